Context: an optimization exercise on an open-source flow, tuned for small area. The choices shown serve that exercise and are no tape-out recipe. At most, simulation tests tie the RTL to the original design; equivalence was not proved. Runs are listed by start time; runs that overlapped did not see each other's results, and the first one shown may already differ from the original design. Some runs may be left out. An edit can pass the tests and still lose a function that they never use. Only the layout flow was run in runs 16, 18 to 20 and 28; the RTL was not checked for function there. The clock port is modelled as an ideal driver; clocking choices that lean on that would not hold on a real chip. Power figures rest on the tool's default switching activity, not on a simulated workload.

$ cat run.sh
#!/bin/bash
# synth_recipe.tcl (not shown) runs the flow's synth.tcl, then flattens the netlist and writes it again
# the make line also repeats each setting of config.mk as NAME=value (left out here)
make -C /OpenROAD-flow-scripts/flow DESIGN_CONFIG=/design/flow/config.mk WORK_HOME=/design/flow/orfs CLKGATE_MAP_FILE= SYNTH_SCRIPT=/design/flow/synth_recipe.tcl finish
$ cat config.mk
export PLATFORM = sky130hd
export DESIGN_NAME = dvi_status
export DESIGN_NICKNAME = dvi_status
export VERILOG_FILES = /design/flow/design.v
export SDC_FILE = /design/flow/constraint.sdc
export NUM_CORES = 4
export LEC_CHECK = 0
export CAP_MARGIN = 20
export CORE_MARGIN = 2
export CORE_UTILIZATION = 40
export PLACE_DENSITY = 0.6
export SLEW_MARGIN = 20
$ cat constraint.sdc
create_clock -name core_clock -period 10.0 [get_ports {clk}]
set_input_delay 2.0000 -clock core_clock [delete_from_list [all_inputs] [get_ports {clk}]]
set_output_delay 2.0000 -clock core_clock [all_outputs]
set_load 0.01 [all_outputs]
$ cat design.v
module vgaout
(
	input clk,
	input rst,  
	input clk_en,
	input [31:0] rez1,
	input [31:0] rez2,
	input [15:0] freq,
	input [15:0] elapsed,
	input  [7:0] mark,
	output reg hs,
	output reg vs,
	output reg de,
	output reg [1:0] b,
	output reg [1:0] r,
	output reg [1:0] g
);
localparam HSYNC_BEG   = 12'd0;
localparam HSYNC_END   = 12'd62;
localparam HSCRN_BEG   = 12'd128;
localparam HREZ        = 12'd240;
localparam HSCRN_END   = 12'd848;
localparam HMAX        = 12'd858;
localparam VSYNC_BEG   = 12'd0;
localparam VSYNC_END   = 12'd6;
localparam VSCRN_BEG   = 12'd30;
localparam VREZ4       = 12'd96;
localparam VREZ3       = 12'd112;
localparam VREZ1       = 12'd240;
localparam VREZ2       = 12'd368;
localparam VSCRN_END   = 12'd510;
localparam VMAX        = 12'd525;
reg [11:0] hcount, vcount;
reg hscr, vscr, nextline;
reg [31:0] r1, r2, r3;
reg [7:0] r4;
reg [5:0] xr;
reg [3:0] yr;
wire [3:0] rn;
wire rezpix;
assign rn = (vcount>=VREZ2) ? r2[31:28] : (vcount>=VREZ1) ? r1[31:28] : r3[31:28];
wire pix = (vcount<VREZ3) ? mpix : rezpix;
wire [5:0] pixcolor = (vcount>=VREZ2) ? 6'b001100 : (vcount>=VREZ1) ? 6'b110000 : (vcount>=VREZ3) ? 6'b111100 : 6'b110011;
hexnum digs
(
	.value(rn),
	.x({xr[2],xr[1]|xr[0]}),
	.y({yr[3:2],yr[1]|yr[0]}),
	.hide(vcount<VREZ1 && xr[5:3]==4),
	.image(rezpix)
);
wire mpix = ({xr[2],xr[1]|xr[0]} <= 2) && ((vcount>>3) == (VREZ4>>3)) && r4[7];
always @(posedge clk) 
if(rst)
begin
	hcount <= 12'd0;
	vcount <= 12'd0;
	hscr <= 1'b0;
	vscr <= 1'b0;
	nextline <= 1'b0;
	de <= 1'b0;
	hs <= 1'b1;
	vs <= 1'b0;
	xr <= 6'd0;
	yr <= 4'd0;
	r1 <= 32'd0;
	r2 <= 32'd0;
	r3 <= 32'd0;
	r4 <= 8'd0;
	{g,r,b} <= 6'd0;
end
else if(clk_en)
begin
	if (hcount==HMAX) hcount <= 9'd0;
		else hcount <= hcount + 9'd1;
	if (hcount==HSCRN_END) begin
		hscr <= 1'b0;
		de <= 0;
	end else if (hcount==HSCRN_BEG) begin
		hscr <= 1'b1;
		de <= vscr;
	end
	if (hcount==HSYNC_BEG) begin
		nextline <= 1'b1;
		hs <= 1'b0;                   
	end
	else
	begin
		nextline <= 1'b0;
		if (hcount==HSYNC_END)
			hs <= 1'b1;
	end
	if (hcount==HREZ) begin
		xr <= 6'd0;
		r1 <= rez1;
		r2 <= rez2;
		r3 <= {elapsed, freq};
		r4 <= mark;
	end
	else if ( (!hcount[2:0]) && (xr!=6'h3f) ) begin
		xr <= xr + 6'd1;
		if (xr[2:0]==3'd7) begin
			r1[31:4] <= r1[27:0];
			r2[31:4] <= r2[27:0];
			r3[31:4] <= r3[27:0];
			r4[7:1]  <= r4[6:0];
		end
	end
	if (nextline) begin
		if (vcount==VMAX)
			vcount <= 9'd0;
		else
			vcount <= vcount + 9'd1;
		if (vcount==VSCRN_END)
			vscr <= 1'b0;
		else if (vcount==VSCRN_BEG)
			vscr <= 1'b1;
		if (vcount==VSYNC_BEG)
			vs <= 1'b1;                  
		else if (vcount==VSYNC_END)
			vs <= 1'b0;
		if ( (vcount==VREZ1) || (vcount==VREZ2) || (vcount==VREZ3))
			yr <= 4'd0;
		else if ( (vcount[2:0]==3'b000) && (yr!=4'hf) )
			yr <= yr + 4'd1;
	end
	{g,r,b} <= pix ? pixcolor : (hscr&vscr) ? 6'b000001 : 6'b000000;
end
endmodule
module hexnum
(
	input  [3:0] value,
	input  [1:0] x,
	input  [2:0] y,
	input        hide,
	output image
);
reg [6:0] ss;
reg i;
always @(*) begin
	if(hide) ss <= 7'b0000000;
	else
	case (value)   
	4'h0: ss <= 7'b0111111;
	4'h1: ss <= 7'b0000110;
	4'h2: ss <= 7'b1011011;
	4'h3: ss <= 7'b1001111;
	4'h4: ss <= 7'b1100110;
	4'h5: ss <= 7'b1101101;
	4'h6: ss <= 7'b1111101;
	4'h7: ss <= 7'b0000111;
	4'h8: ss <= 7'b1111111;
	4'h9: ss <= 7'b1101111;
	4'ha: ss <= 7'b1110111;
	4'hb: ss <= 7'b1111100;
	4'hc: ss <= 7'b0111001;
	4'hd: ss <= 7'b1011110;
	4'he: ss <= 7'b1111001;
	4'hf: ss <= 7'b1110001;
	endcase
end
always @(*) begin
	case (y)
	3'd0: case (x)
				3'd0: i <= ss[0]|ss[5];
				3'd1: i <= ss[0];
				3'd2: i <= ss[0]|ss[1];
				default: i <= 1'b0;
			endcase
	3'd1: case (x)
				3'd0: i <= ss[5];
				3'd2: i <= ss[1];
				default: i <= 1'b0;
			endcase
	3'd2: case (x)
				3'd0: i <= ss[5]|ss[4]; 
				3'd1: i <= ss[6];
				3'd2: i <= ss[1]|ss[2]; 
				default: i <= 1'b0;
			endcase
	3'd3: case (x)
				3'd0: i <= ss[4];
				3'd2: i <= ss[2];
				default: i <= 1'b0;
			endcase
	3'd4: case (x)
				3'd0: i <= ss[3]|ss[4];
				3'd1: i <= ss[3];
				3'd2: i <= ss[3]|ss[2];
				default: i <= 1'b0;
			endcase
	default: i <= 1'b0;
	endcase
end
assign image = i;
endmodule
module tmds_encoder
(
	input clk,
	input rst,  
	input [7:0] data,
	input [1:0] c,
	input blank,
	output reg [9:0] encoded
);
	wire [8:0] xored, xnored;
	assign xored[0] = data[0];
	assign xnored[0] = data[0];
	genvar i;
	generate
		for (i = 1; i < 8; i = i + 1) begin : g_x
			assign xored[i]  = data[i] ^ xored[i-1];
			assign xnored[i] = ~(data[i] ^ xnored[i-1]);
		end
	endgenerate
	assign xored[8] = 1'b1;
	assign xnored[8] = 1'b0;
	wire [3:0] ones = data[0] + data[1] + data[2] + data[3]
	                + data[4] + data[5] + data[6] + data[7];
	wire use_xnor = (ones > 4'd4) || (ones == 4'd4 && data[0] == 1'b0);
	wire [8:0] data_word     = use_xnor ? xnored : xored;
	wire [8:0] data_word_inv = ~data_word;
	wire [3:0] data_word_disparity = 4'b1100 + data_word[0] + data_word[1] + data_word[2] + data_word[3]
	                                         + data_word[4] + data_word[5] + data_word[6] + data_word[7];
	reg [3:0] dc_bias;
	always @(posedge clk) begin
		if (rst) begin
			encoded <= 10'b1101010100;
			dc_bias <= 4'd0;
		end else if (blank) begin
			case (c)
				2'b00:   encoded <= 10'b1101010100;
				2'b01:   encoded <= 10'b0010101011;
				2'b10:   encoded <= 10'b0101010100;
				default: encoded <= 10'b1010101011;
			endcase
			dc_bias <= 4'd0;
		end else begin
			if (data_word_disparity == 4'd0) begin
				if (data_word[8]) begin
					encoded <= {2'b01, data_word[7:0]};
					dc_bias <= dc_bias + data_word_disparity;
				end else begin
					encoded <= {2'b10, data_word_inv[7:0]};
					dc_bias <= dc_bias - data_word_disparity;
				end
			end else if (dc_bias[3] == data_word_disparity[3]) begin
				encoded <= {1'b1, data_word[8], data_word_inv[7:0]};
				dc_bias <= dc_bias + data_word[8] - data_word_disparity;
			end else begin
				encoded <= {1'b0, data_word};
				dc_bias <= dc_bias - data_word_inv[8] + data_word_disparity;
			end
		end
	end
endmodule
module dvi_status
(
	input clk,               
	input rst,               
	input clk_en,            
	input [31:0] rez1,       
	input [31:0] rez2,       
	input [15:0] freq,       
	input [15:0] elapsed,    
	input  [7:0] mark,
	output [9:0] tmds_red,
	output [9:0] tmds_green,
	output [9:0] tmds_blue
);
	wire vga_hsync, vga_vsync, vga_de;
	wire [1:0] vga_r, vga_g, vga_b;
	vgaout showrez
	(
		.clk(clk),
		.rst(rst),
		.clk_en(clk_en),
		.rez1(rez1),
		.rez2(rez2),
		.elapsed(elapsed),
		.freq(freq),
		.mark(mark),
		.hs(vga_hsync),
		.vs(vga_vsync),
		.de(vga_de),
		.r(vga_r),
		.g(vga_g),
		.b(vga_b)
	);
	wire in_hsync = ~vga_hsync;
	wire in_vsync = ~vga_vsync;
	wire in_blank = ~vga_de;
	wire [7:0] red_d   = {vga_r, {6{vga_r[0]}}};
	wire [7:0] green_d = {vga_g, {6{vga_g[0]}}};
	wire [7:0] blue_d  = {vga_b, {6{vga_b[0]}}};
	wire [9:0] encoded_red, encoded_green, encoded_blue;
	tmds_encoder u21 (.clk(clk), .rst(rst), .data(red_d),   .c(2'b00), .blank(in_blank), .encoded(encoded_red));
	tmds_encoder u22 (.clk(clk), .rst(rst), .data(green_d), .c(2'b00), .blank(in_blank), .encoded(encoded_green));
	tmds_encoder u23 (.clk(clk), .rst(rst), .data(blue_d),  .c({in_vsync, in_hsync}), .blank(in_blank), .encoded(encoded_blue));
	reg [9:0] latched_red, latched_green, latched_blue;
	always @(posedge clk) begin
		latched_red   <= encoded_red;
		latched_green <= encoded_green;
		latched_blue  <= encoded_blue;
	end
	assign tmds_red   = latched_red;
	assign tmds_green = latched_green;
	assign tmds_blue  = latched_blue;
endmodule
==> impl_metrics.toml, run 1 <==
[status]
status = "no timing/DRC/antenna violations"

[placed_design]
port_buffers = 136
place_congestion = 0.871
pre_cts_ws_ns = 4.34
dpl.hpwl_mm = 15.2

[cts]
cts_root_buffer = "clkbuf_16"
numCtsBuffers = 17
tritoncts = "yes"
cts-htree-levels = 4
clkTransAtPathRegs_ns = 0.08
cts_hold_buf = 0
cts_buffer_depth = 2
post_cts_buffers = 0
insertion_delay_ns = 0.44
clock-sinks = 188
cts_resized = 0

[drt]
drc = 0
first_pass_iters = 5
first_iter_violations = 481
drt-total-wl_mm = 21.8
viasPerCell = 5.14
drt.antenna.violating_nets = 0
vias = 7550
wl_per_cell_um = 14.9

[critical_path]
critPathSlowestCell = "buf_4"
cp_cell_sequence = "clkdlybuf4s50_1, nand2_1, nand2_4, buf_4, nor2_1, a211oi_1"
start_kind = "input port"
arrival_ns = 5.54
cp-end-kind = "flop"
path_max_fanout = 107
crit_required_ns = 10.34
timing.critical_path.slowest_cell_delay_ns = 0.91
critPathKind = "input port to flop"

[grt]
grt_use_met1 = 0.245
grt_pass1_vias = 7164
grt-ovfl-total = 0
grt_usage = 0.176
gr-usage-met2 = 0.271
busiest_layer = "met2"
grt_first_pass_wirelength_mm = 35.1
grt_max_degree = 108
grtUsageMet3 = 0.0403
antenna_found_initial = 2

[sta]
finClkSkew_ns = 0.0167
hold_violations = 0
period_needed_ns = 5.19
final_max_slew_viol_count = 0
slew_headroom = 0.336
hold_slack_ns = 0.330
clock.fmax_ghz = 0.193
fin_crit_sh = 0.519
setup_viol = 0
rsz0062_at_grt = "false"
setup_tns_ns = 0
fin_ws_ns = 4.81
worstMarginPinSlew_ns = 0.995

[logic_synthesis]
yosys_register_bits = 188
synth_cell_types = 64
synth_area_um2 = 9530
synth.most_common_cell = "dfxtp_1"
async_reset_ff_frac = 0
synth_flop_cell = "dfxtp_1"
ys_warn_count = 4
synth_top_area_share = 0.395
synth_seq_area_share = 0.395
syn_inst = 1061
synth_edf_count = 0
synth_common_cells = "dfxtp_1 (188), nor2_1 (153), mux2i_1 (102)"
avgSynthCellArea_um2 = 8.98
yosys.area.top_type = "dfxtp_1"
synth.area.top_cells = "dfxtp_1 (39%), mux2i_1 (11%), a211oi_1 (8.0%)"

[power]
irDropWorstVdd_uv = 93.1
finalPower_uw = 1600
power_leakage_uw = 0.00392
powerDensity_nw_per_um2 = 138

[final_layout]
drive_gt1_frac = 0.0487
nets = 1302
area_growth_pct = 21.5

[floorplan]
io_pins = 137
fp.dieW_um = 158
num_rows = 56
core_um2 = 23400
start_util = 0.407
die-area_um2 = 25100
die_h_um = 158

[hold_path]
min_path_type = "flop to flop"

[flow_run]
drv_cap = 0
[worst paths after layout]
kind	depth (start not counted)	slack [ns]	to	startpoint
setup / recovery	6	4.81	showrez.r1[10]$_SDFFE_PP0P_	clk_en
hold / removal	0	0.33	latched_blue[8]$_DFF_P_	u23.encoded[8]$_SDFF_PP1_
setup reg to reg	10	5.46	showrez.r1[10]$_SDFFE_PP0P_	showrez.hcount[0]$_SDFFE_PP0P_
hold reg to reg	0	0.33	latched_blue[8]$_DFF_P_	u23.encoded[8]$_SDFF_PP1_
[cells by family after synthesis]
group,synth area share
AOI/OAI and AO/OA,0.155
adders and majority gates,0.0793
xor gates and xnor gates,0.0413
buffers and inverters,0.0578
DFF,0.395
and+or+nand+nor,0.157
muxes,0.114
[worst max-delay path: cells and delay by family]
family,cells,cell delay (ns)
AO/OA/AOI/OAI,1,0.27
buffers and inverters,2,1.79
AND/OR/NAND/NOR,3,1.44
[cell usage in the layout (no fill, tap or decap), drive strengths merged, types with 7 or more instances in the layout]
master and count:
o21ai 17, a211oi 101, inv 47, and2 9, clkbuf 17, clkdlybuf4s50 135
dfxtp 188, xor2 28, a31oi 8, a21oi 46, nand2 75, nand3 13
ha 54, o211ai 8, or3 7, nand4 13, clkinv 9, mux2i 102
xnor2 17, nor3 18, nor2 153
[power by group]
part	switching, µW	internal (µW)
sequential	7.89	758
combinational	56.2	68.8
clock	345	363
total	409	1190
[sequential cells by signal, summed over array words and instances (netlist names), 2 cells and up]
signal and count:
latched_blue 6, latched_green 4, latched_red 4, showrez.b 2, showrez.hcount 12, showrez.r1 32
showrez.r2 32, showrez.r3 32, showrez.r4 8, showrez.vcount 12, showrez.xr 6, showrez.yr 4
u21.dc_bias 4, u21.encoded 4, u22.dc_bias 4, u22.encoded 4, u23.dc_bias 4, u23.encoded 6
[metal layers]
| layer | up-vias | part of all wire |
|---|---|---|
| li1 | 3872 | - |
| met1 | 3474 | 0.49 |
| met2 | 177 | 0.44 |
| met3 | 25 | 0.055 |
| met4 | 2 | 0.013 |
| met5 | - | 0.00055 |
[final cells by class]
type                    count  area (µm²)
clock inverters            15         196
flip-flops and latches    188        3760
well taps                 319         399
repair buffers            141        1400
diodes                      1        2.50
multi-input cells         747        5230
clock buffers              17         425
fillers                  2247       11800
inverters                  42         158
[through the flow]
stage	std cells	instance area [µm²]	utilization
final	1470	11600	0.495
after global routing	1469	11600	0.495
after CTS	1469	11600	0.494
after detailed placement	1437	10900	0.468
after global placement	1437	10900	0.468
after floorplan	1061	9530	-
==> run 2: changes to the inputs <==
==> design.v (replaced) <==
module vgaout
(
	input clk,
	input rst,       
	input en,        
	input en1,       
	input [31:0] rez1,
	input [31:0] rez2,
	input [15:0] freq,
	input [15:0] elapsed,
	input  [7:0] mark,
	output de,
	output hs,
	output vs,
	output first,    
	output pix,      
	output [1:0] row
);
reg [9:0] c, d;
wire c_wrap = c[9] & c[8] & c[6] & c[5] & c[3];
wire d_wrap = d[9] & d[4] & d[3] & d[2];
wire nextline = (c == 10'd15);
always @(posedge clk)
	if (rst) begin
		c <= 10'd14;
		d <= 10'd15;
	end else if (en) begin
		c <= c_wrap ? 10'd14 : c + 10'd1;
		if (nextline)
			d <= d_wrap ? 10'd15 : d + 10'd1;
	end
assign hs = !(c >= 10'd15 && c <= 10'd76);
assign vs = (d >= 10'd16 && d <= 10'd21);
assign de = (c >= 10'd143 && c <= 10'd862) && (d >= 10'd46 && d <= 10'd525);
assign first = (c == 10'd143);
assign row = d[8:7];
reg [31:0] rv;
wire [1:0] ahead = {1'b0, en1} + {1'b0, en};
wire ld = (c[9:7] == 3'b001) && (c[6:0] != 7'h7f) &&
          !(c[6:0] == 7'h7e && ahead != 2'd0) &&
          !(c[6:0] == 7'h7d && ahead == 2'd2);
wire [31:0] r3 = {elapsed, freq};
wire [31:0] src;
genvar i;
generate
	for (i = 0; i < 32; i = i + 1) begin : g_src
		if (i % 4 == 3) begin : g_m
			assign src[i] = d[8] ? (d[7] ? rez2[i] : rez1[i]) : (d[7] ? r3[i] : mark[i/4]);
		end else begin : g_n
			assign src[i] = d[8] ? (d[7] ? rez2[i] : rez1[i]) : r3[i];
		end
	end
endgenerate
always @(posedge clk)
	if (ld)
		rv <= src;
wire window = c[9] ^ c[8];
wire [2:0] digit = {c[9], c[7:6]};
wire [1:0] x = {c[5], c[4] | c[3]};
wire [2:0] y = {d[6:5], d[4] | d[3]};
reg [3:0] nib;
always @(*)
	case (digit)
	3'd0: nib = rv[31:28];
	3'd1: nib = rv[27:24];
	3'd2: nib = rv[23:20];
	3'd3: nib = rv[19:16];
	3'd4: nib = rv[15:12];
	3'd5: nib = rv[11:8];
	3'd6: nib = rv[7:4];
	default: nib = rv[3:0];
	endcase
wire rezpix;
hexnum digs
(
	.value(nib),
	.x(x),
	.y(y),
	.hide(d[8:7] == 2'b01 && digit == 3'd4),
	.image(rezpix)
);
wire mrow = (d >= 10'd111 && d <= 10'd118);
wire mpix = (x != 2'd3) && mrow && nib[3];
assign pix = window && (d[9:7] == 3'b000 ? mpix : (!d[9] && rezpix));
endmodule
module hexnum
(
	input  [3:0] value,
	input  [1:0] x,
	input  [2:0] y,
	input        hide,
	output image
);
reg [6:0] ss;
reg i;
always @(*) begin
	if(hide) ss = 7'b0000000;
	else
	case (value)   
	4'h0: ss = 7'b0111111;
	4'h1: ss = 7'b0000110;
	4'h2: ss = 7'b1011011;
	4'h3: ss = 7'b1001111;
	4'h4: ss = 7'b1100110;
	4'h5: ss = 7'b1101101;
	4'h6: ss = 7'b1111101;
	4'h7: ss = 7'b0000111;
	4'h8: ss = 7'b1111111;
	4'h9: ss = 7'b1101111;
	4'ha: ss = 7'b1110111;
	4'hb: ss = 7'b1111100;
	4'hc: ss = 7'b0111001;
	4'hd: ss = 7'b1011110;
	4'he: ss = 7'b1111001;
	4'hf: ss = 7'b1110001;
	endcase
end
always @(*) begin
	case (y)
	3'd0: case (x)
				2'd0: i = ss[0]|ss[5];
				2'd1: i = ss[0];
				2'd2: i = ss[0]|ss[1];
				default: i = 1'b0;
			endcase
	3'd1: case (x)
				2'd0: i = ss[5];
				2'd2: i = ss[1];
				default: i = 1'b0;
			endcase
	3'd2: case (x)
				2'd0: i = ss[5]|ss[4];
				2'd1: i = ss[6];
				2'd2: i = ss[1]|ss[2];
				default: i = 1'b0;
			endcase
	3'd3: case (x)
				2'd0: i = ss[4];
				2'd2: i = ss[2];
				default: i = 1'b0;
			endcase
	3'd4: case (x)
				2'd0: i = ss[3]|ss[4];
				2'd1: i = ss[3];
				2'd2: i = ss[3]|ss[2];
				default: i = 1'b0;
			endcase
	default: i = 1'b0;
	endcase
end
assign image = i;
endmodule
module tmds_encoder
(
	input clk,
	input rst,        
	input blank,
	input ff,         
	input f7,         
	output neg        
);
	reg [3:0] dc_bias;
	assign neg = dc_bias[3];
	always @(posedge clk)
		if (rst || blank)
			dc_bias <= 4'd0;
		else if (neg)
			dc_bias <= dc_bias + (ff ? 4'd3 : f7 ? 4'd2 : 4'd5);
		else
			dc_bias <= dc_bias - (f7 ? 4'd3 : 4'd4);
endmodule
module dvi_status
(
	input clk,               
	input rst,               
	input clk_en,            
	input [31:0] rez1,       
	input [31:0] rez2,       
	input [15:0] freq,       
	input [15:0] elapsed,    
	input  [7:0] mark,
	output [9:0] tmds_red,
	output [9:0] tmds_green,
	output [9:0] tmds_blue
);
	reg rst1, rst2, en1, en2;
	always @(posedge clk) begin
		rst1 <= rst;
		rst2 <= rst1;
		en1 <= clk_en;
		en2 <= en1;
	end
	wire de, hs, vs, first, pix;
	wire [1:0] row;
	vgaout showrez
	(
		.clk(clk),
		.rst(rst2),
		.en(en2),
		.en1(en1),
		.rez1(rez1),
		.rez2(rez2),
		.freq(freq),
		.elapsed(elapsed),
		.mark(mark),
		.de(de),
		.hs(hs),
		.vs(vs),
		.first(first),
		.pix(pix),
		.row(row)
	);
	wire r_ff = pix & row[0];
	wire g_ff = pix & ~(row[1] & row[0]);
	wire b_ff = pix & ~row[1] & ~row[0];
	wire b_7f = ~pix & ~first;
	wire blank = ~de;
	wire r_neg, g_neg, b_neg;
	tmds_encoder u21 (.clk(clk), .rst(rst2), .blank(blank), .ff(r_ff), .f7(1'b0), .neg(r_neg));
	tmds_encoder u22 (.clk(clk), .rst(rst2), .blank(blank), .ff(g_ff), .f7(1'b0), .neg(g_neg));
	tmds_encoder u23 (.clk(clk), .rst(rst2), .blank(blank), .ff(b_ff), .f7(b_7f), .neg(b_neg));
	wire k = rst2 | blank;
	assign tmds_red   = {k | (r_ff ^ r_neg), k | ~r_ff,
	                     ~k & r_neg, k | r_neg, ~k & r_neg, k | r_neg,
	                     ~k & r_neg, k | r_neg, ~k & r_neg, ~k & r_neg};
	assign tmds_green = {k | (g_ff ^ g_neg), k | ~g_ff,
	                     ~k & g_neg, k | g_neg, ~k & g_neg, k | g_neg,
	                     ~k & g_neg, k | g_neg, ~k & g_neg, ~k & g_neg};
	wire c0 = ~hs;                       
	wire c1 = ~vs;                       
	wire b_00 = ~b_ff & ~b_7f;
	wire b9 = blank ? ~(c1 ^ c0) : (b_neg ^ ~b_00);
	wire b8 = blank ? ~c0 : b_00;
	wire b7 = blank ? c0 : (b_neg ^ b_7f);
	wire bo = blank ? c0 : b_neg;        
	wire be = blank ? ~c0 : b_neg;       
	assign tmds_blue = {b9 | rst2, b8 | rst2, b7 & ~rst2, be | rst2, bo & ~rst2, be | rst2,
	                    bo & ~rst2, be | rst2, bo & ~rst2, bo & ~rst2};
endmodule
==> run 2 against run 1 <==
  * Combinational power shrank 23%
  * Total power shrank 58%
  * Clock-buffer cell count shrank 4
  * Area after synthesis shrank 50%
  * Via count shrank 46%
  * Global-route usage grew 1.6 points
  * Sequential power shrank about 60%
  * Clock power shrank 61%
  * Sequential share of layout area shrank 5.9 points
  * Worst hold slack lost 0.0023 ns
  * Non-clock buffer count shrank 2
  * Core utilization grew 5.3 points
==> impl_metrics.toml, run 2 <==
[hold_path]
min_path_cells = 0
hp-start = "rst1$_DFF_P_"
min_path_type = "flop to flop"
min_to = "rst2$_DFF_P_"

[final_layout]
largest_reg_flops = 32
nets = 749
area_growth_pct = 32.2
num_antenna_cells = 0
fillers = 1072
seq_area_um2 = 1680
mostFrequentLayoutCells = "clkdlybuf4s50_1 (136), nor2_1 (62), a21oi_1 (48)"
multi_input_area_um2 = 2750
reg_top3 = "showrez.rv (32), showrez.c (10), showrez.d (10)"
mostFrequentLayoutCell = "clkdlybuf4s50_1"
regMostFlops = "showrez.rv"
drive_gt1_frac = 0.0722

[grt]
grt_usage = 0.191
grt_first_pass_wirelength_mm = 19.6
grt_pass1_vias = 4096
grt-ovfl-total = 0
grt_max_degree = 62
antenna_found_initial = 0

[logic_synthesis]
synth.area.top_cells = "edfxtp_1 (20%), dfxtp_1 (15%), mux2i_1 (6.5%)"
yosys.area.top_type = "edfxtp_1"
yosys_register_bits = 68
avgSynthCellArea_um2 = 9.27
async_reset_ff_frac = 0
synth_cell_types = 68
synth.most_common_cell = "nor2_1"
synth_edf_count = 32
ys_warn_count = 4
syn_inst = 517
synth_seq_area_share = 0.351
synth_top_area_share = 0.201
synth_area_um2 = 4790
synth_common_cells = "nor2_1 (62), a21oi_1 (48), dfxtp_1 (36)"
synth_flop_cell = "dfxtp_1"

[cts]
tritoncts = "yes"
clkTransAtPathRegs_ns = 0.05
cts-htree-levels = 3
numCtsBuffers = 9
post_cts_buffers = 0
cts_hold_buf = 0
cts_root_buffer = "clkbuf_16"
cts_buffer_depth = 2
clock-sinks = 68
cts_resized = 0
insertion_delay_ns = 0.34

[floorplan]
die_h_um = 113
num_rows = 39
core_um2 = 11600
fp.dieW_um = 113
io_pins = 137
start_util = 0.414
die-area_um2 = 12900

[sta]
worstMarginPinSlew_ns = 0.862
final_max_slew_viol_count = 0
setup_viol = 0
rsz0062_at_grt = "false"
fin_crit_sh = 0.666
slew_headroom = 0.424
period_needed_ns = 6.66
finClkSkew_ns = 0.00739
clock.fmax_ghz = 0.150
setup_tns_ns = 0
hold_violations = 0

[critical_path]
crit_required_ns = 8.00
cp-end-kind = "primary output"
path_max_fanout = 23
regToRegSetupSlack_ns = 5.61
reg2reg_to = "u23.dc_bias[2]$_SDFF_PP0_"
start_kind = "flop"
critPathKind = "flop to primary output"
arrival_ns = 4.66
rr_worst_depth = 14
r2r_start = "showrez.c[7]$_SDFFE_PP0P_"

[placed_design]
port_buffers = 136
place_congestion = 0.910
dpl.hpwl_mm = 9.12

[drt]
first_iter_violations = 239
drc = 0
drt-total-wl_mm = 11.6
first_pass_iters = 4
drt.antenna.violating_nets = 0
vias = 4045
wl_per_cell_um = 15.2
viasPerCell = 5.28

[power]
powerDensity_nw_per_um2 = 107
power_leakage_uw = 0.00233
finalPower_uw = 676
irDropWorstVdd_uv = 68.0

[flow_run]
drv_cap = 0

[status]
status = "no timing/DRC/antenna violations"
run 2: cell count changes in the layout (fill, tap and decap cells not counted), sizes merged, moves of 13 or more:
cell	before	now
dfxtp	188	36
nand3	13	26
inv	47	19
xor2	28	11
mux2i	102	31
a211oi	101	4
nand2	75	30
ha	54	21
nor2	153	62
edfxtp	0	32
run 2: per-stage QoR:
step                hold WS [ns]  worst slack, ns  std cells  cell area (µm²)  utilization
finish                     0.327             3.34        766             6330        0.548
global route               0.342             2.88        766             6330        0.548
CTS                        0.330             3.32        766             6330        0.548
detailed placement         0.315             3.70        750             6080        0.525
global placement           0.318             3.79        750             6080        0.525
floorplan                  0.310             4.85        517             4790            -
run 2: kinds of logic after synthesis:
logic type               count (synthesis)  synth area share
AND/OR/NAND/NOR                        174             0.179
AO/OA/AOI/OAI                          118             0.170
buffers and inverters                   69            0.0750
flip-flops                              68             0.351
multiplexers                            43             0.120
adder cells (fa/ha/maj)                 24            0.0674
XOR/XNOR                                21            0.0384
run 2: worst max-delay path: stages (launching register included):
cell	delay [ns]
dfxtp_1	0.88
mux4_1	0.64
mux2_4	0.34
ha_1	0.29
o211ai_1	0.08
o2111ai_1	0.17
nor2_1	0.13
o41ai_4	0.38
nand3_1	0.18
a21oi_1	0.26
ha_1	0.29
mux2i_1	0.14
nand2b_1	0.07
clkdlybuf4s50_1	0.47
run 2: power by group:
group | leakage (µW) | total [µW] | internal (µW) | switching (µW)
Combinational | 0.00162 | 96.0 | 63.0 | 32.9
Sequential | 0.000581 | 303 | 296 | 7.70
Clock | 0.000127 | 277 | 166 | 111
Total | 0.00233 | 676 | 525 | 151
run 2: worst max-delay path by stage:
stage	from	endpoint	depth (start not counted)
2_1_floorplan	showrez.c[9]$_SDFFE_PP0P_	tmds_blue[9]	17
3_3_place_gp	showrez.c[9]$_SDFFE_PP0P_	tmds_blue[9]	16
3_5_place_dp	showrez.c[7]$_SDFFE_PP0P_	tmds_blue[9]	13
4_1_cts	showrez.c[7]$_SDFFE_PP0P_	tmds_blue[9]	13
5_1_grt	showrez.c[6]$_SDFFE_PP0P_	tmds_blue[9]	16
6_report	showrez.c[7]$_SDFFE_PP0P_	tmds_blue[9]	13
run 2: layer usage:
layer,GRT usage,part of all wire
met1,0.230,0.43
met5,0,0
met4,0.0585,0.017
met3,0.0579,0.051
met2,0.330,0.50
run 2: cell type report:
cell class / instances / area share
inverter: 20 / 0.0126
clock inverter: 3 / 0.00237
sequential: 68 / 0.266
multi-input combinational: 380 / 0.434
tap: 143 / 0.0283
clock buffer: 13 / 0.0379
timing repair buffer: 139 / 0.219
==> run 3: changes to the inputs <==
--- a/config.mk
+++ b/config.mk
@@ -8,5 +8,6 @@
 export CAP_MARGIN = 20
 export CORE_MARGIN = 2
 export CORE_UTILIZATION = 40
+export CTS_BUF_LIST = sky130_fd_sc_hd__clkbuf_4
 export PLACE_DENSITY = 0.6
 export SLEW_MARGIN = 20
==> run 3 against run 2 <==
  * Still clean on timing, DRC and antenna
  * Non-clock buffer count unchanged
  * Routed wire length increased by 0.23%
  * Sequential share of layout area increased by 0.61 points
  * First-iteration DRC count decreased by 2.9%
  * Cell count unchanged
  * Global-route usage about the same
  * Via count increased by 0.64%
  * Clock skew increased by 0.0034 ns
  * Flip-flop and latch count unchanged
  * Critical path type unchanged
  * Largest cell class unchanged
==> impl_metrics.toml, run 3 <==
[floorplan]
core_um2 = 11600
io_pins = 137
fp.dieW_um = 113
die_h_um = 113
num_rows = 39
start_util = 0.414
die-area_um2 = 12900

[cts]
numCtsBuffers = 9
tritoncts = "yes"
post_cts_buffers = 0
cts-htree-levels = 3
cts_resized = 0
cts_buffer_depth = 2
clkTransAtPathRegs_ns = 0.11
insertion_delay_ns = 0.43
cts_root_buffer = "clkbuf_4"
cts_hold_buf = 0
clock-sinks = 68

[drt]
first_iter_violations = 232
drc = 0
first_pass_iters = 4
viasPerCell = 5.31
route.met2.wl_mm = 5.76
vias = 4071
wl_met1_mm = 5.14
top_layer = "met4"
dr_wl_met3_um = 563
drt-total-wl_mm = 11.7
drt.antenna.violating_nets = 0
wl_per_cell_um = 15.2

[critical_path]
crit_required_ns = 8.00
cp_cell_sequence = "mux4_1, mux2_4, ha_1, o211ai_1, o2111ai_1, nor2_1, o41ai_4, nand3_1, a21oi_1, ha_1, mux2i_1, nand2b_1, clkdlybuf4s50_1"
timing.critical_path.slowest_cell_delay_ns = 0.91
critPathKind = "flop to primary output"
path_max_fanout = 23
cp-end-kind = "primary output"
arrival_ns = 4.79
crit_path_frequent_cell = "ha_1"
start_kind = "flop"
critPathSlowestCell = "dfxtp_1"

[placed_design]
pre_cts_ws_ns = 3.70
dp.cells = 750
dpl.hpwl_mm = 9.12
port_buffers = 136
place_congestion = 0.910

[final_layout]
fin_cells = 766
regMostFlops = "showrez.rv"
mostFrequentLayoutCells = "clkdlybuf4s50_1 (136), nor2_1 (62), a21oi_1 (48)"
final_util = 0.535
mostFrequentLayoutCell = "clkdlybuf4s50_1"
nets = 749
largest_reg_flops = 32
area_growth_pct = 29.2
num_antenna_cells = 0
reg_top3 = "showrez.rv (32), showrez.c (10), showrez.d (10)"
drive_gt1_frac = 0.0787

[power]
irDropWorstVdd_uv = 69.2
seqPwrFrac = 0.546
p_switching_uw = 135
clock_power_share = 0.281
p_int_uw = 419
powerDensity_nw_per_um2 = 89.5
combPwrFrac = 0.173
power_leakage_uw = 0.00227
switching_share = 0.243

[grt]
grt_max_degree = 62
grt-ovfl-total = 0
grt_pass1_vias = 4094
grt_first_pass_wirelength_mm = 19.6
grt_usage = 0.191
antenna_found_initial = 0

[logic_synthesis]
avgSynthCellArea_um2 = 9.27
synth_flop_cell = "dfxtp_1"
synth.most_common_cell = "nor2_1"
synth_edf_count = 32
yosys_register_bits = 68
synth_common_cells = "nor2_1 (62), a21oi_1 (48), dfxtp_1 (36)"
synth_area_um2 = 4790
synth_seq_area_share = 0.351
async_reset_ff_frac = 0
ys_warn_count = 4
synth.area.top_cells = "edfxtp_1 (20%), dfxtp_1 (15%), mux2i_1 (6.5%)"
yosys.area.top_type = "edfxtp_1"
synth_cell_types = 68
synth_top_area_share = 0.201
syn_inst = 517

[sta]
period_needed_ns = 6.79
fin_ws_ns = 3.21
slew_headroom = 0.413
rsz0062_at_grt = "false"
setup_viol = 0
setup_tns_ns = 0
hold_violations = 0
clock.fmax_ghz = 0.147
fin_crit_sh = 0.679
worstMarginPinSlew_ns = 0.879
finClkSkew_ns = 0.0108
final_max_slew_viol_count = 0

[hold_path]
min_path_type = "flop to flop"

[flow_run]
drv_cap = 0

[status]
status = "no timing/DRC/antenna violations"
==> run 3: cell count changes in the layout (fill, tap and decap cells not counted) <==
| cell | previous run | this run |
|---|---|---|
| clkbuf_16 | 9 | 0 |
| clkbuf_1 | 4 | 0 |
| clkbuf_4 | 0 | 13 |
==> run 3: per-layer routing <==
layer | vias to the layer above | GRT usage
met5 | - | 0
met4 | 0 | 0.0561
met2 | 107 | 0.331
li1 | 2059 | -
met3 | 18 | 0.0579
met1 | 1887 | 0.230
==> run 3: power groups by stage <==
stage	clock [µW]	sequential (µW)	combinational, µW
3_5_place_dp	0	309	96.6
5_1_grt	177	304	106
6_report	155	303	96.0
3_3_place_gp	0	309	95.5
4_1_cts	164	303	97.0
2_1_floorplan	0	305	44.3
==> run 3: area by class of cell <==
class / count / area, µm²
clock inverters: 3 / 15.0
well taps: 143 / 179
clock buffers: 13 / 97.6
multi-input cells: 380 / 2750
inverters: 20 / 80.1
repair buffers: 139 / 1380
fillers: 1086 / 5380
flip-flops and latches: 68 / 1680
==> run 3: worst paths after layout <==
check | from | to | slack, ns | cells past startpoint
worst max-delay path | showrez.c[7]$_SDFFE_PP0P_ | tmds_blue[9] | 3.21 | 13
worst max register to register | showrez.c[7]$_SDFFE_PP0P_ | u23.dc_bias[2]$_SDFF_PP0_ | 5.58 | 14
worst min register to register | rst1$_DFF_P_ | rst2$_DFF_P_ | 0.34 | 0
worst min-delay path | rst1$_DFF_P_ | rst2$_DFF_P_ | 0.34 | 0
==> run 3: cell families after synthesis <==
logic type                 after synthesis  share of synthesized area
AOI/OAI and AO/OA                      118                      0.170
xor gates and xnor gates                21                     0.0384
adders and majority gates               24                     0.0674
buffers and inverters                   69                     0.0750
DFF                                     68                      0.351
muxes                                   43                      0.120
and+or+nand+nor                        174                      0.179
==> run 3: critical path: cells and delay by family (launching register included) <==
family / cells / cell delay (ns)
AO/OA/AOI/OAI: 4 / 0.89
adder cells (fa/ha/maj): 2 / 0.58
multiplexers: 3 / 1.12
buffers and inverters: 1 / 0.47
flip-flops: 1 / 0.91
AND/OR/NAND/NOR: 3 / 0.38
==> run 3: metrics by stage <==
| stage | total power [µW] | area [µm²] | hold WS [ns] |
|---|---|---|---|
| CTS | 563 | 6190 | 0.342 |
| floorplan | 349 | 4790 | 0.310 |
| detailed placement | 405 | 6080 | 0.315 |
| global placement | 404 | 6080 | 0.318 |
| global route | 587 | 6190 | 0.354 |
| finish | 554 | 6190 | 0.341 |
==> run 4: changes to the inputs <==
--- a/config.mk
+++ b/config.mk
@@ -8,6 +8,6 @@
 export CAP_MARGIN = 20
 export CORE_MARGIN = 2
 export CORE_UTILIZATION = 40
-export CTS_BUF_LIST = sky130_fd_sc_hd__clkbuf_4
+export CTS_BUF_LIST = sky130_fd_sc_hd__clkbuf_2 sky130_fd_sc_hd__clkbuf_4 sky130_fd_sc_hd__clkbuf_8
 export PLACE_DENSITY = 0.6
 export SLEW_MARGIN = 20
==> run 4 against run 3 <==
  * Still clean on timing, DRC and antenna
  * Setup slack improved by 0.093 ns
  * Flip-flop and latch count unchanged
  * Via count barely moved
  * Register-to-register slack improved by 0.02 ns
  * Sequential power is essentially flat
  * Maximum frequency increased by 1.4%
  * Global-route usage grew 0.054 points
  * Clock power grew about 30%
  * Total power up 8.5%
  * Sequential share of layout area down 0.25 points
  * Critical path type unchanged
==> impl_metrics.toml, run 4 <==
[logic_synthesis]
synth_flop_cell = "dfxtp_1"
synth_top_area_share = 0.201
synth_edf_count = 32
synth_seq_area_share = 0.351
yosys.area.top_type = "edfxtp_1"
ys_warn_count = 4
yosys_register_bits = 68
synth_area_um2 = 4790
syn_inst = 517
async_reset_ff_frac = 0
synth_cell_types = 68
synth_common_cells = "nor2_1 (62), a21oi_1 (48), dfxtp_1 (36)"
synth.area.top_cells = "edfxtp_1 (20%), dfxtp_1 (15%), mux2i_1 (6.5%)"
avgSynthCellArea_um2 = 9.27
synth.most_common_cell = "nor2_1"

[critical_path]
start_kind = "flop"
cp-end-kind = "primary output"
arrival_ns = 4.69
path_max_fanout = 19
crit_required_ns = 8.00
critPathKind = "flop to primary output"
rr_worst_depth = 18

[grt]
grt_first_pass_wirelength_mm = 19.6
grt-ovfl-total = 0
antenna_found_initial = 0
grt_usage = 0.192
grt_pass1_vias = 4100
grt_max_degree = 62

[floorplan]
fp.dieW_um = 113
core_um2 = 11600
die_h_um = 113
num_rows = 39
io_pins = 137
die-area_um2 = 12900
start_util = 0.414

[power]
powerDensity_nw_per_um2 = 96.2
p_int_uw = 458
irDropWorstVdd_uv = 55.7
combPwrFrac = 0.160
clock_power_share = 0.337
switching_share = 0.238
p_switching_uw = 143
power_leakage_uw = 0.00229
seqPwrFrac = 0.504

[final_layout]
mostFrequentLayoutCells = "clkdlybuf4s50_1 (136), nor2_1 (62), a21oi_1 (48)"
num_antenna_cells = 0
reg_top3 = "showrez.rv (32), showrez.c (10), showrez.d (10)"
mostFrequentLayoutCell = "clkdlybuf4s50_1"
regMostFlops = "showrez.rv"
multi_input_area_um2 = 2750
fillers = 1084
largest_reg_flops = 32
nets = 749
fin_cells = 766
area_growth_pct = 30.4
final_util = 0.540
seq_area_um2 = 1680
drive_gt1_frac = 0.0787

[cts]
cts_buffer_depth = 2
cts_root_buffer = "clkbuf_8"
clock-sinks = 68
cts_resized = 0
numCtsBuffers = 9
clkTransAtPathRegs_ns = 0.07
insertion_delay_ns = 0.37
post_cts_buffers = 0
cts_hold_buf = 0
cts-htree-levels = 3
tritoncts = "yes"

[sta]
slew_headroom = 0.418
hold_violations = 0
finClkSkew_ns = 0.00924
setup_viol = 0
clock.fmax_ghz = 0.149
worstMarginPinSlew_ns = 0.872
fin_ws_ns = 3.31
period_needed_ns = 6.69
setup_tns_ns = 0
fin_crit_sh = 0.669
final_max_slew_viol_count = 0
rsz0062_at_grt = "false"

[drt]
drt-total-wl_mm = 11.7
viasPerCell = 5.32
vias = 4072
wl_per_cell_um = 15.2
drt.antenna.violating_nets = 0
drc = 0
first_iter_violations = 217
first_pass_iters = 4

[placed_design]
dpl.hpwl_mm = 9.12
port_buffers = 136
place_congestion = 0.910
dp.cells = 750
pre_cts_ws_ns = 3.70

[hold_path]
min_path_type = "flop to flop"
min_path_cells = 0

[status]
status = "no timing/DRC/antenna violations"

[flow_run]
drv_cap = 0
run 4: cells by family after synthesis:
family / after synthesis / synth area share
simple gates: 174 / 0.179
mux: 43 / 0.120
buf+inv: 69 / 0.0750
compound gates: 118 / 0.170
flops: 68 / 0.351
fa+ha+maj: 24 / 0.0674
xor+xnor: 21 / 0.0384
run 4: cell type report:
class                           instances  area share
Sequential cell                        68       0.270
Tap cell                              143      0.0286
Inverter                               20      0.0128
Multi-Input combinational cell        380       0.440
Timing Repair Buffer                  139       0.222
Clock buffer                           13      0.0246
Clock inverter                          3     0.00240
run 4: path summary, 6_finish.rpt:
kind / start / to / slack (ns)
worst max-delay path: showrez.c[9]$_SDFFE_PP0P_ / tmds_blue[9] / 3.31
worst min register to register: rst1$_DFF_P_ / rst2$_DFF_P_ / 0.33
worst max register to register: showrez.c[9]$_SDFFE_PP0P_ / u23.dc_bias[2]$_SDFF_PP0_ / 5.60
worst min-delay path: rst1$_DFF_P_ / rst2$_DFF_P_ / 0.33
run 4: layer usage:
layer / global-route usage / share of wire / vias to the layer above
met2: 0.328 / 0.50 / 112
met5: 0 / 0 / -
met4: 0.0683 / 0.022 / 0
li1: - / - / 2060
met1: 0.232 / 0.43 / 1880
met3: 0.0531 / 0.053 / 20
run 4: critical path: stages (launching register included):
cell             delay [ns]
dfxtp_1                0.77
mux2_4                 0.35
a22o_1                 0.23
o21bai_2               0.13
and2_1                 0.30
inv_2                  0.11
ha_1                   0.28
o211ai_1               0.08
o2111ai_1              0.17
nor2_1                 0.13
o41ai_4                0.38
nand3_1                0.17
a21oi_1                0.25
ha_1                   0.28
mux2i_1                0.14
nand2b_1               0.07
clkdlybuf4s50_1        0.47
run 4: per-stage QoR:
stage	total power (µW)	hold slack [ns]	instance area [µm²]
final	601	0.332	6250
after global routing	632	0.347	6250
after CTS	608	0.334	6250
after detailed placement	405	0.315	6080
after global placement	404	0.318	6080
after floorplan	349	0.310	4790
run 4: power by group through the flow:
stage	sequential [µW]	clock, µW	combinational (µW)
CTS	303	209	96.9
floorplan	305	0	44.3
detailed placement	309	0	96.6
global route	303	223	106
global placement	309	0	95.5
finish	303	202	95.9
==> run 5: changes to the inputs <==
--- a/config.mk
+++ b/config.mk
@@ -8,6 +8,8 @@
 export CAP_MARGIN = 20
 export CORE_MARGIN = 2
 export CORE_UTILIZATION = 40
-export CTS_BUF_LIST = sky130_fd_sc_hd__clkbuf_2 sky130_fd_sc_hd__clkbuf_4 sky130_fd_sc_hd__clkbuf_8
+export CTS_BUF_LIST = sky130_fd_sc_hd__clkbuf_4
+export CTS_CLUSTER_DIAMETER = 200
+export CTS_CLUSTER_SIZE = 40
 export PLACE_DENSITY = 0.6
 export SLEW_MARGIN = 20
==> run 5 against run 4 <==
  * Synthesized cell count unchanged
  * Clock skew increased by 0.0015 ns
  * Flip-flop and latch count unchanged
  * Worst hold slack improved by 0.0086 ns
  * Cell area decreased by 0.90%
  * Maximum frequency decreased by 1.4%
  * Setup slack got worse by 0.093 ns
  * Clock-buffer cell count unchanged
  * Combinational power about the same
  * Sequential share of layout area increased by 0.25 points
  * Critical path type unchanged
  * Largest cell class unchanged
  * Highest routed layer unchanged
==> impl_metrics.toml, run 5 <==
[cts]
clkTransAtPathRegs_ns = 0.11
clock-sinks = 68
tritoncts = "yes"
cts_resized = 0
cts-htree-levels = 3
post_cts_buffers = 0
insertion_delay_ns = 0.43
cts_buffer_depth = 2
numCtsBuffers = 9
cts_hold_buf = 0
cts_root_buffer = "clkbuf_4"

[drt]
vias = 4071
drc = 0
first_iter_violations = 232
drt-total-wl_mm = 11.7
drt.antenna.violating_nets = 0
viasPerCell = 5.31
first_pass_iters = 4
wl_per_cell_um = 15.2

[final_layout]
regMostFlops = "showrez.rv"
mostFrequentLayoutCell = "clkdlybuf4s50_1"
reg_top3 = "showrez.rv (32), showrez.c (10), showrez.d (10)"
largest_reg_flops = 32
fillers = 1086
mostFrequentLayoutCells = "clkdlybuf4s50_1 (136), nor2_1 (62), a21oi_1 (48)"
num_antenna_cells = 0
multi_input_area_um2 = 2750
drive_gt1_frac = 0.0787
nets = 749
seq_area_um2 = 1680
area_growth_pct = 29.2
final_util = 0.535

[power]
powerDensity_nw_per_um2 = 89.5
irDropWorstVdd_uv = 69.2
power_leakage_uw = 0.00227

[logic_synthesis]
ys_warn_count = 4
synth_flop_cell = "dfxtp_1"
synth.area.top_cells = "edfxtp_1 (20%), dfxtp_1 (15%), mux2i_1 (6.5%)"
synth_seq_area_share = 0.351
async_reset_ff_frac = 0
synth_area_um2 = 4790
synth.most_common_cell = "nor2_1"
synth_top_area_share = 0.201
synth_common_cells = "nor2_1 (62), a21oi_1 (48), dfxtp_1 (36)"
syn_inst = 517
yosys.area.top_type = "edfxtp_1"
yosys_register_bits = 68
avgSynthCellArea_um2 = 9.27
synth_cell_types = 68
synth_edf_count = 32

[placed_design]
place_congestion = 0.910
dpl.hpwl_mm = 9.12
port_buffers = 136

[flow_run]
drv_cap = 0

[sta]
clock.fmax_ghz = 0.147
period_needed_ns = 6.79
setup_viol = 0
slew_headroom = 0.413
finClkSkew_ns = 0.0108
setup_tns_ns = 0
worstMarginPinSlew_ns = 0.879
hold_violations = 0
rsz0062_at_grt = "false"
final_max_slew_viol_count = 0
fin_crit_sh = 0.679

[critical_path]
critPathKind = "flop to primary output"
cp_top_family = "multiplexers"
cp-end-kind = "primary output"
critical_path_buf_inv_count = 1
path_max_fanout = 23
cp_cell_sequence = "mux4_1, mux2_4, ha_1, o211ai_1, o2111ai_1, nor2_1, o41ai_4, nand3_1, a21oi_1, ha_1, mux2i_1, nand2b_1, clkdlybuf4s50_1"
arrival_ns = 4.79
crit_path_frequent_cell = "ha_1"
crit_required_ns = 8.00
timing.critical_path.slowest_cell_delay_ns = 0.91
critPathSlowestCell = "dfxtp_1"
start_kind = "flop"

[floorplan]
fp.dieW_um = 113
io_pins = 137
die_h_um = 113
start_util = 0.414
core_um2 = 11600
num_rows = 39
die-area_um2 = 12900

[grt]
antenna_found_initial = 0
grt_pass1_vias = 4094
grt_max_degree = 62
grt_first_pass_wirelength_mm = 19.6
grt-ovfl-total = 0
grt_usage = 0.191

[status]
status = "no timing/DRC/antenna violations"

[hold_path]
min_path_type = "flop to flop"
run 5: per-stage QoR:
step / std cells / worst slack [ns] / hold WS [ns] / instance area, µm² / total power [µW]
after floorplan: 517 / 4.85 / 0.310 / 4790 / 349
after global placement: 750 / 3.79 / 0.318 / 6080 / 404
after detailed placement: 750 / 3.70 / 0.315 / 6080 / 405
after CTS: 766 / 3.16 / 0.342 / 6190 / 563
after global routing: 766 / 2.72 / 0.354 / 6190 / 587
final: 766 / 3.21 / 0.341 / 6190 / 554
run 5: path summary, 6_finish.rpt:
| path | from | end | slack (ns) | depth (start not counted) |
|---|---|---|---|---|
| worst max-delay path | showrez.c[7]$_SDFFE_PP0P_ | tmds_blue[9] | 3.21 | 13 |
| worst min-delay path | rst1$_DFF_P_ | rst2$_DFF_P_ | 0.34 | 0 |
| worst max register to register | showrez.c[7]$_SDFFE_PP0P_ | u23.dc_bias[2]$_SDFF_PP0_ | 5.58 | 14 |
| worst min register to register | rst1$_DFF_P_ | rst2$_DFF_P_ | 0.34 | 0 |
run 5: routing by layer:
metal / wire length, µm / vias up / global-route usage
met2: 5760 / 107 / 0.331
met4: 199 / 0 / 0.0561
met1: 5140 / 1887 / 0.230
li1: - / 2059 / -
met5: 0 / - / 0
met3: 563 / 18 / 0.0579
run 5: kinds of logic after synthesis:
group | share of synthesized area
buf+inv | 0.0750
fa+ha+maj | 0.0674
simple gates | 0.179
flops | 0.351
xor+xnor | 0.0384
mux | 0.120
compound gates | 0.170
run 5: area by class of cell:
| class | count | share of cell area |
|---|---|---|
| Tap cell | 143 | 0.0289 |
| Multi-Input combinational cell | 380 | 0.444 |
| Clock buffer | 13 | 0.0158 |
| Timing Repair Buffer | 139 | 0.224 |
| Clock inverter | 3 | 0.00243 |
| Inverter | 20 | 0.0129 |
| Sequential cell | 68 | 0.272 |
run 5: report_power, final:
group	total [µW]	switching (µW)	internal (µW)
Combinational	96.0	33.0	63.0
Sequential	303	7.69	295
Clock	155	94.2	61.2
Total	554	135	419
==> run 6: changes to the inputs <==
--- a/config.mk
+++ b/config.mk
@@ -8,8 +8,8 @@
 export CAP_MARGIN = 20
 export CORE_MARGIN = 2
 export CORE_UTILIZATION = 40
-export CTS_BUF_LIST = sky130_fd_sc_hd__clkbuf_4
-export CTS_CLUSTER_DIAMETER = 200
-export CTS_CLUSTER_SIZE = 40
+export CTS_BUF_LIST = sky130_fd_sc_hd__clkbuf_8
+export CTS_CLUSTER_DIAMETER = 500
+export CTS_CLUSTER_SIZE = 100
 export PLACE_DENSITY = 0.6
 export SLEW_MARGIN = 20
==> run 6 against run 5 <==
  * Still clean on timing, DRC and antenna
  * Cell count unchanged
  * Core utilization is 0.36 points higher
  * Sequential share of layout area shrank 0.18 points
  * Clock-buffer cell count down 4
  * Via count grew 0.39%
  * Register-to-register slack about the same
  * Clock power rose by about 20%
  * Die area did not move
  * Setup slack improved by 0.073 ns
  * Synthesized cell count did not move
  * Cell area is 0.67% higher
  * Sequential power about the same
==> impl_metrics.toml, run 6 <==
[status]
status = "no timing/DRC/antenna violations"

[final_layout]
fin_cells = 766
regMostFlops = "showrez.rv"
area_growth_pct = 30.1
final_util = 0.539
nets = 749
largest_reg_flops = 32
reg_top3 = "showrez.rv (32), showrez.c (10), showrez.d (10)"
num_antenna_cells = 0
mostFrequentLayoutCells = "clkdlybuf4s50_1 (136), nor2_1 (62), a21oi_1 (48)"
mostFrequentLayoutCell = "clkdlybuf4s50_1"
drive_gt1_frac = 0.0722
fillers = 1088

[critical_path]
critical_path_buf_inv_count = 2
path_max_fanout = 19
cp_cell_sequence = "mux2_4, a22o_1, o21bai_2, and2_1, inv_2, ha_1, o211ai_1, o2111ai_1, nor2_1, o41ai_4, nand3_1, a21oi_1, ha_1, mux2i_1, nand2b_1, clkdlybuf4s50_1"
cp_top_family = "compound AO/OA/AOI/OAI gates"
cp-end-kind = "primary output"
arrival_ns = 4.71
timing.critical_path.slowest_cell_delay_ns = 0.77
start_kind = "flop"
crit_required_ns = 8.00
crit_path_frequent_cell = "ha_1"
critPathKind = "flop to primary output"
critPathSlowestCell = "dfxtp_1"

[logic_synthesis]
synth_top_family_by_area = "simple AND/OR/NAND/NOR gates"
synth.area.top_cells = "edfxtp_1 (20%), dfxtp_1 (15%), mux2i_1 (6.5%)"
synth_area_um2 = 4790
yosys.area_share.simple = 0.179
synth_flop_cell = "dfxtp_1"
synthXorXnorAreaFrac = 0.0384
synth_seq_area_share = 0.351
async_reset_ff_frac = 0
yosys.area.top_type = "edfxtp_1"
synth_top_area_share = 0.201
synth_cell_types = 68
ys_warn_count = 4
avgSynthCellArea_um2 = 9.27
synth_edf_count = 32
synth.most_common_cell = "nor2_1"
synth_compound_area_frac = 0.170
synth_fa_ha_area_frac = 0.0674
yosys-mux-area-fraction = 0.120
synth_common_cells = "nor2_1 (62), a21oi_1 (48), dfxtp_1 (36)"
yosys_register_bits = 68
syn_inst = 517

[power]
clock_power_share = 0.318
irDropWorstVdd_uv = 55.4
p_switching_uw = 141
seqPwrFrac = 0.518
power_leakage_uw = 0.00230
p_int_uw = 443
combPwrFrac = 0.164
switching_share = 0.242
powerDensity_nw_per_um2 = 93.8
finalPower_uw = 584

[grt]
grt_pass1_vias = 4099
grt-ovfl-total = 0
grt_usage = 0.191
grt_max_degree = 62
grt_first_pass_wirelength_mm = 19.6
antenna_found_initial = 0

[placed_design]
dp.cells = 750
port_buffers = 136
place_congestion = 0.910
dpl.hpwl_mm = 9.12

[sta]
clock.fmax_ghz = 0.149
setup_tns_ns = 0
final_max_slew_viol_count = 0
period_needed_ns = 6.71
slew_headroom = 0.417
rsz0062_at_grt = "false"
hold_violations = 0
fin_crit_sh = 0.671
finClkSkew_ns = 0.00857
setup_viol = 0
worstMarginPinSlew_ns = 0.873

[cts]
cts-htree-levels = 3
insertion_delay_ns = 0.36
cts_root_buffer = "clkbuf_8"
post_cts_buffers = 0
cts_hold_buf = 0
tritoncts = "yes"
clock-sinks = 68
cts_resized = 0
numCtsBuffers = 9
clkTransAtPathRegs_ns = 0.07
cts_buffer_depth = 2

[drt]
vias = 4087
viasPerCell = 5.34
drt-total-wl_mm = 11.7
wl_per_cell_um = 15.2
drc = 0
drt.antenna.violating_nets = 0
first_iter_violations = 237
first_pass_iters = 4

[hold_path]
min_path_type = "flop to flop"

[floorplan]
io_pins = 137
num_rows = 39
core_um2 = 11600
die_h_um = 113
die-area_um2 = 12900
start_util = 0.414
fp.dieW_um = 113

[flow_run]
drv_cap = 0
-- run 6: cell counts after synthesis --
Identical to the previous run, type by type.
-- run 6: per-stage QoR --
stage / setup WS [ns] / hold slack, ns / area [µm²]
2_1_floorplan: 4.85 / 0.310 / 4790
5_1_grt: 2.83 / 0.347 / 6230
3_3_place_gp: 3.79 / 0.318 / 6080
3_5_place_dp: 3.70 / 0.315 / 6080
6_report: 3.29 / 0.332 / 6230
4_1_cts: 3.27 / 0.334 / 6230
-- run 6: kinds of logic after synthesis --
kind of cell / after synthesis
xor gates and xnor gates: 21
AOI/OAI and AO/OA: 118
buffers and inverters: 69
muxes: 43
DFF: 68
adders and majority gates: 24
and+or+nand+nor: 174
-- run 6: routing by layer --
layer  wire [µm]  track usage
met3         630       0.0531
met4         202       0.0659
met2        5850        0.329
met5           0            0
met1        4990        0.232
-- run 6: worst reg2reg max path, stage by stage, from the launching register on --
cell and delay (ns):
dfxtp_1 0.77, mux2_4 0.35, a22o_1 0.23, o21bai_2 0.13, and2_1 0.30, inv_2 0.11
ha_1 0.28, o211ai_1 0.08, o2111ai_1 0.17, nor2_1 0.13, o41ai_4 0.38, nand3_1 0.18
a21oi_1 0.27, ha_1 0.24, inv_1 0.08, fa_1 0.40, xor2_1 0.14, nor2_1 0.05
-- run 6: power groups by stage --
stage	Combinational [µW]	Clock, µW	Sequential (µW)
2_1_floorplan	44.3	0	305
3_3_place_gp	95.5	0	309
3_5_place_dp	96.6	0	309
4_1_cts	96.9	194	303
5_1_grt	106	208	303
6_report	95.9	186	303
-- run 6: final timing paths --
kind | start | endpoint | slack [ns] | cells after the start
max | showrez.c[9]$_SDFFE_PP0P_ | tmds_blue[9] | 3.29 | 16
min reg2reg | rst1$_DFF_P_ | rst2$_DFF_P_ | 0.33 | 0
min | rst1$_DFF_P_ | rst2$_DFF_P_ | 0.33 | 0
max reg2reg | showrez.c[9]$_SDFFE_PP0P_ | u23.dc_bias[2]$_SDFF_PP0_ | 5.58 | 17
-- run 6: area by class of cell --
type	instances	area [µm²]	share of cell area
multi-input cells	380	2750	0.441
flip-flops and latches	68	1680	0.270
repair buffers	139	1380	0.222
well taps	143	179	0.0287
clock buffers	9	124	0.0199
inverters	20	80.1	0.0129
clock inverters	7	30.0	0.00482
==> run 7: changes to the inputs <==
--- a/design.v
+++ b/design.v
@@ -20,15 +20,14 @@
 wire c_wrap = c[9] & c[8] & c[6] & c[5] & c[3];
 wire d_wrap = d[9] & d[4] & d[3] & d[2];
 wire nextline = (c == 10'd15);
-always @(posedge clk)
-	if (rst) begin
-		c <= 10'd14;
-		d <= 10'd15;
-	end else if (en) begin
-		c <= c_wrap ? 10'd14 : c + 10'd1;
-		if (nextline)
-			d <= d_wrap ? 10'd15 : d + 10'd1;
-	end
+wire c_load = rst | (en & c_wrap);
+wire d_load = rst | (en & nextline & d_wrap);
+wire [9:0] c_inc = c + {9'd0, en};
+wire [9:0] d_inc = d + {9'd0, en & nextline};
+always @(posedge clk) begin
+	c <= c_load ? 10'd14 : c_inc;
+	d <= d_load ? 10'd15 : d_inc;
+end
 assign hs = !(c >= 10'd15 && c <= 10'd76);
 assign vs = (d >= 10'd16 && d <= 10'd21);
 assign de = (c >= 10'd143 && c <= 10'd862) && (d >= 10'd46 && d <= 10'd525);
@@ -215,10 +214,12 @@
 	wire b_ff = pix & ~row[1] & ~row[0];
 	wire b_7f = ~pix & ~first;
 	wire blank = ~de;
-	wire r_neg, g_neg, b_neg;
-	tmds_encoder u21 (.clk(clk), .rst(rst2), .blank(blank), .ff(r_ff), .f7(1'b0), .neg(r_neg));
-	tmds_encoder u22 (.clk(clk), .rst(rst2), .blank(blank), .ff(g_ff), .f7(1'b0), .neg(g_neg));
+	wire p_neg, z_neg, b_neg;
+	tmds_encoder u21 (.clk(clk), .rst(rst2), .blank(blank), .ff(pix),  .f7(1'b0), .neg(p_neg));
+	tmds_encoder u22 (.clk(clk), .rst(rst2), .blank(blank), .ff(1'b0), .f7(1'b0), .neg(z_neg));
 	tmds_encoder u23 (.clk(clk), .rst(rst2), .blank(blank), .ff(b_ff), .f7(b_7f), .neg(b_neg));
+	wire r_neg = row[0] ? p_neg : z_neg;
+	wire g_neg = (row[1] & row[0]) ? z_neg : p_neg;
 	wire k = rst2 | blank;
 	assign tmds_red   = {k | (r_ff ^ r_neg), k | ~r_ff,
 	                     ~k & r_neg, k | r_neg, ~k & r_neg, k | r_neg,
==> flow/run.sh (new file) <==
#!/bin/bash
# Layout flow: the standard layout (standard.sh), with three changes:
#  - ports are buffered with the smallest buffer (buf_1) instead of the
#    resizer's default pick;
#  - right after floorplan, each combinational cell is set to the smallest
#    cell of the same function (repair_design sizes up again where needed);
#  - clock tree built from clkbuf_4 without dummy loads.
# Each step's full tool output goes to orfs/logs (ORFS's own logs); make's
# output goes to standard.log in this folder.
set -euo pipefail
here=$(cd "$(dirname "$0")" && pwd)
export BUFFER_PORTS_ARGS="-buffer_cell sky130_fd_sc_hd__buf_1"
export POST_FLOORPLAN_TCL="$here/downsize.tcl"
bash standard.sh > standard.log 2>&1
==> flow/downsize.tcl (new file) <==
# Set every combinational cell to the smallest-area cell of the same
# function (same base name, other drive strength). Registers, clock cells,
# tie cells and physical cells are left as they are.
set n 0
foreach inst [get_cells *] {
  set master [get_property $inst ref_name]
  if {![regexp {^(sky130_fd_sc_hd__([a-z0-9]+))_([0-9]+)$} $master -> base short size]} { continue }
  if {[regexp {^(df|edf|sdf|sedf|dl|clk|conb|tap|fill|decap|diode|lpflow|probe)} $short]} { continue }
  set best ""
  set best_area 1e9
  foreach lc [get_lib_cells -quiet "*/${base}_*"] {
    set name [get_name $lc]
    if {![regexp "^${base}_\[0-9\]+\$" $name]} { continue }
    if {[get_property $lc is_dont_use]} { continue }
    set a [get_property $lc area]
    if {$a < $best_area} { set best_area $a; set best $lc }
  }
  if {$best ne "" && [get_name $best] ne $master} {
    replace_cell $inst $best
    incr n
  }
}
puts "downsize: replaced $n cells"
==> standard.sh (new file) <==
#!/bin/bash
# synth_recipe.tcl (not shown) runs the flow's synth.tcl, then flattens the netlist and writes it again
# the make line also repeats each setting of config.mk as NAME=value (left out here)
make -C /OpenROAD-flow-scripts/flow DESIGN_CONFIG=/design/flow/config.mk WORK_HOME=/design/flow/orfs CLKGATE_MAP_FILE= SYNTH_SCRIPT=/design/flow/synth_recipe.tcl "${@:-finish}"
--- a/config.mk
+++ b/config.mk
@@ -8,8 +8,6 @@
 export CAP_MARGIN = 20
 export CORE_MARGIN = 2
 export CORE_UTILIZATION = 40
-export CTS_BUF_LIST = sky130_fd_sc_hd__clkbuf_8
-export CTS_CLUSTER_DIAMETER = 500
-export CTS_CLUSTER_SIZE = 100
+export CTS_BUF_LIST = sky130_fd_sc_hd__clkbuf_4
 export PLACE_DENSITY = 0.6
 export SLEW_MARGIN = 20
removed: run.sh
==> run 7 against run 6 <==
  * The flow now stops in 2_1_floorplan
  * Area after synthesis decreased by 6.6%
  * Synthesized cell count decreased by 7.2%
==> impl_metrics.toml, run 7 <==
[logic_synthesis]
async_reset_ff_frac = 0
synth_flop_cell = "dfxtp_1"
synth_top_area_share = 0.215
synth.most_common_cell = "nor2_1"
synth_common_cells = "nor2_1 (66), dfxtp_1 (36), a21oi_1 (35)"
avgSynthCellArea_um2 = 9.33
yosys.area.top_type = "edfxtp_1"
yosys_register_bits = 68
synth_edf_count = 32
synth_area_um2 = 4480
ys_warn_count = 4
synth_seq_area_share = 0.376
synth.area.top_cells = "edfxtp_1 (21%), dfxtp_1 (16%), mux2i_1 (7.2%)"
syn_inst = 480
synth_cell_types = 69

[floorplan]
fp.dieW_um = 110
start_util = 0.411
die_h_um = 110
num_rows = 38

[status]
status = "aborted with a tool error"
error = "Error: floorplan.tcl, 161 liberty_cell objects do not have a is_dont_use property."
haltStage = "2_1_floorplan"
## run 7: cell types whose count changed after synthesis, sizes merged, moves of 5 or more
cell	delta
xnor2	+6
nand2	-7
ha	-5
a31oi	+5
a21o	-9
nand3	-8
a21oi	-13
## run 7: kinds of logic after synthesis
family,count (synthesis),synth area share
simple gates,157,0.167
compound gates,106,0.165
flops,68,0.376
buf+inv,65,0.0741
mux,43,0.122
xor+xnor,23,0.0450
fa+ha+maj,18,0.0517
==> run 8: changes to the inputs <==
==> run.sh (new file) <==
#!/bin/bash
# synth_recipe.tcl (not shown) runs the flow's synth.tcl, then flattens the netlist and writes it again
# the make line also repeats each setting of config.mk as NAME=value (left out here)
make -C /OpenROAD-flow-scripts/flow DESIGN_CONFIG=/design/flow/config.mk WORK_HOME=/design/flow/orfs CLKGATE_MAP_FILE= SYNTH_SCRIPT=/design/flow/synth_recipe.tcl finish
removed: flow/run.sh
removed: flow/downsize.tcl
removed: standard.sh
==> run 8 against run 7 <==
  * Now clean on timing, DRC and antenna
  * Area after synthesis did not move
  * Synthesized cell count stayed put
==> impl_metrics.toml, run 8 <==
[final_layout]
mostFrequentLayoutCell = "clkdlybuf4s50_1"
regMostFlops = "showrez.rv"
mostFrequentLayoutCells = "clkdlybuf4s50_1 (136), nor2_1 (66), a21oi_1 (35)"
nets = 706
largest_reg_flops = 32
stdcell_area_um2 = 5920
drive_gt1_frac = 0.0852
area_growth_pct = 32.3
reg_top3 = "showrez.rv (32), showrez.c (10), showrez.d (10)"

[grt]
grt-ovfl-total = 0
grt_max_degree = 63
antenna_found_initial = 1
grt_pass1_vias = 3741
grt_first_pass_wirelength_mm = 17.8
grt_usage = 0.188

[floorplan]
num_rows = 38
die_h_um = 110
start_util = 0.411
io_pins = 137
fp.dieW_um = 110
core_um2 = 10900
die-area_um2 = 12100

[sta]
hold_slack_ns = 0.338
finClkSkew_ns = 0.0179
slew_headroom = 0.452
rsz0062_at_grt = "false"
worstMarginPinSlew_ns = 0.821
hold_violations = 0
setup_tns_ns = 0
final_max_slew_viol_count = 0
clock.fmax_ghz = 0.148
setup_viol = 0
fin_crit_sh = 0.677
period_needed_ns = 6.77

[placed_design]
dpl.hpwl_mm = 8.20
port_buffers = 136
post_dp_cell_area_um2 = 5780
place_congestion = 0.958

[cts]
post_cts_buffers = 0
cts-htree-levels = 3
cts_root_buffer = "clkbuf_4"
cts_hold_buf = 0
tritoncts = "yes"
insertion_delay_ns = 0.41
cts_resized = 0
clock-sinks = 68
clkTransAtPathRegs_ns = 0.11
cts_buffer_depth = 2
numCtsBuffers = 9

[critical_path]
path_max_fanout = 20
cp-end-kind = "primary output"
start_kind = "flop"
critPathSlowestCell = "dfxtp_1"
timing.critical_path.slowest_cell_delay_ns = 0.87
critPathKind = "flop to primary output"
crit_required_ns = 8.00
cp_cell_sequence = "mux2i_1, o311ai_1, o22ai_1, inv_1, ha_1, o21bai_1, a31oi_1, a31oi_1, o32ai_1, o31ai_2, a21boi_0, ha_1, o21ai_0, nand2b_1, clkdlybuf4s50_1"
arrival_ns = 4.77

[power]
power_leakage_uw = 0.00204
irDropWorstVdd_uv = 55.6
powerDensity_nw_per_um2 = 91.8

[drt]
viasPerCell = 5.35
drc = 0
vias = 3898
first_pass_iters = 4
drt.antenna.violating_nets = 0
drt-total-wl_mm = 10.8
wl_per_cell_um = 14.8
first_iter_violations = 236

[logic_synthesis]
synth.area.top_cells = "edfxtp_1 (21%), dfxtp_1 (16%), mux2i_1 (7.2%)"
synth_top_area_share = 0.215
synth_flop_cell = "dfxtp_1"
synth_cell_types = 69
syn_inst = 480
synth_area_um2 = 4480
avgSynthCellArea_um2 = 9.33
synth_edf_count = 32
synth_seq_area_share = 0.376
ys_warn_count = 4
yosys_register_bits = 68
async_reset_ff_frac = 0
synth_common_cells = "nor2_1 (66), dfxtp_1 (36), a21oi_1 (35)"
yosys.area.top_type = "edfxtp_1"
synth.most_common_cell = "nor2_1"

[flow_run]
drv_cap = 0

[status]
status = "no timing/DRC/antenna violations"

[hold_path]
min_path_type = "flop to flop"
run 8: logic make-up (layout without fill, tap and decap cells):
family,Yosys count,in the layout,share of synthesized area
simple gates,157,157,0.167
compound gates,106,106,0.165
flops,68,68,0.376
buf+inv,65,172,0.0741
mux,43,43,0.122
xor+xnor,23,23,0.0450
fa+ha+maj,18,18,0.0517
other cells,0,1,0
run 8: stage by stage:
step / cells / total power (µW) / utilization / setup slack (ns)
after floorplan: 480 / 346 / - / 5.00
after global placement: 710 / 400 / 0.531 / 3.86
after detailed placement: 710 / 402 / 0.531 / 3.73
after CTS: 726 / 552 / 0.541 / 3.26
after global routing: 728 / 574 / 0.544 / 2.80
final: 728 / 543 / 0.544 / 3.23
run 8: worst paths after layout:
kind,start,endpoint,slack (ns),depth (start not counted)
setup / recovery,showrez.c[6]$_SDFF_PP0_,tmds_blue[9],3.23,15
setup reg to reg,showrez.c[6]$_SDFF_PP0_,u23.dc_bias[1]$_SDFF_PN0_,5.42,17
hold reg to reg,rst1$_DFF_P_,rst2$_DFF_P_,0.34,0
hold / removal,rst1$_DFF_P_,rst2$_DFF_P_,0.34,0
run 8: power breakdown:
part,switching [µW],leakage (µW),internal [µW]
clock network,98.0,0.0000701,50.1
registers,8.68,0.000581,295
logic,29.3,0.00139,62.1
run 8: layer usage:
layer,GRT usage,vias to the layer above,wire length [µm]
li1,-,1939,-
met1,0.231,1829,4620
met2,0.326,114,5390
met3,0.0397,16,637
met4,0.0651,0,161
met5,0,-,0
run 8: final cells by class:
| cell class | count | area (µm²) |
|---|---|---|
| tap | 140 | 175 |
| inverter | 17 | 63.8 |
| fill | 999 | 4970 |
| timing repair buffer | 139 | 1400 |
| clock inverter | 7 | 42.5 |
| multi-input combinational | 347 | 2480 |
| sequential | 68 | 1680 |
| antenna | 1 | 2.50 |
| clock buffer | 9 | 67.6 |
run 8: critical path: cells and delay by family, from the launching register on:
family,cells,cell delay (ns)
multiplexers,1,0.35
buffers and inverters,2,0.69
flip-flops,1,0.87
adder cells (fa/ha/maj),2,0.60
AND/OR/NAND/NOR,1,0.07
AO/OA/AOI/OAI,9,1.77
==> run 9: changes to the inputs <==
==> flow/run.sh (new file) <==
#!/bin/bash
# Layout flow: the standard layout (standard.sh), with three changes:
#  - ports are buffered with the smallest buffer (buf_1) instead of the
#    resizer's default pick;
#  - right after floorplan, each combinational cell is set to the smallest
#    cell of the same function (repair_design sizes up again where needed);
#  - clock tree built from clkbuf_4 without dummy loads.
# Each step's full tool output goes to orfs/logs (ORFS's own logs); make's
# output goes to standard.log in this folder.
set -euo pipefail
here=$(cd "$(dirname "$0")" && pwd)
export BUFFER_PORTS_ARGS="-buffer_cell sky130_fd_sc_hd__buf_1"
export POST_FLOORPLAN_TCL="$here/downsize.tcl"
bash standard.sh > standard.log 2>&1
==> flow/downsize.tcl (new file) <==
# Set every combinational cell to the smallest-area cell of the same
# function (same base name, other drive strength). Registers, clock cells,
# tie cells and physical cells are left as they are.
set n 0
foreach inst [get_cells *] {
  set master [get_property $inst ref_name]
  if {![regexp {^(sky130_fd_sc_hd__([a-z0-9]+))_([0-9]+)$} $master -> base short size]} { continue }
  if {[regexp {^(df|edf|sdf|sedf|dl|clk|conb|tap|fill|decap|diode|lpflow|probe)} $short]} { continue }
  set best ""
  set best_area 1e9
  foreach lc [get_lib_cells -quiet "*/${base}_*"] {
    set name [get_name $lc]
    if {![regexp "^${base}_\[0-9\]+\$" $name]} { continue }
    if {[get_property $lc dont_use]} { continue }
    set skip 0
    foreach pat $::env(DONT_USE_CELLS) { if {[string match $pat $name]} { set skip 1 } }
    if {$skip} { continue }
    set a [get_property $lc area]
    if {$a < $best_area} { set best_area $a; set best $lc }
  }
  if {$best ne "" && [get_name $best] ne $master} {
    replace_cell $inst $best
    incr n
  }
}
puts "downsize: replaced $n cells"
==> standard.sh (new file) <==
#!/bin/bash
# synth_recipe.tcl (not shown) runs the flow's synth.tcl, then flattens the netlist and writes it again
# the make line also repeats each setting of config.mk as NAME=value (left out here)
make -C /OpenROAD-flow-scripts/flow DESIGN_CONFIG=/design/flow/config.mk WORK_HOME=/design/flow/orfs CLKGATE_MAP_FILE= SYNTH_SCRIPT=/design/flow/synth_recipe.tcl "${@:-finish}"
--- a/config.mk
+++ b/config.mk
@@ -8,6 +8,6 @@
 export CAP_MARGIN = 20
 export CORE_MARGIN = 2
 export CORE_UTILIZATION = 40
-export CTS_BUF_LIST = sky130_fd_sc_hd__clkbuf_4
+export CTS_BUF_LIST = sky130_fd_sc_hd__clkbuf_4 sky130_fd_sc_hd__clkbuf_8
 export PLACE_DENSITY = 0.6
 export SLEW_MARGIN = 20
removed: run.sh
==> run 9 against run 8 <==
  * Total power grew 9.8%
  * Worst hold slack got worse by 0.0051 ns
  * Global-route usage shrank 1.7 points
  * Clock power rose by 58%
  * Combinational power decreased by 35%
  * Sequential share of layout area up 4.5 points
  * Register-to-register slack worse by 0.39 ns
  * Still clean on timing, DRC and antenna
  * Cell area is 14% lower
==> impl_metrics.toml, run 9 <==
[status]
status = "no timing/DRC/antenna violations"

[logic_synthesis]
ys_warn_count = 4
syn_inst = 480
async_reset_ff_frac = 0
synth_area_um2 = 4480
synth_seq_area_share = 0.376
synth.most_common_cell = "nor2_1"
synth_cell_types = 69
synth.area.top_cells = "edfxtp_1 (21%), dfxtp_1 (16%), mux2i_1 (7.2%)"
synth_common_cells = "nor2_1 (66), dfxtp_1 (36), a21oi_1 (35)"
synth_edf_count = 32
yosys.area.top_type = "edfxtp_1"
avgSynthCellArea_um2 = 9.33
synth_top_area_share = 0.215
yosys_register_bits = 68
synth_flop_cell = "dfxtp_1"

[floorplan]
die_h_um = 110
io_pins = 137
die-area_um2 = 12100
core_um2 = 10900
start_util = 0.411
num_rows = 38
fp.dieW_um = 110

[drt]
first_pass_iters = 4
drt-total-wl_mm = 9.91
first_iter_violations = 187
wl_per_cell_um = 13.6
vias = 3799
drt.antenna.violating_nets = 0
drc = 0
viasPerCell = 5.23

[placed_design]
post_dp_cell_area_um2 = 4880
port_buffers = 136
place_congestion = 0.832
dp.cells = 710
dpl.hpwl_mm = 7.53

[critical_path]
critPathSlowestCell = "dfxtp_1"
r2r_start = "showrez.c[7]$_SDFF_PP0_"
crit_start = "showrez.c[7]$_SDFF_PP0_"
path_max_fanout = 23
regToRegSetupSlack_ns = 5.03
start_kind = "flop"
arrival_ns = 4.59
critPathKind = "flop to primary output"
cp-endpoint = "tmds_blue[7]"
cp-end-kind = "primary output"
cp_cell_sequence = "mux4_2, nor2_1, a211oi_1, inv_1, ha_1, o21ai_0, o211ai_1, a22oi_1, a311oi_1, o31ai_1, nand2_1, o21a_1, o31a_1, buf_1"
rr_worst_depth = 18
timing.critical_path.slowest_cell_delay_ns = 0.86
reg2reg_to = "u23.dc_bias[2]$_SDFF_PN0_"
crit_required_ns = 8.00

[grt]
grt-ovfl-total = 0
grt_usage = 0.172
grt_pass1_vias = 3531
grt_max_degree = 62
grt_first_pass_wirelength_mm = 16.4
antenna_found_initial = 0

[cts]
numCtsBuffers = 9
post_cts_buffers = 0
clkTransAtPathRegs_ns = 0.09
insertion_delay_ns = 0.35
cts-htree-levels = 3
cts_root_buffer = "clkbuf_8"
tritoncts = "yes"
cts_buffer_depth = 2
clock-sinks = 68
cts_resized = 0
cts_hold_buf = 0

[final_layout]
reg_top3 = "showrez.rv (32), showrez.c (10), showrez.d (10)"
nets = 706
area_growth_pct = 14.3
largest_reg_flops = 32
fin_cells = 727
stdcell_area_um2 = 5120
drive_gt1_frac = 0.0528
final_util = 0.470
mostFrequentLayoutCells = "buf_1 (136), nor2_1 (66), a21oi_1 (36)"
regMostFlops = "showrez.rv"
num_antenna_cells = 0
mostFrequentLayoutCell = "buf_1"

[sta]
finClkSkew_ns = 0.00950
fin_crit_sh = 0.659
final_max_slew_viol_count = 0
hold_violations = 0
period_needed_ns = 6.59
setup_viol = 0
clock.fmax_ghz = 0.152
rsz0062_at_grt = "false"
slew_headroom = 0.398
setup_tns_ns = 0
worstMarginPinSlew_ns = 0.903

[hold_path]
min_path_type = "flop to flop"

[power]
power_leakage_uw = 0.00168
irDropWorstVdd_uv = 61.9
powerDensity_nw_per_um2 = 117

[flow_run]
drv_cap = 0
==> run 9: kinds of logic (layout without fill, tap and decap cells) <==
family / count (synthesis) / after routing / share of synthesized area
adder cells (fa/ha/maj): 18 / 18 / 0.0517
AO/OA/AOI/OAI: 106 / 106 / 0.165
buffers and inverters: 65 / 172 / 0.0741
flip-flops: 68 / 68 / 0.376
AND/OR/NAND/NOR: 157 / 157 / 0.167
multiplexers: 43 / 43 / 0.122
XOR/XNOR: 23 / 23 / 0.0450
==> run 9: layer usage <==
| layer | GRT usage | routed length, µm | vias up |
|---|---|---|---|
| li1 | - | - | 1938 |
| met1 | 0.225 | 4470 | 1768 |
| met2 | 0.289 | 4970 | 86 |
| met3 | 0.0362 | 389 | 7 |
| met4 | 0.0425 | 88 | 0 |
| met5 | 0 | 0 | - |
==> run 9: through the flow <==
stage / total power, µW / setup WS, ns / hold WS (ns)
floorplan: 346 / 5.00 / 0.310
global placement: 368 / 3.98 / 0.316
detailed placement: 369 / 3.82 / 0.314
CTS: 604 / 3.42 / 0.338
global route: 626 / 2.87 / 0.346
finish: 597 / 3.41 / 0.333
==> run 9: how the worst min path moves through the flow <==
stage,from,slack (ns),end,cells after the start
global route,rst1$_DFF_P_,0.35,rst2$_DFF_P_,0
global placement,rst1$_DFF_P_,0.32,rst2$_DFF_P_,0
floorplan,rst1$_DFF_P_,0.31,rst2$_DFF_P_,0
CTS,rst1$_DFF_P_,0.34,rst2$_DFF_P_,0
finish,rst1$_DFF_P_,0.33,rst2$_DFF_P_,0
detailed placement,rst1$_DFF_P_,0.31,rst2$_DFF_P_,0
==> run 9: power by group <==
group / leakage, µW / switching, µW / internal (µW)
combinational: 0.00100 / 29.4 / 29.6
sequential: 0.000581 / 8.35 / 295
clock: 0.0000984 / 115 / 119
==> run 9: layout make-up <==
type	count	area, µm²
Tap cell	140	175
Sequential cell	68	1680
Fill cell	1030	5770
Timing Repair Buffer	139	553
Clock inverter	7	82.6
Multi-Input combinational cell	347	2430
Inverter	17	63.8
Clock buffer	9	124
==> run 9: worst max-delay path: cells and delay by family (launching register included) <==
family / cells / cell delay (ns)
AOI/OAI and AO/OA: 8 / 2.03
buffers and inverters: 2 / 0.36
muxes: 1 / 0.36
and+or+nand+nor: 2 / 0.36
DFF: 1 / 0.86
adders and majority gates: 1 / 0.27
==> run 10: changes to the inputs <==
--- a/config.mk
+++ b/config.mk
@@ -8,6 +8,6 @@
 export CAP_MARGIN = 20
 export CORE_MARGIN = 2
 export CORE_UTILIZATION = 40
-export CTS_BUF_LIST = sky130_fd_sc_hd__clkbuf_4 sky130_fd_sc_hd__clkbuf_8
+export CTS_BUF_LIST = sky130_fd_sc_hd__clkbuf_8
 export PLACE_DENSITY = 0.6
 export SLEW_MARGIN = 20
==> run 10 against run 9 <==
  * Register-to-register slack barely moved
  * Largest power group unchanged
  * Total power unchanged
  * Core utilization unchanged
  * Largest cell class unchanged
  * Die area stayed put
  * Cell count unchanged
  * Setup slack unchanged
  * First-iteration DRC count stayed put
  * Clock power about the same
  * Combinational power about the same
  * Sequential share of layout area stayed put
==> impl_metrics.toml, run 10 <==
[critical_path]
rr_worst_depth = 18
arrival_ns = 4.59
path_max_fanout = 23
start_kind = "flop"
critPathKind = "flop to primary output"
crit_required_ns = 8.00
cp-end-kind = "primary output"

[drt]
drt-total-wl_mm = 9.91
vias = 3799
wl_per_cell_um = 13.6
drc = 0
first_pass_iters = 4
drt.antenna.violating_nets = 0
first_iter_violations = 187
viasPerCell = 5.23

[sta]
worstMarginPinSlew_ns = 0.903
slew_headroom = 0.398
final_max_slew_viol_count = 0
hold_violations = 0
clock.fmax_ghz = 0.152
period_needed_ns = 6.59
setup_tns_ns = 0
setup_viol = 0
finClkSkew_ns = 0.00950
rsz0062_at_grt = "false"
fin_crit_sh = 0.659

[logic_synthesis]
async_reset_ff_frac = 0
synth.area.top_cells = "edfxtp_1 (21%), dfxtp_1 (16%), mux2i_1 (7.2%)"
synth_common_cells = "nor2_1 (66), dfxtp_1 (36), a21oi_1 (35)"
ys_warn_count = 4
syn_inst = 480
synth_edf_count = 32
yosys_register_bits = 68
synth_seq_area_share = 0.376
synth_top_area_share = 0.215
avgSynthCellArea_um2 = 9.33
synth_flop_cell = "dfxtp_1"
yosys.area.top_type = "edfxtp_1"
synth.most_common_cell = "nor2_1"
synth_area_um2 = 4480
synth_cell_types = 69

[cts]
cts_resized = 0
clkTransAtPathRegs_ns = 0.09
cts_buffer_depth = 2
cts-htree-levels = 3
tritoncts = "yes"
post_cts_buffers = 0
insertion_delay_ns = 0.35
cts_hold_buf = 0
clock-sinks = 68
cts_root_buffer = "clkbuf_8"
numCtsBuffers = 9

[final_layout]
regMostFlops = "showrez.rv"
nets = 706
reg_top3 = "showrez.rv (32), showrez.c (10), showrez.d (10)"
area_growth_pct = 14.3
num_antenna_cells = 0
largest_reg_flops = 32
mostFrequentLayoutCells = "buf_1 (136), nor2_1 (66), a21oi_1 (36)"
drive_gt1_frac = 0.0528
fillers = 1030
mostFrequentLayoutCell = "buf_1"

[hold_path]
min_path_cells = 0
min_path_type = "flop to flop"

[flow_run]
drv_cap = 0

[grt]
grt_pass1_vias = 3531
grt_first_pass_wirelength_mm = 16.4
grt_usage = 0.172
grt-ovfl-total = 0
grt_max_degree = 62
antenna_found_initial = 0

[status]
status = "no timing/DRC/antenna violations"

[floorplan]
num_rows = 38
die-area_um2 = 12100
die_h_um = 110
core_um2 = 10900
fp.dieW_um = 110
io_pins = 137
start_util = 0.411

[power]
powerDensity_nw_per_um2 = 117
power_leakage_uw = 0.00168
irDropWorstVdd_uv = 61.9
finalPower_uw = 597

[placed_design]
port_buffers = 136
dpl.hpwl_mm = 7.53
place_congestion = 0.832
run 10: final timing paths:
check	slack, ns	start	end
worst min register to register	0.33	rst1$_DFF_P_	rst2$_DFF_P_
worst max-delay path	3.41	showrez.c[7]$_SDFF_PP0_	tmds_blue[7]
worst max register to register	5.03	showrez.c[7]$_SDFF_PP0_	u23.dc_bias[2]$_SDFF_PN0_
worst min-delay path	0.33	rst1$_DFF_P_	rst2$_DFF_P_
run 10: power by group:
| part | internal, µW | leakage (µW) | total (µW) | switching (µW) |
|---|---|---|---|---|
| Sequential | 295 | 0.000581 | 304 | 8.35 |
| Clock | 119 | 0.0000984 | 234 | 115 |
| Combinational | 29.6 | 0.00100 | 59.0 | 29.4 |
| Total | 444 | 0.00168 | 597 | 153 |
run 10: worst max-delay path: stages (launching register included):
cell and delay [ns]:
dfxtp_1 0.86, mux4_2 0.36, nor2_1 0.04, a211oi_1 0.46
inv_1 0.24, ha_1 0.27, o21ai_0 0.07, o211ai_1 0.11
a22oi_1 0.31, a311oi_1 0.14, o31ai_1 0.38, nand2_1 0.32
o21a_1 0.28, o31a_1 0.28, buf_1 0.12
run 10: area by class of cell:
class	count	area [µm²]	area share
sequential	68	1680	0.329
clock buffer	9	124	0.0242
timing repair buffer	139	553	0.108
inverter	17	63.8	0.0125
multi-input combinational	347	2430	0.476
tap	140	175	0.0342
clock inverter	7	82.6	0.0161
run 10: cell families after synthesis:
group / count (synthesis) / synth area share
flops: 68 / 0.376
fa+ha+maj: 18 / 0.0517
buf+inv: 65 / 0.0741
compound gates: 106 / 0.165
simple gates: 157 / 0.167
mux: 43 / 0.122
xor+xnor: 23 / 0.0450
run 10: metrics by stage:
| stage | hold WS [ns] | utilization | setup slack (ns) | area [µm²] | instances |
|---|---|---|---|---|---|
| finish | 0.333 | 0.470 | 3.41 | 5120 | 727 |
| global placement | 0.316 | 0.448 | 3.98 | 4880 | 710 |
| global route | 0.346 | 0.470 | 2.87 | 5120 | 727 |
| floorplan | 0.310 | - | 5.00 | 4480 | 480 |
| detailed placement | 0.314 | 0.448 | 3.82 | 4880 | 710 |
| CTS | 0.338 | 0.467 | 3.42 | 5090 | 726 |
run 10: metal layers:
metal | global-route usage | wire [µm] | share of wire | vias up
met4 | 0.0425 | 88 | 0.0089 | 0
met3 | 0.0362 | 389 | 0.039 | 7
met5 | 0 | 0 | 0 | -
li1 | - | - | - | 1938
met2 | 0.289 | 4970 | 0.50 | 86
met1 | 0.225 | 4470 | 0.45 | 1768
==> run 11: changes to the inputs <==
--- a/flow/run.sh
+++ b/flow/run.sh
@@ -11,4 +11,5 @@
 here=$(cd "$(dirname "$0")" && pwd)
 export BUFFER_PORTS_ARGS="-buffer_cell sky130_fd_sc_hd__buf_1"
 export POST_FLOORPLAN_TCL="$here/downsize.tcl"
+export CTS_ARGS="-buf_list sky130_fd_sc_hd__clkbuf_16 -root_buf sky130_fd_sc_hd__clkbuf_16 -dont_use_dummy_load -repair_clock_nets"
 bash standard.sh > standard.log 2>&1
==> run 11 against run 10 <==
  * Via count barely moved
  * Combinational power barely moved
  * Register-to-register slack about the same
  * Routed wire length increased by 0.52%
  * Sequential share of layout area is 0.12 points lower
  * Sequential power barely moved
  * Clock-buffer cell count unchanged
  * Critical path type unchanged
  * Largest power group unchanged
  * Highest routed layer unchanged
==> impl_metrics.toml, run 11 <==
[hold_path]
min_path_type = "flop to flop"

[final_layout]
area_growth_pct = 14.7
reg_top3 = "showrez.rv (32), showrez.c (10), showrez.d (10)"
drive_gt1_frac = 0.0414
stdcell_area_um2 = 5130
regMostFlops = "showrez.rv"
fin_cells = 720
seq_area_um2 = 1680
num_antenna_cells = 0
multi_input_area_um2 = 2430
final_util = 0.472
mostFrequentLayoutCells = "buf_1 (136), nor2_1 (66), a21oi_1 (36)"
fillers = 1026
mostFrequentLayoutCell = "buf_1"
largest_reg_flops = 32
nets = 706

[grt]
grt_max_degree = 62
grt_pass1_vias = 3540
antenna_found_initial = 0
grt-ovfl-total = 0
grt_first_pass_wirelength_mm = 16.4
grt_usage = 0.173

[critical_path]
crit_required_ns = 8.00
critPathKind = "flop to primary output"
arrival_ns = 4.57
start_kind = "flop"
path_max_fanout = 23
cp-end-kind = "primary output"

[logic_synthesis]
async_reset_ff_frac = 0
synth.most_common_cell = "nor2_1"
synth_common_cells = "nor2_1 (66), dfxtp_1 (36), a21oi_1 (35)"
synth_flop_cell = "dfxtp_1"
ys_warn_count = 4
avgSynthCellArea_um2 = 9.33
yosys.area.top_type = "edfxtp_1"
yosys_register_bits = 68
synth_top_area_share = 0.215
synth_cell_types = 69
synth_seq_area_share = 0.376
syn_inst = 480
synth.area.top_cells = "edfxtp_1 (21%), dfxtp_1 (16%), mux2i_1 (7.2%)"
synth_area_um2 = 4480
synth_edf_count = 32

[drt]
drt.antenna.violating_nets = 0
vias = 3797
wl_per_cell_um = 13.8
viasPerCell = 5.27
drc = 0
drt-total-wl_mm = 9.96
first_iter_violations = 178
first_pass_iters = 4

[cts]
cts_resized = 0
cts_hold_buf = 0
numCtsBuffers = 9
cts-htree-levels = 3
insertion_delay_ns = 0.33
post_cts_buffers = 0
clkTransAtPathRegs_ns = 0.06
clock-sinks = 68
cts_root_buffer = "clkbuf_16"
cts_buffer_depth = 2
tritoncts = "yes"

[placed_design]
post_dp_cell_area_um2 = 4880
pre_cts_ws_ns = 3.82
dpl.hpwl_mm = 7.53
dp.cells = 710
place_congestion = 0.832
port_buffers = 136

[flow_run]
drv_cap = 0

[sta]
period_needed_ns = 6.57
finClkSkew_ns = 0.0218
hold_violations = 0
final_max_slew_viol_count = 0
setup_viol = 0
fin_ws_ns = 3.43
fin_crit_sh = 0.657
rsz0062_at_grt = "false"
clock.fmax_ghz = 0.152
setup_tns_ns = 0
slew_headroom = 0.405
worstMarginPinSlew_ns = 0.892

[floorplan]
core_um2 = 10900
die_h_um = 110
fp.dieW_um = 110
io_pins = 137
num_rows = 38
die-area_um2 = 12100
start_util = 0.411

[status]
status = "no timing/DRC/antenna violations"

[power]
powerDensity_nw_per_um2 = 121
irDropWorstVdd_uv = 62.8
power_leakage_uw = 0.00170
[run 11: cell counts after synthesis]
Identical to the previous run, type by type.
[run 11: metal layers]
metal | GRT usage | vias to the layer above | wire [µm] | share of wire
met5 | 0 | - | 0 | 0
met4 | 0.0542 | 0 | 129 | 0.013
met3 | 0.0379 | 14 | 377 | 0.038
met2 | 0.290 | 82 | 4940 | 0.50
met1 | 0.223 | 1772 | 4510 | 0.45
li1 | - | 1929 | - | -
[run 11: per-stage QoR]
stage | total power (µW) | hold WS [ns]
CTS | 627 | 0.329
detailed placement | 369 | 0.314
floorplan | 346 | 0.310
global placement | 368 | 0.316
finish | 621 | 0.325
global route | 648 | 0.337
[run 11: cell families (layout without fill, tap and decap cells)]
family / after synthesis / count (layout) / share of synthesized area
fa+ha+maj: 18 / 18 / 0.0517
buf+inv: 65 / 165 / 0.0741
mux: 43 / 43 / 0.122
simple gates: 157 / 157 / 0.167
compound gates: 106 / 106 / 0.165
flops: 68 / 68 / 0.376
xor+xnor: 23 / 23 / 0.0450
[run 11: area by class of cell]
| type | count | share of cell area |
|---|---|---|
| tap | 140 | 0.0341 |
| timing repair buffer | 139 | 0.108 |
| clock buffer | 9 | 0.0439 |
| multi-input combinational | 347 | 0.474 |
| inverter | 17 | 0.0124 |
| sequential | 68 | 0.328 |
[run 11: worst paths after layout]
path              slack (ns)               startpoint  depth (start not counted)                        end
setup / recovery        3.43  showrez.c[7]$_SDFF_PP0_                         14               tmds_blue[7]
hold / removal          0.32             rst1$_DFF_P_                          0               rst2$_DFF_P_
setup reg to reg        5.02  showrez.c[7]$_SDFF_PP0_                         18  u23.dc_bias[2]$_SDFF_PN0_
hold reg to reg         0.32             rst1$_DFF_P_                          0               rst2$_DFF_P_
[run 11: worst max-delay path: stages, from the launching register on]
cell      delay (ns)
dfxtp_1         0.83
mux4_2          0.36
nor2_1          0.04
a211oi_1        0.46
inv_1           0.24
ha_1            0.27
o21ai_0         0.07
o211ai_1        0.11
a22oi_1         0.31
a311oi_1        0.14
o31ai_1         0.39
nand2_1         0.32
o21a_1          0.28
o31a_1          0.28
buf_1           0.12
[run 11: report_power, final]
group          switching, µW  total (µW)  internal (µW)
Sequential              8.36         305            296
Clock                    100         257            157
Combinational           29.4        59.0           29.6
==> run 12: changes to the inputs <==
--- a/flow/run.sh
+++ b/flow/run.sh
@@ -11,5 +11,5 @@
 here=$(cd "$(dirname "$0")" && pwd)
 export BUFFER_PORTS_ARGS="-buffer_cell sky130_fd_sc_hd__buf_1"
 export POST_FLOORPLAN_TCL="$here/downsize.tcl"
-export CTS_ARGS="-buf_list sky130_fd_sc_hd__clkbuf_16 -root_buf sky130_fd_sc_hd__clkbuf_16 -dont_use_dummy_load -repair_clock_nets"
+export CTS_ARGS="-sink_clustering_enable -sink_clustering_size 34 -sink_clustering_max_diameter 200 -buf_list sky130_fd_sc_hd__clkbuf_8 -dont_use_dummy_load -repair_clock_nets"
 bash standard.sh > standard.log 2>&1
==> run 12 against run 11 <==
  * Global-route usage is 0.10 points lower
  * Total power decreased by 14%
  * Synthesized cell count did not move
  * Critical path depth unchanged
  * Core utilization decreased by 0.93 points
  * Clock-buffer cell count stayed put
  * Combinational power about the same
  * Sequential share of layout area is 0.66 points higher
  * Non-clock buffer count stayed put
  * Register-to-register slack worse by 0.02 ns
  * Area after synthesis stayed put
  * Critical endpoint unchanged
  * Highest routed layer unchanged
==> impl_metrics.toml, run 12 <==
[drt]
wl_per_cell_um = 13.8
first_iter_violations = 176
drt.antenna.violating_nets = 0
drt-total-wl_mm = 9.92
drc = 0
viasPerCell = 5.22
vias = 3758
first_pass_iters = 4

[sta]
worstMarginPinSlew_ns = 0.896
rsz0062_at_grt = "false"
fin_crit_sh = 0.660
finClkSkew_ns = 0.0285
slew_headroom = 0.403
hold_violations = 0
period_needed_ns = 6.60
final_max_slew_viol_count = 0
setup_viol = 0
clock.fmax_ghz = 0.151
setup_tns_ns = 0
hold_slack_ns = 0.326

[placed_design]
dpl.hpwl_mm = 7.53
place_congestion = 0.832
port_buffers = 136
dp.cells = 710

[cts]
clkTransAtPathRegs_ns = 0.07
tritoncts = "yes"
cts_resized = 0
cts-htree-levels = 3
post_cts_buffers = 0
cts_root_buffer = "clkbuf_8"
numCtsBuffers = 9
cts_buffer_depth = 2
clock-sinks = 68
cts_hold_buf = 0
insertion_delay_ns = 0.35

[final_layout]
area_growth_pct = 12.4
final_util = 0.462
nets = 706
drive_gt1_frac = 0.0414
num_antenna_cells = 0
mostFrequentLayoutCells = "buf_1 (136), nor2_1 (66), a21oi_1 (36)"
regMostFlops = "showrez.rv"
mostFrequentLayoutCell = "buf_1"
reg_top3 = "showrez.rv (32), showrez.c (10), showrez.d (10)"
largest_reg_flops = 32
fin_cells = 720

[power]
p_int_uw = 405
switching_share = 0.238
powerDensity_nw_per_um2 = 106
combPwrFrac = 0.111
irDropWorstVdd_uv = 45.5
power_leakage_uw = 0.00165
seqPwrFrac = 0.572
clock_power_share = 0.317
p_switching_uw = 126

[critical_path]
cp_top_family = "compound AO/OA/AOI/OAI gates"
arrival_ns = 4.60
critPathKind = "flop to primary output"
critPathSlowestCell = "dfxtp_1"
crit_required_ns = 8.00
path_max_fanout = 23
r2r_start = "showrez.c[7]$_SDFF_PP0_"
start_kind = "flop"
timing.critical_path.slowest_cell_delay_ns = 0.85
critical_path_buf_inv_count = 2
cp_cell_sequence = "mux4_2, nor2_1, a211oi_1, inv_1, ha_1, o21ai_0, o211ai_1, a22oi_1, a311oi_1, o31ai_1, nand2_1, o21a_1, o31a_1, buf_1"
cp-end-kind = "primary output"
crit_start = "showrez.c[7]$_SDFF_PP0_"

[logic_synthesis]
synth_compound_area_frac = 0.165
synth_edf_count = 32
yosys.area.top_type = "edfxtp_1"
yosys.area_share.simple = 0.167
synth_fa_ha_area_frac = 0.0517
synth_flop_cell = "dfxtp_1"
synth_cell_types = 69
async_reset_ff_frac = 0
synth_common_cells = "nor2_1 (66), dfxtp_1 (36), a21oi_1 (35)"
yosys-mux-area-fraction = 0.122
syn_inst = 480
synth.most_common_cell = "nor2_1"
ys_warn_count = 4
synth_area_um2 = 4480
yosys_register_bits = 68
avgSynthCellArea_um2 = 9.33
synthXorXnorAreaFrac = 0.0450
synth_top_area_share = 0.215
synth.area.top_cells = "edfxtp_1 (21%), dfxtp_1 (16%), mux2i_1 (7.2%)"
synth_seq_area_share = 0.376
synth_top_family_by_area = "simple AND/OR/NAND/NOR gates"

[grt]
antenna_found_initial = 0
grt_max_degree = 62
grt_pass1_vias = 3539
grt_usage = 0.172
grt-ovfl-total = 0
grt_first_pass_wirelength_mm = 16.3

[hold_path]
hp-start = "rst1$_DFF_P_"
min_path_type = "flop to flop"

[status]
status = "no timing/DRC/antenna violations"

[floorplan]
die-area_um2 = 12100
core_um2 = 10900
die_h_um = 110
io_pins = 137
fp.dieW_um = 110
start_util = 0.411
num_rows = 38

[flow_run]
drv_cap = 0
## run 12: cell counts after synthesis
Identical to the previous run, type by type.
## run 12: logic make-up after synthesis
kind of cell / after synthesis
adders and majority gates: 18
muxes: 43
xor gates and xnor gates: 23
AOI/OAI and AO/OA: 106
and+or+nand+nor: 157
buffers and inverters: 65
DFF: 68
## run 12: worst paths after layout
path	endpoint	slack, ns	cells after the start
worst max-delay path	tmds_blue[7]	3.40	14
worst min-delay path	rst2$_DFF_P_	0.33	0
worst max register to register	u23.dc_bias[2]$_SDFF_PN0_	5.00	18
worst min register to register	rst2$_DFF_P_	0.33	0
## run 12: layout make-up
cell class | instances | area, µm²
well taps | 140 | 175
multi-input cells | 347 | 2430
repair buffers | 139 | 553
fillers | 1038 | 5850
flip-flops and latches | 68 | 1680
clock buffers | 9 | 124
inverters | 17 | 63.8
## run 12: per-stage QoR
stage	worst slack, ns	area (µm²)	power, µW
2_1_floorplan	5.00	4480	346
5_1_grt	2.91	5030	559
3_5_place_dp	3.82	4880	369
4_1_cts	3.43	5010	538
3_3_place_gp	3.98	4880	368
6_report	3.40	5030	531
## run 12: per-layer routing
metal,track usage,vias to the layer above,share of wire
met3,0.0290,12,0.038
li1,-,1924,-
met1,0.223,1743,0.45
met5,0,-,0
met2,0.289,79,0.50
met4,0.0624,0,0.015
## run 12: power groups by stage
stage	Sequential, µW	Combinational (µW)	Clock (µW)
2_1_floorplan	304	42.2	0
3_3_place_gp	310	58.1	0
3_5_place_dp	310	59.4	0
4_1_cts	304	59.7	175
5_1_grt	305	67.9	186
6_report	304	59.0	168
==> run 13: changes to the inputs <==
--- a/flow/run.sh
+++ b/flow/run.sh
@@ -11,5 +11,6 @@
 here=$(cd "$(dirname "$0")" && pwd)
 export BUFFER_PORTS_ARGS="-buffer_cell sky130_fd_sc_hd__buf_1"
 export POST_FLOORPLAN_TCL="$here/downsize.tcl"
-export CTS_ARGS="-sink_clustering_enable -sink_clustering_size 34 -sink_clustering_max_diameter 200 -buf_list sky130_fd_sc_hd__clkbuf_8 -dont_use_dummy_load -repair_clock_nets"
+export PRE_CTS_TCL="$here/cts_pre.tcl"
+export CTS_ARGS="-buf_list sky130_fd_sc_hd__clkbuf_8 -dont_use_dummy_load -repair_clock_nets"
 bash standard.sh > standard.log 2>&1
==> flow/cts_pre.tcl (new file) <==
# One clock buffer between the clock port and all the registers.
insert_buffer -buffer_cell sky130_fd_sc_hd__clkbuf_16 -net clk -buffer_name clkroot -net_name clk_root
==> run 13 against run 12 <==
  * Maximum frequency down 1.8%
  * Global-route usage unchanged
  * Critical path depth unchanged
  * Sequential power about the same
  * Cell count up 0.14%
  * Cell area up 0.50%
  * Clock power up 14%
  * Routed wire length about the same
  * Die area unchanged
  * Sequential share of layout area down 0.17 points
  * Flip-flop and latch count unchanged
==> impl_metrics.toml, run 13 <==
[sta]
finClkSkew_ns = 0.0287
fin_ws_ns = 3.28
setup_viol = 0
period_needed_ns = 6.72
worstMarginPinSlew_ns = 0.896
slew_headroom = 0.403
setup_tns_ns = 0
clock.fmax_ghz = 0.149
hold_violations = 0
rsz0062_at_grt = "false"
fin_crit_sh = 0.672
final_max_slew_viol_count = 0

[floorplan]
start_util = 0.411
core_um2 = 10900
die_h_um = 110
io_pins = 137
fp.dieW_um = 110
num_rows = 38
die-area_um2 = 12100

[final_layout]
num_antenna_cells = 0
mostFrequentLayoutCell = "buf_1"
fillers = 1036
area_growth_pct = 13.0
largest_reg_flops = 32
seq_area_um2 = 1680
regMostFlops = "showrez.rv"
mostFrequentLayoutCells = "buf_1 (136), nor2_1 (66), a21oi_1 (36)"
multi_input_area_um2 = 2430
nets = 707
reg_top3 = "showrez.rv (32), showrez.c (10), showrez.d (10)"
drive_gt1_frac = 0.0430

[grt]
grt_pass1_vias = 3543
grt_max_degree = 62
antenna_found_initial = 0
grt-ovfl-total = 0
grt_first_pass_wirelength_mm = 16.3
grt_usage = 0.172

[drt]
route.met2.wl_mm = 4.93
wl_met1_mm = 4.46
dr_wl_met3_um = 376
wl_per_cell_um = 13.8
first_iter_violations = 173
first_pass_iters = 4
viasPerCell = 5.24
vias = 3780
drc = 0
drt-total-wl_mm = 9.92
drt.antenna.violating_nets = 0
top_layer = "met4"

[logic_synthesis]
yosys.area_share.simple = 0.167
avgSynthCellArea_um2 = 9.33
yosys_register_bits = 68
synth.most_common_cell = "nor2_1"
synth_area_um2 = 4480
synth_common_cells = "nor2_1 (66), dfxtp_1 (36), a21oi_1 (35)"
yosys-mux-area-fraction = 0.122
synth.area.top_cells = "edfxtp_1 (21%), dfxtp_1 (16%), mux2i_1 (7.2%)"
async_reset_ff_frac = 0
synth_compound_area_frac = 0.165
synth_edf_count = 32
ys_warn_count = 4
synth_top_area_share = 0.215
synth_flop_cell = "dfxtp_1"
synth_top_family_by_area = "simple AND/OR/NAND/NOR gates"
yosys.area.top_type = "edfxtp_1"
syn_inst = 480
synthXorXnorAreaFrac = 0.0450
synth_seq_area_share = 0.376
synth_fa_ha_area_frac = 0.0517
synth_cell_types = 69

[cts]
post_cts_buffers = 0
clock-sinks = 68
clkTransAtPathRegs_ns = 0.07
insertion_delay_ns = 0.47
tritoncts = "yes"
cts_hold_buf = 0
numCtsBuffers = 9
cts_resized = 0

[critical_path]
start_kind = "flop"
reg2reg_to = "u23.dc_bias[2]$_SDFF_PN0_"
critPathKind = "flop to primary output"
cp-end-kind = "primary output"
arrival_ns = 4.72
rr_worst_depth = 18
path_max_fanout = 23
crit_required_ns = 8.00
regToRegSetupSlack_ns = 5.00
r2r_start = "showrez.c[7]$_SDFF_PP0_"

[status]
status = "no timing/DRC/antenna violations"

[power]
powerDensity_nw_per_um2 = 110
power_leakage_uw = 0.00166
irDropWorstVdd_uv = 101

[hold_path]
min_to = "rst2$_DFF_P_"
min_path_type = "flop to flop"
min_path_cells = 0
hp-start = "rst1$_DFF_P_"

[placed_design]
port_buffers = 136
place_congestion = 0.832
pre_cts_ws_ns = 3.82
dpl.hpwl_mm = 7.53

[flow_run]
drv_cap = 0
run 13: critical path, stage by stage (launching register included):
cell and delay [ns]:
dfxtp_1 0.84, mux4_2 0.36, nor2_1 0.04, a211oi_1 0.46
inv_1 0.24, ha_1 0.27, o21ai_0 0.07, o211ai_1 0.11
a22oi_1 0.30, a311oi_1 0.14, o31ai_1 0.40, nand2_1 0.33
o21a_1 0.28, o31a_1 0.28, buf_1 0.12
run 13: how the worst max path moves through the flow:
stage | depth (start not counted) | end | slack, ns | start
after global routing | 14 | tmds_blue[7] | 2.78 | showrez.c[7]$_SDFF_PP0_
after CTS | 14 | tmds_blue[7] | 3.30 | showrez.c[7]$_SDFF_PP0_
after detailed placement | 14 | tmds_blue[7] | 3.82 | showrez.c[7]$_SDFF_PP0_
after global placement | 14 | tmds_blue[7] | 3.98 | showrez.c[7]$_SDFF_PP0_
after floorplan | 16 | tmds_blue[9] | 5.00 | showrez.c[9]$_SDFF_PP0_
final | 14 | tmds_blue[7] | 3.28 | showrez.c[7]$_SDFF_PP0_
run 13: kinds of logic (layout without fill, tap and decap cells):
logic type	count (synthesis)	count (layout)
simple gates	157	157
flops	68	68
fa+ha+maj	18	18
mux	43	43
xor+xnor	23	23
buf+inv	65	166
compound gates	106	106
run 13: metal layers:
layer,vias to the layer above,track usage
li1,1928,-
met1,1762,0.223
met2,78,0.289
met3,12,0.0290
met4,0,0.0624
met5,-,0
run 13: power by group:
group	switching (µW)	internal, µW
Sequential	8.34	296
Clock	93.8	97.2
Combinational	29.3	29.6
Total	131	422
run 13: layout make-up, clock buffers not listed:
class / instances / share of cell area
well taps: 140 / 0.0346
flip-flops and latches: 68 / 0.333
multi-input cells: 347 / 0.481
repair buffers: 139 / 0.109
inverters: 17 / 0.0126
run 13: per-stage QoR:
| step | instance area, µm² | std cells | power (µW) | utilization | hold slack, ns |
|---|---|---|---|---|---|
| floorplan | 4480 | 480 | 346 | - | 0.310 |
| global placement | 4880 | 710 | 368 | 0.448 | 0.316 |
| detailed placement | 4880 | 710 | 369 | 0.448 | 0.314 |
| CTS | 5030 | 720 | 563 | 0.462 | 0.331 |
| global route | 5060 | 721 | 583 | 0.465 | 0.339 |
| finish | 5060 | 721 | 554 | 0.465 | 0.326 |
==> run 14: changes to the inputs <==
--- a/flow/run.sh
+++ b/flow/run.sh
@@ -11,6 +11,5 @@
 here=$(cd "$(dirname "$0")" && pwd)
 export BUFFER_PORTS_ARGS="-buffer_cell sky130_fd_sc_hd__buf_1"
 export POST_FLOORPLAN_TCL="$here/downsize.tcl"
-export PRE_CTS_TCL="$here/cts_pre.tcl"
-export CTS_ARGS="-buf_list sky130_fd_sc_hd__clkbuf_8 -dont_use_dummy_load -repair_clock_nets"
+export CTS_ARGS="-sink_clustering_enable -sink_clustering_size 34 -sink_clustering_max_diameter 200 -buf_list sky130_fd_sc_hd__clkbuf_8 -dont_use_dummy_load -repair_clock_nets"
 bash standard.sh > standard.log 2>&1
--- a/config.mk
+++ b/config.mk
@@ -5,9 +5,9 @@
 export SDC_FILE = /design/flow/constraint.sdc
 export NUM_CORES = 4
 export LEC_CHECK = 0
-export CAP_MARGIN = 20
+export CAP_MARGIN = 0
 export CORE_MARGIN = 2
 export CORE_UTILIZATION = 40
 export CTS_BUF_LIST = sky130_fd_sc_hd__clkbuf_8
 export PLACE_DENSITY = 0.6
-export SLEW_MARGIN = 20
+export SLEW_MARGIN = 0
removed: flow/cts_pre.tcl
==> run 14 against run 13 <==
  * Sequential share of layout area rose by 0.35 points
  * Cell count decreased by 0.28%
  * Combinational power barely moved
  * Largest cell class unchanged
  * Clock power fell by 12%
  * Register-to-register slack is essentially flat
  * Via count hardly changed
  * Global-route usage is the same
  * Area after synthesis unchanged
  * Flip-flop and latch count is the same
  * Critical path type unchanged
  * Synthesized cell count unchanged
==> impl_metrics.toml, run 14 <==
[status]
status = "no timing/DRC/antenna violations"

[cts]
clock-sinks = 68
insertion_delay_ns = 0.35
tritoncts = "yes"
cts-htree-levels = 3
cts_hold_buf = 0
cts_buffer_depth = 2
post_cts_buffers = 0
cts_resized = 0
cts_root_buffer = "clkbuf_8"
clkTransAtPathRegs_ns = 0.07
numCtsBuffers = 9

[sta]
slew_headroom = 0.260
fin_crit_sh = 0.660
setup_tns_ns = 0
rsz0062_at_grt = "false"
final_max_slew_viol_count = 0
clock.fmax_ghz = 0.152
worstMarginPinSlew_ns = 1.11
hold_violations = 0
hold_slack_ns = 0.326
period_needed_ns = 6.60
finClkSkew_ns = 0.0289
fin_ws_ns = 3.40
setup_viol = 0

[logic_synthesis]
async_reset_ff_frac = 0
yosys.area.top_type = "edfxtp_1"
synth_common_cells = "nor2_1 (66), dfxtp_1 (36), a21oi_1 (35)"
avgSynthCellArea_um2 = 9.33
syn_inst = 480
synth_edf_count = 32
synth_top_area_share = 0.215
synth.most_common_cell = "nor2_1"
synth_cell_types = 69
synth.area.top_cells = "edfxtp_1 (21%), dfxtp_1 (16%), mux2i_1 (7.2%)"
synth_area_um2 = 4480
ys_warn_count = 4
synth_flop_cell = "dfxtp_1"
yosys_register_bits = 68
synth_seq_area_share = 0.376

[flow_run]
drv_cap = 0

[hold_path]
min_path_type = "flop to flop"

[drt]
first_iter_violations = 203
drt.antenna.violating_nets = 0
viasPerCell = 5.25
drc = 0
first_pass_iters = 4
vias = 3778
drt-total-wl_mm = 9.95
wl_per_cell_um = 13.8

[final_layout]
largest_reg_flops = 32
nets = 705
drive_gt1_frac = 0.0397
reg_top3 = "showrez.rv (32), showrez.c (10), showrez.d (10)"
mostFrequentLayoutCell = "buf_1"
area_growth_pct = 11.8
num_antenna_cells = 0
fin_cells = 719
regMostFlops = "showrez.rv"
stdcell_area_um2 = 5010
mostFrequentLayoutCells = "buf_1 (136), nor2_1 (66), a21oi_1 (36)"
fillers = 1040

[critical_path]
start_kind = "flop"
critPathSlowestCell = "dfxtp_1"
timing.critical_path.slowest_cell_delay_ns = 0.84
crit_required_ns = 8.00
cp-end-kind = "primary output"
path_max_fanout = 23
critPathKind = "flop to primary output"
cp_cell_sequence = "mux4_2, nor2_1, a211oi_1, inv_1, ha_1, o21ai_0, o211ai_1, a22oi_1, a311oi_1, o31ai_1, nand2_1, o21a_1, o31a_1, buf_1"
arrival_ns = 4.60

[power]
powerDensity_nw_per_um2 = 106
power_leakage_uw = 0.00164
irDropWorstVdd_uv = 45.6

[floorplan]
io_pins = 137
die_h_um = 110
start_util = 0.411
num_rows = 38
fp.dieW_um = 110
core_um2 = 10900
die-area_um2 = 12100

[placed_design]
post_dp_cell_area_um2 = 4880
pre_cts_ws_ns = 3.82
port_buffers = 136
dpl.hpwl_mm = 7.53
dp.cells = 710
place_congestion = 0.832

[grt]
grt-ovfl-total = 0
antenna_found_initial = 0
grt_max_degree = 62
grt_pass1_vias = 3539
grt_usage = 0.172
grt_first_pass_wirelength_mm = 16.3
## run 14: cell types whose count changed in the layout (fill, tap and decap cells not counted)
cell and change:
clkbuf_16 -1, buf_16 -1
## run 14: final timing paths
check,slack (ns),startpoint,to,depth (start not counted)
worst max register to register,5.00,showrez.c[7]$_SDFF_PP0_,u23.dc_bias[2]$_SDFF_PN0_,18
worst min register to register,0.33,rst1$_DFF_P_,rst2$_DFF_P_,0
worst min-delay path,0.33,rst1$_DFF_P_,rst2$_DFF_P_,0
worst max-delay path,3.40,showrez.c[7]$_SDFF_PP0_,tmds_blue[7],14
## run 14: cells by family after synthesis
family	share of synthesized area
simple gates	0.167
compound gates	0.165
flops	0.376
buf+inv	0.0741
mux	0.122
xor+xnor	0.0450
fa+ha+maj	0.0517
## run 14: power breakdown
| group | internal (µW) | switching, µW |
|---|---|---|
| combinational | 29.6 | 29.5 |
| clock | 80.0 | 88.4 |
| sequential | 296 | 8.40 |
| total | 405 | 126 |
## run 14: layer usage
layer  share of wire  GRT usage
met1            0.46      0.223
met2            0.49      0.289
met3           0.032     0.0290
met4           0.015     0.0624
met5               0          0
## run 14: worst max-delay path, delay by kind of cell, from the launching register on
kind / cells / cell delay [ns]
adder cells (fa/ha/maj): 1 / 0.27
flip-flops: 1 / 0.84
AND/OR/NAND/NOR: 2 / 0.37
buffers and inverters: 2 / 0.36
multiplexers: 1 / 0.36
AO/OA/AOI/OAI: 8 / 2.04
## run 14: metrics by stage
stage | util | power, µW
after global placement | 0.448 | 368
final | 0.460 | 532
after CTS | 0.460 | 538
after detailed placement | 0.448 | 369
after global routing | 0.460 | 559
after floorplan | - | 346
## run 14: area by class of cell
class / count / area, µm² / share of cell area
clock buffer: 9 / 124 / 0.0247
inverter: 17 / 63.8 / 0.0127
multi-input combinational: 347 / 2430 / 0.486
sequential: 68 / 1680 / 0.336
tap: 140 / 175 / 0.0350
timing repair buffer: 138 / 526 / 0.105
==> run 15: changes to the inputs <==
--- a/design.v
+++ b/design.v
@@ -43,7 +43,11 @@
 genvar i;
 generate
 	for (i = 0; i < 32; i = i + 1) begin : g_src
-		if (i % 4 == 3) begin : g_m
+		if (i == 15) begin : g_h
+			assign src[i] = d[8] ? (d[7] ? rez2[i] : rez1[i]) : mark[i/4];
+		end else if (i >= 12 && i < 15) begin : g_hn
+			assign src[i] = d[7] ? rez2[i] : rez1[i];
+		end else if (i % 4 == 3) begin : g_m
 			assign src[i] = d[8] ? (d[7] ? rez2[i] : rez1[i]) : (d[7] ? r3[i] : mark[i/4]);
 		end else begin : g_n
 			assign src[i] = d[8] ? (d[7] ? rez2[i] : rez1[i]) : r3[i];
==> run 15 against run 14 <==
  * Die area is 0.87% higher
  * Clock skew is 0.00057 ns lower
  * Core utilization is 0.13 points lower
  * Via count hardly changed
  * Critical path type unchanged
  * Still clean on timing, DRC and antenna
  * Cell count is 1.1% lower
  * Maximum frequency is 6.9% lower
  * Combinational power is 4.7% lower
  * Register-to-register slack worse by 0.16 ns
  * Cell area is 0.15% higher
  * Largest power group unchanged
==> impl_metrics.toml, run 15 <==
[final_layout]
regMostFlops = "showrez.rv"
reg_top3 = "showrez.rv (32), showrez.c (10), showrez.d (10)"
mostFrequentLayoutCells = "buf_1 (132), nor2_1 (57), a21oi_1 (41)"
drive_gt1_frac = 0.0438
largest_reg_flops = 32
num_antenna_cells = 0
nets = 697
stdcell_area_um2 = 5010
area_growth_pct = 11.0
mostFrequentLayoutCell = "buf_1"

[cts]
cts-htree-levels = 3
tritoncts = "yes"
cts_buffer_depth = 2
insertion_delay_ns = 0.35
cts_resized = 0
cts_hold_buf = 0
clock-sinks = 68
post_cts_buffers = 0
cts_root_buffer = "clkbuf_8"
clkTransAtPathRegs_ns = 0.05
numCtsBuffers = 9

[status]
status = "no timing/DRC/antenna violations"

[sta]
hold_violations = 0
slew_headroom = 0.384
worstMarginPinSlew_ns = 0.924
final_max_slew_viol_count = 0
period_needed_ns = 7.09
setup_tns_ns = 0
fin_crit_sh = 0.709
rsz0062_at_grt = "false"
clock.fmax_ghz = 0.141
finClkSkew_ns = 0.0284
setup_viol = 0

[logic_synthesis]
synthXorXnorAreaFrac = 0.0446
synth.most_common_cell = "nor2_1"
synth_cell_types = 73
synth_fa_ha_area_frac = 0.0512
yosys-mux-area-fraction = 0.120
synth_seq_area_share = 0.372
async_reset_ff_frac = 0
synth_common_cells = "nor2_1 (57), a21oi_1 (39), dfxtp_1 (36)"
synth_edf_count = 32
yosys.area.top_type = "edfxtp_1"
syn_inst = 476
synth_top_area_share = 0.213
synth_compound_area_frac = 0.152
avgSynthCellArea_um2 = 9.49
synth_area_um2 = 4520
synth.area.top_cells = "edfxtp_1 (21%), dfxtp_1 (16%), mux2i_1 (6.4%)"
synth_flop_cell = "dfxtp_1"
ys_warn_count = 4
yosys.area_share.simple = 0.188
yosys_register_bits = 68
synth_top_family_by_area = "simple AND/OR/NAND/NOR gates"

[grt]
grt-ovfl-total = 0
grt_max_degree = 60
grt_first_pass_wirelength_mm = 16.2
antenna_found_initial = 0
grt_pass1_vias = 3523
grt_usage = 0.172

[hold_path]
min_path_type = "flop to flop"

[power]
irDropWorstVdd_uv = 61.8
power_leakage_uw = 0.00162
powerDensity_nw_per_um2 = 105

[critical_path]
critPathSlowestCell = "o32ai_1"
start_kind = "flop"
cp_cell_sequence = "inv_1, o32ai_1, inv_1, o311ai_0, a22oi_1, o2111ai_1, o31a_1, clkinv_4, nand2_1, nand2_1, ha_1, mux2i_1, nand2b_1, buf_1"
crit_required_ns = 8.00
critPathKind = "flop to primary output"
timing.critical_path.slowest_cell_delay_ns = 0.84
arrival_ns = 5.09
path_max_fanout = 21
cp-end-kind = "primary output"

[placed_design]
post_dp_cell_area_um2 = 4890
dpl.hpwl_mm = 7.42
port_buffers = 132
place_congestion = 0.890

[floorplan]
io_pins = 137
fp.dieW_um = 110
die_h_um = 110
die-area_um2 = 12200
core_um2 = 10900
num_rows = 38
start_util = 0.413

[flow_run]
drv_cap = 0

[drt]
first_pass_iters = 4
viasPerCell = 5.31
drt-total-wl_mm = 10.0
drc = 0
wl_per_cell_um = 14.1
drt.antenna.violating_nets = 0
first_iter_violations = 161
vias = 3776
run 15: stage by stage:
| stage | power (µW) | utilization | cells | setup WS [ns] | hold slack (ns) |
|---|---|---|---|---|---|
| CTS | 535 | 0.458 | 711 | 2.92 | 0.333 |
| finish | 528 | 0.458 | 711 | 2.91 | 0.331 |
| global placement | 365 | 0.447 | 702 | 3.53 | 0.310 |
| global route | 556 | 0.458 | 711 | 2.68 | 0.338 |
| floorplan | 346 | - | 476 | 4.93 | 0.310 |
| detailed placement | 366 | 0.447 | 702 | 3.29 | 0.319 |
run 15: path summary, 6_finish.rpt:
check | from | end | slack [ns] | cells past startpoint
worst max-delay path | showrez.c[9]$_SDFF_PP0_ | tmds_blue[9] | 2.91 | 14
worst min-delay path | rst1$_DFF_P_ | rst2$_DFF_P_ | 0.33 | 0
worst max register to register | showrez.c[9]$_SDFF_PP0_ | u23.dc_bias[2]$_SDFF_PN0_ | 4.84 | 15
worst min register to register | rst1$_DFF_P_ | rst2$_DFF_P_ | 0.33 | 0
run 15: report_power, final:
group	total (µW)	leakage, µW	switching, µW	internal, µW
Clock	169	0.0000647	88.6	80.0
Sequential	303	0.000581	7.57	296
Combinational	56.3	0.000978	27.8	28.5
run 15: cell type report:
class | instances | area (µm²)
Timing Repair Buffer | 135 | 518
Sequential cell | 68 | 1680
Multi-Input combinational cell | 346 | 2460
Fill cell | 1092 | 5920
Tap cell | 140 | 175
Clock buffer | 9 | 124
Inverter | 13 | 53.8
run 15: layer usage:
metal | part of all wire | global-route usage
met1 | 0.45 | 0.212
met2 | 0.49 | 0.291
met3 | 0.044 | 0.0482
met4 | 0.016 | 0.0554
met5 | 0 | 0
run 15: kinds of logic (layout without fill, tap and decap cells):
logic type                 count (synthesis)  in the layout
muxes                                     42             42
adders and majority gates                 18             18
and+or+nand+nor                          165            165
xor gates and xnor gates                  23             23
buffers and inverters                     62            157
AOI/OAI and AO/OA                         98             98
DFF                                       68             68
run 15: worst max-delay path, delay by kind of cell (launching register included):
family | cells | cell delay (ns)
multiplexers | 1 | 0.14
buffers and inverters | 4 | 0.92
adder cells (fa/ha/maj) | 1 | 0.27
flip-flops | 1 | 0.83
AND/OR/NAND/NOR | 3 | 0.30
AO/OA/AOI/OAI | 5 | 2.28
==> run 16: changes to the inputs <==
--- a/design.v
+++ b/design.v
@@ -73,33 +73,9 @@
 	3'd6: nib = rv[7:4];
 	default: nib = rv[3:0];
 	endcase
-wire rezpix;
-hexnum digs
-(
-	.value(nib),
-	.x(x),
-	.y(y),
-	.hide(d[8:7] == 2'b01 && digit == 3'd4),
-	.image(rezpix)
-);
-wire mrow = (d >= 10'd111 && d <= 10'd118);
-wire mpix = (x != 2'd3) && mrow && nib[3];
-assign pix = window && (d[9:7] == 3'b000 ? mpix : (!d[9] && rezpix));
-endmodule
-module hexnum
-(
-	input  [3:0] value,
-	input  [1:0] x,
-	input  [2:0] y,
-	input        hide,
-	output image
-);
-reg [6:0] ss;
-reg i;
-always @(*) begin
-	if(hide) ss = 7'b0000000;
-	else
-	case (value)   
+reg [6:0] ss;    
+always @(*)
+	case (nib)
 	4'h0: ss = 7'b0111111;
 	4'h1: ss = 7'b0000110;
 	4'h2: ss = 7'b1011011;
@@ -115,43 +91,24 @@
 	4'hc: ss = 7'b0111001;
 	4'hd: ss = 7'b1011110;
 	4'he: ss = 7'b1111001;
-	4'hf: ss = 7'b1110001;
+	default: ss = 7'b1110001;
 	endcase
-end
-always @(*) begin
-	case (y)
-	3'd0: case (x)
-				2'd0: i = ss[0]|ss[5];
-				2'd1: i = ss[0];
-				2'd2: i = ss[0]|ss[1];
-				default: i = 1'b0;
-			endcase
-	3'd1: case (x)
-				2'd0: i = ss[5];
-				2'd2: i = ss[1];
-				default: i = 1'b0;
-			endcase
-	3'd2: case (x)
-				2'd0: i = ss[5]|ss[4];
-				2'd1: i = ss[6];
-				2'd2: i = ss[1]|ss[2];
-				default: i = 1'b0;
-			endcase
-	3'd3: case (x)
-				2'd0: i = ss[4];
-				2'd2: i = ss[2];
-				default: i = 1'b0;
-			endcase
-	3'd4: case (x)
-				2'd0: i = ss[3]|ss[4];
-				2'd1: i = ss[3];
-				2'd2: i = ss[3]|ss[2];
-				default: i = 1'b0;
-			endcase
-	default: i = 1'b0;
-	endcase
-end
-assign image = i;
+wire [3:0] yr = d[6:3];
+wire l_top = (yr == 4'd0);
+wire l_mid = (yr == 4'd4);
+wire l_bot = (yr == 4'd8);
+wire l_upper = (yr <= 4'd4);
+wire l_lower = (yr >= 4'd4) && (yr <= 4'd8);
+wire x0 = (x == 2'd0), x1 = (x == 2'd1), x2 = (x == 2'd2);
+wire hide = (d[8:7] == 2'b01) && (digit == 3'd4);
+wire rezpix = !hide && (
+	((ss[0] & l_top | ss[3] & l_bot) & !(x[1] & x[0])) |
+	(ss[6] & l_mid & x1) |
+	((ss[5] & x0 | ss[1] & x2) & l_upper) |
+	((ss[4] & x0 | ss[2] & x2) & l_lower));
+wire mrow = (d >= 10'd111 && d <= 10'd118);
+wire mpix = (x != 2'd3) && mrow && nib[3];
+assign pix = window && (d[9:7] == 3'b000 ? mpix : (!d[9] && rezpix));
 endmodule
 module tmds_encoder
 (
==> run 16 against run 15 <==
  * Area after synthesis rose by 2.2%
  * Clock power is essentially flat
  * Non-clock buffer count stayed put
  * Synthesized cell count up 1.3%
  * Critical path type unchanged
  * Highest routed layer unchanged
  * Still clean on timing, DRC and antenna
  * Sequential share of layout area down 0.32 points
==> impl_metrics.toml, run 16 <==
[grt]
antenna_found_initial = 0
grt_pass1_vias = 3695
grt_usage = 0.165
grt_max_degree = 59
grt_first_pass_wirelength_mm = 17.0
grt-ovfl-total = 0

[sta]
setup_viol = 0
rsz0062_at_grt = "false"
setup_tns_ns = 0
clock.fmax_ghz = 0.141
hold_violations = 0
final_max_slew_viol_count = 0
finClkSkew_ns = 0.0312
slew_headroom = 0.253
fin_crit_sh = 0.707
period_needed_ns = 7.07
worstMarginPinSlew_ns = 1.12

[critical_path]
cp_cell_sequence = "mux2_1, o2bb2ai_1, o32ai_1, inv_1, ha_1, mux4_2, or2_0, nand3_1, a221oi_1, buf_4, o21bai_1, o21ai_0, ha_1, a211o_1, buf_1"
critPathKind = "flop to primary output"
timing.critical_path.slowest_cell_delay_ns = 0.98
crit_required_ns = 8.00
crit_path_frequent_cell = "ha_1"
critPathSlowestCell = "dfxtp_1"
path_max_fanout = 23
cp-end-kind = "primary output"
start_kind = "flop"
arrival_ns = 5.07

[logic_synthesis]
synth_edf_count = 32
yosys.area.top_type = "edfxtp_1"
synth_cell_types = 72
yosys_register_bits = 68
synth_flop_cell = "dfxtp_1"
synth_top_area_share = 0.208
syn_inst = 482
async_reset_ff_frac = 0
ys_warn_count = 3
synth_seq_area_share = 0.364
avgSynthCellArea_um2 = 9.57
synth.most_common_cell = "nor2_1"
synth.area.top_cells = "edfxtp_1 (21%), dfxtp_1 (16%), mux2i_1 (8.2%)"
synth_common_cells = "nor2_1 (61), mux2i_1 (38), dfxtp_1 (36)"
synth_area_um2 = 4610

[status]
status = "no timing/DRC/antenna violations"

[final_layout]
mostFrequentLayoutCell = "buf_1"
regMostFlops = "showrez.rv"
area_growth_pct = 9.68
largest_reg_flops = 32
reg_top3 = "showrez.rv (32), showrez.c (10), showrez.d (10)"
nets = 705
fin_cells = 720
drive_gt1_frac = 0.0399
final_util = 0.447
num_antenna_cells = 0
mostFrequentLayoutCells = "buf_1 (132), nor2_1 (61), mux2i_1 (38)"

[cts]
cts_hold_buf = 0
clkTransAtPathRegs_ns = 0.07
tritoncts = "yes"
post_cts_buffers = 0
numCtsBuffers = 9
insertion_delay_ns = 0.35
cts_buffer_depth = 2
cts-htree-levels = 3
cts_root_buffer = "clkbuf_8"
clock-sinks = 68
cts_resized = 0

[floorplan]
start_util = 0.408
core_um2 = 11300
die_h_um = 111
fp.dieW_um = 111
io_pins = 137
die-area_um2 = 12400
num_rows = 39

[drt]
wl_met1_mm = 4.45
drt-total-wl_mm = 9.89
drt.antenna.violating_nets = 0
wl_per_cell_um = 13.7
vias = 3768
dr_wl_met3_um = 462
first_pass_iters = 5
first_iter_violations = 183
route.met2.wl_mm = 4.82
drc = 0
viasPerCell = 5.23
top_layer = "met4"

[placed_design]
dpl.hpwl_mm = 7.46
place_congestion = 0.825
port_buffers = 132
dp.cells = 711

[power]
finalPower_uw = 530
irDropWorstVdd_uv = 48.0
power_leakage_uw = 0.00166
powerDensity_nw_per_um2 = 105

[flow_run]
drv_cap = 0

[hold_path]
min_path_type = "flop to flop"
## run 16: power by group
part           internal (µW)  leakage (µW)  switching [µW]
combinational           29.5       0.00101            30.7
sequential               296      0.000581            7.82
clock                   80.0     0.0000647            86.8
## run 16: cells by family (layout without fill, tap and decap cells)
kind of cell,after synthesis,after routing,synth area share
AO/OA/AOI/OAI,94,94,0.152
XOR/XNOR,19,19,0.0361
adder cells (fa/ha/maj),19,19,0.0531
buffers and inverters,64,159,0.0748
flip-flops,68,68,0.364
multiplexers,54,54,0.142
AND/OR/NAND/NOR,164,164,0.178
## run 16: stage by stage
| step | setup WS [ns] | hold slack [ns] | instance area (µm²) |
|---|---|---|---|
| 3_5_place_dp | 3.27 | 0.320 | 4940 |
| 6_report | 2.93 | 0.330 | 5060 |
| 2_1_floorplan | 4.50 | 0.310 | 4610 |
| 4_1_cts | 2.91 | 0.330 | 5060 |
| 3_3_place_gp | 3.36 | 0.313 | 4940 |
| 5_1_grt | 2.59 | 0.335 | 5060 |
## run 16: final timing paths
path | start | endpoint | slack, ns | cells past startpoint
hold reg to reg | rst1$_DFF_P_ | rst2$_DFF_P_ | 0.33 | 0
hold / removal | rst1$_DFF_P_ | rst2$_DFF_P_ | 0.33 | 0
setup reg to reg | showrez.c[9]$_SDFF_PP0_ | u23.dc_bias[2]$_SDFF_PN0_ | 4.87 | 17
setup / recovery | showrez.c[9]$_SDFF_PP0_ | tmds_blue[9] | 2.93 | 15
## run 16: metal layers
| layer | GRT usage | vias to the layer above |
|---|---|---|
| met3 | 0.0348 | 9 |
| met2 | 0.279 | 102 |
| li1 | - | 1927 |
| met4 | 0.0535 | 0 |
| met1 | 0.210 | 1730 |
| met5 | 0 | - |
## run 16: cell type report
class / instances / area [µm²]
clock buffers: 9 / 124
fillers: 1121 / 6260
inverters: 15 / 56.3
multi-input cells: 350 / 2500
flip-flops and latches: 68 / 1680
well taps: 143 / 179
repair buffers: 135 / 518
## run 16: worst max-delay path, delay by kind of cell, from the launching register on
family / cells / cell delay [ns]
compound gates: 6 / 1.49
fa+ha+maj: 2 / 0.66
buf+inv: 3 / 0.49
flops: 1 / 0.98
mux: 2 / 0.85
simple gates: 2 / 0.29
==> run 17: changes to the inputs <==
--- a/design.v
+++ b/design.v
@@ -73,9 +73,33 @@
 	3'd6: nib = rv[7:4];
 	default: nib = rv[3:0];
 	endcase
-reg [6:0] ss;    
-always @(*)
-	case (nib)
+wire rezpix;
+hexnum digs
+(
+	.value(nib),
+	.x(x),
+	.y(y),
+	.hide(d[8:7] == 2'b01 && digit == 3'd4),
+	.image(rezpix)
+);
+wire mrow = (d >= 10'd111 && d <= 10'd118);
+wire mpix = (x != 2'd3) && mrow && nib[3];
+assign pix = window && (d[9:7] == 3'b000 ? mpix : (!d[9] && rezpix));
+endmodule
+module hexnum
+(
+	input  [3:0] value,
+	input  [1:0] x,
+	input  [2:0] y,
+	input        hide,
+	output image
+);
+reg [6:0] ss;
+reg i;
+always @(*) begin
+	if(hide) ss = 7'b0000000;
+	else
+	case (value)   
 	4'h0: ss = 7'b0111111;
 	4'h1: ss = 7'b0000110;
 	4'h2: ss = 7'b1011011;
@@ -91,24 +115,43 @@
 	4'hc: ss = 7'b0111001;
 	4'hd: ss = 7'b1011110;
 	4'he: ss = 7'b1111001;
-	default: ss = 7'b1110001;
+	4'hf: ss = 7'b1110001;
 	endcase
-wire [3:0] yr = d[6:3];
-wire l_top = (yr == 4'd0);
-wire l_mid = (yr == 4'd4);
-wire l_bot = (yr == 4'd8);
-wire l_upper = (yr <= 4'd4);
-wire l_lower = (yr >= 4'd4) && (yr <= 4'd8);
-wire x0 = (x == 2'd0), x1 = (x == 2'd1), x2 = (x == 2'd2);
-wire hide = (d[8:7] == 2'b01) && (digit == 3'd4);
-wire rezpix = !hide && (
-	((ss[0] & l_top | ss[3] & l_bot) & !(x[1] & x[0])) |
-	(ss[6] & l_mid & x1) |
-	((ss[5] & x0 | ss[1] & x2) & l_upper) |
-	((ss[4] & x0 | ss[2] & x2) & l_lower));
-wire mrow = (d >= 10'd111 && d <= 10'd118);
-wire mpix = (x != 2'd3) && mrow && nib[3];
-assign pix = window && (d[9:7] == 3'b000 ? mpix : (!d[9] && rezpix));
+end
+always @(*) begin
+	case (y)
+	3'd0: case (x)
+				2'd0: i = ss[0]|ss[5];
+				2'd1: i = ss[0];
+				2'd2: i = ss[0]|ss[1];
+				default: i = 1'b0;
+			endcase
+	3'd1: case (x)
+				2'd0: i = ss[5];
+				2'd2: i = ss[1];
+				default: i = 1'b0;
+			endcase
+	3'd2: case (x)
+				2'd0: i = ss[5]|ss[4];
+				2'd1: i = ss[6];
+				2'd2: i = ss[1]|ss[2];
+				default: i = 1'b0;
+			endcase
+	3'd3: case (x)
+				2'd0: i = ss[4];
+				2'd2: i = ss[2];
+				default: i = 1'b0;
+			endcase
+	3'd4: case (x)
+				2'd0: i = ss[3]|ss[4];
+				2'd1: i = ss[3];
+				2'd2: i = ss[3]|ss[2];
+				default: i = 1'b0;
+			endcase
+	default: i = 1'b0;
+	endcase
+end
+assign image = i;
 endmodule
 module tmds_encoder
 (
--- a/config.mk
+++ b/config.mk
@@ -5,9 +5,9 @@
 export SDC_FILE = /design/flow/constraint.sdc
 export NUM_CORES = 4
 export LEC_CHECK = 0
-export CAP_MARGIN = 0
+export CAP_MARGIN = 10
 export CORE_MARGIN = 2
 export CORE_UTILIZATION = 40
 export CTS_BUF_LIST = sky130_fd_sc_hd__clkbuf_8
 export PLACE_DENSITY = 0.6
-export SLEW_MARGIN = 0
+export SLEW_MARGIN = 10
==> run 17 against run 16 <==
  * First-iteration DRC count down 12%
  * Sequential share of layout area up 0.32 points
  * Total power down 0.43%
  * Highest routed layer unchanged
  * Still clean on timing, DRC and antenna
  * Clock skew down 0.0028 ns
==> impl_metrics.toml, run 17 <==
[critical_path]
reg2reg_to = "u23.dc_bias[2]$_SDFF_PN0_"
cp-endpoint = "tmds_blue[9]"
r2r_start = "showrez.c[9]$_SDFF_PP0_"
arrival_ns = 5.09
crit_required_ns = 8.00
critPathKind = "flop to primary output"
cp-end-kind = "primary output"
start_kind = "flop"
path_max_fanout = 21
rr_worst_depth = 15
regToRegSetupSlack_ns = 4.84
crit_start = "showrez.c[9]$_SDFF_PP0_"

[sta]
clock.fmax_ghz = 0.141
final_max_slew_viol_count = 0
hold_violations = 0
slew_headroom = 0.384
setup_tns_ns = 0
fin_crit_sh = 0.709
rsz0062_at_grt = "false"
setup_viol = 0
worstMarginPinSlew_ns = 0.924
hold_slack_ns = 0.331
finClkSkew_ns = 0.0284
period_needed_ns = 7.09

[final_layout]
multi_input_area_um2 = 2460
reg_top3 = "showrez.rv (32), showrez.c (10), showrez.d (10)"
num_antenna_cells = 0
mostFrequentLayoutCells = "buf_1 (132), nor2_1 (57), a21oi_1 (41)"
seq_area_um2 = 1680
regMostFlops = "showrez.rv"
area_growth_pct = 11.0
largest_reg_flops = 32
nets = 697
fillers = 1092
drive_gt1_frac = 0.0438
mostFrequentLayoutCell = "buf_1"
final_util = 0.458

[logic_synthesis]
synth_edf_count = 32
yosys.area.top_type = "edfxtp_1"
synth_common_cells = "nor2_1 (57), a21oi_1 (39), dfxtp_1 (36)"
ys_warn_count = 4
syn_inst = 476
synth_seq_area_share = 0.372
synth_cell_types = 73
synth.most_common_cell = "nor2_1"
synth_flop_cell = "dfxtp_1"
synth_area_um2 = 4520
synth_top_area_share = 0.213
synth.area.top_cells = "edfxtp_1 (21%), dfxtp_1 (16%), mux2i_1 (6.4%)"
yosys_register_bits = 68
avgSynthCellArea_um2 = 9.49
async_reset_ff_frac = 0

[floorplan]
fp.dieW_um = 110
core_um2 = 10900
die_h_um = 110
start_util = 0.413
io_pins = 137
num_rows = 38
die-area_um2 = 12200

[cts]
cts_hold_buf = 0
clock-sinks = 68
clkTransAtPathRegs_ns = 0.05
cts_resized = 0
cts_root_buffer = "clkbuf_8"
numCtsBuffers = 9
tritoncts = "yes"
insertion_delay_ns = 0.35
post_cts_buffers = 0
cts-htree-levels = 3
cts_buffer_depth = 2

[placed_design]
dpl.hpwl_mm = 7.42
place_congestion = 0.890
port_buffers = 132

[drt]
wl_per_cell_um = 14.1
vias = 3776
drc = 0
drt.antenna.violating_nets = 0
first_pass_iters = 4
drt-total-wl_mm = 10.0
first_iter_violations = 161
viasPerCell = 5.31

[grt]
grt_pass1_vias = 3523
grt_usage = 0.172
grt_first_pass_wirelength_mm = 16.2
grt_max_degree = 60
grt-ovfl-total = 0
antenna_found_initial = 0

[power]
powerDensity_nw_per_um2 = 105
power_leakage_uw = 0.00162
irDropWorstVdd_uv = 61.8

[flow_run]
drv_cap = 0

[hold_path]
min_path_type = "flop to flop"

[status]
status = "no timing/DRC/antenna violations"
-- run 17: cell count changes after synthesis, moves of 4 or more --
cell | previous run | this run
o21ai_0 | 14 | 10
and3_1 | 8 | 4
nor2_1 | 61 | 57
inv_1 | 15 | 9
a21oi_1 | 32 | 39
mux2i_1 | 38 | 29
xnor2_1 | 9 | 14
nor4_1 | 3 | 7
-- run 17: worst max-delay path: stages, from the launching register on --
cell and delay [ns]:
dfxtp_1 0.83, inv_1 0.31, o32ai_1 0.84, inv_1 0.34
o311ai_0 0.65, a22oi_1 0.19, o2111ai_1 0.22, o31a_1 0.38
clkinv_4 0.15, nand2_1 0.15, nand2_1 0.08, ha_1 0.27
mux2i_1 0.14, nand2b_1 0.07, buf_1 0.12
-- run 17: how the worst min path moves through the flow --
stage | slack [ns] | cells after the start | to | start
2_1_floorplan | 0.31 | 0 | rst2$_DFF_P_ | rst1$_DFF_P_
3_3_place_gp | 0.31 | 0 | rst2$_DFF_P_ | rst1$_DFF_P_
3_5_place_dp | 0.32 | 0 | rst2$_DFF_P_ | rst1$_DFF_P_
4_1_cts | 0.33 | 0 | rst2$_DFF_P_ | rst1$_DFF_P_
5_1_grt | 0.34 | 0 | rst2$_DFF_P_ | rst1$_DFF_P_
6_report | 0.33 | 0 | rst2$_DFF_P_ | rst1$_DFF_P_
-- run 17: where the power goes --
group          internal [µW]  switching, µW
logic                   28.5           27.8
registers                296           7.57
clock network           80.0           88.6
-- run 17: cell type report --
type                    count  area share
clock buffers               9      0.0247
repair buffers            135       0.103
inverters                  13      0.0107
multi-input cells         346       0.490
well taps                 140      0.0349
flip-flops and latches     68       0.336
-- run 17: per-layer routing --
metal	wire, µm	global-route usage	up-vias	share of wire
met1	4480	0.212	1742	0.45
met5	0	0	-	0
met4	156	0.0554	0	0.016
li1	-	-	1921	-
met2	4970	0.291	100	0.49
met3	439	0.0482	13	0.044
-- run 17: logic make-up (layout without fill, tap and decap cells) --
family                   after synthesis  after routing  share of synthesized area
buffers and inverters                 62            157                     0.0723
multiplexers                          42             42                      0.120
adder cells (fa/ha/maj)               18             18                     0.0512
AND/OR/NAND/NOR                      165            165                      0.188
flip-flops                            68             68                      0.372
AO/OA/AOI/OAI                         98             98                      0.152
XOR/XNOR                              23             23                     0.0446
-- run 17: stage by stage --
stage	std cells	power [µW]	area [µm²]	setup slack, ns
after floorplan	476	346	4520	4.93
after global placement	702	365	4890	3.53
after detailed placement	702	366	4890	3.29
after CTS	711	535	5010	2.92
after global routing	711	556	5010	2.68
final	711	528	5010	2.91
==> run 18: changes to the inputs <==
--- a/design.v
+++ b/design.v
@@ -17,6 +17,26 @@
 	output [1:0] row
 );
 reg [9:0] c, d;
+function ge;    
+	input [9:0] x;
+	input [9:0] k;
+	integer i;
+	begin
+		ge = 1'b1;
+		for (i = 0; i < 10; i = i + 1)
+			ge = k[i] ? (x[i] & ge) : (x[i] | ge);
+	end
+endfunction
+function le;    
+	input [9:0] x;
+	input [9:0] k;
+	integer i;
+	begin
+		le = 1'b1;
+		for (i = 0; i < 10; i = i + 1)
+			le = k[i] ? (~x[i] | le) : (~x[i] & le);
+	end
+endfunction
 wire c_wrap = c[9] & c[8] & c[6] & c[5] & c[3];
 wire d_wrap = d[9] & d[4] & d[3] & d[2];
 wire nextline = (c == 10'd15);
@@ -28,16 +48,15 @@
 	c <= c_load ? 10'd14 : c_inc;
 	d <= d_load ? 10'd15 : d_inc;
 end
-assign hs = !(c >= 10'd15 && c <= 10'd76);
-assign vs = (d >= 10'd16 && d <= 10'd21);
-assign de = (c >= 10'd143 && c <= 10'd862) && (d >= 10'd46 && d <= 10'd525);
+assign hs = !(ge(c, 10'd15) && le(c, 10'd76));
+assign vs = ge(d, 10'd16) && le(d, 10'd21);
+assign de = ge(c, 10'd143) && le(c, 10'd862) && ge(d, 10'd46) && le(d, 10'd525);
 assign first = (c == 10'd143);
 assign row = d[8:7];
 reg [31:0] rv;
-wire [1:0] ahead = {1'b0, en1} + {1'b0, en};
 wire ld = (c[9:7] == 3'b001) && (c[6:0] != 7'h7f) &&
-          !(c[6:0] == 7'h7e && ahead != 2'd0) &&
-          !(c[6:0] == 7'h7d && ahead == 2'd2);
+          !(c[6:0] == 7'h7e && (en1 || en)) &&
+          !(c[6:0] == 7'h7d && en1 && en);
 wire [31:0] r3 = {elapsed, freq};
 wire [31:0] src;
 genvar i;
@@ -82,7 +101,7 @@
 	.hide(d[8:7] == 2'b01 && digit == 3'd4),
 	.image(rezpix)
 );
-wire mrow = (d >= 10'd111 && d <= 10'd118);
+wire mrow = ge(d, 10'd111) && le(d, 10'd118);
 wire mpix = (x != 2'd3) && mrow && nib[3];
 assign pix = window && (d[9:7] == 3'b000 ? mpix : (!d[9] && rezpix));
 endmodule
--- a/flow/run.sh
+++ b/flow/run.sh
@@ -4,7 +4,7 @@
 #    resizer's default pick;
 #  - right after floorplan, each combinational cell is set to the smallest
 #    cell of the same function (repair_design sizes up again where needed);
-#  - clock tree built from clkbuf_4 without dummy loads.
+#  - clock tree built from clkbuf_8 without dummy loads.
 # Each step's full tool output goes to orfs/logs (ORFS's own logs); make's
 # output goes to standard.log in this folder.
 set -euo pipefail
==> run 18 against run 17 <==
  * First-iteration DRC count rose by 59%
  * Setup slack got worse by 0.11 ns
  * Via count fell by 0.13%
  * Synthesized cell count rose by 0.84%
==> impl_metrics.toml, run 18 <==
[critical_path]
critical_path_buf_inv_count = 2
crit_required_ns = 8.00
critPathKind = "flop to primary output"
start_kind = "flop"
cp_cell_sequence = "inv_1, or4_1, a32oi_1, nor2_1, ha_1, a31oi_1, o311ai_0, o32ai_1, a211oi_1, o21ai_0, xor2_1, a211o_1, buf_1"
path_max_fanout = 25
arrival_ns = 5.20
critPathSlowestCell = "dfxtp_1"
timing.critical_path.slowest_cell_delay_ns = 0.95
cp_top_family = "compound AO/OA/AOI/OAI gates"
cp-end-kind = "primary output"

[cts]
clkTransAtPathRegs_ns = 0.07
cts_buffer_depth = 2
cts_hold_buf = 0
insertion_delay_ns = 0.34
cts_resized = 0
cts-htree-levels = 3
post_cts_buffers = 0
numCtsBuffers = 9
clock-sinks = 68
tritoncts = "yes"
cts_root_buffer = "clkbuf_8"

[sta]
fin_ws_ns = 2.80
fin_crit_sh = 0.720
period_needed_ns = 7.20
hold_slack_ns = 0.347
finClkSkew_ns = 0.0160
rsz0062_at_grt = "false"
worstMarginPinSlew_ns = 1.03
hold_violations = 0
slew_headroom = 0.313
final_max_slew_viol_count = 0
setup_viol = 0
setup_tns_ns = 0
clock.fmax_ghz = 0.139

[drt]
drt-total-wl_mm = 9.95
wl_per_cell_um = 13.9
dr_wl_met3_um = 500
drc = 0
top_layer = "met4"
vias = 3771
first_iter_violations = 256
first_pass_iters = 5
viasPerCell = 5.29
wl_met1_mm = 4.58
drt.antenna.violating_nets = 0
route.met2.wl_mm = 4.78

[final_layout]
drive_gt1_frac = 0.0366
mostFrequentLayoutCell = "buf_1"
largest_reg_flops = 32
reg_top3 = "showrez.rv (32), showrez.c (10), showrez.d (10)"
num_antenna_cells = 0
mostFrequentLayoutCells = "buf_1 (132), nor2_1 (64), a21oi_1 (34), dfxtp_1 (34)"
regMostFlops = "showrez.rv"
nets = 698
area_growth_pct = 9.56

[logic_synthesis]
yosys.area.top_type = "edfxtp_1"
synth.area.top_cells = "edfxtp_1 (21%), dfxtp_1 (16%), mux2i_1 (7.1%)"
synth_area_um2 = 4520
synth_top_area_share = 0.213
synth.most_common_cell = "nor2_1"
yosys_register_bits = 68
async_reset_ff_frac = 0
synth_common_cells = "nor2_1 (63), dfxtp_1 (36), a21oi_1 (33)"
syn_inst = 480
avgSynthCellArea_um2 = 9.41
synth_cell_types = 73
synth_seq_area_share = 0.372
ys_warn_count = 4
synth_flop_cell = "dfxtp_1"
synth_edf_count = 32

[power]
irDropWorstVdd_uv = 39.6
p_int_uw = 404
power_leakage_uw = 0.00162
switching_share = 0.241
combPwrFrac = 0.112
powerDensity_nw_per_um2 = 108
clock_power_share = 0.320
seqPwrFrac = 0.568
p_switching_uw = 129
finalPower_uw = 533

[placed_design]
port_buffers = 132
place_congestion = 0.833
dpl.hpwl_mm = 7.36
pre_cts_ws_ns = 3.31

[hold_path]
min_path_type = "flop to flop"

[status]
status = "no timing/DRC/antenna violations"

[floorplan]
start_util = 0.413
fp.dieW_um = 110
die_h_um = 110
core_um2 = 10900
die-area_um2 = 12200
io_pins = 137
num_rows = 38

[flow_run]
drv_cap = 0

[grt]
grt_usage = 0.173
grt_first_pass_wirelength_mm = 16.3
grt-ovfl-total = 0
antenna_found_initial = 0
grt_max_degree = 59
grt_pass1_vias = 3485
[run 18: per-layer routing]
layer | GRT usage | vias up
li1 | - | 1917
met1 | 0.228 | 1732
met2 | 0.283 | 116
met3 | 0.0429 | 6
met4 | 0.0518 | 0
met5 | 0 | -
[run 18: per-stage QoR]
| step | instance area [µm²] | std cells | utilization |
|---|---|---|---|
| after detailed placement | 4820 | 704 | 0.441 |
| after floorplan | 4520 | 480 | - |
| final | 4950 | 713 | 0.453 |
| after global routing | 4950 | 713 | 0.453 |
| after global placement | 4820 | 704 | 0.441 |
| after CTS | 4950 | 713 | 0.453 |
[run 18: worst paths after layout]
| kind | from | end | slack, ns | depth (start not counted) |
|---|---|---|---|---|
| max | showrez.c[7]$_SDFF_PP0_ | tmds_green[9] | 2.80 | 13 |
| min | rst1$_DFF_P_ | rst2$_DFF_P_ | 0.35 | 0 |
| max reg2reg | showrez.c[7]$_SDFF_PP0_ | u21.dc_bias[2]$_SDFF_PN0_ | 4.81 | 15 |
| min reg2reg | rst1$_DFF_P_ | rst2$_DFF_P_ | 0.35 | 0 |
[run 18: power groups by stage]
| stage | clock [µW] | sequential, µW | combinational, µW |
|---|---|---|---|
| 6_report | 171 | 303 | 59.6 |
| 5_1_grt | 189 | 304 | 68.5 |
| 4_1_cts | 177 | 303 | 60.4 |
| 3_5_place_dp | 0 | 308 | 60.1 |
| 3_3_place_gp | 0 | 308 | 58.8 |
| 2_1_floorplan | 0 | 304 | 43.2 |
[run 18: cells by family (layout without fill, tap and decap cells)]
logic type                 Yosys count  after routing  share of synthesized area
AOI/OAI and AO/OA                  107            107                      0.175
xor gates and xnor gates            23             23                     0.0446
adders and majority gates           17             17                     0.0485
buffers and inverters               66            159                     0.0748
DFF                                 68             68                      0.372
muxes                               42             42                      0.113
and+or+nand+nor                    157            157                      0.171
[run 18: cell type report]
class                      instances  area, µm²
clock buffer                       9        124
sequential                        68       1680
tap                              140        175
fill                            1118       5990
timing repair buffer             134        510
inverter                          16       60.1
multi-input combinational        346       2390
==> run 19: changes to the inputs <==
--- a/design.v
+++ b/design.v
@@ -181,15 +181,24 @@
 	input f7,         
 	output neg        
 );
-	reg [3:0] dc_bias;
-	assign neg = dc_bias[3];
+	reg [3:0] k;
+	assign neg = k[0];
+	reg [3:0] nxt;
+	always @(*)
+		case (k)
+		4'd0: nxt = f7 ? 4'd3 : 4'd1;
+		4'd1: nxt = ff ? 4'd7 : f7 ? 4'd5 : 4'd2;
+		4'd2: nxt = f7 ? 4'd5 : 4'd3;
+		4'd3: nxt = ff ? 4'd0 : f7 ? 4'd7 : 4'd4;
+		4'd4: nxt = f7 ? 4'd7 : 4'd5;
+		4'd5: nxt = ff ? 4'd2 : f7 ? 4'd0 : 4'd6;
+		4'd6: nxt = f7 ? 4'd0 : 4'd7;
+		4'd7: nxt = ff ? 4'd4 : f7 ? 4'd2 : 4'd8;
+		default: nxt = f7 ? 4'd2 : 4'd0;
+		endcase
 	always @(posedge clk)
-		if (rst || blank)
-			dc_bias <= 4'd0;
-		else if (neg)
-			dc_bias <= dc_bias + (ff ? 4'd3 : f7 ? 4'd2 : 4'd5);
-		else
-			dc_bias <= dc_bias - (f7 ? 4'd3 : 4'd4);
+		if (rst || blank) k <= 4'd0;
+		else k <= nxt;
 endmodule
 module dvi_status
 (
==> run 19 against run 18 <==
  * Sequential power barely moved
  * Cell count rose by 2.1%
  * Cell area rose by 0.25%
  * Clock skew rose by 0.0093 ns
  * Non-clock buffer count did not move
  * Global-route usage rose by 0.29 points
  * Die area fell by 0.16%
  * Core utilization rose by 0.11 points
  * Clock-buffer cell count did not move
  * Total power fell by 0.43%
  * Setup slack got worse by 0.32 ns
  * Clock power barely moved
  * Largest cell class unchanged
  * Highest routed layer unchanged
==> impl_metrics.toml, run 19 <==
[status]
status = "no timing/DRC/antenna violations"

[logic_synthesis]
synth.most_common_cell = "nor2_1"
async_reset_ff_frac = 0
synth_seq_area_share = 0.373
yosys.area_share.simple = 0.192
avgSynthCellArea_um2 = 9.04
synth_cell_types = 68
synth_flop_cell = "dfxtp_1"
synth_area_um2 = 4510
synth_fa_ha_area_frac = 0.0222
synth_top_family_by_area = "simple AND/OR/NAND/NOR gates"
ys_warn_count = 4
syn_inst = 499
synth_edf_count = 32
synth_compound_area_frac = 0.163
synth_common_cells = "nor2_1 (58), a21oi_1 (40), dfxtp_1 (36)"
synth.area.top_cells = "edfxtp_1 (21%), dfxtp_1 (16%), mux2i_1 (6.7%)"
yosys-mux-area-fraction = 0.127
synthXorXnorAreaFrac = 0.0408
synth_top_area_share = 0.213
yosys_register_bits = 68
yosys.area.top_type = "edfxtp_1"

[sta]
fin_ws_ns = 2.48
finClkSkew_ns = 0.0253
setup_viol = 0
worstMarginPinSlew_ns = 1.22
clock.fmax_ghz = 0.133
fin_crit_sh = 0.752
final_max_slew_viol_count = 0
hold_violations = 0
setup_tns_ns = 0
rsz0062_at_grt = "false"
period_needed_ns = 7.52
slew_headroom = 0.181

[grt]
grt-ovfl-total = 0
grt_usage = 0.176
grt_pass1_vias = 3684
grt_first_pass_wirelength_mm = 16.9
gr-usage-met2 = 0.301
busiest_layer = "met2"
grt_max_degree = 61
grt_use_met1 = 0.226
antenna_found_initial = 0
grtUsageMet3 = 0.0394

[critical_path]
cp_cell_sequence = "mux2_1, o221a_1, o32ai_1, inv_1, ha_1, and2_0, o31ai_1, nand2_1, o31a_1, o21ai_0, o21ai_0, o2111ai_1, buf_1"
critPathSlowestCell = "dfxtp_1"
critPathKind = "flop to primary output"
crit_path_frequent_cell = "o21ai_0"
arrival_ns = 5.52
start_kind = "flop"
crit_required_ns = 8.00
path_max_fanout = 19
regToRegSetupSlack_ns = 4.97
timing.critical_path.slowest_cell_delay_ns = 0.84
cp-end-kind = "primary output"

[floorplan]
num_rows = 38
fp.dieW_um = 110
die_h_um = 110
start_util = 0.412
io_pins = 137
die-area_um2 = 12100
core_um2 = 10900

[drt]
drt.antenna.violating_nets = 0
drt-total-wl_mm = 10.3
first_iter_violations = 251
drc = 0
viasPerCell = 5.42
first_pass_iters = 4
vias = 3945
wl_per_cell_um = 14.2

[cts]
cts_root_buffer = "clkbuf_8"
post_cts_buffers = 0
cts-htree-levels = 3
cts_buffer_depth = 2
numCtsBuffers = 9
cts_hold_buf = 0
clkTransAtPathRegs_ns = 0.07
insertion_delay_ns = 0.34
cts_resized = 0
tritoncts = "yes"
clock-sinks = 68

[hold_path]
min_path_type = "flop to flop"

[final_layout]
stdcell_area_um2 = 4960
drive_gt1_frac = 0.0374
regMostFlops = "showrez.rv"
mostFrequentLayoutCell = "buf_1"
fin_cells = 728
nets = 705
area_growth_pct = 10.0
mostFrequentLayoutCells = "buf_1 (132), nor2_1 (58), a21oi_1 (39)"
largest_reg_flops = 32
num_antenna_cells = 0
reg_top3 = "showrez.rv (32), showrez.c (10), showrez.d (10)"
fillers = 1089

[power]
irDropWorstVdd_uv = 49.0
power_leakage_uw = 0.00158
powerDensity_nw_per_um2 = 107
finalPower_uw = 531

[placed_design]
place_congestion = 0.842
post_dp_cell_area_um2 = 4840
dpl.hpwl_mm = 7.74
dp.cells = 719
pre_cts_ws_ns = 2.90
port_buffers = 132

[flow_run]
drv_cap = 0
[run 19: cell count changes after synthesis, moves of 6 or more]
cell      previous run  this run
a21oi_1             33        40
ha_1                15         8
nor3_1               4        19
nand2_1             24        31
nand2b_1             4        10
nand3_1             17        27
[run 19: cell type report]
cell class | count | area (µm²) | share of cell area
sequential | 68 | 1680 | 0.339
multi-input combinational | 362 | 2400 | 0.483
timing repair buffer | 134 | 510 | 0.103
clock buffer | 9 | 124 | 0.0250
inverter | 15 | 68.8 | 0.0139
tap | 140 | 175 | 0.0353
[run 19: worst paths after layout]
kind / from / endpoint / depth (start not counted)
setup / recovery: showrez.c[9]$_SDFF_PP0_ / tmds_green[9] / 13
hold reg to reg: rst1$_DFF_P_ / rst2$_DFF_P_ / 0
hold / removal: rst1$_DFF_P_ / rst2$_DFF_P_ / 0
setup reg to reg: showrez.c[9]$_SDFF_PP0_ / u21.k[3]$_SDFF_PN0_ / 12
[run 19: cells by family after synthesis]
family	Yosys count
simple gates	181
compound gates	106
buf+inv	69
flops	68
mux	46
xor+xnor	21
fa+ha+maj	8
[run 19: where the power goes]
group          switching, µW  leakage [µW]  internal, µW
Sequential              7.87      0.000581           296
Clock                   88.1     0.0000647          80.1
Combinational           30.4      0.000933          28.5
[run 19: per-layer routing]
| metal | vias up | share of wire |
|---|---|---|
| met2 | 141 | 0.49 |
| li1 | 1977 | - |
| met4 | 0 | 0.010 |
| met3 | 7 | 0.058 |
| met1 | 1820 | 0.44 |
| met5 | - | 0 |
[run 19: metrics by stage]
stage | utilization | hold WS (ns)
final | 0.454 | 0.332
after global routing | 0.454 | 0.339
after floorplan | - | 0.310
after detailed placement | 0.442 | 0.320
after global placement | 0.442 | 0.311
after CTS | 0.454 | 0.336
[run 19: worst max-delay path: cells and delay by family (launching register included)]
kind / cells / cell delay, ns
buf+inv: 2 / 0.52
fa+ha+maj: 1 / 0.29
simple gates: 2 / 0.23
compound gates: 7 / 2.91
flops: 1 / 0.84
mux: 1 / 0.39
==> run 20: changes to the inputs <==
--- a/design.v
+++ b/design.v
@@ -172,7 +172,60 @@
 end
 assign image = i;
 endmodule
-module tmds_encoder
+module tmds_bias_p
+(
+	input clk,
+	input rst,        
+	input blank,
+	input ff,         
+	output neg        
+);
+	reg [3:0] k;
+	assign neg = k[0];
+	reg [3:0] nxt;
+	always @(*)
+		case (k)
+		4'd0: nxt = 4'd1;
+		4'd1: nxt = ff ? 4'd7 : 4'd2;
+		4'd2: nxt = 4'd3;
+		4'd3: nxt = ff ? 4'd0 : 4'd4;
+		4'd4: nxt = 4'd5;
+		4'd5: nxt = ff ? 4'd2 : 4'd6;
+		4'd6: nxt = 4'd7;
+		4'd7: nxt = ff ? 4'd4 : 4'd8;
+		default: nxt = 4'd0;
+		endcase
+	always @(posedge clk)
+		if (rst || blank) k <= 4'd0;
+		else k <= nxt;
+endmodule
+module tmds_bias_z
+(
+	input clk,
+	input rst,        
+	input blank,
+	output neg        
+);
+	reg [3:0] k;
+	assign neg = k[0];
+	reg [3:0] nxt;
+	always @(*)
+		case (k)
+		4'd0: nxt = 4'd1;
+		4'd1: nxt = 4'd2;
+		4'd2: nxt = 4'd3;
+		4'd3: nxt = 4'd4;
+		4'd4: nxt = 4'd5;
+		4'd5: nxt = 4'd6;
+		4'd6: nxt = 4'd7;
+		4'd7: nxt = 4'd8;
+		default: nxt = 4'd0;
+		endcase
+	always @(posedge clk)
+		if (rst || blank) k <= 4'd0;
+		else k <= nxt;
+endmodule
+module tmds_bias_b
 (
 	input clk,
 	input rst,        
@@ -247,9 +300,9 @@
 	wire b_7f = ~pix & ~first;
 	wire blank = ~de;
 	wire p_neg, z_neg, b_neg;
-	tmds_encoder u21 (.clk(clk), .rst(rst2), .blank(blank), .ff(pix),  .f7(1'b0), .neg(p_neg));
-	tmds_encoder u22 (.clk(clk), .rst(rst2), .blank(blank), .ff(1'b0), .f7(1'b0), .neg(z_neg));
-	tmds_encoder u23 (.clk(clk), .rst(rst2), .blank(blank), .ff(b_ff), .f7(b_7f), .neg(b_neg));
+	tmds_bias_p u21 (.clk(clk), .rst(rst2), .blank(blank), .ff(pix), .neg(p_neg));
+	tmds_bias_z u22 (.clk(clk), .rst(rst2), .blank(blank), .neg(z_neg));
+	tmds_bias_b u23 (.clk(clk), .rst(rst2), .blank(blank), .ff(b_ff), .f7(b_7f), .neg(b_neg));
 	wire r_neg = row[0] ? p_neg : z_neg;
 	wire g_neg = (row[1] & row[0]) ? z_neg : p_neg;
 	wire k = rst2 | blank;
==> run 20 against run 19 <==
  * First-iteration DRC count fell by 2.0%
  * Highest routed layer unchanged
  * Total power fell by 0.44%
  * Largest power group unchanged
  * Clock skew rose by 0.0040 ns
  * Largest cell class unchanged
  * Combinational power fell by 2%
  * Core utilization fell by 0.13 points
  * Register-to-register slack improved by 0.99 ns
  * Sequential power barely moved
==> impl_metrics.toml, run 20 <==
[critical_path]
crit_required_ns = 8.00
timing.critical_path.slowest_cell_delay_ns = 0.87
cp_top_family = "compound AO/OA/AOI/OAI gates"
arrival_ns = 4.52
cp-end-kind = "primary output"
critPathSlowestCell = "dfxtp_1"
critPathKind = "flop to primary output"
start_kind = "flop"
cp_cell_sequence = "mux2_1, a22oi_1, o22a_1, inv_1, ha_1, nand3_1, o311a_1, o41ai_1, a31oi_1, o22ai_1, nand2_1, xor2_1, a211o_1, buf_1"
critical_path_buf_inv_count = 2
path_max_fanout = 24

[final_layout]
area_growth_pct = 10.6
mostFrequentLayoutCell = "buf_1"
largest_reg_flops = 32
num_antenna_cells = 0
fillers = 1069
mostFrequentLayoutCells = "buf_1 (132), nor2_1 (55), a21oi_1 (35)"
reg_top3 = "showrez.rv (32), showrez.c (10), showrez.d (10)"
multi_input_area_um2 = 2340
regMostFlops = "showrez.rv"
drive_gt1_frac = 0.0390
nets = 683
seq_area_um2 = 1680

[power]
powerDensity_nw_per_um2 = 108
irDropWorstVdd_uv = 54.6
power_leakage_uw = 0.00164
finalPower_uw = 528

[grt]
grt_pass1_vias = 3526
grt_usage = 0.171
antenna_found_initial = 0
grt_first_pass_wirelength_mm = 16.2
grt_max_degree = 59
grt-ovfl-total = 0

[logic_synthesis]
avgSynthCellArea_um2 = 9.37
synth_area_um2 = 4420
async_reset_ff_frac = 0
synth_common_cells = "nor2_1 (55), dfxtp_1 (36), a21oi_1 (35)"
yosys.area_share.simple = 0.192
synth_flop_cell = "dfxtp_1"
synth_top_area_share = 0.218
synth.most_common_cell = "nor2_1"
ys_warn_count = 6
syn_inst = 471
synth_fa_ha_area_frac = 0.0283
synth_edf_count = 32
yosys_register_bits = 68
yosys-mux-area-fraction = 0.120
synth_compound_area_frac = 0.158
synth_cell_types = 71
synth_seq_area_share = 0.381
synthXorXnorAreaFrac = 0.0436
synth_top_family_by_area = "simple AND/OR/NAND/NOR gates"
yosys.area.top_type = "edfxtp_1"
synth.area.top_cells = "edfxtp_1 (22%), dfxtp_1 (16%), mux2i_1 (5.9%)"

[hold_path]
min_path_type = "flop to flop"

[cts]
numCtsBuffers = 9
cts_root_buffer = "clkbuf_8"
cts-htree-levels = 3
tritoncts = "yes"
clock-sinks = 68
cts_buffer_depth = 2
cts_hold_buf = 0
post_cts_buffers = 0
insertion_delay_ns = 0.34
clkTransAtPathRegs_ns = 0.07
cts_resized = 0

[drt]
wl_per_cell_um = 13.7
viasPerCell = 5.27
drc = 0
first_iter_violations = 246
vias = 3707
drt.antenna.violating_nets = 0
drt-total-wl_mm = 9.61
first_pass_iters = 5

[floorplan]
num_rows = 38
fp.dieW_um = 109
die-area_um2 = 11900
start_util = 0.409
die_h_um = 109
io_pins = 137
core_um2 = 10800

[flow_run]
drv_cap = 0

[placed_design]
place_congestion = 0.842
dpl.hpwl_mm = 7.16
port_buffers = 132

[sta]
setup_tns_ns = 0
hold_violations = 0
rsz0062_at_grt = "false"
final_max_slew_viol_count = 0
period_needed_ns = 6.52
setup_viol = 0
slew_headroom = 0.324
fin_crit_sh = 0.652
worstMarginPinSlew_ns = 1.01
clock.fmax_ghz = 0.153
finClkSkew_ns = 0.0293

[status]
status = "no timing/DRC/antenna violations"
[run 20: power by group]
| part | internal, µW | switching [µW] |
|---|---|---|
| logic | 29.0 | 29.1 |
| clock network | 80.0 | 86.8 |
| registers | 296 | 7.77 |
| total | 405 | 124 |
[run 20: path summary, 6_finish.rpt]
kind	from	endpoint	slack, ns	cells after the start
min reg2reg	rst1$_DFF_P_	rst2$_DFF_P_	0.34	0
max reg2reg	showrez.c[7]$_SDFF_PP0_	u23.k[2]$_SDFF_PN0_	5.96	13
max	showrez.c[7]$_SDFF_PP0_	tmds_red[9]	3.48	14
min	rst1$_DFF_P_	rst2$_DFF_P_	0.34	0
[run 20: area by class of cell]
cell class,instances,area share
multi-input cells,340,0.479
clock buffers,9,0.0254
flip-flops and latches,68,0.345
inverters,13,0.00999
well taps,140,0.0359
repair buffers,134,0.105
[run 20: logic make-up after synthesis]
group                    after synthesis
adder cells (fa/ha/maj)               10
multiplexers                          42
XOR/XNOR                              22
flip-flops                            68
AO/OA/AOI/OAI                        100
buffers and inverters                 63
AND/OR/NAND/NOR                      166
[run 20: through the flow]
step	instance area [µm²]	instances	setup slack [ns]	hold slack, ns	util
floorplan	4420	471	5.02	0.310	-
global placement	4760	695	3.96	0.312	0.441
detailed placement	4760	695	3.88	0.314	0.441
CTS	4880	704	3.47	0.339	0.452
global route	4880	704	3.00	0.357	0.452
finish	4880	704	3.48	0.342	0.452
[run 20: worst reg2reg max path, cell delays in order (launching register included)]
cell and delay [ns]:
dfxtp_1 0.87, mux2_1 0.41, a22oi_1 0.16, o22a_1 0.27, inv_1 0.19, ha_1 0.26
nand3_1 0.09, nor4b_1 0.42, nor2_1 0.12, nor4_1 0.26, o22ai_1 0.24, o21a_1 0.23
a2bb2oi_1 0.23, mux2i_1 0.20
[run 20: routing by layer]
| layer | GRT usage | part of all wire | up-vias |
|---|---|---|---|
| li1 | - | - | 1885 |
| met1 | 0.217 | 0.45 | 1705 |
| met2 | 0.293 | 0.49 | 106 |
| met3 | 0.0359 | 0.048 | 11 |
| met4 | 0.0476 | 0.012 | 0 |
| met5 | 0 | 0 | - |
==> run 21: changes to the inputs <==
--- a/design.v
+++ b/design.v
@@ -17,6 +17,19 @@
 	output [1:0] row
 );
 reg [9:0] c, d;
+function [9:0] inc;
+	input [9:0] x;
+	input ci;
+	integer i;
+	reg cy;
+	begin
+		cy = ci;
+		for (i = 0; i < 10; i = i + 1) begin
+			inc[i] = x[i] ^ cy;
+			cy = cy & x[i];
+		end
+	end
+endfunction
 function ge;    
 	input [9:0] x;
 	input [9:0] k;
@@ -42,8 +55,8 @@
 wire nextline = (c == 10'd15);
 wire c_load = rst | (en & c_wrap);
 wire d_load = rst | (en & nextline & d_wrap);
-wire [9:0] c_inc = c + {9'd0, en};
-wire [9:0] d_inc = d + {9'd0, en & nextline};
+wire [9:0] c_inc = inc(c, en);
+wire [9:0] d_inc = inc(d, en & nextline);
 always @(posedge clk) begin
 	c <= c_load ? 10'd14 : c_inc;
 	d <= d_load ? 10'd15 : d_inc;
==> run 21 against run 20 <==
  * Still clean
  * Non-clock buffer count decreased by 1
  * Flip-flop and latch count unchanged
  * Clock skew decreased by 0.0094 ns
  * Total power about the same
  * Sequential power about the same
  * Routed wire length decreased by 3.0%
  * Area after synthesis decreased by 1.8%
  * Core utilization decreased by 0.18 points
  * Setup slack got worse by 0.86 ns
  * Critical path type unchanged
  * Critical endpoint is now tmds_blue[7]
  * Largest cell class unchanged
  * Largest power group unchanged
==> impl_metrics.toml, run 21 <==
[status]
status = "no timing/DRC/antenna violations"

[sta]
worstMarginPinSlew_ns = 1.05
final_max_slew_viol_count = 0
setup_viol = 0
clock.fmax_ghz = 0.135
slew_headroom = 0.301
fin_crit_sh = 0.738
fin_ws_ns = 2.62
finClkSkew_ns = 0.0200
hold_violations = 0
rsz0062_at_grt = "false"
setup_tns_ns = 0
period_needed_ns = 7.38
hold_slack_ns = 0.351

[final_layout]
drive_gt1_frac = 0.0407
reg_top3 = "showrez.rv (32), showrez.c (10), showrez.d (10)"
regMostFlops = "showrez.rv"
num_antenna_cells = 0
fin_cells = 680
mostFrequentLayoutCells = "buf_1 (132), nor2_1 (51), mux2i_1 (36), a21oi_1 (36), dfxtp_1 (34)"
mostFrequentLayoutCell = "buf_1"
nets = 673
area_growth_pct = 11.1
stdcell_area_um2 = 4820
largest_reg_flops = 32

[critical_path]
crit_start = "showrez.c[9]$_SDFF_PP0_"
critPathKind = "flop to primary output"
path_max_fanout = 25
regToRegSetupSlack_ns = 5.13
arrival_ns = 5.38
reg2reg_to = "u23.k[2]$_SDFF_PN0_"
cp-endpoint = "tmds_blue[7]"
r2r_start = "showrez.c[9]$_SDFF_PP0_"
crit_required_ns = 8.00
cp-end-kind = "primary output"
rr_worst_depth = 13
start_kind = "flop"

[power]
powerDensity_nw_per_um2 = 110
p_int_uw = 404
clock_power_share = 0.320
p_switching_uw = 125
combPwrFrac = 0.106
irDropWorstVdd_uv = 55.2
seqPwrFrac = 0.574
switching_share = 0.236
power_leakage_uw = 0.00166

[floorplan]
io_pins = 137
die-area_um2 = 11700
start_util = 0.405
die_h_um = 108
fp.dieW_um = 108
num_rows = 38
core_um2 = 10700

[logic_synthesis]
synth_common_cells = "nor2_1 (50), dfxtp_1 (36), mux2i_1 (36)"
synth_edf_count = 32
synth_flop_cell = "dfxtp_1"
synth_seq_area_share = 0.388
syn_inst = 443
ys_warn_count = 6
async_reset_ff_frac = 0
synth_top_area_share = 0.222
synth.area.top_cells = "edfxtp_1 (22%), dfxtp_1 (17%), mux2i_1 (8.3%)"
yosys_register_bits = 68
synth_cell_types = 59
yosys.area.top_type = "edfxtp_1"
synth_area_um2 = 4340
avgSynthCellArea_um2 = 9.79
synth.most_common_cell = "nor2_1"

[grt]
grt_first_pass_wirelength_mm = 15.5
grt_pass1_vias = 3350
grt_usage = 0.168
antenna_found_initial = 0
grt-ovfl-total = 0
grt_max_degree = 60

[drt]
first_pass_iters = 4
drt.antenna.violating_nets = 0
drc = 0
wl_per_cell_um = 13.7
viasPerCell = 5.25
vias = 3571
drt-total-wl_mm = 9.33
first_iter_violations = 172

[cts]
cts_buffer_depth = 2
clock-sinks = 68
tritoncts = "yes"
insertion_delay_ns = 0.34
cts-htree-levels = 3
numCtsBuffers = 9
cts_hold_buf = 0
cts_resized = 0
post_cts_buffers = 0
clkTransAtPathRegs_ns = 0.07
cts_root_buffer = "clkbuf_8"

[placed_design]
dp.cells = 671
place_congestion = 0.891
post_dp_cell_area_um2 = 4700
pre_cts_ws_ns = 2.97
dpl.hpwl_mm = 6.95
port_buffers = 132

[flow_run]
drv_cap = 0

[hold_path]
min_path_type = "flop to flop"
==> run 21: cell types whose count changed after synthesis, moves of 6 or more <==
cell | previous run | this run
and3_1 | 10 | 3
mux2i_1 | 26 | 36
xnor2_1 | 13 | 3
and2_1 | 1 | 14
or3_1 | 3 | 10
nand3_1 | 23 | 12
ha_1 | 10 | 24
nand2_1 | 23 | 17
==> run 21: through the flow <==
step / power (µW) / util
after floorplan: 344 / -
final: 528 / 0.451
after detailed placement: 366 / 0.439
after CTS: 535 / 0.451
after global routing: 555 / 0.451
after global placement: 364 / 0.439
==> run 21: critical path: stages (launching register included) <==
cell and delay [ns]:
dfxtp_1 0.99, mux2i_1 0.18, mux4_2 0.49, nor2_1 0.37, inv_1 0.21, ha_1 0.26, a211oi_1 0.20, a2111oi_0 0.11
o41ai_1 0.38, a21oi_1 0.10, a311oi_1 0.70, nand2_1 0.30, nor4bb_1 0.23, or3_1 0.38, buf_1 0.13
==> run 21: final cells by class <==
cell class,instances,area [µm²]
tap,140,175
sequential,68,1680
fill,1058,5880
timing repair buffer,133,503
multi-input combinational,320,2300
clock buffer,9,124
inverter,10,37.5
==> run 21: power by group through the flow <==
stage               Clock [µW]  Sequential [µW]  Combinational, µW
floorplan                    0              306               37.7
global placement             0              309               54.9
detailed placement           0              309               56.6
CTS                        175              303               56.9
global route               185              304               65.5
finish                     169              303               56.0
==> run 21: cells by family (layout without fill, tap and decap cells) <==
kind of cell,count (synthesis),count (layout),synth area share
simple gates,153,153,0.181
compound gates,87,87,0.137
flops,68,68,0.388
buf+inv,55,152,0.0712
mux,48,48,0.138
fa+ha+maj,24,24,0.0692
xor+xnor,8,8,0.0162
==> run 21: how the worst min path moves through the flow <==
stage            startpoint           end  slack, ns  cells past startpoint
6_report       rst1$_DFF_P_  rst2$_DFF_P_       0.35                      0
3_3_place_gp   rst1$_DFF_P_  rst2$_DFF_P_       0.31                      0
2_1_floorplan  rst1$_DFF_P_  rst2$_DFF_P_       0.31                      0
4_1_cts        rst1$_DFF_P_  rst2$_DFF_P_       0.35                      0
5_1_grt        rst1$_DFF_P_  rst2$_DFF_P_       0.36                      0
3_5_place_dp   rst1$_DFF_P_  rst2$_DFF_P_       0.33                      0
==> run 21: routing by layer <==
layer | up-vias | part of all wire | track usage
li1 | 1808 | - | -
met1 | 1651 | 0.44 | 0.205
met2 | 104 | 0.50 | 0.304
met3 | 8 | 0.047 | 0.0338
met4 | 0 | 0.010 | 0.0412
met5 | - | 0 | 0
==> run 22: changes to the inputs <==
--- a/flow/run.sh
+++ b/flow/run.sh
@@ -11,5 +11,7 @@
 here=$(cd "$(dirname "$0")" && pwd)
 export BUFFER_PORTS_ARGS="-buffer_cell sky130_fd_sc_hd__buf_1"
 export POST_FLOORPLAN_TCL="$here/downsize.tcl"
-export CTS_ARGS="-sink_clustering_enable -sink_clustering_size 34 -sink_clustering_max_diameter 200 -buf_list sky130_fd_sc_hd__clkbuf_8 -dont_use_dummy_load -repair_clock_nets"
+export PRE_CTS_TCL="$here/cts_pre.tcl"
+export CLK_NLEAF=4 CLK_LEAF_CELL=sky130_fd_sc_hd__clkbuf_8
+export CTS_ARGS="-clk_nets clk -buf_list sky130_fd_sc_hd__clkbuf_8 -dont_use_dummy_load"
 bash standard.sh > standard.log 2>&1
==> flow/cts_pre.tcl (new file) <==
# Clock tree built by hand: the clock port drives NLEAF buffers directly,
# each driving the clock pins of one group of registers that lie close
# together (groups from the placement: split by x, then each half by y).
# clock_tree_synthesis is then given only the port net, which it skips.
set nleaf $::env(CLK_NLEAF)
set cell $::env(CLK_LEAF_CELL)
set block [ord::get_db_block]
set dbu [$block getDbUnitsPerMicron]
set net [$block findNet clk]
set sinks {}
foreach it [$net getITerms] {
  set inst [$it getInst]
  set bb [$inst getBBox]
  set x [expr {([$bb xMin] + [$bb xMax]) / 2.0 / $dbu}]
  set y [expr {([$bb yMin] + [$bb yMax]) / 2.0 / $dbu}]
  lappend sinks [list $x $y "[$inst getName]/[[$it getMTerm] getName]"]
}
set n [llength $sinks]
puts "manual clock tree: $n clock pins, $nleaf leaf buffers of $cell"
# split into two columns by x, then each column into rows by y
set ncol [expr {$nleaf >= 2 ? 2 : 1}]
set nrow [expr {$nleaf / $ncol}]
set byx [lsort -real -index 0 $sinks]
set groups {}
for {set ci 0} {$ci < $ncol} {incr ci} {
  set lo [expr {$ci * $n / $ncol}]
  set hi [expr {($ci + 1) * $n / $ncol - 1}]
  set col [lsort -real -index 1 [lrange $byx $lo $hi]]
  set m [llength $col]
  for {set ri 0} {$ri < $nrow} {incr ri} {
    set lo2 [expr {$ri * $m / $nrow}]
    set hi2 [expr {($ri + 1) * $m / $nrow - 1}]
    lappend groups [lrange $col $lo2 $hi2]
  }
}
set k 0
foreach g $groups {
  set sx 0.0; set sy 0.0; set pins {}
  foreach s $g {
    set sx [expr {$sx + [lindex $s 0]}]
    set sy [expr {$sy + [lindex $s 1]}]
    lappend pins [get_pins [lindex $s 2]]
  }
  set cx [expr {$sx / [llength $g]}]
  set cy [expr {$sy / [llength $g]}]
  insert_buffer -buffer_cell $cell -net clk -load_pins $pins -location [list $cx $cy] -buffer_name clkleaf_$k -net_name clk_leaf_$k
  puts "  leaf $k: [llength $g] pins at ($cx, $cy)"
  incr k
}
==> run 22 against run 21 <==
  * Worst hold slack worse by 0.0026 ns
  * Sequential share of layout area grew 0.51 points
  * Area after synthesis unchanged
  * Die area did not move
  * Clock power down 39%
  * Routed wire length down 1.8%
  * Clock skew down 0.0085 ns
  * Critical path type unchanged
  * Largest cell class unchanged
  * Largest power group unchanged
  * Highest routed layer unchanged
==> impl_metrics.toml, run 22 <==
[logic_synthesis]
async_reset_ff_frac = 0
avgSynthCellArea_um2 = 9.79
synth_top_area_share = 0.222
synth_seq_area_share = 0.388
syn_inst = 443
synth_flop_cell = "dfxtp_1"
yosys_register_bits = 68
synth_cell_types = 59
synth_common_cells = "nor2_1 (50), dfxtp_1 (36), mux2i_1 (36)"
synth_edf_count = 32
synth.most_common_cell = "nor2_1"
synth_area_um2 = 4340
ys_warn_count = 6
yosys.area.top_type = "edfxtp_1"
synth.area.top_cells = "edfxtp_1 (22%), dfxtp_1 (17%), mux2i_1 (8.3%)"

[final_layout]
area_growth_pct = 9.52
num_antenna_cells = 0
largest_reg_flops = 32
mostFrequentLayoutCells = "buf_1 (132), nor2_1 (51), mux2i_1 (36), a21oi_1 (36), dfxtp_1 (34)"
nets = 668
reg_top3 = "showrez.rv (32), showrez.c (10), showrez.d (10)"
mostFrequentLayoutCell = "buf_1"
drive_gt1_frac = 0.0318
regMostFlops = "showrez.rv"
stdcell_area_um2 = 4750

[power]
power_leakage_uw = 0.00163
powerDensity_nw_per_um2 = 97.3
irDropWorstVdd_uv = 52.5
finalPower_uw = 462

[sta]
rsz0062_at_grt = "false"
fin_ws_ns = 2.78
period_needed_ns = 7.22
finClkSkew_ns = 0.0114
clock.fmax_ghz = 0.138
slew_headroom = 0.283
setup_viol = 0
setup_tns_ns = 0
worstMarginPinSlew_ns = 1.08
fin_crit_sh = 0.722
hold_violations = 0
final_max_slew_viol_count = 0

[critical_path]
crit_required_ns = 8.00
critPathKind = "flop to primary output"
path_max_fanout = 25
cp-end-kind = "primary output"
arrival_ns = 5.22
start_kind = "flop"

[grt]
grt_first_pass_wirelength_mm = 15.2
grt_usage = 0.157
grt_pass1_vias = 3266
grt_max_degree = 60
antenna_found_initial = 0
grt-ovfl-total = 0

[placed_design]
post_dp_cell_area_um2 = 4700
place_congestion = 0.891
pre_cts_ws_ns = 2.97
port_buffers = 132
dpl.hpwl_mm = 6.95

[flow_run]
drv_cap = 0

[cts]
clkTransAtPathRegs_ns = 0.11
insertion_delay_ns = 0.16
post_cts_buffers = 0
cts_hold_buf = 0
cts_resized = 0

[drt]
drt.antenna.violating_nets = 0
vias = 3516
viasPerCell = 5.21
wl_per_cell_um = 13.6
first_iter_violations = 175
drc = 0
drt-total-wl_mm = 9.16
first_pass_iters = 6

[floorplan]
io_pins = 137
die-area_um2 = 11700
num_rows = 38
start_util = 0.405
core_um2 = 10700
die_h_um = 108
fp.dieW_um = 108

[status]
status = "no timing/DRC/antenna violations"

[hold_path]
min_path_type = "flop to flop"
## run 22: cell types whose count changed in the layout (fill, tap and decap cells not counted)
cell	change
clkbuf_8	-5
## run 22: metal layers
layer	global-route usage	vias to the layer above	share of wire
met5	0	-	0
met4	0.0101	0	0.0073
met3	0.0121	6	0.047
met2	0.299	103	0.51
met1	0.202	1610	0.44
li1	-	1797	-
## run 22: cell families after synthesis
logic type	Yosys count	share of synthesized area
and+or+nand+nor	153	0.181
AOI/OAI and AO/OA	87	0.137
DFF	68	0.388
buffers and inverters	55	0.0712
muxes	48	0.138
adders and majority gates	24	0.0692
xor gates and xnor gates	8	0.0162
## run 22: report_power, final
group	total, µW	switching [µW]	internal [µW]	leakage, µW
registers	303	7.72	295	0.000581
logic	55.9	28.0	27.9	0.00102
clock network	103	66.2	37.2	0.0000288
## run 22: cell type report, clock buffers not listed
| cell class | instances | area, µm² |
|---|---|---|
| Fill cell | 1064 | 5950 |
| Multi-Input combinational cell | 320 | 2300 |
| Sequential cell | 68 | 1680 |
| Timing Repair Buffer | 133 | 503 |
| Tap cell | 140 | 175 |
| Inverter | 10 | 37.5 |
## run 22: stage by stage
stage,utilization,hold WS (ns),cells
2_1_floorplan,-,0.310,443
3_3_place_gp,0.439,0.311,671
3_5_place_dp,0.439,0.328,671
4_1_cts,0.444,0.328,675
5_1_grt,0.444,0.354,675
6_report,0.444,0.348,675
## run 22: worst max-delay path: stages (launching register included)
cell       delay, ns
dfxtp_1         1.00
mux2i_1         0.19
mux4_2          0.49
nor2_1          0.37
inv_1           0.21
ha_1            0.26
a211oi_1        0.20
a2111oi_0       0.11
o41ai_1         0.38
a21oi_1         0.10
a311oi_1        0.70
nand2_1         0.30
nor4bb_1        0.23
or3_1           0.38
buf_1           0.13
## run 22: path summary, 6_finish.rpt
path	start	endpoint	slack (ns)	depth (start not counted)
setup reg to reg	showrez.c[9]$_SDFF_PP0_	u23.k[2]$_SDFF_PN0_	5.12	13
hold reg to reg	rst1$_DFF_P_	rst2$_DFF_P_	0.35	0
hold / removal	rst1$_DFF_P_	rst2$_DFF_P_	0.35	0
setup / recovery	showrez.c[9]$_SDFF_PP0_	tmds_blue[7]	2.78	14
==> run 23: changes to the inputs <==
--- a/design.v
+++ b/design.v
@@ -66,29 +66,36 @@
 assign de = ge(c, 10'd143) && le(c, 10'd862) && ge(d, 10'd46) && le(d, 10'd525);
 assign first = (c == 10'd143);
 assign row = d[8:7];
-reg [31:0] rv;
 wire ld = (c[9:7] == 3'b001) && (c[6:0] != 7'h7f) &&
           !(c[6:0] == 7'h7e && (en1 || en)) &&
           !(c[6:0] == 7'h7d && en1 && en);
 wire [31:0] r3 = {elapsed, freq};
-wire [31:0] src;
+wire s_m  = ~d[8] & ~d[7];
+wire s_r3 = ~d[8] &  d[7];
+wire s_r1 =  d[8] & ~d[7];
+wire s_r2 =  d[8] &  d[7];
+wire [31:0] src_n;
 genvar i;
 generate
 	for (i = 0; i < 32; i = i + 1) begin : g_src
 		if (i == 15) begin : g_h
-			assign src[i] = d[8] ? (d[7] ? rez2[i] : rez1[i]) : mark[i/4];
+			aoi3 u (.a(rez1[i]), .sa(s_r1), .b(rez2[i]), .sb(s_r2), .c(mark[i/4]), .sc(~d[8]), .y(src_n[i]));
 		end else if (i >= 12 && i < 15) begin : g_hn
-			assign src[i] = d[7] ? rez2[i] : rez1[i];
+			aoi3 u (.a(rez1[i]), .sa(~d[7]), .b(rez2[i]), .sb(d[7]), .c(1'b0), .sc(1'b0), .y(src_n[i]));
 		end else if (i % 4 == 3) begin : g_m
-			assign src[i] = d[8] ? (d[7] ? rez2[i] : rez1[i]) : (d[7] ? r3[i] : mark[i/4]);
+			wire t;
+			aoi3 u (.a(rez1[i]), .sa(s_r1), .b(rez2[i]), .sb(s_r2), .c(r3[i]), .sc(s_r3), .y(t));
+			assign src_n[i] = t & ~(mark[i/4] & s_m);
 		end else begin : g_n
-			assign src[i] = d[8] ? (d[7] ? rez2[i] : rez1[i]) : r3[i];
+			aoi3 u (.a(rez1[i]), .sa(s_r1), .b(rez2[i]), .sb(s_r2), .c(r3[i]), .sc(~d[8]), .y(src_n[i]));
 		end
 	end
 endgenerate
+reg [31:0] rv_n;
 always @(posedge clk)
 	if (ld)
-		rv <= src;
+		rv_n <= src_n;
+wire [31:0] rv = ~rv_n;
 wire window = c[9] ^ c[8];
 wire [2:0] digit = {c[9], c[7:6]};
 wire [1:0] x = {c[5], c[4] | c[3]};
@@ -185,6 +192,13 @@
 end
 assign image = i;
 endmodule
+module aoi3
+(
+	input a, sa, b, sb, c, sc,
+	output y
+);
+	assign y = ~((a & sa) | (b & sb) | (c & sc));
+endmodule
 module tmds_bias_p
 (
 	input clk,
==> flow/run.sh (replaced) <==
#!/bin/bash
# Layout flow: the standard layout (standard.sh) with these changes:
#  - synthesis keeps the small modules aoi3 and hexnum apart while it maps
#    them, so each is mapped on its own (synth_recipe.tcl still flattens the
#    design at the end; the registers are the standard synthesis's);
#  - ports are buffered with the smallest buffer (buf_1) instead of the
#    resizer's default pick;
#  - right after floorplan, each combinational cell is set to the smallest
#    cell of the same function (repair_design sizes up again where needed);
#  - the clock tree is four clkbuf_8, each driving a quarter of the
#    registers, placed by cts_pre.tcl; clock_tree_synthesis then has nothing
#    left to do.
# Each step's full tool output goes to orfs/logs (ORFS's own logs); make's
# output goes to standard.log in this folder.
set -euo pipefail
here=$(cd "$(dirname "$0")" && pwd)
export SYNTH_KEEP_MODULES="aoi3 hexnum"
export BUFFER_PORTS_ARGS="-buffer_cell sky130_fd_sc_hd__buf_1"
export POST_FLOORPLAN_TCL="$here/downsize.tcl"
export PRE_CTS_TCL="$here/cts_pre.tcl"
export CLK_NLEAF=4 CLK_LEAF_CELL=sky130_fd_sc_hd__clkbuf_8
export CTS_ARGS="-clk_nets clk -buf_list sky130_fd_sc_hd__clkbuf_8 -dont_use_dummy_load"
bash standard.sh > standard.log 2>&1
==> run 23 against run 22 <==
  * Via count is 1.2% lower
  * Clock skew is 0.0039 ns higher
  * Critical endpoint is now tmds_blue[8]
  * Highest routed layer unchanged
  * Cell area is 1.7% lower
  * Sequential power hardly changed
==> impl_metrics.toml, run 23 <==
[hold_path]
min_path_type = "flop to flop"
min_path_cells = 0
min_to = "rst2$_DFF_P_"
hp-start = "rst1$_DFF_P_"

[sta]
period_needed_ns = 7.30
final_max_slew_viol_count = 0
fin_crit_sh = 0.730
setup_tns_ns = 0
slew_headroom = 0.256
finClkSkew_ns = 0.0154
rsz0062_at_grt = "false"
hold_violations = 0
setup_viol = 0
worstMarginPinSlew_ns = 1.11
clock.fmax_ghz = 0.137

[logic_synthesis]
synth.area.top_cells = "edfxtp_1 (23%), dfxtp_1 (17%), ha_1 (8.4%)"
synth_seq_area_share = 0.404
synth_common_cells = "dfxtp_1 (36), a222oi_1 (32), edfxtp_1 (32)"
synth_edf_count = 32
synth_area_um2 = 4160
yosys_register_bits = 68
yosys.area.top_type = "edfxtp_1"
synth_cell_types = 69
synth.most_common_cell = "dfxtp_1"
syn_inst = 399
synth_top_area_share = 0.231
synth_flop_cell = "dfxtp_1"
avgSynthCellArea_um2 = 10.4
ys_warn_count = 6
async_reset_ff_frac = 0

[critical_path]
r2r_start = "showrez.c[9]$_SDFF_PP0_"
cp_top_family = "compound AO/OA/AOI/OAI gates"
critPathSlowestCell = "dfxtp_1"
arrival_ns = 5.30
cp_cell_sequence = "inv_1, nand3_1, o211ai_1, o21ai_0, nand2_1, a21oi_1, inv_1, ha_1, inv_1, mux4_2, o31ai_1, o21ai_0, o22ai_1, o2111ai_1, nor3_1, o21a_1, or2b_1, a21o_1, buf_1"
critical_path_buf_inv_count = 4
critPathKind = "flop to primary output"
timing.critical_path.slowest_cell_delay_ns = 0.84
cp-end-kind = "primary output"
crit_required_ns = 8.00
regToRegSetupSlack_ns = 4.75
reg2reg_to = "u23.k[0]$_SDFF_PN0_"
rr_worst_depth = 18
crit_path_frequent_cell = "inv_1"
start_kind = "flop"
path_max_fanout = 18

[floorplan]
io_pins = 137
start_util = 0.407
num_rows = 37
die_h_um = 106
die-area_um2 = 11200
core_um2 = 10200
fp.dieW_um = 106

[drt]
route.met2.wl_mm = 4.46
first_iter_violations = 237
drt-total-wl_mm = 9.30
first_pass_iters = 10
drc = 0
vias = 3474
viasPerCell = 5.40
top_layer = "met4"
wl_met1_mm = 4.36
wl_per_cell_um = 14.5
drt.antenna.violating_nets = 0
dr_wl_met3_um = 380

[power]
irDropWorstVdd_uv = 78.3
power_leakage_uw = 0.00162
switching_share = 0.218
seqPwrFrac = 0.658
combPwrFrac = 0.114
p_switching_uw = 100
finalPower_uw = 459
p_int_uw = 359
clock_power_share = 0.229
powerDensity_nw_per_um2 = 98.3

[final_layout]
mostFrequentLayoutCell = "buf_1"
stdcell_area_um2 = 4670
largest_reg_flops = 32
num_antenna_cells = 0
fin_cells = 643
reg_top3 = "showrez.rv_n (32), showrez.c (10), showrez.d (10)"
drive_gt1_frac = 0.0256
area_growth_pct = 12.2
nets = 644
mostFrequentLayoutCells = "buf_1 (132), dfxtp_1 (36), a222oi_1 (32), edfxtp_1 (32), ha_1 (28)"
regMostFlops = "showrez.rv_n"

[grt]
grt_first_pass_wirelength_mm = 15.8
grt-ovfl-total = 0
grt_usage = 0.166
grt_max_degree = 33
grt_pass1_vias = 3347
antenna_found_initial = 0

[placed_design]
post_dp_cell_area_um2 = 4620
dpl.hpwl_mm = 6.94
place_congestion = 0.796
port_buffers = 132
dp.cells = 639

[cts]
clkTransAtPathRegs_ns = 0.11
insertion_delay_ns = 0.16
cts_hold_buf = 0
post_cts_buffers = 0
cts_resized = 0

[flow_run]
drv_cap = 0

[status]
status = "no timing/DRC/antenna violations"
[run 23: cell types whose count changed after synthesis, sizes merged, moves of 7 or more]
cell	before	now
a222oi	0	32
mux2i	36	7
nor2	51	24
a21oi	36	12
or3	10	2
a21boi	0	7
a31oi	8	1
[run 23: worst max path at each step]
stage	from	endpoint	slack, ns	depth (start not counted)
after floorplan	showrez.c[7]$_SDFF_PP0_	tmds_blue[8]	3.77	18
after global placement	showrez.c[9]$_SDFF_PP0_	tmds_blue[8]	2.95	19
after detailed placement	showrez.c[9]$_SDFF_PP0_	tmds_blue[8]	2.84	19
after CTS	showrez.c[9]$_SDFF_PP0_	tmds_blue[8]	2.84	19
after global routing	showrez.c[9]$_SDFF_PP0_	tmds_blue[8]	2.20	19
final	showrez.c[9]$_SDFF_PP0_	tmds_blue[8]	2.70	19
[run 23: layer usage]
metal,GRT usage,up-vias
met1,0.234,1620
li1,-,1752
met2,0.288,94
met5,0,-
met4,0.0197,0
met3,0.0110,8
[run 23: cell type report, clock buffers not listed]
| class | count | area (µm²) |
|---|---|---|
| inverter | 13 | 48.8 |
| multi-input combinational | 289 | 2210 |
| sequential | 68 | 1680 |
| timing repair buffer | 133 | 503 |
| tap | 136 | 170 |
| fill | 954 | 5560 |
[run 23: cells by family after synthesis]
| kind of cell | synth area share |
|---|---|
| buffers and inverters | 0.0613 |
| xor gates and xnor gates | 0.0252 |
| adders and majority gates | 0.0841 |
| muxes | 0.0583 |
| DFF | 0.404 |
| other | 0.000901 |
| and+or+nand+nor | 0.173 |
| AOI/OAI and AO/OA | 0.194 |
[run 23: through the flow]
| stage | hold WS (ns) | setup WS, ns | utilization |
|---|---|---|---|
| floorplan | 0.310 | 3.77 | - |
| finish | 0.334 | 2.70 | 0.457 |
| global placement | 0.314 | 2.95 | 0.451 |
| CTS | 0.312 | 2.84 | 0.457 |
| global route | 0.354 | 2.20 | 0.457 |
| detailed placement | 0.312 | 2.84 | 0.451 |
[run 23: Yosys stat by module (local to each module, per instance)]
module	cells inside	times used	cell area, µm²
hexnum	50	1	378
dvi_status	317	1	3470
aoi3	1	32	10.0
[run 23: power by group through the flow]
stage | clock (µW) | combinational [µW] | sequential, µW
5_1_grt | 118 | 61.1 | 303
3_5_place_dp | 0 | 52.5 | 308
2_1_floorplan | 0 | 33.7 | 305
6_report | 105 | 52.2 | 302
4_1_cts | 77.4 | 52.9 | 308
3_3_place_gp | 0 | 50.8 | 308
==> run 24: changes to the inputs <==
--- a/design.v
+++ b/design.v
@@ -81,7 +81,7 @@
 		if (i == 15) begin : g_h
 			aoi3 u (.a(rez1[i]), .sa(s_r1), .b(rez2[i]), .sb(s_r2), .c(mark[i/4]), .sc(~d[8]), .y(src_n[i]));
 		end else if (i >= 12 && i < 15) begin : g_hn
-			aoi3 u (.a(rez1[i]), .sa(~d[7]), .b(rez2[i]), .sb(d[7]), .c(1'b0), .sc(1'b0), .y(src_n[i]));
+			aoi2 u (.a(rez1[i]), .sa(~d[7]), .b(rez2[i]), .sb(d[7]), .y(src_n[i]));
 		end else if (i % 4 == 3) begin : g_m
 			wire t;
 			aoi3 u (.a(rez1[i]), .sa(s_r1), .b(rez2[i]), .sb(s_r2), .c(r3[i]), .sc(s_r3), .y(t));
@@ -199,6 +199,13 @@
 );
 	assign y = ~((a & sa) | (b & sb) | (c & sc));
 endmodule
+module aoi2
+(
+	input a, sa, b, sb,
+	output y
+);
+	assign y = ~((a & sa) | (b & sb));
+endmodule
 module tmds_bias_p
 (
 	input clk,
--- a/flow/run.sh
+++ b/flow/run.sh
@@ -1,6 +1,7 @@
 #!/bin/bash
 # Layout flow: the standard layout (standard.sh) with these changes:
-#  - synthesis keeps the small modules aoi3 and hexnum apart while it maps
+#  - synthesis keeps the small modules (aoi3, aoi2, hexnum, tmds_bias_*)
+#    apart while it maps
 #    them, so each is mapped on its own (synth_recipe.tcl still flattens the
 #    design at the end; the registers are the standard synthesis's);
 #  - ports are buffered with the smallest buffer (buf_1) instead of the
@@ -14,7 +15,7 @@
 # output goes to standard.log in this folder.
 set -euo pipefail
 here=$(cd "$(dirname "$0")" && pwd)
-export SYNTH_KEEP_MODULES="aoi3 hexnum"
+export SYNTH_KEEP_MODULES="aoi3 aoi2 hexnum tmds_bias_p tmds_bias_z tmds_bias_b"
 export BUFFER_PORTS_ARGS="-buffer_cell sky130_fd_sc_hd__buf_1"
 export POST_FLOORPLAN_TCL="$here/downsize.tcl"
 export PRE_CTS_TCL="$here/cts_pre.tcl"
==> run 24 against run 23 <==
  * Area after synthesis up 1.0%
  * Setup slack got worse by 0.26 ns
  * Critical endpoint is now tmds_blue[7]
  * Maximum frequency shrank 3.5%
  * Highest routed layer unchanged
  * Sequential power is essentially flat
==> impl_metrics.toml, run 24 <==
[grt]
grt_max_degree = 33
grt-ovfl-total = 0
grt_pass1_vias = 3395
grt_first_pass_wirelength_mm = 15.9
antenna_found_initial = 0
grt_usage = 0.168

[cts]
cts_resized = 0
post_cts_buffers = 0
cts_hold_buf = 0
clkTransAtPathRegs_ns = 0.10
insertion_delay_ns = 0.16

[logic_synthesis]
synth_area_um2 = 4210
synth_seq_area_share = 0.400
synth.area.top_cells = "edfxtp_1 (23%), dfxtp_1 (17%), ha_1 (8.3%)"
synth_common_cells = "dfxtp_1 (36), edfxtp_1 (32), a222oi_1 (29)"
async_reset_ff_frac = 0
synth_edf_count = 32
ys_warn_count = 6
yosys.area.top_type = "edfxtp_1"
avgSynthCellArea_um2 = 10.3
synth_cell_types = 80
synth_top_area_share = 0.228
synth_flop_cell = "dfxtp_1"
synth.most_common_cell = "dfxtp_1"
syn_inst = 408
yosys_register_bits = 68

[drt]
drc = 0
drt-total-wl_mm = 9.78
vias = 3624
wl_per_cell_um = 14.9
drt.antenna.violating_nets = 0
viasPerCell = 5.54
first_pass_iters = 8
first_iter_violations = 244

[placed_design]
place_congestion = 0.835
port_buffers = 132
pre_cts_ws_ns = 2.71
dpl.hpwl_mm = 7.44

[sta]
period_needed_ns = 7.56
setup_tns_ns = 0
final_max_slew_viol_count = 0
rsz0062_at_grt = "false"
hold_slack_ns = 0.340
clock.fmax_ghz = 0.132
setup_viol = 0
worstMarginPinSlew_ns = 1.06
fin_crit_sh = 0.756
finClkSkew_ns = 0.0149
hold_violations = 0
slew_headroom = 0.285
fin_ws_ns = 2.44

[floorplan]
die-area_um2 = 11400
io_pins = 137
die_h_um = 107
core_um2 = 10300
fp.dieW_um = 107
start_util = 0.409
num_rows = 37

[final_layout]
area_growth_pct = 9.70
drive_gt1_frac = 0.0135
num_antenna_cells = 0
mostFrequentLayoutCells = "buf_1 (132), dfxtp_1 (36), edfxtp_1 (32)"
final_util = 0.449
nets = 655
mostFrequentLayoutCell = "buf_1"
reg_top3 = "showrez.rv_n (32), showrez.c (10), showrez.d (10)"
regMostFlops = "showrez.rv_n"
largest_reg_flops = 32

[critical_path]
cp-end-kind = "primary output"
path_max_fanout = 21
start_kind = "flop"
arrival_ns = 5.56
rr_worst_depth = 20
critPathKind = "flop to primary output"
crit_required_ns = 8.00

[power]
irDropWorstVdd_uv = 62.2
finalPower_uw = 459
power_leakage_uw = 0.00159
powerDensity_nw_per_um2 = 99.4

[flow_run]
drv_cap = 0

[hold_path]
min_path_type = "flop to flop"
min_path_cells = 0

[status]
status = "no timing/DRC/antenna violations"
## run 24: kinds of logic after synthesis
group	synth area share
fa+ha+maj	0.0833
mux	0.0226
compound gates	0.231
xor+xnor	0.0208
buf+inv	0.0631
simple gates	0.180
flops	0.400
## run 24: routing by layer
layer | GRT usage | vias up | part of all wire
met5 | 0 | - | 0
met3 | 0.0104 | 8 | 0.055
met2 | 0.310 | 120 | 0.48
li1 | - | 1807 | -
met1 | 0.223 | 1689 | 0.45
met4 | 0.0195 | 0 | 0.012
## run 24: layout make-up, clock buffers not listed
type                            count  area (µm²)
Fill cell                        1030        5660
Sequential cell                    68        1680
Timing Repair Buffer              134         510
Tap cell                          136         170
Inverter                           17        63.8
Multi-Input combinational cell    295        2130
## run 24: modules after synthesis (local to each module, per instance)
module,times used,cells inside,cell area [µm²],flip-flops and latches
aoi3,29,1,10.0,0
aoi2,3,1,12.5,0
dvi_status,1,266,2930,56
tmds_bias_b,1,30,249,4
tmds_bias_p,1,17,160,4
tmds_bias_z,1,13,158,4
hexnum,1,50,378,0
## run 24: power breakdown
group / switching, µW / total (µW) / internal, µW
Combinational: 25.0 / 51.5 / 26.5
Sequential: 7.06 / 302 / 295
Clock: 67.5 / 105 / 37.2
Total: 99.5 / 459 / 359
## run 24: through the flow
| step | area (µm²) | instances |
|---|---|---|
| final | 4610 | 654 |
| after CTS | 4610 | 654 |
| after global routing | 4610 | 654 |
| after global placement | 4560 | 650 |
| after floorplan | 4210 | 408 |
| after detailed placement | 4560 | 650 |
## run 24: path summary, 6_finish.rpt
kind	startpoint	to	slack, ns
setup / recovery	showrez.c[7]$_SDFF_PP0_	tmds_blue[7]	2.44
hold / removal	rst1$_DFF_P_	rst2$_DFF_P_	0.34
setup reg to reg	showrez.c[7]$_SDFF_PP0_	u23.k[2]$_SDFF_PP0_	4.30
hold reg to reg	rst1$_DFF_P_	rst2$_DFF_P_	0.34
## run 24: critical path, cell delays in order (launching register included)
cell	delay [ns]
dfxtp_1	0.81
inv_1	0.18
nor3_1	0.28
a21oi_1	0.07
o221ai_1	0.19
a21oi_1	0.07
a31oi_1	0.47
inv_1	0.18
ha_1	0.21
nor2b_1	0.13
o311ai_0	0.37
nand2_1	0.15
a211oi_1	0.25
o22ai_1	0.16
nand3b_1	0.19
nor2_1	0.08
a31oi_1	0.24
a21boi_0	0.88
xnor2_1	0.14
a21oi_1	0.18
buf_1	0.17
==> run 25: changes to the inputs <==
--- a/flow/run.sh
+++ b/flow/run.sh
@@ -1,9 +1,12 @@
 #!/bin/bash
 # Layout flow: the standard layout (standard.sh) with these changes:
 #  - synthesis keeps the small modules (aoi3, aoi2, hexnum, tmds_bias_*)
-#    apart while it maps
-#    them, so each is mapped on its own (synth_recipe.tcl still flattens the
-#    design at the end; the registers are the standard synthesis's);
+#    apart while it maps them, so each is mapped on its own (synth_recipe.tcl
+#    still flattens the design at the end; the registers are the standard
+#    synthesis's);
+#  - no adder extraction before abc (ADDER_MAP_FILE empty): the adder step
+#    turns xor/and pairs anywhere into half-adder cells that abc cannot
+#    optimise;
 #  - ports are buffered with the smallest buffer (buf_1) instead of the
 #    resizer's default pick;
 #  - right after floorplan, each combinational cell is set to the smallest
@@ -16,6 +19,7 @@
 set -euo pipefail
 here=$(cd "$(dirname "$0")" && pwd)
 export SYNTH_KEEP_MODULES="aoi3 aoi2 hexnum tmds_bias_p tmds_bias_z tmds_bias_b"
+export ADDER_MAP_FILE=
 export BUFFER_PORTS_ARGS="-buffer_cell sky130_fd_sc_hd__buf_1"
 export POST_FLOORPLAN_TCL="$here/downsize.tcl"
 export PRE_CTS_TCL="$here/cts_pre.tcl"
==> run 25 against run 24 <==
  * Combinational power increased by 8.9%
  * Synthesized cell count grew 7.4%
  * Die area fell by 1.4%
  * Sequential share of layout area up 0.25 points
  * Global-route usage up 0.42 points
  * Core utilization grew 0.10 points
  * Cell count grew 2.9%
  * Sequential power about the same
  * Largest power group unchanged
==> impl_metrics.toml, run 25 <==
[critical_path]
critPathKind = "flop to primary output"
path_max_fanout = 24
reg2reg_to = "u23.k[2]$_SDFF_PP0_"
arrival_ns = 5.78
cp-end-kind = "primary output"
crit_required_ns = 8.00
critPathSlowestCell = "dfxtp_1"
regToRegSetupSlack_ns = 4.08
rr_worst_depth = 16
cp_cell_sequence = "mux4_2, inv_1, o21ai_0, a31o_1, a21oi_1, nand2b_1, o31ai_1, o21ai_0, o22ai_1, a22oi_1, o2111ai_1, o22ai_1, a41oi_1, xnor2_1, a21oi_1, buf_1"
r2r_start = "showrez.c[7]$_SDFF_PP0_"
start_kind = "flop"
cp-endpoint = "tmds_blue[7]"
timing.critical_path.slowest_cell_delay_ns = 0.94
crit_start = "showrez.c[7]$_SDFF_PP0_"

[logic_synthesis]
syn_inst = 438
synth_fa_ha_area_frac = 0.00272
synth_flop_cell = "dfxtp_1"
synth_common_cells = "nor2_1 (37), dfxtp_1 (36), edfxtp_1 (32), nand2_1 (32), a222oi_1 (30)"
synth_cell_types = 73
yosys.area.top_type = "edfxtp_1"
yosys-mux-area-fraction = 0.0284
synth_area_um2 = 4150
synth.area.top_cells = "edfxtp_1 (23%), dfxtp_1 (17%), a222oi_1 (7.2%)"
synth_top_area_share = 0.232
async_reset_ff_frac = 0
avgSynthCellArea_um2 = 9.46
ys_warn_count = 6
synth_top_family_by_area = "compound AO/OA/AOI/OAI gates"
synth.most_common_cell = "nor2_1"
yosys.area_share.simple = 0.189
yosys_register_bits = 68
synth_edf_count = 32
synth_seq_area_share = 0.406
synth_compound_area_frac = 0.248
synthXorXnorAreaFrac = 0.0486

[floorplan]
die-area_um2 = 11200
die_h_um = 106
io_pins = 137
num_rows = 37
start_util = 0.407
core_um2 = 10200
fp.dieW_um = 106

[cts]
insertion_delay_ns = 0.17
clkTransAtPathRegs_ns = 0.11
post_cts_buffers = 0
cts_hold_buf = 0
cts_resized = 0

[sta]
slew_headroom = 0.261
setup_viol = 0
fin_crit_sh = 0.778
hold_violations = 0
period_needed_ns = 7.78
rsz0062_at_grt = "false"
setup_tns_ns = 0
finClkSkew_ns = 0.0101
clock.fmax_ghz = 0.129
worstMarginPinSlew_ns = 1.11
final_max_slew_viol_count = 0

[hold_path]
min_path_type = "flop to flop"
hp-start = "rst1$_DFF_P_"

[placed_design]
port_buffers = 132
place_congestion = 0.846
dpl.hpwl_mm = 7.26

[grt]
grt_pass1_vias = 3547
grt_max_degree = 33
antenna_found_initial = 0
grt_first_pass_wirelength_mm = 16.5
grt-ovfl-total = 0
grt_usage = 0.172

[power]
p_switching_uw = 107
seqPwrFrac = 0.647
power_leakage_uw = 0.00140
switching_share = 0.230
combPwrFrac = 0.120
powerDensity_nw_per_um2 = 102
clock_power_share = 0.233
p_int_uw = 360
irDropWorstVdd_uv = 50.0

[drt]
drc = 0
drt-total-wl_mm = 9.89
first_iter_violations = 298
drt.antenna.violating_nets = 0
vias = 3763
wl_per_cell_um = 14.7
first_pass_iters = 13
viasPerCell = 5.59

[flow_run]
drv_cap = 0

[final_layout]
num_antenna_cells = 0
nets = 646
drive_gt1_frac = 0.0168
mostFrequentLayoutCell = "buf_1"
mostFrequentLayoutCells = "buf_1 (132), nor2_1 (36), dfxtp_1 (36)"
multi_input_area_um2 = 2100
largest_reg_flops = 32
seq_area_um2 = 1680
fillers = 1052
area_growth_pct = 10.6
regMostFlops = "showrez.rv_n"
final_util = 0.450
reg_top3 = "showrez.rv_n (32), showrez.c (10), showrez.d (10)"

[status]
status = "no timing/DRC/antenna violations"
## run 25: kinds of logic after synthesis
logic type	after synthesis
mux	9
compound gates	131
simple gates	149
fa+ha+maj	1
xor+xnor	23
flops	68
buf+inv	57
## run 25: modules after synthesis, one instance, submodules excluded
module,flops+latches,copies in the design,cells
tmds_bias_p,4,1,17
tmds_bias_b,4,1,30
aoi3,0,29,1
aoi2,0,3,1
hexnum,0,1,50
tmds_bias_z,4,1,13
dvi_status,56,1,296
## run 25: final cells by class, clock buffers not listed
class / instances / area share
well taps: 136 / 0.0371
multi-input cells: 313 / 0.459
repair buffers: 133 / 0.110
flip-flops and latches: 68 / 0.367
inverters: 19 / 0.0156
## run 25: worst min-delay path by stage
stage / end / cells after the start / slack, ns
2_1_floorplan: rst2$_DFF_P_ / 0 / 0.31
3_3_place_gp: rst2$_DFF_P_ / 0 / 0.31
3_5_place_dp: rst2$_DFF_P_ / 0 / 0.32
4_1_cts: rst2$_DFF_P_ / 0 / 0.32
5_1_grt: rst2$_DFF_P_ / 0 / 0.35
6_report: rst2$_DFF_P_ / 0 / 0.34
## run 25: worst max-delay path: cells and delay by family, from the launching register on
family	cells	cell delay, ns
compound gates	11	3.44
flops	1	0.94
mux	1	0.59
simple gates	1	0.27
buf+inv	2	0.23
xor+xnor	1	0.13
## run 25: stage by stage
| step | cells | instance area [µm²] | total power, µW | hold WS [ns] | setup WS (ns) |
|---|---|---|---|---|---|
| final | 673 | 4580 | 468 | 0.338 | 2.22 |
| after global routing | 673 | 4580 | 489 | 0.347 | 1.61 |
| after CTS | 673 | 4580 | 443 | 0.317 | 2.51 |
| after detailed placement | 669 | 4530 | 365 | 0.317 | 2.56 |
| after global placement | 669 | 4530 | 364 | 0.310 | 2.75 |
| after floorplan | 438 | 4150 | 346 | 0.310 | 4.28 |
## run 25: per-layer routing
layer,GRT usage,routed length [µm]
met1,0.245,4600
met2,0.289,4640
met3,0.0155,499
met4,0.0273,152
met5,0,0
## run 25: power by group through the flow
stage	registers (µW)	logic (µW)	clock network [µW]
finish	303	56.1	109
global route	304	64.5	121
CTS	309	56.3	77.4
detailed placement	309	56.0	0
global placement	309	55.0	0
floorplan	305	40.3	0
==> run 26: changes to the inputs <==
--- a/design.v
+++ b/design.v
@@ -133,12 +133,24 @@
 	input        hide,
 	output image
 );
-reg [6:0] ss;
-reg i;
-always @(*) begin
-	if(hide) ss = 7'b0000000;
-	else
-	case (value)   
+wire [6:0] ss;
+seg7 dec (.value(value), .ss(ss));
+wire x0 = (x == 2'd0), x1 = (x == 2'd1), x2 = (x == 2'd2);
+wire y0 = (y == 3'd0), y1 = (y == 3'd1), y2 = (y == 3'd2), y3 = (y == 3'd3), y4 = (y == 3'd4);
+wire up = y0 | y1 | y2, lo = y2 | y3 | y4;
+assign image = !hide & (
+	((ss[0] & y0 | ss[3] & y4) & (x0 | x1 | x2)) |
+	(ss[6] & y2 & x1) |
+	((ss[5] & x0 | ss[1] & x2) & up) |
+	((ss[4] & x0 | ss[2] & x2) & lo));
+endmodule
+module seg7
+(
+	input [3:0] value,
+	output reg [6:0] ss
+);
+always @(*)
+	case (value)
 	4'h0: ss = 7'b0111111;
 	4'h1: ss = 7'b0000110;
 	4'h2: ss = 7'b1011011;
@@ -154,43 +166,8 @@
 	4'hc: ss = 7'b0111001;
 	4'hd: ss = 7'b1011110;
 	4'he: ss = 7'b1111001;
-	4'hf: ss = 7'b1110001;
-	endcase
-end
-always @(*) begin
-	case (y)
-	3'd0: case (x)
-				2'd0: i = ss[0]|ss[5];
-				2'd1: i = ss[0];
-				2'd2: i = ss[0]|ss[1];
-				default: i = 1'b0;
-			endcase
-	3'd1: case (x)
-				2'd0: i = ss[5];
-				2'd2: i = ss[1];
-				default: i = 1'b0;
-			endcase
-	3'd2: case (x)
-				2'd0: i = ss[5]|ss[4];
-				2'd1: i = ss[6];
-				2'd2: i = ss[1]|ss[2];
-				default: i = 1'b0;
-			endcase
-	3'd3: case (x)
-				2'd0: i = ss[4];
-				2'd2: i = ss[2];
-				default: i = 1'b0;
-			endcase
-	3'd4: case (x)
-				2'd0: i = ss[3]|ss[4];
-				2'd1: i = ss[3];
-				2'd2: i = ss[3]|ss[2];
-				default: i = 1'b0;
-			endcase
-	default: i = 1'b0;
+	default: ss = 7'b1110001;
 	endcase
-end
-assign image = i;
 endmodule
 module aoi3
 (
@@ -242,22 +219,13 @@
 );
 	reg [3:0] k;
 	assign neg = k[0];
-	reg [3:0] nxt;
-	always @(*)
-		case (k)
-		4'd0: nxt = 4'd1;
-		4'd1: nxt = 4'd2;
-		4'd2: nxt = 4'd3;
-		4'd3: nxt = 4'd4;
-		4'd4: nxt = 4'd5;
-		4'd5: nxt = 4'd6;
-		4'd6: nxt = 4'd7;
-		4'd7: nxt = 4'd8;
-		default: nxt = 4'd0;
-		endcase
-	always @(posedge clk)
-		if (rst || blank) k <= 4'd0;
-		else k <= nxt;
+	wire run = ~(rst | blank);
+	always @(posedge clk) begin
+		k[0] <= run & ~k[0] & ~k[3];
+		k[1] <= run & (k[1] ^ k[0]);
+		k[2] <= run & (k[2] ^ (k[1] & k[0]));
+		k[3] <= run & k[2] & k[1] & k[0];
+	end
 endmodule
 module tmds_bias_b
 (
--- a/flow/run.sh
+++ b/flow/run.sh
@@ -1,6 +1,6 @@
 #!/bin/bash
 # Layout flow: the standard layout (standard.sh) with these changes:
-#  - synthesis keeps the small modules (aoi3, aoi2, hexnum, tmds_bias_*)
+#  - synthesis keeps the small modules (aoi3, aoi2, hexnum, seg7, tmds_bias_*)
 #    apart while it maps them, so each is mapped on its own (synth_recipe.tcl
 #    still flattens the design at the end; the registers are the standard
 #    synthesis's);
@@ -18,7 +18,7 @@
 # output goes to standard.log in this folder.
 set -euo pipefail
 here=$(cd "$(dirname "$0")" && pwd)
-export SYNTH_KEEP_MODULES="aoi3 aoi2 hexnum tmds_bias_p tmds_bias_z tmds_bias_b"
+export SYNTH_KEEP_MODULES="aoi3 aoi2 hexnum seg7 tmds_bias_p tmds_bias_z tmds_bias_b"
 export ADDER_MAP_FILE=
 export BUFFER_PORTS_ARGS="-buffer_cell sky130_fd_sc_hd__buf_1"
 export POST_FLOORPLAN_TCL="$here/downsize.tcl"
==> run 26 against run 25 <==
  * Still clean
  * Maximum frequency is 0.20% lower
  * Combinational power decreased by 5.0%
  * Area after synthesis decreased by 1.0%
  * Worst hold slack gained 0.0023 ns
  * Flip-flop and latch count unchanged
  * Sequential share of layout area is 0.36 points higher
  * Largest cell class unchanged
  * Largest power group unchanged
==> impl_metrics.toml, run 26 <==
[status]
status = "no timing/DRC/antenna violations"

[sta]
fin_ws_ns = 2.21
setup_viol = 0
hold_slack_ns = 0.340
hold_violations = 0
clock.fmax_ghz = 0.128
period_needed_ns = 7.79
worstMarginPinSlew_ns = 1.10
slew_headroom = 0.269
fin_crit_sh = 0.779
rsz0062_at_grt = "false"
setup_tns_ns = 0
final_max_slew_viol_count = 0
finClkSkew_ns = 0.0104

[logic_synthesis]
ys_warn_count = 6
synth_top_area_share = 0.234
yosys.area_share.simple = 0.190
synth_common_cells = "nor2_1 (38), dfxtp_1 (36), edfxtp_1 (32), nand2_1 (32), a222oi_1 (30)"
synth_area_um2 = 4100
synth.most_common_cell = "nor2_1"
synth_compound_area_frac = 0.242
synth_top_family_by_area = "compound AO/OA/AOI/OAI gates"
yosys.area.top_type = "edfxtp_1"
synth_edf_count = 32
synth_fa_ha_area_frac = 0
synth_flop_cell = "dfxtp_1"
yosys_register_bits = 68
synth.area.top_cells = "edfxtp_1 (23%), dfxtp_1 (18%), a222oi_1 (7.3%)"
synthXorXnorAreaFrac = 0.0470
synth_cell_types = 72
synth_seq_area_share = 0.410
yosys-mux-area-fraction = 0.0360
async_reset_ff_frac = 0
syn_inst = 434
avgSynthCellArea_um2 = 9.46

[critical_path]
start_kind = "flop"
timing.critical_path.slowest_cell_delay_ns = 0.94
r2r_start = "showrez.c[7]$_SDFF_PP0_"
reg2reg_to = "u23.k[2]$_SDFF_PP0_"
cp_cell_sequence = "mux4_2, inv_1, o21ai_0, a31o_1, a21oi_1, nand2_1, o221ai_1, o21ai_0, a31oi_1, o22ai_1, a22o_1, o2111ai_1, o22ai_1, a41oi_1, xnor2_1, a21oi_1, buf_1"
regToRegSetupSlack_ns = 4.00
cp.depth = 17
critical_path_buf_inv_count = 2
cp-end-kind = "primary output"
path_max_fanout = 24
arrival_ns = 5.79
critPathKind = "flop to primary output"
critPathSlowestCell = "dfxtp_1"
crit_start = "showrez.c[7]$_SDFF_PP0_"
cp-endpoint = "tmds_blue[7]"
cp_top_family = "compound AO/OA/AOI/OAI gates"
rr_worst_depth = 17
crit_required_ns = 8.00

[hold_path]
min_path_type = "flop to flop"

[final_layout]
reg_top3 = "showrez.rv_n (32), showrez.c (10), showrez.d (10)"
regMostFlops = "showrez.rv_n"
drive_gt1_frac = 0.0150
fillers = 995
seq_area_um2 = 1680
nets = 642
area_growth_pct = 10.6
mostFrequentLayoutCells = "buf_1 (132), nor2_1 (37), dfxtp_1 (36)"
largest_reg_flops = 32
multi_input_area_um2 = 2080
mostFrequentLayoutCell = "buf_1"
num_antenna_cells = 0

[grt]
antenna_found_initial = 0
grt_first_pass_wirelength_mm = 16.1
grt_pass1_vias = 3440
grt_usage = 0.168
grt_max_degree = 33
grt-ovfl-total = 0

[drt]
drt.antenna.violating_nets = 0
wl_per_cell_um = 14.6
drc = 0
viasPerCell = 5.61
drt-total-wl_mm = 9.75
vias = 3739
first_pass_iters = 9
first_iter_violations = 260

[flow_run]
drv_cap = 0

[cts]
cts_hold_buf = 0
clkTransAtPathRegs_ns = 0.10
insertion_delay_ns = 0.17
post_cts_buffers = 0
cts_resized = 0

[power]
power_leakage_uw = 0.00139
powerDensity_nw_per_um2 = 102
irDropWorstVdd_uv = 49.9

[floorplan]
fp.dieW_um = 105
num_rows = 36
core_um2 = 9860
io_pins = 137
start_util = 0.416
die-area_um2 = 11100
die_h_um = 105

[placed_design]
port_buffers = 132
pre_cts_ws_ns = 2.52
place_congestion = 0.843
dpl.hpwl_mm = 7.14
## run 26: cell families (layout without fill, tap and decap cells)
kind of cell / Yosys count / in the layout
AND/OR/NAND/NOR: 150 / 150
AO/OA/AOI/OAI: 128 / 128
flip-flops: 68 / 68
buffers and inverters: 54 / 153
XOR/XNOR: 22 / 22
multiplexers: 12 / 12
## run 26: worst min path at each step
stage,from,to,slack (ns),cells after the start
after global placement,rst1$_DFF_P_,rst2$_DFF_P_,0.31,0
after global routing,rst1$_DFF_P_,rst2$_DFF_P_,0.35,0
after floorplan,rst1$_DFF_P_,rst2$_DFF_P_,0.31,0
after CTS,rst1$_DFF_P_,rst2$_DFF_P_,0.32,0
after detailed placement,rst1$_DFF_P_,rst2$_DFF_P_,0.32,0
final,rst1$_DFF_P_,rst2$_DFF_P_,0.34,0
## run 26: area by class of cell, clock buffers not listed
cell class,instances,area share
Multi-Input combinational cell,312,0.457
Sequential cell,68,0.371
Timing Repair Buffer,132,0.109
Tap cell,133,0.0367
Inverter,17,0.0141
## run 26: where the power goes
part           switching (µW)  leakage [µW]  internal (µW)  total, µW
sequential               7.76      0.000580            295        303
clock                    70.6     0.0000288           37.3        108
combinational            26.8      0.000785           26.5       53.3
## run 26: modules after synthesis (local to each module, per instance)
module | flops+latches | copies in the design | cells inside
dvi_status | 56 | 1 | 296
tmds_bias_b | 4 | 1 | 30
seg7 | 0 | 1 | 33
tmds_bias_p | 4 | 1 | 17
tmds_bias_z | 4 | 1 | 13
hexnum | 0 | 1 | 13
aoi2 | 0 | 3 | 1
aoi3 | 0 | 29 | 1
## run 26: metal layers
| layer | GRT usage | up-vias | share of wire |
|---|---|---|---|
| met5 | 0 | - | 0 |
| met4 | 0.0210 | 0 | 0.013 |
| met3 | 0.0130 | 10 | 0.058 |
| met2 | 0.288 | 118 | 0.48 |
| met1 | 0.238 | 1760 | 0.45 |
| li1 | - | 1851 | - |
## run 26: worst register-to-register path, stage by stage (launching register included)
cell       delay (ns)
dfxtp_1          0.94
mux4_2           0.60
inv_1            0.06
o21ai_0          0.13
a31o_1           0.25
a21oi_1          0.70
nand2_1          0.19
o221ai_1         0.22
o21ai_0          0.13
a31oi_1          0.20
o22ai_1          0.10
a22o_1           0.25
o2111ai_1        0.42
o22ai_1          0.22
a41oi_1          0.73
a21oi_1          0.17
a311oi_1         0.39
mux2i_1          0.23
## run 26: per-stage QoR
| step | cell area (µm²) | util | power, µW | instances |
|---|---|---|---|---|
| after floorplan | 4100 | - | 343 | 434 |
| after global placement | 4480 | 0.454 | 361 | 662 |
| after detailed placement | 4480 | 0.454 | 362 | 662 |
| after CTS | 4540 | 0.460 | 440 | 666 |
| after global routing | 4540 | 0.460 | 483 | 666 |
| final | 4540 | 0.460 | 464 | 666 |
==> run 27: changes to the inputs <==
--- a/design.v
+++ b/design.v
@@ -30,29 +30,9 @@
 		end
 	end
 endfunction
-function ge;    
-	input [9:0] x;
-	input [9:0] k;
-	integer i;
-	begin
-		ge = 1'b1;
-		for (i = 0; i < 10; i = i + 1)
-			ge = k[i] ? (x[i] & ge) : (x[i] | ge);
-	end
-endfunction
-function le;    
-	input [9:0] x;
-	input [9:0] k;
-	integer i;
-	begin
-		le = 1'b1;
-		for (i = 0; i < 10; i = i + 1)
-			le = k[i] ? (~x[i] | le) : (~x[i] & le);
-	end
-endfunction
-wire c_wrap = c[9] & c[8] & c[6] & c[5] & c[3];
-wire d_wrap = d[9] & d[4] & d[3] & d[2];
-wire nextline = (c == 10'd15);
+wire c_wrap, d_wrap, nextline, mrow;
+beamdec dec (.c(c), .d(d), .c_wrap(c_wrap), .d_wrap(d_wrap), .nextline(nextline),
+	.hs(hs), .vs(vs), .de(de), .first(first), .mrow(mrow));
 wire c_load = rst | (en & c_wrap);
 wire d_load = rst | (en & nextline & d_wrap);
 wire [9:0] c_inc = inc(c, en);
@@ -61,10 +41,6 @@
 	c <= c_load ? 10'd14 : c_inc;
 	d <= d_load ? 10'd15 : d_inc;
 end
-assign hs = !(ge(c, 10'd15) && le(c, 10'd76));
-assign vs = ge(d, 10'd16) && le(d, 10'd21);
-assign de = ge(c, 10'd143) && le(c, 10'd862) && ge(d, 10'd46) && le(d, 10'd525);
-assign first = (c == 10'd143);
 assign row = d[8:7];
 wire ld = (c[9:7] == 3'b001) && (c[6:0] != 7'h7f) &&
           !(c[6:0] == 7'h7e && (en1 || en)) &&
@@ -100,18 +76,22 @@
 wire [2:0] digit = {c[9], c[7:6]};
 wire [1:0] x = {c[5], c[4] | c[3]};
 wire [2:0] y = {d[6:5], d[4] | d[3]};
-reg [3:0] nib;
-always @(*)
-	case (digit)
-	3'd0: nib = rv[31:28];
-	3'd1: nib = rv[27:24];
-	3'd2: nib = rv[23:20];
-	3'd3: nib = rv[19:16];
-	3'd4: nib = rv[15:12];
-	3'd5: nib = rv[11:8];
-	3'd6: nib = rv[7:4];
-	default: nib = rv[3:0];
-	endcase
+wire [7:0] dsel;
+generate
+	for (i = 0; i < 8; i = i + 1) begin : g_dsel
+		assign dsel[i] = (digit == i);
+	end
+endgenerate
+wire [3:0] nib;
+generate
+	for (i = 0; i < 4; i = i + 1) begin : g_nib
+		wire p0, p1, p2;
+		aoi3 u0 (.a(rv_n[28+i]), .sa(dsel[0]), .b(rv_n[24+i]), .sb(dsel[1]), .c(rv_n[20+i]), .sc(dsel[2]), .y(p0));
+		aoi3 u1 (.a(rv_n[16+i]), .sa(dsel[3]), .b(rv_n[12+i]), .sb(dsel[4]), .c(rv_n[8+i]),  .sc(dsel[5]), .y(p1));
+		aoi2 u2 (.a(rv_n[4+i]),  .sa(dsel[6]), .b(rv_n[i]),    .sb(dsel[7]), .y(p2));
+		assign nib[i] = p0 & p1 & p2;
+	end
+endgenerate
 wire rezpix;
 hexnum digs
 (
@@ -121,7 +101,6 @@
 	.hide(d[8:7] == 2'b01 && digit == 3'd4),
 	.image(rezpix)
 );
-wire mrow = ge(d, 10'd111) && le(d, 10'd118);
 wire mpix = (x != 2'd3) && mrow && nib[3];
 assign pix = window && (d[9:7] == 3'b000 ? mpix : (!d[9] && rezpix));
 endmodule
@@ -183,6 +162,50 @@
 );
 	assign y = ~((a & sa) | (b & sb));
 endmodule
+module beamdec
+(
+	input [9:0] c,
+	input [9:0] d,
+	output c_wrap,      
+	output d_wrap,      
+	output nextline,    
+	output hs,
+	output vs,
+	output de,
+	output first,       
+	output mrow         
+);
+function ge;    
+	input [9:0] x;
+	input [9:0] k;
+	integer i;
+	begin
+		ge = 1'b1;
+		for (i = 0; i < 10; i = i + 1)
+			ge = k[i] ? (x[i] & ge) : (x[i] | ge);
+	end
+endfunction
+function le;    
+	input [9:0] x;
+	input [9:0] k;
+	integer i;
+	begin
+		le = 1'b1;
+		for (i = 0; i < 10; i = i + 1)
+			le = k[i] ? (~x[i] | le) : (~x[i] & le);
+	end
+endfunction
+assign c_wrap = c[9] & c[8] & c[6] & c[5] & c[3];
+assign d_wrap = d[9] & d[4] & d[3] & d[2];
+assign nextline = (c[9:4] == 6'd0) & c[0];                            
+assign hs = !(((c[9:4] != 6'd0) | c[0]) && le(c, 10'd76));             
+assign vs = (d[9:5] == 5'd0) & d[4] & ~d[3] & ~(d[2] & d[1]);          
+wire c_gt_862 = c[9] & c[8] & c[6] & (c[5] | (c[4:0] == 5'h1f));       
+wire d_gt_525 = d[9] & (d[4] | (d[3] & d[2] & d[1]));                  
+assign de = ge(c, 10'd143) && !c_gt_862 && ge(d, 10'd46) && !d_gt_525;
+assign first = c[7] & ~(c[9] | c[8] | c[6] | c[5] | c[4]);
+assign mrow = d[6] & d[5] & (d[4] ? (~d[3] & ~(d[2] & d[1] & d[0])) : (d[3:0] == 4'hf));
+endmodule
 module tmds_bias_p
 (
 	input clk,
@@ -296,8 +319,6 @@
 		.pix(pix),
 		.row(row)
 	);
-	wire r_ff = pix & row[0];
-	wire g_ff = pix & ~(row[1] & row[0]);
 	wire b_ff = pix & ~row[1] & ~row[0];
 	wire b_7f = ~pix & ~first;
 	wire blank = ~de;
@@ -305,23 +326,48 @@
 	tmds_bias_p u21 (.clk(clk), .rst(rst2), .blank(blank), .ff(pix), .neg(p_neg));
 	tmds_bias_z u22 (.clk(clk), .rst(rst2), .blank(blank), .neg(z_neg));
 	tmds_bias_b u23 (.clk(clk), .rst(rst2), .blank(blank), .ff(b_ff), .f7(b_7f), .neg(b_neg));
+	tmds_symbols sym
+	(
+		.rst(rst2), .de(de), .hs(hs), .vs(vs), .pix(pix), .row(row),
+		.b_ff(b_ff), .b_7f(b_7f), .p_neg(p_neg), .z_neg(z_neg), .b_neg(b_neg),
+		.tmds_red(tmds_red), .tmds_green(tmds_green), .tmds_blue(tmds_blue)
+	);
+endmodule
+module tmds_symbols
+(
+	input rst,
+	input de,
+	input hs,
+	input vs,
+	input pix,
+	input [1:0] row,
+	input b_ff,      
+	input b_7f,      
+	input p_neg,
+	input z_neg,
+	input b_neg,
+	output [9:0] tmds_red,
+	output [9:0] tmds_green,
+	output [9:0] tmds_blue
+);
+	wire k = rst | ~de;                  
+	wire hs_c = hs | rst;
+	wire vs_c = vs | rst;
+	wire r_ff = pix & row[0];
+	wire g_ff = pix & ~(row[1] & row[0]);
 	wire r_neg = row[0] ? p_neg : z_neg;
 	wire g_neg = (row[1] & row[0]) ? z_neg : p_neg;
-	wire k = rst2 | blank;
 	assign tmds_red   = {k | (r_ff ^ r_neg), k | ~r_ff,
 	                     ~k & r_neg, k | r_neg, ~k & r_neg, k | r_neg,
 	                     ~k & r_neg, k | r_neg, ~k & r_neg, ~k & r_neg};
 	assign tmds_green = {k | (g_ff ^ g_neg), k | ~g_ff,
 	                     ~k & g_neg, k | g_neg, ~k & g_neg, k | g_neg,
 	                     ~k & g_neg, k | g_neg, ~k & g_neg, ~k & g_neg};
-	wire c0 = ~hs;                       
-	wire c1 = ~vs;                       
 	wire b_00 = ~b_ff & ~b_7f;
-	wire b9 = blank ? ~(c1 ^ c0) : (b_neg ^ ~b_00);
-	wire b8 = blank ? ~c0 : b_00;
-	wire b7 = blank ? c0 : (b_neg ^ b_7f);
-	wire bo = blank ? c0 : b_neg;        
-	wire be = blank ? ~c0 : b_neg;       
-	assign tmds_blue = {b9 | rst2, b8 | rst2, b7 & ~rst2, be | rst2, bo & ~rst2, be | rst2,
-	                    bo & ~rst2, be | rst2, bo & ~rst2, bo & ~rst2};
+	wire b9 = k ? ~(vs_c ^ hs_c) : (b_neg ^ ~b_00);
+	wire b8 = k ? hs_c : b_00;
+	wire b7 = k ? ~hs_c : (b_neg ^ b_7f);
+	wire bo = k ? ~hs_c : b_neg;         
+	wire be = k ? hs_c : b_neg;          
+	assign tmds_blue = {b9, b8, b7, be, bo, be, bo, be, bo, bo};
 endmodule
--- a/flow/run.sh
+++ b/flow/run.sh
@@ -1,6 +1,7 @@
 #!/bin/bash
 # Layout flow: the standard layout (standard.sh) with these changes:
-#  - synthesis keeps the small modules (aoi3, aoi2, hexnum, seg7, tmds_bias_*)
+#  - synthesis keeps the small modules (aoi3, aoi2, hexnum, seg7, beamdec,
+#    tmds_bias_*, tmds_symbols)
 #    apart while it maps them, so each is mapped on its own (synth_recipe.tcl
 #    still flattens the design at the end; the registers are the standard
 #    synthesis's);
@@ -18,7 +19,7 @@
 # output goes to standard.log in this folder.
 set -euo pipefail
 here=$(cd "$(dirname "$0")" && pwd)
-export SYNTH_KEEP_MODULES="aoi3 aoi2 hexnum seg7 tmds_bias_p tmds_bias_z tmds_bias_b"
+export SYNTH_KEEP_MODULES="aoi3 aoi2 hexnum seg7 tmds_bias_p tmds_bias_z tmds_bias_b beamdec tmds_symbols"
 export ADDER_MAP_FILE=
 export BUFFER_PORTS_ARGS="-buffer_cell sky130_fd_sc_hd__buf_1"
 export POST_FLOORPLAN_TCL="$here/downsize.tcl"
==> run 27 against run 26 <==
  * Worst hold slack improved by 0.0058 ns
  * Global-route usage is 0.47 points higher
  * Largest cell class unchanged
  * Cell area is 2.2% lower
  * Routed wire length grew 1.7%
  * Cell count shrank 2.3%
  * Critical path type unchanged
  * Via count shrank 0.94%
==> impl_metrics.toml, run 27 <==
[critical_path]
cp_cell_sequence = "inv_1, nor3b_1, a222oi_1, and3_1, or2_0, a21oi_1, a31oi_1, nor2b_1, a31oi_1, o22ai_1, a22o_1, nor2_1, o41a_1, nor2_1, xnor2_1, o21ai_0, buf_1"
path_max_fanout = 13
critical_path_buf_inv_count = 2
critPathSlowestCell = "dfxtp_1"
cp_top_family = "simple AND/OR/NAND/NOR gates"
r2r_start = "showrez.c[6]$_SDFF_PP0_"
regToRegSetupSlack_ns = 5.70
arrival_ns = 4.36
timing.critical_path.slowest_cell_delay_ns = 0.62
critPathKind = "flop to primary output"
rr_worst_depth = 16
cp-endpoint = "tmds_blue[9]"
reg2reg_to = "u23.k[2]$_SDFF_PP0_"
cp-end-kind = "primary output"
crit_start = "showrez.c[6]$_SDFF_PP0_"
start_kind = "flop"
crit_required_ns = 8.00
cp.depth = 17

[cts]
post_cts_buffers = 0
cts_resized = 0
insertion_delay_ns = 0.17
cts_hold_buf = 0
clkTransAtPathRegs_ns = 0.11

[logic_synthesis]
synthXorXnorAreaFrac = 0.0259
avgSynthCellArea_um2 = 9.80
synth.most_common_cell = "a222oi_1"
syn_inst = 414
ys_warn_count = 7
yosys-mux-area-fraction = 0.0148
synth_compound_area_frac = 0.282
synth_cell_types = 68
synth_flop_cell = "dfxtp_1"
synth_area_um2 = 4060
yosys.area_share.simple = 0.184
synth_top_family_by_area = "compound AO/OA/AOI/OAI gates"
synth_edf_count = 32
synth_common_cells = "a222oi_1 (37), dfxtp_1 (36), edfxtp_1 (32)"
synth_top_area_share = 0.237
synth_seq_area_share = 0.414
yosys.area.top_type = "edfxtp_1"
synth_fa_ha_area_frac = 0
synth.area.top_cells = "edfxtp_1 (24%), dfxtp_1 (18%), a222oi_1 (9.1%)"
yosys_register_bits = 68
async_reset_ff_frac = 0

[sta]
period_needed_ns = 6.36
worstMarginPinSlew_ns = 1.09
finClkSkew_ns = 0.0163
setup_tns_ns = 0
final_max_slew_viol_count = 0
clock.fmax_ghz = 0.157
hold_violations = 0
setup_viol = 0
rsz0062_at_grt = "false"
slew_headroom = 0.270
fin_crit_sh = 0.636

[final_layout]
mostFrequentLayoutCells = "buf_1 (132), a222oi_1 (37), dfxtp_1 (36)"
reg_top3 = "showrez.rv_n (32), showrez.c (10), showrez.d (10)"
nets = 627
fillers = 1052
regMostFlops = "showrez.rv_n"
mostFrequentLayoutCell = "buf_1"
fin_cells = 651
num_antenna_cells = 0
largest_reg_flops = 32
stdcell_area_um2 = 4440
area_growth_pct = 9.34
drive_gt1_frac = 0.0193

[power]
powerDensity_nw_per_um2 = 104
power_leakage_uw = 0.00136
irDropWorstVdd_uv = 58.0

[grt]
grt_first_pass_wirelength_mm = 16.3
grt_usage = 0.173
antenna_found_initial = 0
grt_pass1_vias = 3388
grt_max_degree = 33
grt-ovfl-total = 0

[floorplan]
num_rows = 36
die_h_um = 105
core_um2 = 9820
die-area_um2 = 11000
io_pins = 137
fp.dieW_um = 105
start_util = 0.413

[drt]
viasPerCell = 5.69
drt-total-wl_mm = 9.91
drt.antenna.violating_nets = 0
drc = 0
wl_per_cell_um = 15.2
first_iter_violations = 249
first_pass_iters = 7
vias = 3704

[hold_path]
min_path_type = "flop to flop"

[placed_design]
dpl.hpwl_mm = 7.42
dp.cells = 647
place_congestion = 0.811
port_buffers = 132
post_dp_cell_area_um2 = 4380

[status]
status = "no timing/DRC/antenna violations"

[flow_run]
drv_cap = 0
==> run 27: power by group <==
part           switching, µW  internal [µW]
Sequential              8.40            295
Clock                   69.8           37.3
Combinational           25.2           25.0
==> run 27: per-layer routing <==
layer / vias up / GRT usage / wire, µm / part of all wire
met4: 0 / 0.0133 / 70 / 0.0071
met1: 1712 / 0.239 / 4450 / 0.45
met3: 5 / 0.0125 / 570 / 0.058
met5: - / 0 / 0 / 0
li1: 1857 / - / - / -
met2: 130 / 0.309 / 4820 / 0.49
==> run 27: cell families (layout without fill, tap and decap cells) <==
group                     after synthesis  count (layout)
AOI/OAI and AO/OA                     146             146
and+or+nand+nor                       131             131
DFF                                    68              68
buffers and inverters                  51             155
xor gates and xnor gates               12              12
muxes                                   6               6
==> run 27: worst min-delay path by stage <==
stage | start | end | slack [ns] | cells after the start
finish | rst1$_DFF_P_ | rst2$_DFF_P_ | 0.35 | 0
global route | rst1$_DFF_P_ | rst2$_DFF_P_ | 0.35 | 0
CTS | rst1$_DFF_P_ | rst2$_DFF_P_ | 0.32 | 0
detailed placement | rst1$_DFF_P_ | rst2$_DFF_P_ | 0.32 | 0
global placement | rst1$_DFF_P_ | rst2$_DFF_P_ | 0.31 | 0
floorplan | rst1$_DFF_P_ | rst2$_DFF_P_ | 0.31 | 0
==> run 27: layout make-up, clock buffers not listed <==
cell class | count | area (µm²) | share of cell area
multi-input cells | 295 | 1960 | 0.441
well taps | 133 | 166 | 0.0375
inverters | 16 | 60.1 | 0.0135
flip-flops and latches | 68 | 1680 | 0.379
repair buffers | 135 | 518 | 0.117
==> run 27: metrics by stage <==
step                setup WS (ns)   util  power [µW]  hold slack (ns)
global route                 3.15  0.452         483            0.354
global placement             3.91  0.446         359            0.313
detailed placement           3.86  0.446         360            0.323
CTS                          3.85  0.451         438            0.323
floorplan                    4.38      -         343            0.310
finish                       3.64  0.452         461            0.346
==> run 27: worst reg2reg max path, cell delays in order, from the launching register on <==
cell,delay [ns]
dfxtp_1,0.62
inv_1,0.21
nor3b_1,0.47
a222oi_1,0.17
and3_1,0.35
or2_0,0.33
a21oi_1,0.14
a31oi_1,0.05
nor2b_1,0.15
a31oi_1,0.16
o22ai_1,0.10
a22o_1,0.24
nor2_1,0.15
o41a_1,0.45
a21oi_1,0.14
a311oi_1,0.32
mux2i_1,0.21
==> run 27: Yosys stat by module, one instance, submodules excluded, excerpt <==
| module | cells | flops+latches | cell area (µm²) | copies in the design |
|---|---|---|---|---|
| beamdec | 29 | 0 | 205 | 1 |
| seg7 | 33 | 0 | 209 | 1 |
| aoi2 | 1 | 0 | 12.5 | 7 |
| aoi3 | 1 | 0 | 10.0 | 37 |
| tmds_bias_p | 17 | 4 | 160 | 1 |
| tmds_bias_z | 13 | 4 | 138 | 1 |
| hexnum | 13 | 0 | 93.8 | 1 |
| dvi_status | 182 | 56 | 2210 | 1 |
| tmds_symbols | 53 | 0 | 339 | 1 |
==> run 28: changes to the inputs <==
--- a/design.v
+++ b/design.v
@@ -209,8 +209,7 @@
 module tmds_bias_p
 (
 	input clk,
-	input rst,        
-	input blank,
+	input clr,        
 	input ff,         
 	output neg        
 );
@@ -230,19 +229,18 @@
 		default: nxt = 4'd0;
 		endcase
 	always @(posedge clk)
-		if (rst || blank) k <= 4'd0;
+		if (clr) k <= 4'd0;
 		else k <= nxt;
 endmodule
 module tmds_bias_z
 (
 	input clk,
-	input rst,        
-	input blank,
+	input clr,        
 	output neg        
 );
 	reg [3:0] k;
 	assign neg = k[0];
-	wire run = ~(rst | blank);
+	wire run = ~clr;
 	always @(posedge clk) begin
 		k[0] <= run & ~k[0] & ~k[3];
 		k[1] <= run & (k[1] ^ k[0]);
@@ -253,8 +251,7 @@
 module tmds_bias_b
 (
 	input clk,
-	input rst,        
-	input blank,
+	input clr,        
 	input ff,         
 	input f7,         
 	output neg        
@@ -275,7 +272,7 @@
 		default: nxt = f7 ? 4'd2 : 4'd0;
 		endcase
 	always @(posedge clk)
-		if (rst || blank) k <= 4'd0;
+		if (clr) k <= 4'd0;
 		else k <= nxt;
 endmodule
 module dvi_status
@@ -321,14 +318,14 @@
 	);
 	wire b_ff = pix & ~row[1] & ~row[0];
 	wire b_7f = ~pix & ~first;
-	wire blank = ~de;
+	wire clr = rst2 | ~de;
 	wire p_neg, z_neg, b_neg;
-	tmds_bias_p u21 (.clk(clk), .rst(rst2), .blank(blank), .ff(pix), .neg(p_neg));
-	tmds_bias_z u22 (.clk(clk), .rst(rst2), .blank(blank), .neg(z_neg));
-	tmds_bias_b u23 (.clk(clk), .rst(rst2), .blank(blank), .ff(b_ff), .f7(b_7f), .neg(b_neg));
+	tmds_bias_p u21 (.clk(clk), .clr(clr), .ff(pix), .neg(p_neg));
+	tmds_bias_z u22 (.clk(clk), .clr(clr), .neg(z_neg));
+	tmds_bias_b u23 (.clk(clk), .clr(clr), .ff(b_ff), .f7(b_7f), .neg(b_neg));
 	tmds_symbols sym
 	(
-		.rst(rst2), .de(de), .hs(hs), .vs(vs), .pix(pix), .row(row),
+		.rst(rst2), .k(clr), .hs(hs), .vs(vs), .pix(pix), .row(row),
 		.b_ff(b_ff), .b_7f(b_7f), .p_neg(p_neg), .z_neg(z_neg), .b_neg(b_neg),
 		.tmds_red(tmds_red), .tmds_green(tmds_green), .tmds_blue(tmds_blue)
 	);
@@ -336,7 +333,7 @@
 module tmds_symbols
 (
 	input rst,
-	input de,
+	input k,         
 	input hs,
 	input vs,
 	input pix,
@@ -350,7 +347,6 @@
 	output [9:0] tmds_green,
 	output [9:0] tmds_blue
 );
-	wire k = rst | ~de;                  
 	wire hs_c = hs | rst;
 	wire vs_c = vs | rst;
 	wire r_ff = pix & row[0];
==> run 28 against run 27 <==
  * Sequential share of layout area grew 0.14 points
  * Synthesized cell count down 1.7%
  * Clock skew fell by 0.0032 ns
  * Clock power decreased by 5%
  * Global-route usage down 0.47 points
  * Maximum frequency decreased by 3.1%
  * Total power shrank 1.3%
  * Area after synthesis decreased by 0.28%
  * Critical path type unchanged
==> impl_metrics.toml, run 28 <==
[floorplan]
io_pins = 137
start_util = 0.412
die-area_um2 = 10900
die_h_um = 105
num_rows = 36
core_um2 = 9820
fp.dieW_um = 105

[sta]
slew_headroom = 0.358
clock.fmax_ghz = 0.152
hold_violations = 0
final_max_slew_viol_count = 0
finClkSkew_ns = 0.0131
period_needed_ns = 6.56
setup_viol = 0
rsz0062_at_grt = "false"
hold_slack_ns = 0.346
fin_crit_sh = 0.656
setup_tns_ns = 0
worstMarginPinSlew_ns = 0.954

[final_layout]
regMostFlops = "showrez.rv_n"
fin_cells = 645
mostFrequentLayoutCells = "buf_1 (132), a222oi_1 (37), dfxtp_1 (36)"
largest_reg_flops = 32
area_growth_pct = 9.25
drive_gt1_frac = 0.0176
num_antenna_cells = 0
reg_top3 = "showrez.rv_n (32), showrez.c (10), showrez.d (10)"
final_util = 0.450
mostFrequentLayoutCell = "buf_1"
nets = 621

[cts]
clkTransAtPathRegs_ns = 0.11
post_cts_buffers = 0
cts_hold_buf = 0
cts_resized = 0
insertion_delay_ns = 0.16

[logic_synthesis]
ys_warn_count = 7
synth_cell_types = 67
synth_common_cells = "a222oi_1 (37), dfxtp_1 (36), edfxtp_1 (32)"
synth_flop_cell = "dfxtp_1"
async_reset_ff_frac = 0
yosys.area.top_type = "edfxtp_1"
avgSynthCellArea_um2 = 9.94
yosys_register_bits = 68
syn_inst = 407
synth.most_common_cell = "a222oi_1"
synth.area.top_cells = "edfxtp_1 (24%), dfxtp_1 (18%), a222oi_1 (9.2%)"
synth_top_area_share = 0.237
synth_area_um2 = 4050
synth_edf_count = 32
synth_seq_area_share = 0.416

[critical_path]
start_kind = "flop"
cp-end-kind = "primary output"
rr_worst_depth = 16
arrival_ns = 4.56
crit_required_ns = 8.00
critPathKind = "flop to primary output"
path_max_fanout = 13

[grt]
grt-ovfl-total = 0
grt_max_degree = 33
grt_first_pass_wirelength_mm = 16.0
grt_pass1_vias = 3522
antenna_found_initial = 0
grt_usage = 0.168

[drt]
drt-total-wl_mm = 9.56
route.met2.wl_mm = 4.73
first_pass_iters = 8
first_iter_violations = 262
top_layer = "met4"
drt.antenna.violating_nets = 0
drc = 0
dr_wl_met3_um = 597
wl_met1_mm = 4.16
viasPerCell = 5.75
vias = 3706
wl_per_cell_um = 14.8

[placed_design]
dp.cells = 641
place_congestion = 0.778
dpl.hpwl_mm = 7.16
port_buffers = 132

[hold_path]
min_path_type = "flop to flop"
min_path_cells = 0

[power]
powerDensity_nw_per_um2 = 103
irDropWorstVdd_uv = 50.2
power_leakage_uw = 0.00136

[status]
status = "no timing/DRC/antenna violations"

[flow_run]
drv_cap = 0
-- run 28: per-module statistics from Yosys (local to each module, per instance), excerpt --
| module | cells | area (µm²) |
|---|---|---|
| tmds_symbols | 51 | 338 |
| tmds_bias_b | 29 | 246 |
| seg7 | 33 | 209 |
| beamdec | 29 | 205 |
| tmds_bias_p | 16 | 164 |
| aoi2 | 1 | 12.5 |
-- run 28: layer usage --
metal | global-route usage | vias to the layer above
met5 | 0 | -
met4 | 0.0143 | 0
met3 | 0.0131 | 5
met2 | 0.310 | 121
met1 | 0.224 | 1742
li1 | - | 1838
-- run 28: critical path, stage by stage, from the launching register on --
cell and delay (ns):
dfxtp_1 0.59, inv_1 0.20, nor3b_1 0.53, a222oi_1 0.21, and3_1 0.35, o21bai_1 0.20
a21oi_1 0.08, a31oi_1 0.19, mux2i_1 0.10, a211o_1 0.27, o21ai_0 0.08, a22o_1 0.15
nor2_1 0.05, nor4_1 0.84, xnor2_1 0.18, a31oi_1 0.21, buf_1 0.16
-- run 28: final cells by class, clock buffers not listed --
type / instances / area (µm²)
multi-input cells: 290 / 1940
repair buffers: 136 / 526
well taps: 133 / 166
inverters: 14 / 52.6
fillers: 1001 / 5400
flip-flops and latches: 68 / 1680
-- run 28: cell families (layout without fill, tap and decap cells) --
| logic type | count (synthesis) | after routing | synth area share |
|---|---|---|---|
| AOI/OAI and AO/OA | 139 | 139 | 0.276 |
| xor gates and xnor gates | 12 | 12 | 0.0260 |
| buffers and inverters | 49 | 154 | 0.0748 |
| DFF | 68 | 68 | 0.416 |
| muxes | 9 | 9 | 0.0223 |
| and+or+nand+nor | 130 | 130 | 0.186 |
-- run 28: through the flow --
step	total power [µW]	setup WS (ns)	cell area, µm²
after CTS	437	3.64	4420
after detailed placement	359	3.66	4370
after global routing	476	3.07	4420
final	455	3.44	4420
after global placement	358	3.69	4370
after floorplan	343	4.62	4050
-- run 28: worst paths after layout --
| check | startpoint | to | slack, ns |
|---|---|---|---|
| setup / recovery | showrez.c[6]$_SDFF_PP0_ | tmds_green[9] | 3.44 |
| hold / removal | rst1$_DFF_P_ | rst2$_DFF_P_ | 0.35 |
| setup reg to reg | showrez.c[6]$_SDFF_PP0_ | u21.k[2]$_SDFF_PP0_ | 5.30 |
| hold reg to reg | rst1$_DFF_P_ | rst2$_DFF_P_ | 0.35 |
-- run 28: where the power goes --
part | switching [µW] | internal (µW)
sequential | 8.20 | 295
combinational | 24.8 | 25.0
clock | 64.8 | 37.1
total | 97.8 | 357
==> run 29: changes to the inputs <==
--- a/design.v
+++ b/design.v
@@ -126,27 +126,16 @@
 module seg7
 (
 	input [3:0] value,
-	output reg [6:0] ss
+	output [6:0] ss
 );
-always @(*)
-	case (value)
-	4'h0: ss = 7'b0111111;
-	4'h1: ss = 7'b0000110;
-	4'h2: ss = 7'b1011011;
-	4'h3: ss = 7'b1001111;
-	4'h4: ss = 7'b1100110;
-	4'h5: ss = 7'b1101101;
-	4'h6: ss = 7'b1111101;
-	4'h7: ss = 7'b0000111;
-	4'h8: ss = 7'b1111111;
-	4'h9: ss = 7'b1101111;
-	4'ha: ss = 7'b1110111;
-	4'hb: ss = 7'b1111100;
-	4'hc: ss = 7'b0111001;
-	4'hd: ss = 7'b1011110;
-	4'he: ss = 7'b1111001;
-	default: ss = 7'b1110001;
-	endcase
+wire [3:0] v = value;
+assign ss[0] = ~((~v[0] & ~v[1] & v[2] & ~v[3]) | (v[0] & ~v[1] & ~v[2] & ~v[3]) | (v[0] & ~v[1] & v[2] & v[3]) | (v[0] & v[1] & ~v[2] & v[3]));
+assign ss[1] = ~((~v[0] & v[1] & v[2]) | (~v[0] & v[2] & v[3]) | (v[0] & ~v[1] & v[2] & ~v[3]) | (v[0] & v[1] & v[3]));
+assign ss[2] = ~((~v[0] & v[1] & ~v[2] & ~v[3]) | (~v[0] & v[2] & v[3]) | (v[1] & v[2] & v[3]));
+assign ss[3] = ~((~v[0] & ~v[1] & v[2] & ~v[3]) | (~v[0] & v[1] & ~v[2] & v[3]) | (v[0] & ~v[1] & ~v[2] & ~v[3]) | (v[0] & v[1] & v[2]));
+assign ss[4] = ~((v[0] & ~v[1] & ~v[2]) | (v[0] & ~v[3]) | (~v[1] & v[2] & ~v[3]));
+assign ss[5] = ~((v[0] & ~v[1] & v[2] & v[3]) | (v[0] & v[1] & ~v[3]) | (v[0] & ~v[2] & ~v[3]) | (v[1] & ~v[2] & ~v[3]));
+assign ss[6] = ~((~v[0] & ~v[1] & v[2] & v[3]) | (v[0] & v[1] & v[2] & ~v[3]) | (~v[1] & ~v[2] & ~v[3]));
 endmodule
 module aoi3
 (
--- a/flow/run.sh
+++ b/flow/run.sh
@@ -1,13 +1,9 @@
 #!/bin/bash
 # Layout flow: the standard layout (standard.sh) with these changes:
 #  - synthesis keeps the small modules (aoi3, aoi2, hexnum, seg7, beamdec,
-#    tmds_bias_*, tmds_symbols)
-#    apart while it maps them, so each is mapped on its own (synth_recipe.tcl
-#    still flattens the design at the end; the registers are the standard
-#    synthesis's);
-#  - no adder extraction before abc (ADDER_MAP_FILE empty): the adder step
-#    turns xor/and pairs anywhere into half-adder cells that abc cannot
-#    optimise;
+#    tmds_bias_*, tmds_symbols) apart while it maps them, so each is mapped
+#    on its own (synth_recipe.tcl still flattens the design at the end; the
+#    registers are the standard synthesis's);
 #  - ports are buffered with the smallest buffer (buf_1) instead of the
 #    resizer's default pick;
 #  - right after floorplan, each combinational cell is set to the smallest
@@ -20,7 +16,6 @@
 set -euo pipefail
 here=$(cd "$(dirname "$0")" && pwd)
 export SYNTH_KEEP_MODULES="aoi3 aoi2 hexnum seg7 tmds_bias_p tmds_bias_z tmds_bias_b beamdec tmds_symbols"
-export ADDER_MAP_FILE=
 export BUFFER_PORTS_ARGS="-buffer_cell sky130_fd_sc_hd__buf_1"
 export POST_FLOORPLAN_TCL="$here/downsize.tcl"
 export PRE_CTS_TCL="$here/cts_pre.tcl"
==> run 29 against run 28 <==
  * Still clean
  * Synthesized cell count shrank 9.1%
  * Worst hold slack lost 0.0031 ns
  * Cell count shrank 5.3%
  * Combinational power shrank 1%
  * Total power grew 0.43%
  * Sequential share of layout area grew 0.35 points
==> impl_metrics.toml, run 29 <==
[drt]
drc = 0
drt-total-wl_mm = 9.05
drt.antenna.violating_nets = 0
wl_per_cell_um = 14.8
vias = 3300
first_pass_iters = 7
viasPerCell = 5.40
first_iter_violations = 200

[logic_synthesis]
synth.area.top_cells = "edfxtp_1 (24%), dfxtp_1 (18%), a222oi_1 (9.2%)"
yosys_register_bits = 68
synth_flop_cell = "dfxtp_1"
async_reset_ff_frac = 0
synth_seq_area_share = 0.418
synth_common_cells = "a222oi_1 (37), dfxtp_1 (36), edfxtp_1 (32)"
synth_edf_count = 32
ys_warn_count = 6
synth_cell_types = 69
yosys.area.top_type = "edfxtp_1"
synth_top_area_share = 0.239
syn_inst = 370
synth_area_um2 = 4020
synth.most_common_cell = "a222oi_1"
avgSynthCellArea_um2 = 10.9

[final_layout]
nets = 606
reg_top3 = "showrez.rv_n (32), showrez.c (10), showrez.d (10)"
largest_reg_flops = 32
mostFrequentLayoutCells = "buf_1 (132), a222oi_1 (37), dfxtp_1 (36)"
area_growth_pct = 8.93
drive_gt1_frac = 0.0188
mostFrequentLayoutCell = "buf_1"
num_antenna_cells = 0
regMostFlops = "showrez.rv_n"
fin_cells = 611

[placed_design]
dp.cells = 607
place_congestion = 0.789
dpl.hpwl_mm = 6.85
port_buffers = 132

[critical_path]
critPathSlowestCell = "a211oi_1"
reg2reg_to = "u21.k[2]$_SDFF_PP0_"
critPathKind = "flop to primary output"
cp-end-kind = "primary output"
cp_cell_sequence = "nand2b_1, nor2_1, a222oi_1, and3_1, nor2_1, mux2_1, a22oi_1, mux2i_1, a211o_1, o21ai_0, a22o_1, o21ai_0, a211oi_1, xnor2_1, a31oi_1, buf_1"
critical_path_buf_inv_count = 1
crit_required_ns = 8.00
timing.critical_path.slowest_cell_delay_ns = 0.63
regToRegSetupSlack_ns = 5.39
arrival_ns = 4.51
r2r_start = "showrez.c[9]$_SDFF_PP0_"
start_kind = "flop"
cp_top_family = "compound AO/OA/AOI/OAI gates"
rr_worst_depth = 16
path_max_fanout = 14

[grt]
grt_first_pass_wirelength_mm = 14.6
grt_max_degree = 33
antenna_found_initial = 0
grt-ovfl-total = 0
grt_pass1_vias = 3057
grt_usage = 0.157

[floorplan]
num_rows = 36
core_um2 = 9770
start_util = 0.411
die-area_um2 = 10900
fp.dieW_um = 104
die_h_um = 104
io_pins = 137

[sta]
hold_violations = 0
period_needed_ns = 6.51
worstMarginPinSlew_ns = 1.08
clock.fmax_ghz = 0.154
fin_crit_sh = 0.651
setup_tns_ns = 0
setup_viol = 0
finClkSkew_ns = 0.0173
final_max_slew_viol_count = 0
slew_headroom = 0.276
rsz0062_at_grt = "false"

[hold_path]
min_path_cells = 0
hp-start = "rst1$_DFF_P_"
min_path_type = "flop to flop"
min_to = "rst2$_DFF_P_"

[power]
power_leakage_uw = 0.00150
powerDensity_nw_per_um2 = 104
irDropWorstVdd_uv = 60.4

[flow_run]
drv_cap = 0

[cts]
insertion_delay_ns = 0.17
clkTransAtPathRegs_ns = 0.11
cts_resized = 0
post_cts_buffers = 0
cts_hold_buf = 0

[status]
status = "no timing/DRC/antenna violations"
==> run 29: final cells by class, clock buffers not listed <==
class,instances,area (µm²)
multi-input combinational,262,1930
inverter,10,37.5
tap,133,166
timing repair buffer,134,510
sequential,68,1680
fill,997,5390
==> run 29: cells by family after synthesis <==
| family | count (synthesis) | share of synthesized area |
|---|---|---|
| buf+inv | 40 | 0.0678 |
| fa+ha+maj | 19 | 0.0591 |
| flops | 68 | 0.418 |
| mux | 8 | 0.0215 |
| compound gates | 102 | 0.228 |
| xor+xnor | 11 | 0.0258 |
| simple gates | 122 | 0.180 |
==> run 29: per-stage QoR <==
| step | power [µW] | hold WS [ns] | setup WS, ns | util | cell area (µm²) |
|---|---|---|---|---|---|
| floorplan | 339 | 0.310 | 4.70 | - | 4020 |
| global placement | 355 | 0.317 | 3.76 | 0.443 | 4330 |
| detailed placement | 356 | 0.316 | 3.69 | 0.443 | 4330 |
| CTS | 435 | 0.318 | 3.69 | 0.448 | 4380 |
| global route | 478 | 0.358 | 2.89 | 0.448 | 4380 |
| finish | 457 | 0.343 | 3.49 | 0.448 | 4380 |
==> run 29: per-module statistics from Yosys, one instance, submodules excluded, a selection <==
module       cell area, µm²  cells
aoi2                   12.5      1
aoi3                   10.0      1
beamdec                 205     29
dvi_status             2170    149
hexnum                 93.8     13
seg7                    220     29
tmds_bias_b             246     29
tmds_bias_p             164     16
tmds_bias_z             129     10
==> run 29: worst max path at each step <==
stage                                  from       endpoint  slack, ns  cells after the start
CTS                 showrez.c[9]$_SDFF_PP0_    tmds_red[9]       3.69                     16
floorplan           showrez.c[9]$_SDFF_PP0_  tmds_green[9]       4.70                     16
finish              showrez.c[9]$_SDFF_PP0_    tmds_red[9]       3.49                     16
global placement    showrez.c[9]$_SDFF_PP0_    tmds_red[9]       3.76                     16
global route        showrez.c[9]$_SDFF_PP0_    tmds_red[9]       2.89                     16
detailed placement  showrez.c[9]$_SDFF_PP0_    tmds_red[9]       3.69                     16
==> run 29: power breakdown <==
group / internal [µW] / switching (µW) / leakage [µW]
combinational: 25.9 / 23.4 / 0.000891
clock: 37.3 / 68.8 / 0.0000288
sequential: 295 / 6.07 / 0.000580
total: 358 / 98.2 / 0.00150
==> run 29: routing by layer <==
metal / share of wire / vias to the layer above / track usage / wire (µm)
met5: 0 / - / 0 / 0
met4: 0.015 / 0 / 0.0270 / 138
met3: 0.050 / 8 / 0.0100 / 454
met2: 0.48 / 113 / 0.275 / 4340
met1: 0.45 / 1504 / 0.215 / 4110
li1: - / 1675 / - / -
==> run 30: changes to the inputs <==
--- a/flow/run.sh
+++ b/flow/run.sh
@@ -1,6 +1,6 @@
 #!/bin/bash
 # Layout flow: the standard layout (standard.sh) with these changes:
-#  - synthesis keeps the small modules (aoi3, aoi2, hexnum, seg7, beamdec,
+#  - synthesis keeps the modules (vgaout, aoi3, aoi2, hexnum, seg7, beamdec,
 #    tmds_bias_*, tmds_symbols) apart while it maps them, so each is mapped
 #    on its own (synth_recipe.tcl still flattens the design at the end; the
 #    registers are the standard synthesis's);
@@ -15,7 +15,7 @@
 # output goes to standard.log in this folder.
 set -euo pipefail
 here=$(cd "$(dirname "$0")" && pwd)
-export SYNTH_KEEP_MODULES="aoi3 aoi2 hexnum seg7 tmds_bias_p tmds_bias_z tmds_bias_b beamdec tmds_symbols"
+export SYNTH_KEEP_MODULES="aoi3 aoi2 hexnum seg7 tmds_bias_p tmds_bias_z tmds_bias_b beamdec tmds_symbols vgaout"
 export BUFFER_PORTS_ARGS="-buffer_cell sky130_fd_sc_hd__buf_1"
 export POST_FLOORPLAN_TCL="$here/downsize.tcl"
 export PRE_CTS_TCL="$here/cts_pre.tcl"
==> run 30 against run 29 <==
  * Still clean on timing, DRC and antenna
  * Clock skew fell by 0.0016 ns
  * Die area fell by 0.62%
  * Routed wire length fell by 1.5%
  * Setup slack got worse by 1.1 ns
==> impl_metrics.toml, run 30 <==
[grt]
grt-ovfl-total = 0
grt_usage = 0.157
antenna_found_initial = 0
grt_max_degree = 33
grt_first_pass_wirelength_mm = 14.7
grt_pass1_vias = 3161

[logic_synthesis]
synth.area.top_cells = "edfxtp_1 (24%), dfxtp_1 (18%), a222oi_1 (9.3%)"
yosys_register_bits = 68
synth_flop_cell = "dfxtp_1"
synth.most_common_cell = "a222oi_1"
async_reset_ff_frac = 0
avgSynthCellArea_um2 = 10.8
synth_seq_area_share = 0.421
syn_inst = 369
synth_cell_types = 66
synth_area_um2 = 4000
synth_top_area_share = 0.241
synth_common_cells = "a222oi_1 (37), dfxtp_1 (36), edfxtp_1 (32)"
ys_warn_count = 6
yosys.area.top_type = "edfxtp_1"
synth_edf_count = 32

[drt]
drt.antenna.violating_nets = 0
dr_wl_met3_um = 434
first_pass_iters = 8
wl_per_cell_um = 14.6
viasPerCell = 5.47
vias = 3332
route.met2.wl_mm = 4.36
drt-total-wl_mm = 8.91
wl_met1_mm = 3.96
first_iter_violations = 270
drc = 0
top_layer = "met4"

[sta]
fin_crit_sh = 0.759
finClkSkew_ns = 0.0156
hold_slack_ns = 0.344
final_max_slew_viol_count = 0
setup_viol = 0
slew_headroom = 0.386
rsz0062_at_grt = "false"
setup_tns_ns = 0
hold_violations = 0
clock.fmax_ghz = 0.132
period_needed_ns = 7.59
worstMarginPinSlew_ns = 0.915

[floorplan]
fp.dieW_um = 104
die_h_um = 104
num_rows = 36
io_pins = 137
start_util = 0.411
core_um2 = 9730
die-area_um2 = 10800

[cts]
post_cts_buffers = 0
cts_resized = 0
clkTransAtPathRegs_ns = 0.11
insertion_delay_ns = 0.16
cts_hold_buf = 0

[critical_path]
path_max_fanout = 13
cp_cell_sequence = "nand2b_1, nor2_1, a222oi_1, and3_1, mux2_1, a22oi_1, mux2i_1, a211o_1, o21ai_0, a22o_1, o21ai_0, a211oi_1, nor3b_1, nor2_1, xnor2_1, o21ai_0, buf_1"
regToRegSetupSlack_ns = 4.50
r2r_start = "showrez.c[9]$_SDFF_PP0_"
critPathKind = "flop to primary output"
crit_required_ns = 8.00
start_kind = "flop"
crit_path_frequent_cell = "o21ai_0"
reg2reg_to = "u23.k[2]$_SDFF_PP0_"
cp-end-kind = "primary output"
arrival_ns = 5.59
timing.critical_path.slowest_cell_delay_ns = 0.78
rr_worst_depth = 16
critPathSlowestCell = "a211oi_1"

[final_layout]
seq_area_um2 = 1680
nets = 604
fillers = 989
area_growth_pct = 8.99
multi_input_area_um2 = 1900
largest_reg_flops = 32
regMostFlops = "showrez.rv_n"
reg_top3 = "showrez.rv_n (32), showrez.c (10), showrez.d (10)"
drive_gt1_frac = 0.0168
num_antenna_cells = 0
final_util = 0.448
mostFrequentLayoutCells = "buf_1 (132), a222oi_1 (37), dfxtp_1 (36)"
mostFrequentLayoutCell = "buf_1"

[power]
power_leakage_uw = 0.00148
powerDensity_nw_per_um2 = 104
irDropWorstVdd_uv = 48.1

[flow_run]
drv_cap = 0

[hold_path]
min_to = "rst2$_DFF_P_"
min_path_type = "flop to flop"
hp-start = "rst1$_DFF_P_"
min_path_cells = 0

[placed_design]
place_congestion = 0.787
port_buffers = 132
dpl.hpwl_mm = 6.81

[status]
status = "no timing/DRC/antenna violations"
-- run 30: how the worst max path moves through the flow --
stage                                        from      endpoint  slack [ns]  depth (start not counted)
final                     showrez.c[9]$_SDFF_PP0_  tmds_blue[9]        2.41                         17
after global routing      showrez.c[9]$_SDFF_PP0_  tmds_blue[9]        1.79                         17
after CTS                 showrez.c[9]$_SDFF_PP0_  tmds_blue[9]        2.62                         17
after detailed placement  showrez.c[9]$_SDFF_PP0_  tmds_blue[9]        2.63                         17
after global placement    showrez.c[9]$_SDFF_PP0_  tmds_blue[9]        2.69                         17
after floorplan           showrez.c[6]$_SDFF_PP0_  tmds_blue[9]        4.27                         18
-- run 30: critical path, delay by kind of cell (launching register included) --
| kind | cells | cell delay, ns |
|---|---|---|
| XOR/XNOR | 1 | 0.16 |
| multiplexers | 2 | 0.49 |
| buffers and inverters | 1 | 0.18 |
| flip-flops | 1 | 0.61 |
| AO/OA/AOI/OAI | 8 | 2.13 |
| AND/OR/NAND/NOR | 5 | 1.86 |
-- run 30: area by class of cell, clock buffers not listed --
type / instances / area share
timing repair buffer: 135 / 0.119
tap: 133 / 0.0382
inverter: 10 / 0.00862
sequential: 68 / 0.386
multi-input combinational: 259 / 0.435
-- run 30: report_power, final --
group	leakage, µW	total, µW	internal, µW	switching [µW]
clock network	0.0000288	103	37.2	65.5
registers	0.000580	302	295	6.18
logic	0.000873	48.9	25.8	23.1
-- run 30: cell families (layout without fill, tap and decap cells) --
family / Yosys count / count (layout) / share of synthesized area
simple gates: 119 / 119 / 0.172
compound gates: 102 / 102 / 0.231
flops: 68 / 68 / 0.421
buf+inv: 42 / 149 / 0.0711
fa+ha+maj: 19 / 19 / 0.0595
xor+xnor: 11 / 11 / 0.0241
mux: 8 / 8 / 0.0216
-- run 30: through the flow --
step / instances / total power, µW / setup slack, ns / instance area [µm²]
after global routing: 609 / 475 / 1.79 / 4350
final: 609 / 453 / 2.41 / 4350
after global placement: 605 / 355 / 2.69 / 4300
after CTS: 609 / 435 / 2.62 / 4350
after floorplan: 369 / 340 / 4.27 / 4000
after detailed placement: 605 / 357 / 2.63 / 4300
-- run 30: metal layers --
metal | vias up | track usage
met3 | 11 | 0.0119
met5 | - | 0
met1 | 1545 | 0.207
met4 | 0 | 0.0309
met2 | 115 | 0.281
li1 | 1661 | -
-- run 30: per-module statistics from Yosys (local to each module, per instance) --
module / times used / cells / cell area [µm²] / flops+latches
tmds_bias_p: 1 / 16 / 164 / 4
seg7: 1 / 29 / 220 / 0
tmds_symbols: 1 / 51 / 338 / 0
dvi_status: 1 / 7 / 103 / 4
vgaout: 1 / 141 / 2040 / 52
aoi3: 37 / 1 / 10.0 / 0
tmds_bias_b: 1 / 29 / 246 / 4
hexnum: 1 / 13 / 93.8 / 0
beamdec: 1 / 29 / 205 / 0
tmds_bias_z: 1 / 10 / 129 / 4
aoi2: 7 / 1 / 12.5 / 0
==> run 31: changes to the inputs <==
--- a/design.v
+++ b/design.v
@@ -71,7 +71,6 @@
 always @(posedge clk)
 	if (ld)
 		rv_n <= src_n;
-wire [31:0] rv = ~rv_n;
 wire window = c[9] ^ c[8];
 wire [2:0] digit = {c[9], c[7:6]};
 wire [1:0] x = {c[5], c[4] | c[3]};
==> run 31 against run 30 <==
  * Cell count stayed put
  * Core utilization stayed put
  * Synthesized cell count stayed put
  * Maximum frequency stayed put
  * Still clean on timing, DRC and antenna
==> impl_metrics.toml, run 31 <==
[status]
status = "no timing/DRC/antenna violations"

[critical_path]
start_kind = "flop"
crit_required_ns = 8.00
reg2reg_to = "u23.k[2]$_SDFF_PP0_"
critPathKind = "flop to primary output"
crit_path_frequent_cell = "o21ai_0"
rr_worst_depth = 16
cp_cell_sequence = "nand2b_1, nor2_1, a222oi_1, and3_1, mux2_1, a22oi_1, mux2i_1, a211o_1, o21ai_0, a22o_1, o21ai_0, a211oi_1, nor3b_1, nor2_1, xnor2_1, o21ai_0, buf_1"
cp-end-kind = "primary output"
timing.critical_path.slowest_cell_delay_ns = 0.78
r2r_start = "showrez.c[9]$_SDFF_PP0_"
regToRegSetupSlack_ns = 4.50
critPathSlowestCell = "a211oi_1"
arrival_ns = 5.59
path_max_fanout = 13

[placed_design]
post_dp_cell_area_um2 = 4300
dp.cells = 605
place_congestion = 0.787
dpl.hpwl_mm = 6.81
port_buffers = 132
pre_cts_ws_ns = 2.63

[final_layout]
mostFrequentLayoutCell = "buf_1"
mostFrequentLayoutCells = "buf_1 (132), a222oi_1 (37), dfxtp_1 (36)"
fillers = 989
num_antenna_cells = 0
stdcell_area_um2 = 4350
regMostFlops = "showrez.rv_n"
reg_top3 = "showrez.rv_n (32), showrez.c (10), showrez.d (10)"
fin_cells = 609
seq_area_um2 = 1680
nets = 604
area_growth_pct = 8.99
largest_reg_flops = 32
drive_gt1_frac = 0.0168
multi_input_area_um2 = 1900

[sta]
setup_tns_ns = 0
fin_ws_ns = 2.41
rsz0062_at_grt = "false"
final_max_slew_viol_count = 0
slew_headroom = 0.386
clock.fmax_ghz = 0.132
setup_viol = 0
hold_slack_ns = 0.344
period_needed_ns = 7.59
fin_crit_sh = 0.759
finClkSkew_ns = 0.0156
worstMarginPinSlew_ns = 0.915
hold_violations = 0

[logic_synthesis]
synth.area.top_cells = "edfxtp_1 (24%), dfxtp_1 (18%), a222oi_1 (9.3%)"
synth_seq_area_share = 0.421
avgSynthCellArea_um2 = 10.8
yosys_register_bits = 68
synth_cell_types = 66
synth_common_cells = "a222oi_1 (37), dfxtp_1 (36), edfxtp_1 (32)"
synth_flop_cell = "dfxtp_1"
yosys.area.top_type = "edfxtp_1"
synth_edf_count = 32
synth_area_um2 = 4000
syn_inst = 369
ys_warn_count = 6
synth.most_common_cell = "a222oi_1"
async_reset_ff_frac = 0
synth_top_area_share = 0.241

[grt]
grt_pass1_vias = 3161
antenna_found_initial = 0
grt_first_pass_wirelength_mm = 14.7
grt_max_degree = 33
grt-ovfl-total = 0
grt_usage = 0.157

[floorplan]
num_rows = 36
start_util = 0.411
fp.dieW_um = 104
die_h_um = 104
core_um2 = 9730
die-area_um2 = 10800
io_pins = 137

[hold_path]
min_path_type = "flop to flop"
min_path_cells = 0
hp-start = "rst1$_DFF_P_"
min_to = "rst2$_DFF_P_"

[drt]
drc = 0
drt.antenna.violating_nets = 0
viasPerCell = 5.47
wl_per_cell_um = 14.6
first_iter_violations = 270
vias = 3332
drt-total-wl_mm = 8.91
first_pass_iters = 8

[cts]
clkTransAtPathRegs_ns = 0.11
insertion_delay_ns = 0.16
cts_hold_buf = 0
post_cts_buffers = 0
cts_resized = 0

[power]
powerDensity_nw_per_um2 = 104
power_leakage_uw = 0.00148
irDropWorstVdd_uv = 48.1

[flow_run]
drv_cap = 0
==> run 31: cell counts after synthesis <==
No cell type changed its count.
==> run 31: final cells by class, clock buffers not listed <==
| type | count | share of cell area |
|---|---|---|
| multi-input combinational | 259 | 0.435 |
| sequential | 68 | 0.386 |
| timing repair buffer | 135 | 0.119 |
| tap | 133 | 0.0382 |
| inverter | 10 | 0.00862 |
==> run 31: kinds of logic (layout without fill, tap and decap cells) <==
family	Yosys count	count (layout)	synth area share
mux	8	8	0.0216
fa+ha+maj	19	19	0.0595
buf+inv	42	149	0.0711
xor+xnor	11	11	0.0241
flops	68	68	0.421
simple gates	119	119	0.172
compound gates	102	102	0.231
==> run 31: worst max-delay path by stage <==
stage                                  startpoint      endpoint
final                     showrez.c[9]$_SDFF_PP0_  tmds_blue[9]
after global routing      showrez.c[9]$_SDFF_PP0_  tmds_blue[9]
after CTS                 showrez.c[9]$_SDFF_PP0_  tmds_blue[9]
after detailed placement  showrez.c[9]$_SDFF_PP0_  tmds_blue[9]
after global placement    showrez.c[9]$_SDFF_PP0_  tmds_blue[9]
after floorplan           showrez.c[6]$_SDFF_PP0_  tmds_blue[9]
==> run 31: Yosys stat by module (local to each module, per instance), excerpt <==
| module | times used | cell area, µm² | cells | flops+latches |
|---|---|---|---|---|
| dvi_status | 1 | 103 | 7 | 4 |
| aoi2 | 7 | 12.5 | 1 | 0 |
| aoi3 | 37 | 10.0 | 1 | 0 |
| vgaout | 1 | 2040 | 141 | 52 |
| hexnum | 1 | 93.8 | 13 | 0 |
| tmds_bias_p | 1 | 164 | 16 | 4 |
| tmds_bias_z | 1 | 129 | 10 | 4 |
| beamdec | 1 | 205 | 29 | 0 |
| tmds_symbols | 1 | 338 | 51 | 0 |
| tmds_bias_b | 1 | 246 | 29 | 4 |
==> run 31: through the flow <==
step | utilization | total power, µW
floorplan | - | 340
global placement | 0.442 | 355
detailed placement | 0.442 | 357
CTS | 0.448 | 435
global route | 0.448 | 475
finish | 0.448 | 453
==> run 31: power breakdown <==
part | total, µW | leakage [µW] | internal, µW | switching, µW
clock | 103 | 0.0000288 | 37.2 | 65.5
combinational | 48.9 | 0.000873 | 25.8 | 23.1
sequential | 302 | 0.000580 | 295 | 6.18
==> run 31: layer usage <==
metal | vias to the layer above | GRT usage | wire length [µm]
li1 | 1661 | - | -
met1 | 1545 | 0.207 | 3960
met2 | 115 | 0.281 | 4360
met3 | 11 | 0.0119 | 434
met4 | 0 | 0.0309 | 159
met5 | - | 0 | 0
==> run 31: critical path: cells and delay by family (launching register included) <==
kind	cells	cell delay, ns
compound gates	8	2.13
buf+inv	1	0.18
simple gates	5	1.86
xor+xnor	1	0.16
flops	1	0.61
mux	2	0.49
==> run 32: changes to the inputs <==
--- a/config.mk
+++ b/config.mk
@@ -5,9 +5,9 @@
 export SDC_FILE = /design/flow/constraint.sdc
 export NUM_CORES = 4
 export LEC_CHECK = 0
-export CAP_MARGIN = 10
+export CAP_MARGIN = 0
 export CORE_MARGIN = 2
 export CORE_UTILIZATION = 40
 export CTS_BUF_LIST = sky130_fd_sc_hd__clkbuf_8
 export PLACE_DENSITY = 0.6
-export SLEW_MARGIN = 10
+export SLEW_MARGIN = 0
==> run 32 against run 31 <==
  * Via count unchanged
  * Flip-flop and latch count stayed put
  * Area after synthesis unchanged
  * Clock power is essentially flat
  * Largest cell class unchanged
  * Sequential share of layout area stayed put
  * Setup slack is the same
  * Combinational power about the same
  * First-iteration DRC count unchanged
  * Core utilization is the same
==> impl_metrics.toml, run 32 <==
[status]
status = "no timing/DRC/antenna violations"

[cts]
clkTransAtPathRegs_ns = 0.11
cts_hold_buf = 0
post_cts_buffers = 0
cts_resized = 0
insertion_delay_ns = 0.16

[grt]
antenna_found_initial = 0
grt-ovfl-total = 0
grt_max_degree = 33
grt_first_pass_wirelength_mm = 14.7
grt_pass1_vias = 3161
grt_usage = 0.157

[floorplan]
io_pins = 137
die-area_um2 = 10800
core_um2 = 9730
start_util = 0.411
fp.dieW_um = 104
die_h_um = 104
num_rows = 36

[drt]
viasPerCell = 5.47
vias = 3332
first_iter_violations = 270
wl_per_cell_um = 14.6
drc = 0
drt.antenna.violating_nets = 0
first_pass_iters = 8
drt-total-wl_mm = 8.91

[critical_path]
cp-end-kind = "primary output"
crit_required_ns = 8.00
regToRegSetupSlack_ns = 4.50
path_max_fanout = 13
start_kind = "flop"
arrival_ns = 5.59
rr_worst_depth = 16
r2r_start = "showrez.c[9]$_SDFF_PP0_"
reg2reg_to = "u23.k[2]$_SDFF_PP0_"
critPathKind = "flop to primary output"
cp-endpoint = "tmds_blue[9]"
crit_start = "showrez.c[9]$_SDFF_PP0_"

[logic_synthesis]
synth_compound_area_frac = 0.231
synth_cell_types = 66
syn_inst = 369
synth_fa_ha_area_frac = 0.0595
synth_common_cells = "a222oi_1 (37), dfxtp_1 (36), edfxtp_1 (32)"
synthXorXnorAreaFrac = 0.0241
synth_flop_cell = "dfxtp_1"
synth_area_um2 = 4000
yosys.area.top_type = "edfxtp_1"
synth_edf_count = 32
yosys_register_bits = 68
avgSynthCellArea_um2 = 10.8
synth_seq_area_share = 0.421
synth.most_common_cell = "a222oi_1"
yosys-mux-area-fraction = 0.0216
ys_warn_count = 6
synth.area.top_cells = "edfxtp_1 (24%), dfxtp_1 (18%), a222oi_1 (9.3%)"
synth_top_family_by_area = "compound AO/OA/AOI/OAI gates"
yosys.area_share.simple = 0.172
async_reset_ff_frac = 0
synth_top_area_share = 0.241

[sta]
period_needed_ns = 7.59
fin_crit_sh = 0.759
worstMarginPinSlew_ns = 0.915
finClkSkew_ns = 0.0156
clock.fmax_ghz = 0.132
fin_ws_ns = 2.41
slew_headroom = 0.386
setup_viol = 0
hold_violations = 0
hold_slack_ns = 0.344
setup_tns_ns = 0
final_max_slew_viol_count = 0
rsz0062_at_grt = "false"

[power]
irDropWorstVdd_uv = 48.1
powerDensity_nw_per_um2 = 104
power_leakage_uw = 0.00148

[final_layout]
regMostFlops = "showrez.rv_n"
mostFrequentLayoutCells = "buf_1 (132), a222oi_1 (37), dfxtp_1 (36)"
drive_gt1_frac = 0.0168
reg_top3 = "showrez.rv_n (32), showrez.c (10), showrez.d (10)"
fillers = 989
num_antenna_cells = 0
largest_reg_flops = 32
area_growth_pct = 8.99
fin_cells = 609
nets = 604
mostFrequentLayoutCell = "buf_1"

[hold_path]
min_path_type = "flop to flop"

[placed_design]
place_congestion = 0.787
dpl.hpwl_mm = 6.81
pre_cts_ws_ns = 2.63
port_buffers = 132
dp.cells = 605

[flow_run]
drv_cap = 0
## run 32: cell counts after synthesis
No cell type changed its count.
## run 32: area by class of cell, clock buffers not listed
class | count | area (µm²) | share of cell area
inverters | 10 | 37.5 | 0.00862
multi-input cells | 259 | 1900 | 0.435
repair buffers | 135 | 518 | 0.119
flip-flops and latches | 68 | 1680 | 0.386
well taps | 133 | 166 | 0.0382
## run 32: cells by family after synthesis
family,Yosys count
muxes,8
buffers and inverters,42
and+or+nand+nor,119
xor gates and xnor gates,11
DFF,68
adders and majority gates,19
AOI/OAI and AO/OA,102
## run 32: how the worst min path moves through the flow
| stage | start | to | depth (start not counted) |
|---|---|---|---|
| final | rst1$_DFF_P_ | rst2$_DFF_P_ | 0 |
| after global routing | rst1$_DFF_P_ | rst2$_DFF_P_ | 0 |
| after CTS | rst1$_DFF_P_ | rst2$_DFF_P_ | 0 |
| after detailed placement | rst1$_DFF_P_ | rst2$_DFF_P_ | 0 |
| after global placement | rst1$_DFF_P_ | rst2$_DFF_P_ | 0 |
| after floorplan | rst1$_DFF_P_ | rst2$_DFF_P_ | 0 |
## run 32: worst max-delay path, stage by stage (launching register included)
cell	delay, ns
dfxtp_1	0.61
nand2b_1	0.28
nor2_1	0.12
a222oi_1	0.45
and3_1	0.53
mux2_1	0.38
a22oi_1	0.18
mux2i_1	0.11
a211o_1	0.27
o21ai_0	0.07
a22o_1	0.14
o21ai_0	0.08
a211oi_1	0.78
nor3b_1	0.77
nor2_1	0.16
xnor2_1	0.16
o21ai_0	0.16
buf_1	0.18
## run 32: where the power goes
group / internal, µW / total (µW) / switching (µW)
clock network: 37.2 / 103 / 65.5
logic: 25.8 / 48.9 / 23.1
registers: 295 / 302 / 6.18
total: 358 / 453 / 94.7
## run 32: routing by layer
metal | track usage | routed length, µm | part of all wire | vias up
li1 | - | - | - | 1661
met1 | 0.207 | 3960 | 0.44 | 1545
met2 | 0.281 | 4360 | 0.49 | 115
met3 | 0.0119 | 434 | 0.049 | 11
met4 | 0.0309 | 159 | 0.018 | 0
met5 | 0 | 0 | 0 | -
## run 32: per-stage QoR
step	total power, µW	utilization	cell area (µm²)
after CTS	435	0.448	4350
after floorplan	340	-	4000
after global placement	355	0.442	4300
after detailed placement	357	0.442	4300
after global routing	475	0.448	4350
final	453	0.448	4350
## run 32: per-module statistics from Yosys, one instance, submodules excluded
module | cells | times used
tmds_symbols | 51 | 1
seg7 | 29 | 1
tmds_bias_z | 10 | 1
tmds_bias_p | 16 | 1
hexnum | 13 | 1
aoi2 | 1 | 7
beamdec | 29 | 1
vgaout | 141 | 1
tmds_bias_b | 29 | 1
dvi_status | 7 | 1
aoi3 | 1 | 37

## static timing again, ports no longer ideal
No port has a modelled driver above. Below, the same layouts with a new extraction and two added sets of constraints.
Step 1, drivers: a clkbuf_16 drives clk and a buf_2 each remaining input, both assumed.
Step 2, shift: input delay + t, output delay - t, t = (earliest + latest rising clock arrival at the registers) / 2. This alone moves slack from input paths to output paths.
Three values: ideal, step 1, step 2; two values: the first two.
| run | t (ns) | setup slack, ns | slew at the worst register clock pin (ns) | worst slew at a driven data input, ns | pins driven straight from the clock port |
|---|---|---|---|---|---|
| run 1 | 0.479 | 4.809 / 4.820 / 4.341 | 0.08 / 0.08 | 0.07 | 1 |
| run 2 | 0.374 | 3.340 / 3.300 / 3.674 | 0.05 / 0.05 | 0.05 | 1 |
| run 3 | 0.464 | 3.212 / 3.179 / 3.642 | 0.11 / 0.11 | 0.05 | 1 |
| run 4 | 0.404 | 3.306 / 3.269 / 3.674 | 0.07 / 0.07 | 0.05 | 1 |
| run 5 | 0.464 | 3.212 / 3.179 / 3.642 | 0.11 / 0.11 | 0.05 | 1 |
| run 6 | 0.395 | 3.286 / 3.250 / 3.644 | 0.07 / 0.07 | 0.05 | 1 |
| run 8 | 0.436 | 3.233 / 3.199 / 3.635 | 0.12 / 0.12 | 0.06 | 1 |
| run 9 | 0.379 | 3.410 / 3.377 / 3.756 | 0.09 / 0.09 | 0.05 | 1 |
| run 10 | 0.379 | 3.410 / 3.377 / 3.756 | 0.09 / 0.09 | 0.05 | 1 |
| run 11 | 0.358 | 3.435 / 3.398 / 3.756 | 0.06 / 0.06 | 0.05 | 1 |
| run 12 | 0.369 | 3.399 / 3.366 / 3.735 | 0.08 / 0.08 | 0.05 | 1 |
| run 13 | 0.480 | 3.279 / 3.257 / 3.736 | 0.08 / 0.08 | 0.05 | 1 |
| run 14 | 0.369 | 3.403 / 3.370 / 3.740 | 0.08 / 0.08 | 0.04 | 1 |
| run 15 | 0.371 | 2.914 / 2.880 / 3.251 | 0.08 / 0.08 | 0.05 | 1 |
| run 16 | 0.365 | 2.929 / 2.896 / 3.261 | 0.08 / 0.08 | 0.03 | 1 |
| run 17 | 0.371 | 2.914 / 2.880 / 3.251 | 0.08 / 0.08 | 0.05 | 1 |
| run 18 | 0.370 | 2.801 / 2.769 / 3.140 | 0.07 / 0.07 | 0.04 | 1 |
| run 19 | 0.361 | 2.482 / 2.449 / 2.810 | 0.08 / 0.08 | 0.04 | 1 |
| run 20 | 0.361 | 3.480 / 3.446 / 3.807 | 0.08 / 0.08 | 0.04 | 1 |
| run 21 | 0.362 | 2.619 / 2.587 / 2.949 | 0.08 / 0.08 | 0.05 | 1 |
| run 22 | 0.221 | 2.779 / 2.713 / 2.934 | 0.11 / 0.11 | 0.04 | 4 |
| run 23 | 0.217 | 2.700 / 2.639 / 2.857 | 0.11 / 0.11 | 0.04 | 4 |
| run 24 | 0.217 | 2.437 / 2.376 / 2.593 | 0.11 / 0.11 | 0.04 | 4 |
| run 25 | 0.225 | 2.223 / 2.159 / 2.384 | 0.11 / 0.11 | 0.04 | 4 |
| run 26 | 0.225 | 2.208 / 2.144 / 2.369 | 0.11 / 0.11 | 0.06 | 4 |
| run 27 | 0.227 | 3.636 / 3.570 / 3.797 | 0.11 / 0.11 | 0.05 | 4 |
| run 28 | 0.217 | 3.436 / 3.374 / 3.592 | 0.11 / 0.11 | 0.04 | 4 |
| run 29 | 0.226 | 3.490 / 3.424 / 3.650 | 0.11 / 0.11 | 0.04 | 4 |
| run 30 | 0.216 | 2.411 / 2.351 / 2.568 | 0.11 / 0.11 | 0.04 | 4 |
| run 31 | 0.216 | 2.411 / 2.351 / 2.568 | 0.11 / 0.11 | 0.04 | 4 |
| run 32 | 0.216 | 2.411 / 2.351 / 2.568 | 0.11 / 0.11 | 0.04 | 4 |
After both steps every run listed still meets setup and hold. For run 1, which loses most, drivers alone change the setup slack by +0.011 ns; drivers and shift together by -0.468 ns.
